This is an optimization exercise on Yosys and OpenROAD, whose aim is small area, not a production implementation. RTL that was checked went through simulation tests only; none was proved equivalent to the original. Order is by start time. A run may have started before the one above it ended, and the first run may already hold edits. Some runs may be left out. An edit can pass the tests and still lose a function that they never use. Only the layout flow was run in runs 2, 3, 6 and 9; the RTL was not checked for function there. No driver is modelled on the clock port, so clocking that relies on it looks cheaper here than on a real chip. Power and IR drop assume default switching activity.

==> flow/design.v <==
	module rtlfa32_4(s, cout, a, b, cin, clk);
		input [31:0] a,b;
		input cin, clk;
		output reg cout;
		output [31:0] s;
		reg [5:0] a1, a2, b1, b2, a22, b22, s1, s11, s111, s1111, s11111, s111111, s2, s22, s222, s2222, s22222, s1111111, s222222;
		reg [3:0] a3, a4, b3, b4, a33, a44, a333, a444, a4444, b333, b33, b44, b444, b4444;
		reg [3:0] s3, s33, s333, s3333, s4, s44, s4444, s33333, s444;
		reg c1, c2, c3, c4, c5, c6, ci;
		reg[3:0] a5,a55,a555,a5555,a55555,b5,b55,b555,b5555,b55555,s5,s55,s555;
		reg[3:0] a6,a66,a666,a6666,a66666,a666666,b6,b66,b666,b6666,b66666,b666666,s6,s66;
		reg[3:0] a7,a77,a777,a7777,a77777,a777777,a7777777,b7,b77,b777,b7777,b77777,b777777,b7777777,s7;
		always @ (posedge clk)
		        begin
		                a1<={a[5:0]};
		                a2<={a[11:6]};
		                a3<={a[15:12]};
		                a4<={a[19:16]};
		                a5<={a[23:20]};
				a6<={a[27:24]};
				a7<={a[31:28]};
		                b1<={b[5:0]};
		                b2<={b[11:6]};
		                b3<={b[15:12]};
		                b4<={b[19:16]};
		                b5<={b[23:20]};
				b6<={b[27:24]};
				b7<={b[31:28]};
		                ci<=cin;
		        end
		always @ (posedge clk)
		        begin
		          {c1,s1}<=a1+b1+ci;
		          a22<=a2;
			  b22<=b2;
		          a33<=a3;
		          a44<=a4;
		          b33<=b3;
		          b44<=b4;
		          a55<=a5;
		          b55<=b5;
			  a66<=a6;
		          b66<=b6;
			  a77<=a7;
			  b77<=b7;
		        end
		always @ (posedge clk)
		        begin
		          s11<=s1;
		          {c2,s2}<=a22+b22+c1;
		          a333<=a33;
		          a444<=a44;
		          b333<=b33;
		          b444<=b44;
		          a555<=a55;
		          b555<=b55;
			  a666<=a66;
		          b666<=b66;
			  a777<=a77;
			  b777<=b77;
		        end
		always @ (posedge clk)
		        begin
		          s111<=s11;
		          s22<=s2;
			{c3,s3}<=a333+b333+c2;
		          a4444<=a444;
		          b4444<=b444;
		          a5555<=a555;
		          b5555<=b555;
			  a6666<=a666;
		          b6666<=b666;
			  a7777<=a777;
			  b7777<=b777;
		        end
		always @ (posedge clk)
		        begin
		          s1111<=s111;
		          s222<=s22;
		          s33<=s3;
		          {c4,s4}<=a4444+b4444+c3;
		          a55555<=a5555;
		          b55555<=b5555;
			  a66666<=a6666;
		          b66666<=b6666;
			  a77777<=a7777;
			  b77777<=b7777;
		        end
		     always @ (posedge clk)
		        begin
		          s11111<=s1111;
		          s2222<=s222;
		          s333<=s33;
		          s44<=s4;
		          {c5,s5}<=a55555+b55555+c4;
			  a666666<=a66666;
		          b666666<=b66666;
			  a777777<=a77777;
			  b777777<=b77777;
		        end
			 always @ (posedge clk)
					begin
					  s111111<=s11111;
					  s22222<=s2222;
		          		s3333<=s333;
		         		 s444<=s44;
					s55<=s5;
				{c6,s6}<=a666666+b666666+c5;
				a7777777<=a777777;
				b7777777<=b777777;
					end
			always @ (posedge clk)
					begin
					  s1111111<=s111111;
					  s222222<=s22222;
		          		s33333<=s3333;
		         		 s4444<=s444;
					s555<=s55;
					s66<=s6;
				{cout,s7}<=a7777777+b7777777+c6;
					end
			assign s={{s7[3:0]},{s66[3:0]},{s555[3:0]},{s4444[3:0]},{s33333[3:0]},{s222222[5:0]},{s1111111[5:0]}};
	endmodule
==> flow/run.sh <==
#!/bin/bash
# synth_recipe.tcl (not shown) runs the flow's synth.tcl, then flattens the netlist and writes it again
# the make line also repeats each setting of config.mk as NAME=value (left out here)
make -C /OpenROAD-flow-scripts/flow DESIGN_CONFIG=/design/flow/config.mk WORK_HOME=/design/flow/orfs CLKGATE_MAP_FILE= SYNTH_SCRIPT=/design/flow/synth_recipe.tcl finish
==> flow/config.mk <==
export PLATFORM = sky130hd
export DESIGN_NAME = rtlfa32_4
export DESIGN_NICKNAME = rtlfa32_4
export VERILOG_FILES = /design/flow/design.v
export SDC_FILE = /design/flow/constraint.sdc
export NUM_CORES = 4
export LEC_CHECK = 0
export CAP_MARGIN = 20
export CORE_MARGIN = 2
export CORE_UTILIZATION = 40
export SLEW_MARGIN = 20
==> flow/constraint.sdc <==
create_clock -name core_clock -period 2.0 [get_ports {clk}]
set_input_delay 0.4000 -clock core_clock [delete_from_list [all_inputs] [get_ports {clk}]]
set_output_delay 0.4000 -clock core_clock [all_outputs]
set_load 0.01 [all_outputs]
==> run_results.csv, run 1 <==
group,metric,value,unit
yosys,yosysMostFrequentCell,"dfxtp_1",
clock_network,cts_tree,"built",
die,coreArea,21800,um2
yosys,syn_nets,637,
power_and_ir_drop,vdd.ir_drop.worst,0.713,mV
final_layout,stdcell_count,975,
clock_network,ctsRootBufferMaster,"clkbuf_16",
clock_network,path_clk_slew,0.06,ns
die,die_h,153,um
yosys,ys_warn_count,1,
final_layout,nFillCells,1766,
global_route,grt_overflow,0,
timing,rsz0062_at_grt,"false",
worst_setup_path,endpoint_kind,"register",
final_layout,multi_input_area,1080,um2
job,maxCapViolCount,0,
worst_setup_path,crit_required,2.39,ns
worst_setup_path,worst-path-max-fanout,3,
timing,period_share,90.7,%
worst_setup_path,slowest_stage,"fa_1",
worst_setup_path,worst-path-buf-inv,2,
clock_network,cts.sinks,382,
die,ios,99,
place,portBuffers,98,
clock_network,htree_levels,2,
yosys,synthTopCellsByCount,"dfxtp_1, inv_1, ha_1",
yosys,synth_simple_gate_area_share,1.44,%
worst_setup_path,slowest_delay,0.42,ns
yosys,synth_top_area_share,86.2,%
worst_setup_path,cp_top_family,"adder cells",
worst_setup_path,cp.arrival,2.20,ns
timing,setup_tns,0,ns
clock_network,cts_resized,0,
clock_network,cts_buffers,37,
worst_setup_path,path_cells,"inv_1, fa_1, inv_1, fa_1, a211oi_1, nor2_1, o21ai_0, nand2b_1",
route,vias,3764,
timing,tightest_slew,0.289,ns
clock_network,insertion_delay,0.50,ns
route,totalWireLength,9.95,mm
place,dp_hpwl,6.11,mm
timing,min_period,1.81,ns
yosys,synth-xor-area-share,1.38,%
die,placementRows,54,
timing,slew_violations,0,
die,start_util,40.6,%
global_route,antenna_found_initial,0,
route,dr.pass1.iters,4,
worst_setup_path,criticalPathCategory,"reg -> reg",
route,drc_errors,0,
die,die_area,23400,um2
yosys,muxShareOfSynthArea,0,%
final_layout,seq_area,7650,um2
yosys,synth_compound_area_share,2.67,%
final_layout,area_growth,28.8,%
yosys,avgSynthCellArea,16.7,um2
timing,finalSetupViolCount,0,
yosys,ys_types,19,
timing,max_freq,551,MHz
yosys,async_flop_share,0,%
timing,fin_skew,0.0151,ns
yosys,synth_area_leaders,"dfxtp_1, ha_1, fa_1",
power_and_ir_drop,power_density,1420,nW/um2
place,dp_cells,910,
yosys,yosysTopAreaCell,"dfxtp_1",
status,status,"finished clean",
final_layout,drive_gt1_share,8.35,%
global_route,track_usage,8.98,%
place,place.gp.congestion,0.733,
timing,slew_headroom,80.6,%
route,viasPerCell,3.86,
global_route,grt_max_degree,15,
yosys,syn-cell-area,8870,um2
worst_hold_path,hold_class,"reg -> reg",
route,drt_iter0_drc,72,
final_layout,diodes,0,
route,post_drt_wl_per_cell,10.2,um
yosys,synth-edff-count,0,
clock_network,cts_hold_buffers,0,
global_route,first_global_vias,3915,
yosys,synth_ff_type,"dfxtp_1",
yosys,synth_top_family_by_area,"adder cells",
power_and_ir_drop,p_leak,4.89,nW
worst_setup_path,start_kind,"register",
yosys,syn_inst,532,
global_route,grt_pass1_wl,17.0,mm
final_layout,nets,774,
timing,finalHoldViolCount,0,
clock_network,cts_buffer_depth,3,
clock_network,post_cts_buffers,0,
yosys,ys_seq_area_share,86.2,%
worst_setup_path,ff2ff_setup_slack,0.19,ns
yosys,synthAdderAreaFrac,6.69,%
route,drtAntennaViolNets,0,
die,fp.dieW,153,um
yosys,ys_seq_elements,382,
[per-stage QoR]
stage / hold slack (ns) / total power [mW] / utilization [%] / cell area, um2 / setup WS (ns)
2_1_floorplan: 0.310 / 9.12 / - / 8870 / 0.398
6_report: 0.309 / 16.2 / 52.4 / 11400 / 0.186
5_1_grt: 0.317 / 17.0 / 52.4 / 11400 / 0.0430
3_3_place_gp: 0.310 / 9.62 / 46.7 / 10200 / 0.314
3_5_place_dp: 0.312 / 9.66 / 46.7 / 10200 / 0.227
4_1_cts: 0.314 / 16.5 / 52.4 / 11400 / 0.166
[final timing paths]
| kind | end | startpoint | depth (start not counted) |
|---|---|---|---|
| hold / removal | a7777[2]$_DFF_P_ | a777[2]$_DFF_P_ | 0 |
| setup reg to reg | c2$_DFF_P_ | a22[0]$_DFF_P_ | 8 |
| hold reg to reg | a7777[2]$_DFF_P_ | a777[2]$_DFF_P_ | 0 |
| setup / recovery | c2$_DFF_P_ | a22[0]$_DFF_P_ | 8 |
[flip-flops by register name (all words and copies together) (netlist names), 6 cells and up]
register  flops
b22           6
s2            6
b1            6
a2            6
a1            6
s22           6
s22222        6
s11           6
a22           6
s111          6
s222222       6
b2            6
s11111        6
s1111         6
s1111111      6
s2222         6
s222          6
s111111       6
s1            6
[layout make-up]
class / instances / area share (%)
multi-input cells: 112 / 9.45
flip-flops and latches: 382 / 66.9
well taps: 280 / 3.07
inverters: 38 / 1.25
clock buffers: 55 / 9.77
repair buffers: 98 / 8.58
clock inverters: 10 / 0.974
[routing by layer]
metal	GRT usage, %	wire [um]
met2	14.7	4650
met1	9.99	4240
met4	5.29	377
met5	0	0
met3	3.40	692
[where the power goes]
part           total [mW]  switching (mW)  internal (mW)
Sequential           8.67           0.201           8.47
Combinational       0.807           0.305          0.502
Clock                6.73            2.61           4.12
[logic make-up (layout without fill, tap and decap cells)]
logic type                 Yosys count  count (layout)
AOI/OAI and AO/OA                   38              38
adders and majority gates           39              39
xor gates and xnor gates            14              14
DFF                                382             382
and+or+nand+nor                     21              21
buffers and inverters               38             201
[cell usage in the layout, fill, tap and decap left out, types with 3 or more instances in the layout]
cell type	instances
inv_1	38
o21ai_0	12
nand2b_1	7
clkdlybuf4s50_1	98
a211oi_1	3
clkbuf_1	8
a21oi_1	9
clkbuf_8	8
clkinvlp_4	3
nor2_1	5
dfxtp_1	382
fa_1	14
a21o_1	7
clkbuf_16	39
xnor2_1	13
nor2b_1	8
ha_1	25
clkinv_2	4
==> run 2, diff against run 1 <==
==> flow/design.v (replaced) <==
module rtlfa32_4(s, cout, a, b, cin, clk);
	input [31:0] a, b;
	input cin, clk;
	output cout;
	output [31:0] s;
	wire [31:0] bs;           
	wire [32:0] k;            
	wire [7:0] bc;            
	assign bs[0] = a[0] ^ b[0] ^ cin;
	assign k[1] = (a[0] & b[0]) | (a[0] & cin) | (b[0] & cin);
	assign bs[1] = a[1] ^ b[1] ^ k[1];
	assign k[2] = (a[1] & b[1]) | (a[1] & k[1]) | (b[1] & k[1]);
	assign bs[2] = a[2] ^ b[2] ^ k[2];
	assign k[3] = (a[2] & b[2]) | (a[2] & k[2]) | (b[2] & k[2]);
	assign bs[3] = a[3] ^ b[3] ^ k[3];
	assign k[4] = (a[3] & b[3]) | (a[3] & k[3]) | (b[3] & k[3]);
	assign bc[0] = k[4];
	assign bs[4] = a[4] ^ b[4];
	assign k[5] = a[4] & b[4];
	assign bs[5] = a[5] ^ b[5] ^ k[5];
	assign k[6] = (a[5] & b[5]) | (a[5] & k[5]) | (b[5] & k[5]);
	assign bs[6] = a[6] ^ b[6] ^ k[6];
	assign k[7] = (a[6] & b[6]) | (a[6] & k[6]) | (b[6] & k[6]);
	assign bs[7] = a[7] ^ b[7] ^ k[7];
	assign k[8] = (a[7] & b[7]) | (a[7] & k[7]) | (b[7] & k[7]);
	assign bc[1] = k[8];
	assign bs[8] = a[8] ^ b[8];
	assign k[9] = a[8] & b[8];
	assign bs[9] = a[9] ^ b[9] ^ k[9];
	assign k[10] = (a[9] & b[9]) | (a[9] & k[9]) | (b[9] & k[9]);
	assign bs[10] = a[10] ^ b[10] ^ k[10];
	assign k[11] = (a[10] & b[10]) | (a[10] & k[10]) | (b[10] & k[10]);
	assign bs[11] = a[11] ^ b[11] ^ k[11];
	assign k[12] = (a[11] & b[11]) | (a[11] & k[11]) | (b[11] & k[11]);
	assign bc[2] = k[12];
	assign bs[12] = a[12] ^ b[12];
	assign k[13] = a[12] & b[12];
	assign bs[13] = a[13] ^ b[13] ^ k[13];
	assign k[14] = (a[13] & b[13]) | (a[13] & k[13]) | (b[13] & k[13]);
	assign bs[14] = a[14] ^ b[14] ^ k[14];
	assign k[15] = (a[14] & b[14]) | (a[14] & k[14]) | (b[14] & k[14]);
	assign bs[15] = a[15] ^ b[15] ^ k[15];
	assign k[16] = (a[15] & b[15]) | (a[15] & k[15]) | (b[15] & k[15]);
	assign bc[3] = k[16];
	assign bs[16] = a[16] ^ b[16];
	assign k[17] = a[16] & b[16];
	assign bs[17] = a[17] ^ b[17] ^ k[17];
	assign k[18] = (a[17] & b[17]) | (a[17] & k[17]) | (b[17] & k[17]);
	assign bs[18] = a[18] ^ b[18] ^ k[18];
	assign k[19] = (a[18] & b[18]) | (a[18] & k[18]) | (b[18] & k[18]);
	assign bs[19] = a[19] ^ b[19] ^ k[19];
	assign k[20] = (a[19] & b[19]) | (a[19] & k[19]) | (b[19] & k[19]);
	assign bc[4] = k[20];
	assign bs[20] = a[20] ^ b[20];
	assign k[21] = a[20] & b[20];
	assign bs[21] = a[21] ^ b[21] ^ k[21];
	assign k[22] = (a[21] & b[21]) | (a[21] & k[21]) | (b[21] & k[21]);
	assign bs[22] = a[22] ^ b[22] ^ k[22];
	assign k[23] = (a[22] & b[22]) | (a[22] & k[22]) | (b[22] & k[22]);
	assign bs[23] = a[23] ^ b[23] ^ k[23];
	assign k[24] = (a[23] & b[23]) | (a[23] & k[23]) | (b[23] & k[23]);
	assign bc[5] = k[24];
	assign bs[24] = a[24] ^ b[24];
	assign k[25] = a[24] & b[24];
	assign bs[25] = a[25] ^ b[25] ^ k[25];
	assign k[26] = (a[25] & b[25]) | (a[25] & k[25]) | (b[25] & k[25]);
	assign bs[26] = a[26] ^ b[26] ^ k[26];
	assign k[27] = (a[26] & b[26]) | (a[26] & k[26]) | (b[26] & k[26]);
	assign bs[27] = a[27] ^ b[27] ^ k[27];
	assign k[28] = (a[27] & b[27]) | (a[27] & k[27]) | (b[27] & k[27]);
	assign bc[6] = k[28];
	assign bs[28] = a[28] ^ b[28];
	assign k[29] = a[28] & b[28];
	assign bs[29] = a[29] ^ b[29] ^ k[29];
	assign k[30] = (a[29] & b[29]) | (a[29] & k[29]) | (b[29] & k[29]);
	assign bs[30] = a[30] ^ b[30] ^ k[30];
	assign k[31] = (a[30] & b[30]) | (a[30] & k[30]) | (b[30] & k[30]);
	assign bs[31] = a[31] ^ b[31] ^ k[31];
	assign k[32] = (a[31] & b[31]) | (a[31] & k[31]) | (b[31] & k[31]);
	assign bc[7] = k[32];
	reg [31:0] ps;
	reg [7:0] pc;
	always @(posedge clk) begin
		ps <= bs;
		pc <= bc;
	end
	wire [8:1] ci;
	wire [31:4] t;            
	wire [31:0] rs;
	assign ci[1] = pc[0];
	assign ci[2] = pc[1] | (&ps[7:4] & ci[1]);
	assign ci[3] = pc[2] | (&ps[11:8] & ci[2]);
	assign ci[4] = pc[3] | (&ps[15:12] & ci[3]);
	assign ci[5] = pc[4] | (&ps[19:16] & ci[4]);
	assign ci[6] = pc[5] | (&ps[23:20] & ci[5]);
	assign ci[7] = pc[6] | (&ps[27:24] & ci[6]);
	assign ci[8] = pc[7] | (&ps[31:28] & ci[7]);
	assign rs[3:0] = ps[3:0];
	assign t[4] = ci[1];
	assign rs[4] = ps[4] ^ t[4];
	assign t[5] = ps[4] & t[4];
	assign rs[5] = ps[5] ^ t[5];
	assign t[6] = ps[5] & t[5];
	assign rs[6] = ps[6] ^ t[6];
	assign t[7] = ps[6] & t[6];
	assign rs[7] = ps[7] ^ t[7];
	assign t[8] = ci[2];
	assign rs[8] = ps[8] ^ t[8];
	assign t[9] = ps[8] & t[8];
	assign rs[9] = ps[9] ^ t[9];
	assign t[10] = ps[9] & t[9];
	assign rs[10] = ps[10] ^ t[10];
	assign t[11] = ps[10] & t[10];
	assign rs[11] = ps[11] ^ t[11];
	assign t[12] = ci[3];
	assign rs[12] = ps[12] ^ t[12];
	assign t[13] = ps[12] & t[12];
	assign rs[13] = ps[13] ^ t[13];
	assign t[14] = ps[13] & t[13];
	assign rs[14] = ps[14] ^ t[14];
	assign t[15] = ps[14] & t[14];
	assign rs[15] = ps[15] ^ t[15];
	assign t[16] = ci[4];
	assign rs[16] = ps[16] ^ t[16];
	assign t[17] = ps[16] & t[16];
	assign rs[17] = ps[17] ^ t[17];
	assign t[18] = ps[17] & t[17];
	assign rs[18] = ps[18] ^ t[18];
	assign t[19] = ps[18] & t[18];
	assign rs[19] = ps[19] ^ t[19];
	assign t[20] = ci[5];
	assign rs[20] = ps[20] ^ t[20];
	assign t[21] = ps[20] & t[20];
	assign rs[21] = ps[21] ^ t[21];
	assign t[22] = ps[21] & t[21];
	assign rs[22] = ps[22] ^ t[22];
	assign t[23] = ps[22] & t[22];
	assign rs[23] = ps[23] ^ t[23];
	assign t[24] = ci[6];
	assign rs[24] = ps[24] ^ t[24];
	assign t[25] = ps[24] & t[24];
	assign rs[25] = ps[25] ^ t[25];
	assign t[26] = ps[25] & t[25];
	assign rs[26] = ps[26] ^ t[26];
	assign t[27] = ps[26] & t[26];
	assign rs[27] = ps[27] ^ t[27];
	assign t[28] = ci[7];
	assign rs[28] = ps[28] ^ t[28];
	assign t[29] = ps[28] & t[28];
	assign rs[29] = ps[29] ^ t[29];
	assign t[30] = ps[29] & t[29];
	assign rs[30] = ps[30] ^ t[30];
	assign t[31] = ps[30] & t[30];
	assign rs[31] = ps[31] ^ t[31];
	reg [32:0] r1, r2, r3, r4, r5, r6, r7;
	always @(posedge clk) begin
		r1 <= {ci[8], rs};
		r2 <= r1;
		r3 <= r2;
		r4 <= r3;
		r5 <= r4;
		r6 <= r5;
		r7 <= r6;
	end
	assign {cout, s} = r7;
endmodule
==> flow/flow/run.sh (new file) <==
#!/bin/bash
# Standard ORFS layout, with the port buffers made of the smallest buffer
# (sky130_fd_sc_hd__buf_1) instead of the default choice.
set -euo pipefail
bash standard.sh finish \
  "BUFFER_PORTS_ARGS=-buffer_cell sky130_fd_sc_hd__buf_1" \
  > standard.log 2>&1
==> flow/standard.sh (new file) <==
#!/bin/bash
# synth_recipe.tcl (not shown) runs the flow's synth.tcl, then flattens the netlist and writes it again
# the make line also repeats each setting of config.mk as NAME=value (left out here)
make -C /OpenROAD-flow-scripts/flow DESIGN_CONFIG=/design/flow/config.mk WORK_HOME=/design/flow/orfs CLKGATE_MAP_FILE= SYNTH_SCRIPT=/design/flow/synth_recipe.tcl "${@:-finish}"
--- a/flow/config.mk
+++ b/flow/config.mk
@@ -5,7 +5,9 @@
 export SDC_FILE = /design/flow/constraint.sdc
 export NUM_CORES = 4
 export LEC_CHECK = 0
+export ABC_AREA = 1
 export CAP_MARGIN = 20
 export CORE_MARGIN = 2
 export CORE_UTILIZATION = 40
+export CTS_BUF_LIST = sky130_fd_sc_hd__clkbuf_4 sky130_fd_sc_hd__clkbuf_8
 export SLEW_MARGIN = 20
removed: flow/run.sh
==> run_results.csv, run 2 <==
group,metric,value,unit
timing,max_freq,534,MHz
die,ios,99,
die,die_area,17800,um2
power_and_ir_drop,power_switching,2.50,mW
place,placed_cell_area,7340,um2
final_layout,final_common_cell,"dfxtp_1",
worst_setup_path,cp.arrival,2.28,ns
global_route,first_global_vias,3117,
worst_hold_path,hold_class,"in -> reg",
worst_setup_path,crit_required,2.40,ns
place,place.gp.congestion,0.729,
yosys,synthTopCellsByCount,"dfxtp_1, inv_1, ha_1",
job,maxCapViolCount,0,
yosys,yosysTopAreaCell,"dfxtp_1",
power_and_ir_drop,p_leak,3.68,nW
global_route,antenna_found_initial,0,
yosys,syn-cell-area,6700,um2
yosys,async_flop_share,0,%
final_layout,drive_gt1_share,17.5,%
clock_network,htree_levels,2,
clock_network,cts_buffer_depth,3,
yosys,avgSynthCellArea,16.1,um2
route,wl_met2,3.48,mm
die,fp.dieW,133,um
yosys,synth_area_leaders,"dfxtp_1, fa_1, ha_1",
route,dr_wl_met3,555,um
clock_network,cts.sinks,271,
timing,fin_skew,0.0160,ns
yosys,synth-edff-count,0,
global_route,grt_overflow,0,
clock_network,cts_tree,"built",
route,drtAntennaViolNets,0,
yosys,synth_top_area_share,81.0,%
worst_setup_path,endpoint_kind,"register",
worst_setup_path,cpMostUsedCell,"nand2_2",
status,status,"finished clean",
route,drc_errors,0,
route,viasPerCell,3.58,
power_and_ir_drop,netSwitchingFraction,20.7,%
power_and_ir_drop,p_int,9.58,mW
yosys,ys_seq_area_share,81.0,%
global_route,grt_pass1_wl,12.9,mm
final_layout,multi_input_area,1130,um2
timing,min_period,1.87,ns
global_route,grt_max_degree,12,
clock_network,path_clk_slew,0.06,ns
timing,slew_violations,0,
timing,setup_tns,0,ns
route,totalWireLength,7.63,mm
yosys,syn_nets,534,
die,coreArea,16500,um2
global_route,track_usage,9.00,%
die,placementRows,47,
power_and_ir_drop,seq_power_share,57.9,%
timing,period_share,93.7,%
final_layout,area_growth,24.1,%
route,vias,2898,
route,dr.max_layer_used,"met4",
route,post_drt_wl_per_cell,9.42,um
worst_setup_path,slowest_stage,"dfxtp_2",
route,drt_iter0_drc,52,
timing,tightest_slew,0.176,ns
worst_setup_path,start_kind,"register",
worst_setup_path,worst-path-max-fanout,2,
power_and_ir_drop,power.share.combinational,4.9,%
yosys,yosysMostFrequentCell,"dfxtp_1",
final_layout,nets,682,
yosys,synth_ff_type,"dfxtp_1",
route,drt-met1-wl,3.36,mm
yosys,ys_warn_count,1,
clock_network,cts_hold_buffers,0,
power_and_ir_drop,power_frac_clock,37.1,%
power_and_ir_drop,power_density,1450,nW/um2
die,die_h,133,um
timing,finalSetupViolCount,0,
clock_network,ctsRootBufferMaster,"clkbuf_8",
die,start_util,40.7,%
clock_network,insertion_delay,0.51,ns
final_layout,diodes,0,
place,portBuffers,98,
yosys,ys_seq_elements,271,
yosys,ys_types,12,
final_layout,seq_area,5430,um2
place,place_ws,-0.133,ns
yosys,syn_inst,415,
final_layout,fin_area,8310,um2
clock_network,cts_buffers,41,
place,dp_hpwl,4.97,mm
worst_setup_path,path_cells,"nand3_2, o21bai_4, nand2_2, nand2_2, nand2_2, nand2_2, nand2_2, nand2_2, nand2_2, nand2_2, buf_4, ha_1, ha_2, ha_2",
worst_setup_path,slowest_delay,0.33,ns
timing,finalHoldViolCount,0,
timing,slew_headroom,88.3,%
route,dr.pass1.iters,2,
final_layout,layout_common_cells,"dfxtp_1, buf_1, inv_1, clkbuf_8, fa_1",
final_layout,nFillCells,1422,
power_and_ir_drop,vdd.ir_drop.worst,0.456,mV
timing,worst_slack,0.126,ns
worst_setup_path,criticalPathCategory,"reg -> reg",
## run 2: changes by cell type after synthesis, sizes merged, moves of 9 or more
cell | previous run | this run
a21oi | 9 | 0
dfxtp | 382 | 271
fa | 14 | 25
inv | 38 | 51
nand2 | 0 | 25
o21ai | 12 | 0
xnor2 | 13 | 0
## run 2: cell type report
type	count	share of cell area (%)
clock buffers	63	9.46
repair buffers	105	5.06
flip-flops and latches	271	65.4
clock inverters	7	0.858
well taps	220	3.31
inverters	51	2.30
multi-input cells	93	13.7
## run 2: final timing paths
| check | slack, ns | endpoint | startpoint | depth (start not counted) |
|---|---|---|---|---|
| setup / recovery | 0.13 | r1[26]$_DFF_P_ | pc[0]$_DFF_P_ | 14 |
| hold reg to reg | 0.32 | r6[9]$_DFF_P_ | r5[9]$_DFF_P_ | 0 |
| setup reg to reg | 0.13 | r1[26]$_DFF_P_ | pc[0]$_DFF_P_ | 14 |
| hold / removal | 0.10 | ps[8]$_DFF_P_ | b[8] | 2 |
## run 2: repair_timing
item / 4_1_cts / 5_1_grt
setup endpoints to repair: 0 / 2
hold endpoints to repair: 0 / 0
resized for setup: 0 / 14
setup buffers: 0 / 7
## run 2: routing by layer
| metal | vias to the layer above | global-route usage (%) |
|---|---|---|
| met1 | 1238 | 9.59 |
| met4 | 0 | 6.80 |
| li1 | 1546 | - |
| met5 | - | 0 |
| met2 | 92 | 14.2 |
| met3 | 22 | 3.77 |
## run 2: through the flow
stage	utilization, %	instances	hold slack [ns]	total power, mW
after floorplan	-	415	0.310	7.32
after global placement	44.6	733	0.310	7.63
after detailed placement	44.6	733	0.312	7.70
after CTS	49.8	803	0.0625	12.3
after global routing	50.5	810	0.0863	12.7
final	50.5	810	0.101	12.1
## run 2: power by group through the flow
| stage | Combinational, mW | Clock, mW | Sequential (mW) |
|---|---|---|---|
| after floorplan | 0.223 | 0 | 7.10 |
| after global placement | 0.541 | 0 | 7.09 |
| after detailed placement | 0.567 | 0 | 7.13 |
| after CTS | 0.575 | 4.69 | 7.01 |
| after global routing | 0.701 | 4.92 | 7.13 |
| final | 0.598 | 4.48 | 7.00 |
## run 2: worst max-delay path, delay by kind of cell, from the launching register on
family | cells | cell delay, ns
flip-flops | 1 | 0.33
adder cells (fa/ha/maj) | 3 | 0.55
buffers and inverters | 1 | 0.10
AO/OA/AOI/OAI | 1 | 0.17
AND/OR/NAND/NOR | 9 | 0.62
## run 2: cell families after synthesis
group                    count (synthesis)  share of synthesized area [%]
adder cells (fa/ha/maj)                 53                           12.7
AND/OR/NAND/NOR                         32                           2.34
AO/OA/AOI/OAI                            1                          0.168
flip-flops                             271                           81.0
XOR/XNOR                                 7                          0.916
buffers and inverters                   51                           2.86
==> run 3, diff against run 2 <==
--- a/flow/design.v
+++ b/flow/design.v
@@ -7,76 +7,76 @@
 	wire [32:0] k;            
 	wire [7:0] bc;            
 	assign bs[0] = a[0] ^ b[0] ^ cin;
-	assign k[1] = (a[0] & b[0]) | (a[0] & cin) | (b[0] & cin);
+	assign k[1] = ~((~a[0] & ~b[0]) | (~cin & ~a[0]) | (~b[0] & ~cin));
 	assign bs[1] = a[1] ^ b[1] ^ k[1];
-	assign k[2] = (a[1] & b[1]) | (a[1] & k[1]) | (b[1] & k[1]);
+	assign k[2] = ~((~a[1] & ~b[1]) | (~k[1] & ~a[1]) | (~b[1] & ~k[1]));
 	assign bs[2] = a[2] ^ b[2] ^ k[2];
-	assign k[3] = (a[2] & b[2]) | (a[2] & k[2]) | (b[2] & k[2]);
+	assign k[3] = ~((~a[2] & ~b[2]) | (~k[2] & ~a[2]) | (~b[2] & ~k[2]));
 	assign bs[3] = a[3] ^ b[3] ^ k[3];
-	assign k[4] = (a[3] & b[3]) | (a[3] & k[3]) | (b[3] & k[3]);
+	assign k[4] = ~((~a[3] & ~b[3]) | (~k[3] & ~a[3]) | (~b[3] & ~k[3]));
 	assign bc[0] = k[4];
 	assign bs[4] = a[4] ^ b[4];
 	assign k[5] = a[4] & b[4];
 	assign bs[5] = a[5] ^ b[5] ^ k[5];
-	assign k[6] = (a[5] & b[5]) | (a[5] & k[5]) | (b[5] & k[5]);
+	assign k[6] = ~((~a[5] & ~b[5]) | (~k[5] & ~a[5]) | (~b[5] & ~k[5]));
 	assign bs[6] = a[6] ^ b[6] ^ k[6];
-	assign k[7] = (a[6] & b[6]) | (a[6] & k[6]) | (b[6] & k[6]);
+	assign k[7] = ~((~a[6] & ~b[6]) | (~k[6] & ~a[6]) | (~b[6] & ~k[6]));
 	assign bs[7] = a[7] ^ b[7] ^ k[7];
-	assign k[8] = (a[7] & b[7]) | (a[7] & k[7]) | (b[7] & k[7]);
+	assign k[8] = ~((~a[7] & ~b[7]) | (~k[7] & ~a[7]) | (~b[7] & ~k[7]));
 	assign bc[1] = k[8];
 	assign bs[8] = a[8] ^ b[8];
 	assign k[9] = a[8] & b[8];
 	assign bs[9] = a[9] ^ b[9] ^ k[9];
-	assign k[10] = (a[9] & b[9]) | (a[9] & k[9]) | (b[9] & k[9]);
+	assign k[10] = ~((~a[9] & ~b[9]) | (~k[9] & ~a[9]) | (~b[9] & ~k[9]));
 	assign bs[10] = a[10] ^ b[10] ^ k[10];
-	assign k[11] = (a[10] & b[10]) | (a[10] & k[10]) | (b[10] & k[10]);
+	assign k[11] = ~((~a[10] & ~b[10]) | (~k[10] & ~a[10]) | (~b[10] & ~k[10]));
 	assign bs[11] = a[11] ^ b[11] ^ k[11];
-	assign k[12] = (a[11] & b[11]) | (a[11] & k[11]) | (b[11] & k[11]);
+	assign k[12] = ~((~a[11] & ~b[11]) | (~k[11] & ~a[11]) | (~b[11] & ~k[11]));
 	assign bc[2] = k[12];
 	assign bs[12] = a[12] ^ b[12];
 	assign k[13] = a[12] & b[12];
 	assign bs[13] = a[13] ^ b[13] ^ k[13];
-	assign k[14] = (a[13] & b[13]) | (a[13] & k[13]) | (b[13] & k[13]);
+	assign k[14] = ~((~a[13] & ~b[13]) | (~k[13] & ~a[13]) | (~b[13] & ~k[13]));
 	assign bs[14] = a[14] ^ b[14] ^ k[14];
-	assign k[15] = (a[14] & b[14]) | (a[14] & k[14]) | (b[14] & k[14]);
+	assign k[15] = ~((~a[14] & ~b[14]) | (~k[14] & ~a[14]) | (~b[14] & ~k[14]));
 	assign bs[15] = a[15] ^ b[15] ^ k[15];
-	assign k[16] = (a[15] & b[15]) | (a[15] & k[15]) | (b[15] & k[15]);
+	assign k[16] = ~((~a[15] & ~b[15]) | (~k[15] & ~a[15]) | (~b[15] & ~k[15]));
 	assign bc[3] = k[16];
 	assign bs[16] = a[16] ^ b[16];
 	assign k[17] = a[16] & b[16];
 	assign bs[17] = a[17] ^ b[17] ^ k[17];
-	assign k[18] = (a[17] & b[17]) | (a[17] & k[17]) | (b[17] & k[17]);
+	assign k[18] = ~((~a[17] & ~b[17]) | (~k[17] & ~a[17]) | (~b[17] & ~k[17]));
 	assign bs[18] = a[18] ^ b[18] ^ k[18];
-	assign k[19] = (a[18] & b[18]) | (a[18] & k[18]) | (b[18] & k[18]);
+	assign k[19] = ~((~a[18] & ~b[18]) | (~k[18] & ~a[18]) | (~b[18] & ~k[18]));
 	assign bs[19] = a[19] ^ b[19] ^ k[19];
-	assign k[20] = (a[19] & b[19]) | (a[19] & k[19]) | (b[19] & k[19]);
+	assign k[20] = ~((~a[19] & ~b[19]) | (~k[19] & ~a[19]) | (~b[19] & ~k[19]));
 	assign bc[4] = k[20];
 	assign bs[20] = a[20] ^ b[20];
 	assign k[21] = a[20] & b[20];
 	assign bs[21] = a[21] ^ b[21] ^ k[21];
-	assign k[22] = (a[21] & b[21]) | (a[21] & k[21]) | (b[21] & k[21]);
+	assign k[22] = ~((~a[21] & ~b[21]) | (~k[21] & ~a[21]) | (~b[21] & ~k[21]));
 	assign bs[22] = a[22] ^ b[22] ^ k[22];
-	assign k[23] = (a[22] & b[22]) | (a[22] & k[22]) | (b[22] & k[22]);
+	assign k[23] = ~((~a[22] & ~b[22]) | (~k[22] & ~a[22]) | (~b[22] & ~k[22]));
 	assign bs[23] = a[23] ^ b[23] ^ k[23];
-	assign k[24] = (a[23] & b[23]) | (a[23] & k[23]) | (b[23] & k[23]);
+	assign k[24] = ~((~a[23] & ~b[23]) | (~k[23] & ~a[23]) | (~b[23] & ~k[23]));
 	assign bc[5] = k[24];
 	assign bs[24] = a[24] ^ b[24];
 	assign k[25] = a[24] & b[24];
 	assign bs[25] = a[25] ^ b[25] ^ k[25];
-	assign k[26] = (a[25] & b[25]) | (a[25] & k[25]) | (b[25] & k[25]);
+	assign k[26] = ~((~a[25] & ~b[25]) | (~k[25] & ~a[25]) | (~b[25] & ~k[25]));
 	assign bs[26] = a[26] ^ b[26] ^ k[26];
-	assign k[27] = (a[26] & b[26]) | (a[26] & k[26]) | (b[26] & k[26]);
+	assign k[27] = ~((~a[26] & ~b[26]) | (~k[26] & ~a[26]) | (~b[26] & ~k[26]));
 	assign bs[27] = a[27] ^ b[27] ^ k[27];
-	assign k[28] = (a[27] & b[27]) | (a[27] & k[27]) | (b[27] & k[27]);
+	assign k[28] = ~((~a[27] & ~b[27]) | (~k[27] & ~a[27]) | (~b[27] & ~k[27]));
 	assign bc[6] = k[28];
 	assign bs[28] = a[28] ^ b[28];
 	assign k[29] = a[28] & b[28];
 	assign bs[29] = a[29] ^ b[29] ^ k[29];
-	assign k[30] = (a[29] & b[29]) | (a[29] & k[29]) | (b[29] & k[29]);
+	assign k[30] = ~((~a[29] & ~b[29]) | (~k[29] & ~a[29]) | (~b[29] & ~k[29]));
 	assign bs[30] = a[30] ^ b[30] ^ k[30];
-	assign k[31] = (a[30] & b[30]) | (a[30] & k[30]) | (b[30] & k[30]);
+	assign k[31] = ~((~a[30] & ~b[30]) | (~k[30] & ~a[30]) | (~b[30] & ~k[30]));
 	assign bs[31] = a[31] ^ b[31] ^ k[31];
-	assign k[32] = (a[31] & b[31]) | (a[31] & k[31]) | (b[31] & k[31]);
+	assign k[32] = ~((~a[31] & ~b[31]) | (~k[31] & ~a[31]) | (~b[31] & ~k[31]));
 	assign bc[7] = k[32];
 	reg [31:0] ps;
 	reg [7:0] pc;
==> flow/flow/run.sh (replaced) <==
#!/bin/bash
# Standard ORFS layout, except:
# - the port buffers are the smallest buffer (sky130_fd_sc_hd__buf_1);
# - clock tree synthesis clusters more flip-flops per leaf buffer and adds
#   no dummy loads.
set -euo pipefail
bash standard.sh finish \
  "BUFFER_PORTS_ARGS=-buffer_cell sky130_fd_sc_hd__buf_1" \
  "CTS_ARGS=-sink_clustering_enable -repair_clock_nets -buf_list sky130_fd_sc_hd__clkbuf_8 -sink_clustering_size 20 -sink_clustering_max_diameter 60 -dont_use_dummy_load" \
  > standard.log 2>&1
--- a/flow/config.mk
+++ b/flow/config.mk
@@ -9,5 +9,4 @@
 export CAP_MARGIN = 20
 export CORE_MARGIN = 2
 export CORE_UTILIZATION = 40
-export CTS_BUF_LIST = sky130_fd_sc_hd__clkbuf_4 sky130_fd_sc_hd__clkbuf_8
 export SLEW_MARGIN = 20
==> run_results.csv, run 3 <==
group,metric,value,unit
status,status,"finished clean",
worst_setup_path,slowest_delay,0.35,ns
worst_setup_path,worst-path-max-fanout,2,
final_layout,final_common_cell,"dfxtp_1",
worst_setup_path,criticalPathCategory,"reg -> reg",
final_layout,layout_common_cells,"dfxtp_1, buf_1, ha_1",
job,maxCapViolCount,0,
clock_network,ctsRootBufferMaster,"clkbuf_8",
timing,period_share,94.2,%
die,start_util,40.9,%
die,die_area,17400,um2
die,fp.dieW,132,um
route,totalWireLength,6.87,mm
clock_network,cts_hold_buffers,0,
global_route,track_usage,8.32,%
final_layout,drive_gt1_share,10.8,%
yosys,synthTopCellsByCount,"dfxtp_1, ha_1, fa_1",
timing,slew_headroom,87.7,%
yosys,syn_nets,489,
timing,min_period,1.88,ns
route,drt-met1-wl,3.07,mm
power_and_ir_drop,vdd.ir_drop.worst,0.443,mV
power_and_ir_drop,power_density,1300,nW/um2
worst_setup_path,start_kind,"register",
route,dr.pass1.iters,4,
route,drt_iter0_drc,112,
route,drc_errors,0,
place,dp_hpwl,4.70,mm
yosys,syn_inst,370,
route,vias,2598,
route,drtAntennaViolNets,0,
power_and_ir_drop,p_leak,3.13,nW
route,wl_met2,3.06,mm
clock_network,cts_buffers,18,
timing,tightest_slew,0.185,ns
power_and_ir_drop,seq_power_share,71.3,%
timing,max_freq,531,MHz
worst_setup_path,crit_required,2.41,ns
place,placed_cell_area,7170,um2
clock_network,htree_levels,1,
route,dr_wl_met3,478,um
final_layout,nets,614,
yosys,syn-cell-area,6530,um2
yosys,ys_types,12,
power_and_ir_drop,power_frac_clock,22.8,%
power_and_ir_drop,power_switching,2.03,mW
place,dp_cells,684,
yosys,synth-edff-count,0,
worst_setup_path,path_cells,"nand3_2, o21bai_4, nand2_2, nand2_2, nand2_2, nand2_2, nand2_2, nand2_2, nand2_2, nand2_4, nand2_2, nand2_2, ha_2, ha_4, ha_4, xor2_1",
global_route,grt_overflow,0,
final_layout,diodes,0,
worst_setup_path,endpoint_kind,"register",
yosys,yosysMostFrequentCell,"dfxtp_1",
final_layout,fin_area,7520,um2
yosys,synth_top_area_share,83.1,%
clock_network,cts_buffer_depth,3,
yosys,ys_seq_elements,271,
clock_network,path_clk_slew,0.10,ns
clock_network,insertion_delay,0.49,ns
global_route,first_global_vias,2774,
route,post_drt_wl_per_cell,9.70,um
yosys,synth_ff_type,"dfxtp_1",
yosys,async_flop_share,0,%
power_and_ir_drop,power.share.combinational,5.9,%
yosys,yosysTopAreaCell,"dfxtp_1",
clock_network,cts_tree,"built",
global_route,grt_pass1_wl,12.0,mm
place,place.gp.congestion,0.748,
die,coreArea,15900,um2
yosys,ys_warn_count,1,
worst_setup_path,cpMostUsedCell,"nand2_2",
place,portBuffers,98,
final_layout,nFillCells,1421,
final_layout,fin_util,47.2,%
route,dr.max_layer_used,"met4",
die,ios,99,
yosys,avgSynthCellArea,17.6,um2
worst_setup_path,slowest_stage,"dfxtp_2",
final_layout,stdcell_count,709,
power_and_ir_drop,p_int,7.74,mW
worst_hold_path,hold_class,"in -> reg",
route,viasPerCell,3.66,
timing,slew_violations,0,
timing,fin_skew,0.0454,ns
yosys,ys_seq_area_share,83.1,%
timing,finalHoldViolCount,0,
worst_setup_path,ff2ff_setup_slack,0.12,ns
die,placementRows,46,
final_layout,area_growth,15.3,%
power_and_ir_drop,p_total,9.77,mW
worst_setup_path,cp.arrival,2.29,ns
global_route,grt_max_degree,21,
timing,holdWs,0.112,ns
global_route,antenna_found_initial,0,
timing,finalSetupViolCount,0,
yosys,synth_area_leaders,"dfxtp_1, fa_1, ha_1",
die,die_h,132,um
power_and_ir_drop,netSwitchingFraction,20.8,%
clock_network,cts.sinks,271,
run 3: cell count changes after synthesis, sizes merged:
cell  delta
inv     -45
run 3: final cells by class:
class	count	area [um2]	share of cell area, %
tap	216	270	3.59
sequential	271	5430	72.2
timing repair buffer	105	420	5.59
inverter	6	22.5	0.299
multi-input combinational	93	1130	15.0
clock buffer	18	248	3.29
run 3: critical path, delay by kind of cell, from the launching register on:
kind / cells / cell delay [ns]
flip-flops: 1 / 0.35
adder cells (fa/ha/maj): 3 / 0.44
AND/OR/NAND/NOR: 11 / 0.73
XOR/XNOR: 1 / 0.13
AO/OA/AOI/OAI: 1 / 0.16
run 3: metal layers:
layer | vias to the layer above | global-route usage (%)
met5 | - | 0
met4 | 0 | 4.77
met3 | 21 | 2.42
met2 | 75 | 13.9
met1 | 1118 | 9.56
li1 | 1384 | -
run 3: path summary, 6_finish.rpt:
kind	startpoint	to	cells after the start
max	pc[0]$_DFF_P_	r1[31]$_DFF_P_	16
min	b[4]	ps[4]$_DFF_P_	2
max reg2reg	pc[0]$_DFF_P_	r1[31]$_DFF_P_	16
min reg2reg	r1[12]$_DFF_P_	r2[12]$_DFF_P_	0
run 3: repair_timing:
item / CTS / global route
buffers inserted: 3 / 4
pin swaps: 4 / 6
gates resized for setup: 7 / 6
hold endpoints to repair: 0 / 0
setup endpoints to repair: 1 / 2
run 3: power by group through the flow:
| stage | Combinational, mW | Clock, mW | Sequential [mW] |
|---|---|---|---|
| after CTS | 0.569 | 2.37 | 6.98 |
| after global placement | 0.523 | 0 | 7.08 |
| after detailed placement | 0.549 | 0 | 7.11 |
| after floorplan | 0.190 | 0 | 7.10 |
| final | 0.574 | 2.23 | 6.97 |
| after global routing | 0.669 | 2.57 | 7.11 |
run 3: cells by family (layout without fill, tap and decap cells):
kind of cell | count (synthesis) | after routing | share of synthesized area, %
compound gates | 1 | 1 | 0.173
simple gates | 32 | 32 | 2.40
fa+ha+maj | 53 | 53 | 13.0
flops | 271 | 271 | 83.1
xor+xnor | 7 | 7 | 0.939
buf+inv | 6 | 129 | 0.345
run 3: through the flow:
stage          setup slack (ns)  setup TNS, ns
6_report                  0.116              0
5_1_grt                -0.00668       -0.00668
4_1_cts                 0.00168              0
3_5_place_dp             -0.190         -0.485
3_3_place_gp             -0.133         -0.197
2_1_floorplan           -0.0167        -0.0167
==> run 4, diff against run 3 <==
--- a/flow/design.v
+++ b/flow/design.v
@@ -4,7 +4,7 @@
 	output cout;
 	output [31:0] s;
 	wire [31:0] bs;           
-	wire [32:0] k;            
+	wire [32:1] k;            
 	wire [7:0] bc;            
 	assign bs[0] = a[0] ^ b[0] ^ cin;
 	assign k[1] = ~((~a[0] & ~b[0]) | (~cin & ~a[0]) | (~b[0] & ~cin));
==> run_results.csv, run 4 <==
group,metric,value,unit
global_route,track_usage,8.32,%
global_route,grt_pass1_wl,12.0,mm
clock_network,insertion_delay,0.49,ns
timing,worst_slack,0.116,ns
worst_setup_path,crit_required,2.41,ns
power_and_ir_drop,power_switching,2.03,mW
timing,tightest_slew,0.185,ns
global_route,use_met3,2.42,%
route,totalWireLength,6.87,mm
power_and_ir_drop,seq_power_share,71.3,%
die,placementRows,46,
clock_network,cts_buffers,18,
global_route,grt_max_degree,21,
route,vias,2598,
final_layout,layout_common_cells,"dfxtp_1, buf_1, ha_1",
yosys,async_flop_share,0,%
place,portBuffers,98,
place,dp_hpwl,4.70,mm
yosys,synth_top_area_share,83.1,%
timing,finalHoldViolCount,0,
place,place_ws,-0.190,ns
final_layout,diodes,0,
route,drt_iter0_drc,112,
final_layout,nFillCells,1421,
timing,period_share,94.2,%
global_route,antenna_found_initial,0,
route,dr.pass1.iters,4,
power_and_ir_drop,power_density,1300,nW/um2
yosys,ys_seq_area_share,83.1,%
power_and_ir_drop,power.share.combinational,5.9,%
timing,max_freq,531,MHz
clock_network,cts_tree,"built",
worst_setup_path,endpoint_kind,"register",
die,coreArea,15900,um2
power_and_ir_drop,p_leak,3.13,nW
clock_network,cts_hold_buffers,0,
yosys,synth_area_leaders,"dfxtp_1, fa_1, ha_1",
final_layout,area_growth,15.3,%
power_and_ir_drop,power_frac_clock,22.8,%
worst_setup_path,reg2reg_depth,16,
global_route,first_global_vias,2774,
power_and_ir_drop,netSwitchingFraction,20.8,%
timing,slew_violations,0,
timing,slew_headroom,87.7,%
power_and_ir_drop,vdd.ir_drop.worst,0.443,mV
power_and_ir_drop,p_int,7.74,mW
clock_network,path_clk_slew,0.10,ns
route,drc_errors,0,
clock_network,htree_levels,1,
yosys,yosysMostFrequentCell,"dfxtp_1",
final_layout,final_common_cell,"dfxtp_1",
route,drtAntennaViolNets,0,
global_route,met1_usage,9.56,%
timing,min_period,1.88,ns
worst_hold_path,holdPathStages,2,
clock_network,cts_buffer_depth,3,
route,viasPerCell,3.66,
yosys,synth_ff_type,"dfxtp_1",
yosys,syn_nets,489,
die,ios,99,
yosys,ys_types,12,
worst_setup_path,start_kind,"register",
yosys,syn_inst,370,
worst_setup_path,cp.arrival,2.29,ns
yosys,syn-cell-area,6530,um2
global_route,grt_use_met2,13.9,%
die,fp.dieW,132,um
place,place.gp.congestion,0.748,
yosys,synthTopCellsByCount,"dfxtp_1, ha_1, fa_1",
final_layout,drive_gt1_share,10.8,%
yosys,avgSynthCellArea,17.6,um2
timing,fin_skew,0.0454,ns
die,die_area,17400,um2
global_route,grt_overflow,0,
power_and_ir_drop,p_total,9.77,mW
worst_hold_path,hold_class,"in -> reg",
yosys,synth-edff-count,0,
worst_setup_path,worst-path-max-fanout,2,
status,status,"finished clean",
yosys,ys_seq_elements,271,
die,die_h,132,um
final_layout,fin_util,47.2,%
clock_network,cts.sinks,271,
final_layout,nets,614,
route,post_drt_wl_per_cell,9.70,um
timing,finalSetupViolCount,0,
die,start_util,40.9,%
yosys,yosysTopAreaCell,"dfxtp_1",
clock_network,ctsRootBufferMaster,"clkbuf_8",
job,maxCapViolCount,0,
global_route,gr-max-usage-layer,"met2",
worst_setup_path,criticalPathCategory,"reg -> reg",
yosys,ys_warn_count,1,
-- run 4: power groups by stage --
stage	clock, mW	combinational, mW	sequential (mW)
finish	2.23	0.574	6.97
global route	2.57	0.669	7.11
CTS	2.37	0.569	6.98
detailed placement	0	0.549	7.11
global placement	0	0.523	7.08
floorplan	0	0.190	7.10
-- run 4: final timing paths --
check	slack [ns]	to	startpoint
worst max-delay path	0.12	r1[31]$_DFF_P_	pc[0]$_DFF_P_
worst min-delay path	0.11	ps[4]$_DFF_P_	b[4]
worst max register to register	0.12	r1[31]$_DFF_P_	pc[0]$_DFF_P_
worst min register to register	0.30	r2[12]$_DFF_P_	r1[12]$_DFF_P_
-- run 4: per-layer routing --
| metal | wire length [um] | vias to the layer above |
|---|---|---|
| li1 | - | 1384 |
| met1 | 3070 | 1118 |
| met2 | 3060 | 75 |
| met3 | 478 | 21 |
| met4 | 262 | 0 |
| met5 | 0 | - |
-- run 4: metrics by stage --
stage,instance area (um2),std cells,setup TNS [ns],hold slack (ns)
final,7520,709,0,0.112
after global routing,7520,709,-0.00668,0.0856
after CTS,7460,705,0,0.0792
after detailed placement,7170,684,-0.485,0.312
after global placement,7170,684,-0.197,0.310
after floorplan,6540,370,-0.0167,0.310
-- run 4: kinds of logic after synthesis --
| logic type | share of synthesized area (%) |
|---|---|
| flops | 83.1 |
| buf+inv | 0.345 |
| xor+xnor | 0.939 |
| fa+ha+maj | 13.0 |
| compound gates | 0.173 |
| simple gates | 2.40 |
-- run 4: layout make-up --
| type | count | area (um2) | share of cell area [%] |
|---|---|---|---|
| Sequential cell | 271 | 5430 | 72.2 |
| Multi-Input combinational cell | 93 | 1130 | 15.0 |
| Timing Repair Buffer | 105 | 420 | 5.59 |
| Tap cell | 216 | 270 | 3.59 |
| Inverter | 6 | 22.5 | 0.299 |
| Clock buffer | 18 | 248 | 3.29 |
-- run 4: worst max-delay path, stage by stage (launching register included) --
cell and delay (ns):
dfxtp_2 0.35, nand3_2 0.10, o21bai_4 0.16, nand2_2 0.07, nand2_2 0.07, nand2_2 0.05
nand2_2 0.08, nand2_2 0.05, nand2_2 0.07, nand2_2 0.06, nand2_4 0.07, nand2_2 0.05
nand2_2 0.06, ha_2 0.19, ha_4 0.13, ha_4 0.12, xor2_1 0.13
-- run 4: what timing repair did --
item | 4_1_cts | 5_1_grt
pin swaps | 4 | 6
setup buffers | 3 | 4
endpoints found under the setup margin | 1 | 2
gates resized for setup | 7 | 6
==> run 5, diff against run 4 <==
--- a/flow/design.v
+++ b/flow/design.v
@@ -5,7 +5,7 @@
 	output [31:0] s;
 	wire [31:0] bs;           
 	wire [32:1] k;            
-	wire [7:0] bc;            
+	wire [6:0] bc;            
 	assign bs[0] = a[0] ^ b[0] ^ cin;
 	assign k[1] = ~((~a[0] & ~b[0]) | (~cin & ~a[0]) | (~b[0] & ~cin));
 	assign bs[1] = a[1] ^ b[1] ^ k[1];
@@ -32,43 +32,42 @@
 	assign k[11] = ~((~a[10] & ~b[10]) | (~k[10] & ~a[10]) | (~b[10] & ~k[10]));
 	assign bs[11] = a[11] ^ b[11] ^ k[11];
 	assign k[12] = ~((~a[11] & ~b[11]) | (~k[11] & ~a[11]) | (~b[11] & ~k[11]));
-	assign bc[2] = k[12];
-	assign bs[12] = a[12] ^ b[12];
-	assign k[13] = a[12] & b[12];
-	assign bs[13] = a[13] ^ b[13] ^ k[13];
-	assign k[14] = ~((~a[13] & ~b[13]) | (~k[13] & ~a[13]) | (~b[13] & ~k[13]));
+	assign bs[12] = a[12] ^ b[12] ^ k[12];
+	assign k[13] = ~((~a[12] & ~b[12]) | (~k[12] & ~a[12]) | (~b[12] & ~k[12]));
+	assign bc[2] = k[13];
+	assign bs[13] = a[13] ^ b[13];
+	assign k[14] = a[13] & b[13];
 	assign bs[14] = a[14] ^ b[14] ^ k[14];
 	assign k[15] = ~((~a[14] & ~b[14]) | (~k[14] & ~a[14]) | (~b[14] & ~k[14]));
 	assign bs[15] = a[15] ^ b[15] ^ k[15];
 	assign k[16] = ~((~a[15] & ~b[15]) | (~k[15] & ~a[15]) | (~b[15] & ~k[15]));
-	assign bc[3] = k[16];
-	assign bs[16] = a[16] ^ b[16];
-	assign k[17] = a[16] & b[16];
+	assign bs[16] = a[16] ^ b[16] ^ k[16];
+	assign k[17] = ~((~a[16] & ~b[16]) | (~k[16] & ~a[16]) | (~b[16] & ~k[16]));
 	assign bs[17] = a[17] ^ b[17] ^ k[17];
 	assign k[18] = ~((~a[17] & ~b[17]) | (~k[17] & ~a[17]) | (~b[17] & ~k[17]));
-	assign bs[18] = a[18] ^ b[18] ^ k[18];
-	assign k[19] = ~((~a[18] & ~b[18]) | (~k[18] & ~a[18]) | (~b[18] & ~k[18]));
+	assign bc[3] = k[18];
+	assign bs[18] = a[18] ^ b[18];
+	assign k[19] = a[18] & b[18];
 	assign bs[19] = a[19] ^ b[19] ^ k[19];
 	assign k[20] = ~((~a[19] & ~b[19]) | (~k[19] & ~a[19]) | (~b[19] & ~k[19]));
-	assign bc[4] = k[20];
-	assign bs[20] = a[20] ^ b[20];
-	assign k[21] = a[20] & b[20];
+	assign bs[20] = a[20] ^ b[20] ^ k[20];
+	assign k[21] = ~((~a[20] & ~b[20]) | (~k[20] & ~a[20]) | (~b[20] & ~k[20]));
 	assign bs[21] = a[21] ^ b[21] ^ k[21];
 	assign k[22] = ~((~a[21] & ~b[21]) | (~k[21] & ~a[21]) | (~b[21] & ~k[21]));
 	assign bs[22] = a[22] ^ b[22] ^ k[22];
 	assign k[23] = ~((~a[22] & ~b[22]) | (~k[22] & ~a[22]) | (~b[22] & ~k[22]));
-	assign bs[23] = a[23] ^ b[23] ^ k[23];
-	assign k[24] = ~((~a[23] & ~b[23]) | (~k[23] & ~a[23]) | (~b[23] & ~k[23]));
-	assign bc[5] = k[24];
-	assign bs[24] = a[24] ^ b[24];
-	assign k[25] = a[24] & b[24];
+	assign bc[4] = k[23];
+	assign bs[23] = a[23] ^ b[23];
+	assign k[24] = a[23] & b[23];
+	assign bs[24] = a[24] ^ b[24] ^ k[24];
+	assign k[25] = ~((~a[24] & ~b[24]) | (~k[24] & ~a[24]) | (~b[24] & ~k[24]));
 	assign bs[25] = a[25] ^ b[25] ^ k[25];
 	assign k[26] = ~((~a[25] & ~b[25]) | (~k[25] & ~a[25]) | (~b[25] & ~k[25]));
 	assign bs[26] = a[26] ^ b[26] ^ k[26];
 	assign k[27] = ~((~a[26] & ~b[26]) | (~k[26] & ~a[26]) | (~b[26] & ~k[26]));
 	assign bs[27] = a[27] ^ b[27] ^ k[27];
 	assign k[28] = ~((~a[27] & ~b[27]) | (~k[27] & ~a[27]) | (~b[27] & ~k[27]));
-	assign bc[6] = k[28];
+	assign bc[5] = k[28];
 	assign bs[28] = a[28] ^ b[28];
 	assign k[29] = a[28] & b[28];
 	assign bs[29] = a[29] ^ b[29] ^ k[29];
@@ -77,24 +76,23 @@
 	assign k[31] = ~((~a[30] & ~b[30]) | (~k[30] & ~a[30]) | (~b[30] & ~k[30]));
 	assign bs[31] = a[31] ^ b[31] ^ k[31];
 	assign k[32] = ~((~a[31] & ~b[31]) | (~k[31] & ~a[31]) | (~b[31] & ~k[31]));
-	assign bc[7] = k[32];
+	assign bc[6] = k[32];
 	reg [31:0] ps;
-	reg [7:0] pc;
+	reg [6:0] pc;
 	always @(posedge clk) begin
 		ps <= bs;
 		pc <= bc;
 	end
-	wire [8:1] ci;
+	wire [7:1] ci;
 	wire [31:4] t;            
 	wire [31:0] rs;
 	assign ci[1] = pc[0];
 	assign ci[2] = pc[1] | (&ps[7:4] & ci[1]);
-	assign ci[3] = pc[2] | (&ps[11:8] & ci[2]);
-	assign ci[4] = pc[3] | (&ps[15:12] & ci[3]);
-	assign ci[5] = pc[4] | (&ps[19:16] & ci[4]);
-	assign ci[6] = pc[5] | (&ps[23:20] & ci[5]);
-	assign ci[7] = pc[6] | (&ps[27:24] & ci[6]);
-	assign ci[8] = pc[7] | (&ps[31:28] & ci[7]);
+	assign ci[3] = pc[2] | (&ps[12:8] & ci[2]);
+	assign ci[4] = pc[3] | (&ps[17:13] & ci[3]);
+	assign ci[5] = pc[4] | (&ps[22:18] & ci[4]);
+	assign ci[6] = pc[5] | (&ps[27:23] & ci[5]);
+	assign ci[7] = pc[6] | (&ps[31:28] & ci[6]);
 	assign rs[3:0] = ps[3:0];
 	assign t[4] = ci[1];
 	assign rs[4] = ps[4] ^ t[4];
@@ -112,31 +110,31 @@
 	assign rs[10] = ps[10] ^ t[10];
 	assign t[11] = ps[10] & t[10];
 	assign rs[11] = ps[11] ^ t[11];
-	assign t[12] = ci[3];
+	assign t[12] = ps[11] & t[11];
 	assign rs[12] = ps[12] ^ t[12];
-	assign t[13] = ps[12] & t[12];
+	assign t[13] = ci[3];
 	assign rs[13] = ps[13] ^ t[13];
 	assign t[14] = ps[13] & t[13];
 	assign rs[14] = ps[14] ^ t[14];
 	assign t[15] = ps[14] & t[14];
 	assign rs[15] = ps[15] ^ t[15];
-	assign t[16] = ci[4];
+	assign t[16] = ps[15] & t[15];
 	assign rs[16] = ps[16] ^ t[16];
 	assign t[17] = ps[16] & t[16];
 	assign rs[17] = ps[17] ^ t[17];
-	assign t[18] = ps[17] & t[17];
+	assign t[18] = ci[4];
 	assign rs[18] = ps[18] ^ t[18];
 	assign t[19] = ps[18] & t[18];
 	assign rs[19] = ps[19] ^ t[19];
-	assign t[20] = ci[5];
+	assign t[20] = ps[19] & t[19];
 	assign rs[20] = ps[20] ^ t[20];
 	assign t[21] = ps[20] & t[20];
 	assign rs[21] = ps[21] ^ t[21];
 	assign t[22] = ps[21] & t[21];
 	assign rs[22] = ps[22] ^ t[22];
-	assign t[23] = ps[22] & t[22];
+	assign t[23] = ci[5];
 	assign rs[23] = ps[23] ^ t[23];
-	assign t[24] = ci[6];
+	assign t[24] = ps[23] & t[23];
 	assign rs[24] = ps[24] ^ t[24];
 	assign t[25] = ps[24] & t[24];
 	assign rs[25] = ps[25] ^ t[25];
@@ -144,7 +142,7 @@
 	assign rs[26] = ps[26] ^ t[26];
 	assign t[27] = ps[26] & t[26];
 	assign rs[27] = ps[27] ^ t[27];
-	assign t[28] = ci[7];
+	assign t[28] = ci[6];
 	assign rs[28] = ps[28] ^ t[28];
 	assign t[29] = ps[28] & t[28];
 	assign rs[29] = ps[29] ^ t[29];
@@ -154,7 +152,7 @@
 	assign rs[31] = ps[31] ^ t[31];
 	reg [32:0] r1, r2, r3, r4, r5, r6, r7;
 	always @(posedge clk) begin
-		r1 <= {ci[8], rs};
+		r1 <= {ci[7], rs};
 		r2 <= r1;
 		r3 <= r2;
 		r4 <= r3;
==> run_results.csv, run 5 <==
group,metric,value,unit
job,maxCapViolCount,0,
yosys,synth-edff-count,0,
clock_network,htree_levels,1,
worst_setup_path,cp.arrival,2.26,ns
route,dr_wl_met3,457,um
worst_setup_path,reg2reg_depth,13,
worst_setup_path,slowest_stage,"dfxtp_1",
clock_network,path_clk_slew,0.11,ns
route,dr.pass1.iters,2,
clock_network,insertion_delay,0.49,ns
power_and_ir_drop,power_density,1300,nW/um2
worst_hold_path,holdPathStages,2,
timing,slew_headroom,87.1,%
route,drtAntennaViolNets,0,
power_and_ir_drop,vdd.ir_drop.worst,0.434,mV
timing,period_share,93.0,%
route,drt_iter0_drc,77,
worst_setup_path,cpMostUsedCell,"nand2_2",
clock_network,cts_buffers,18,
yosys,syn_inst,363,
global_route,grt_overflow,0,
global_route,grt_pass1_wl,11.7,mm
yosys,ys_types,11,
place,placed_cell_area,7230,um2
route,dr.max_layer_used,"met4",
yosys,synth_top_family_by_area,"adder cells",
yosys,ys_seq_area_share,83.2,%
worst_hold_path,hold_class,"in -> reg",
final_layout,nets,601,
place,place.gp.congestion,0.763,
clock_network,cts_buffer_depth,3,
die,placementRows,46,
final_layout,seq_area,5410,um2
die,die_area,17300,um2
global_route,first_global_vias,2567,
clock_network,ctsRootBufferMaster,"clkbuf_8",
die,start_util,40.9,%
final_layout,multi_input_area,1180,um2
final_layout,diodes,0,
worst_hold_path,hold_end,"ps[28]$_DFF_P_",
status,status,"finished clean",
final_layout,drive_gt1_share,11.3,%
worst_setup_path,cp_top_family,"adder cells",
power_and_ir_drop,power.share.combinational,5.5,%
yosys,synth_ff_type,"dfxtp_1",
place,dp_hpwl,4.84,mm
worst_setup_path,r2r-end,"r1[27]$_DFF_P_",
global_route,track_usage,8.25,%
worst_setup_path,crit_required,2.40,ns
clock_network,post_cts_buffers,0,
yosys,synthAdderAreaFrac,13.4,%
route,viasPerCell,3.65,
final_layout,stdcell_count,695,
yosys,syn_nets,483,
timing,rsz0062_at_grt,"false",
route,vias,2539,
global_route,grt_max_degree,21,
timing,holdWs,0.113,ns
final_layout,fin_util,47.1,%
yosys,avgSynthCellArea,17.9,um2
worst_setup_path,endpoint_kind,"register",
global_route,antenna_found_initial,0,
worst_hold_path,worstHoldStart,"b[28]",
yosys,synth_area_leaders,"dfxtp_1, fa_1, ha_1",
power_and_ir_drop,netSwitchingFraction,20.9,%
final_layout,fin_area,7490,um2
timing,fin_skew,0.0522,ns
timing,finalSetupViolCount,0,
yosys,synth_top_area_share,83.2,%
timing,max_freq,538,MHz
clock_network,cts_tree,"built",
worst_setup_path,worst-path-buf-inv,0,
power_and_ir_drop,power_frac_clock,23.2,%
timing,min_period,1.86,ns
worst_setup_path,path_cells,"nand3_1, o21bai_4, nand2_2, nand2_2, nand2_2, nand2_2, nand2_2, nand2_2, ha_1, ha_1, ha_1, ha_1, xor2_1",
die,die_h,131,um
route,drt-met1-wl,3.18,mm
route,totalWireLength,7.07,mm
worst_setup_path,start_kind,"register",
yosys,yosysMostFrequentCell,"dfxtp_1",
worst_setup_path,criticalPathCategory,"reg -> reg",
final_layout,nFillCells,1419,
timing,tightest_slew,0.194,ns
final_layout,layout_common_cells,"dfxtp_1, buf_1, ha_1",
worst_setup_path,r2r-start,"pc[0]$_DFF_P_",
yosys,synth-xor-area-share,0.809,%
power_and_ir_drop,power_switching,2.03,mW
timing,slew_violations,0,
yosys,synthTopCellsByCount,"dfxtp_1, ha_1, fa_1",
yosys,muxShareOfSynthArea,0,%
timing,setup_tns,0,ns
final_layout,final_common_cell,"dfxtp_1",
timing,finalHoldViolCount,0,
yosys,synth_compound_area_share,0.173,%
route,post_drt_wl_per_cell,10.2,um
place,dp_cells,677,
worst_setup_path,ff2ff_setup_slack,0.14,ns
yosys,ys_warn_count,1,
power_and_ir_drop,p_int,7.69,mW
worst_setup_path,slowest_delay,0.33,ns
die,ios,99,
power_and_ir_drop,seq_power_share,71.3,%
final_layout,area_growth,15.3,%
yosys,synth_simple_gate_area_share,2.12,%
yosys,async_flop_share,0,%
die,coreArea,15900,um2
route,drc_errors,0,
yosys,ys_seq_elements,270,
power_and_ir_drop,p_leak,3.05,nW
clock_network,cts.sinks,270,
place,portBuffers,98,
die,fp.dieW,131,um
worst_setup_path,worst-path-max-fanout,2,
yosys,syn-cell-area,6500,um2
route,wl_met2,3.17,mm
yosys,yosysTopAreaCell,"dfxtp_1",
## run 5: repair_timing
| action | CTS | global route |
|---|---|---|
| hold buffers | 0 | 0 |
| endpoints found under the setup margin | 0 | 1 |
| gates resized for setup | 0 | 1 |
## run 5: routing by layer
| layer | up-vias | track usage (%) |
|---|---|---|
| met3 | 23 | 2.20 |
| li1 | 1357 | - |
| met4 | 0 | 4.83 |
| met2 | 73 | 13.1 |
| met5 | - | 0 |
| met1 | 1086 | 10.1 |
## run 5: how the worst max path moves through the flow
stage                              from              to  slack [ns]  cells past startpoint
final                     pc[0]$_DFF_P_  r1[27]$_DFF_P_        0.14                     13
after global routing      pc[0]$_DFF_P_  r1[27]$_DFF_P_        0.02                     13
after CTS                 pc[0]$_DFF_P_  r1[27]$_DFF_P_        0.10                     13
after detailed placement          a[23]  ps[27]$_DFF_P_       -0.29                      6
after global placement            a[23]  ps[27]$_DFF_P_       -0.26                      6
after floorplan                    a[8]  ps[12]$_DFF_P_       -0.11                      5
## run 5: cells by family (layout without fill, tap and decap cells)
kind of cell | after synthesis | count (layout)
xor+xnor | 6 | 6
simple gates | 27 | 27
fa+ha+maj | 54 | 54
flops | 270 | 270
compound gates | 1 | 1
buf+inv | 5 | 121
## run 5: cell type report
| cell class | instances | area share (%) |
|---|---|---|
| repair buffers | 98 | 4.91 |
| clock buffers | 18 | 3.31 |
| inverters | 5 | 0.251 |
| well taps | 216 | 3.61 |
| flip-flops and latches | 270 | 72.2 |
| multi-input cells | 88 | 15.7 |
## run 5: through the flow
| stage | power [mW] | setup WS [ns] |
|---|---|---|
| after floorplan | 7.26 | -0.111 |
| after global placement | 7.58 | -0.258 |
| after detailed placement | 7.64 | -0.286 |
| after CTS | 9.89 | 0.101 |
| after global routing | 10.3 | 0.0153 |
| final | 9.72 | 0.140 |
## run 5: power by group through the flow
| stage | Clock (mW) | Combinational [mW] | Sequential, mW |
|---|---|---|---|
| floorplan | 0 | 0.187 | 7.07 |
| global placement | 0 | 0.528 | 7.05 |
| detailed placement | 0 | 0.550 | 7.09 |
| CTS | 2.38 | 0.558 | 6.96 |
| global route | 2.58 | 0.626 | 7.06 |
| finish | 2.25 | 0.536 | 6.93 |
==> run 6, diff against run 5 <==
==> flow/design.v (replaced) <==
module rtlfa32_4(s, cout, a, b, cin, clk);
	input [31:0] a, b;
	input cin, clk;
	output cout;
	output [31:0] s;
	wire [31:0] bs;           
	wire [32:1] k;            
	wire [6:0] bc;            
	assign bs[0] = a[0] ^ b[0] ^ cin;
	assign k[1] = ~((~a[0] & ~b[0]) | (~cin & ~a[0]) | (~b[0] & ~cin));
	assign bs[1] = a[1] ^ b[1] ^ k[1];
	assign k[2] = ~((~a[1] & ~b[1]) | (~k[1] & ~a[1]) | (~b[1] & ~k[1]));
	assign bs[2] = a[2] ^ b[2] ^ k[2];
	assign k[3] = ~((~a[2] & ~b[2]) | (~k[2] & ~a[2]) | (~b[2] & ~k[2]));
	assign bs[3] = a[3] ^ b[3] ^ k[3];
	assign k[4] = ~((~a[3] & ~b[3]) | (~k[3] & ~a[3]) | (~b[3] & ~k[3]));
	assign bc[0] = k[4];
	assign bs[4] = a[4] ^ b[4];
	assign k[5] = a[4] & b[4];
	assign bs[5] = a[5] ^ b[5] ^ k[5];
	assign k[6] = ~((~a[5] & ~b[5]) | (~k[5] & ~a[5]) | (~b[5] & ~k[5]));
	assign bs[6] = a[6] ^ b[6] ^ k[6];
	assign k[7] = ~((~a[6] & ~b[6]) | (~k[6] & ~a[6]) | (~b[6] & ~k[6]));
	assign bs[7] = a[7] ^ b[7] ^ k[7];
	assign k[8] = ~((~a[7] & ~b[7]) | (~k[7] & ~a[7]) | (~b[7] & ~k[7]));
	assign bs[8] = a[8] ^ b[8] ^ k[8];
	assign k[9] = ~((~a[8] & ~b[8]) | (~k[8] & ~a[8]) | (~b[8] & ~k[8]));
	assign bc[1] = k[9];
	assign bs[9] = a[9] ^ b[9];
	assign k[10] = a[9] & b[9];
	assign bs[10] = a[10] ^ b[10] ^ k[10];
	assign k[11] = ~((~a[10] & ~b[10]) | (~k[10] & ~a[10]) | (~b[10] & ~k[10]));
	assign bs[11] = a[11] ^ b[11] ^ k[11];
	assign k[12] = ~((~a[11] & ~b[11]) | (~k[11] & ~a[11]) | (~b[11] & ~k[11]));
	assign bs[12] = a[12] ^ b[12] ^ k[12];
	assign k[13] = ~((~a[12] & ~b[12]) | (~k[12] & ~a[12]) | (~b[12] & ~k[12]));
	assign bs[13] = a[13] ^ b[13] ^ k[13];
	assign k[14] = ~((~a[13] & ~b[13]) | (~k[13] & ~a[13]) | (~b[13] & ~k[13]));
	assign bc[2] = k[14];
	assign bs[14] = a[14] ^ b[14];
	assign k[15] = a[14] & b[14];
	assign bs[15] = a[15] ^ b[15] ^ k[15];
	assign k[16] = ~((~a[15] & ~b[15]) | (~k[15] & ~a[15]) | (~b[15] & ~k[15]));
	assign bs[16] = a[16] ^ b[16] ^ k[16];
	assign k[17] = ~((~a[16] & ~b[16]) | (~k[16] & ~a[16]) | (~b[16] & ~k[16]));
	assign bs[17] = a[17] ^ b[17] ^ k[17];
	assign k[18] = ~((~a[17] & ~b[17]) | (~k[17] & ~a[17]) | (~b[17] & ~k[17]));
	assign bs[18] = a[18] ^ b[18] ^ k[18];
	assign k[19] = ~((~a[18] & ~b[18]) | (~k[18] & ~a[18]) | (~b[18] & ~k[18]));
	assign bc[3] = k[19];
	assign bs[19] = a[19] ^ b[19];
	assign k[20] = a[19] & b[19];
	assign bs[20] = a[20] ^ b[20] ^ k[20];
	assign k[21] = ~((~a[20] & ~b[20]) | (~k[20] & ~a[20]) | (~b[20] & ~k[20]));
	assign bs[21] = a[21] ^ b[21] ^ k[21];
	assign k[22] = ~((~a[21] & ~b[21]) | (~k[21] & ~a[21]) | (~b[21] & ~k[21]));
	assign bs[22] = a[22] ^ b[22] ^ k[22];
	assign k[23] = ~((~a[22] & ~b[22]) | (~k[22] & ~a[22]) | (~b[22] & ~k[22]));
	assign bs[23] = a[23] ^ b[23] ^ k[23];
	assign k[24] = ~((~a[23] & ~b[23]) | (~k[23] & ~a[23]) | (~b[23] & ~k[23]));
	assign bc[4] = k[24];
	assign bs[24] = a[24] ^ b[24];
	assign k[25] = a[24] & b[24];
	assign bs[25] = a[25] ^ b[25] ^ k[25];
	assign k[26] = ~((~a[25] & ~b[25]) | (~k[25] & ~a[25]) | (~b[25] & ~k[25]));
	assign bs[26] = a[26] ^ b[26] ^ k[26];
	assign k[27] = ~((~a[26] & ~b[26]) | (~k[26] & ~a[26]) | (~b[26] & ~k[26]));
	assign bs[27] = a[27] ^ b[27] ^ k[27];
	assign k[28] = ~((~a[27] & ~b[27]) | (~k[27] & ~a[27]) | (~b[27] & ~k[27]));
	assign bs[28] = a[28] ^ b[28] ^ k[28];
	assign k[29] = ~((~a[28] & ~b[28]) | (~k[28] & ~a[28]) | (~b[28] & ~k[28]));
	assign bc[5] = k[29];
	assign bs[29] = a[29] ^ b[29];
	assign k[30] = a[29] & b[29];
	assign bs[30] = a[30] ^ b[30] ^ k[30];
	assign k[31] = ~((~a[30] & ~b[30]) | (~k[30] & ~a[30]) | (~b[30] & ~k[30]));
	assign bs[31] = a[31] ^ b[31] ^ k[31];
	assign k[32] = ~((~a[31] & ~b[31]) | (~k[31] & ~a[31]) | (~b[31] & ~k[31]));
	assign bc[6] = k[32];
	reg [31:0] ps;
	reg [6:0] pc;
	always @(posedge clk) begin
		ps <= bs;
		pc <= bc;
	end
	wire [7:1] ci;
	wire [31:4] t;            
	wire [31:0] rs;
	assign ci[1] = pc[0];
	assign ci[2] = pc[1] | (&ps[8:4] & ci[1]);
	assign ci[3] = pc[2] | (&ps[13:9] & ci[2]);
	assign ci[4] = pc[3] | (&ps[18:14] & ci[3]);
	assign ci[5] = pc[4] | (&ps[23:19] & ci[4]);
	assign ci[6] = pc[5] | (&ps[28:24] & ci[5]);
	assign ci[7] = pc[6] | (&ps[31:29] & ci[6]);
	assign rs[3:0] = ps[3:0];
	assign t[4] = ci[1];
	assign rs[4] = ps[4] ^ t[4];
	assign t[5] = ps[4] & t[4];
	assign rs[5] = ps[5] ^ t[5];
	assign t[6] = ps[5] & t[5];
	assign rs[6] = ps[6] ^ t[6];
	assign t[7] = ps[6] & t[6];
	assign rs[7] = ps[7] ^ t[7];
	assign t[8] = ps[7] & t[7];
	assign rs[8] = ps[8] ^ t[8];
	assign t[9] = ci[2];
	assign rs[9] = ps[9] ^ t[9];
	assign t[10] = ps[9] & t[9];
	assign rs[10] = ps[10] ^ t[10];
	assign t[11] = ps[10] & t[10];
	assign rs[11] = ps[11] ^ t[11];
	assign t[12] = ps[11] & t[11];
	assign rs[12] = ps[12] ^ t[12];
	assign t[13] = ps[12] & t[12];
	assign rs[13] = ps[13] ^ t[13];
	assign t[14] = ci[3];
	assign rs[14] = ps[14] ^ t[14];
	assign t[15] = ps[14] & t[14];
	assign rs[15] = ps[15] ^ t[15];
	assign t[16] = ps[15] & t[15];
	assign rs[16] = ps[16] ^ t[16];
	assign t[17] = ps[16] & t[16];
	assign rs[17] = ps[17] ^ t[17];
	assign t[18] = ps[17] & t[17];
	assign rs[18] = ps[18] ^ t[18];
	assign t[19] = ci[4];
	assign rs[19] = ps[19] ^ t[19];
	assign t[20] = ps[19] & t[19];
	assign rs[20] = ps[20] ^ t[20];
	assign t[21] = ps[20] & t[20];
	assign rs[21] = ps[21] ^ t[21];
	assign t[22] = ps[21] & t[21];
	assign rs[22] = ps[22] ^ t[22];
	assign t[23] = ps[22] & t[22];
	assign rs[23] = ps[23] ^ t[23];
	assign t[24] = ci[5];
	assign rs[24] = ps[24] ^ t[24];
	assign t[25] = ps[24] & t[24];
	assign rs[25] = ps[25] ^ t[25];
	assign t[26] = ps[25] & t[25];
	assign rs[26] = ps[26] ^ t[26];
	assign t[27] = ps[26] & t[26];
	assign rs[27] = ps[27] ^ t[27];
	assign t[28] = ps[27] & t[27];
	assign rs[28] = ps[28] ^ t[28];
	assign t[29] = ci[6];
	assign rs[29] = ps[29] ^ t[29];
	assign t[30] = ps[29] & t[29];
	assign rs[30] = ps[30] ^ t[30];
	assign t[31] = ps[30] & t[30];
	assign rs[31] = ps[31] ^ t[31];
	reg [32:0] r1, r2, r3, r4, r5, r6, r7;
	always @(posedge clk) begin
		r1 <= {ci[7], rs};
		r2 <= r1;
		r3 <= r2;
		r4 <= r3;
		r5 <= r4;
		r6 <= r5;
		r7 <= r6;
	end
	assign {cout, s} = r7;
endmodule
==> run_results.csv, run 6 <==
group,metric,value,unit
yosys,synth_top_area_share,83.1,%
final_layout,final_common_cell,"dfxtp_1",
yosys,async_flop_share,0,%
clock_network,htree_levels,1,
global_route,grt_pass1_wl,12.7,mm
final_layout,drive_gt1_share,14.2,%
place,place.gp.congestion,0.686,
global_route,first_global_vias,2707,
worst_hold_path,hold_class,"in -> reg",
global_route,grt_max_degree,21,
timing,fin_skew,0.0560,ns
timing,finalHoldViolCount,0,
yosys,ys_warn_count,1,
yosys,syn-cell-area,6510,um2
yosys,synthTopCellsByCount,"dfxtp_1, ha_1, fa_1",
power_and_ir_drop,vdd.ir_drop.worst,0.555,mV
power_and_ir_drop,p_total,9.74,mW
clock_network,path_clk_slew,0.11,ns
yosys,yosysTopAreaCell,"dfxtp_1",
route,drtAntennaViolNets,0,
route,viasPerCell,3.65,
final_layout,layout_common_cells,"dfxtp_1, buf_1, fa_2",
clock_network,cts_tree,"built",
die,die_area,17300,um2
job,maxCapViolCount,0,
place,dp_hpwl,5.08,mm
yosys,avgSynthCellArea,17.8,um2
power_and_ir_drop,seq_power_share,71.3,%
global_route,track_usage,8.92,%
worst_setup_path,crit_required,2.39,ns
timing,max_freq,536,MHz
yosys,yosysMostFrequentCell,"dfxtp_1",
route,drt_iter0_drc,134,
clock_network,cts.sinks,270,
route,dr.pass1.iters,3,
global_route,antenna_found_initial,0,
clock_network,ctsRootBufferMaster,"clkbuf_8",
place,portBuffers,98,
clock_network,insertion_delay,0.50,ns
worst_setup_path,worst-path-max-fanout,2,
die,ios,99,
yosys,ys_types,12,
timing,min_period,1.87,ns
route,post_drt_wl_per_cell,10.5,um
clock_network,cts_buffer_depth,3,
route,drc_errors,0,
die,placementRows,46,
worst_setup_path,criticalPathCategory,"reg -> reg",
clock_network,cts_buffers,18,
global_route,grt_overflow,0,
worst_setup_path,start_kind,"register",
power_and_ir_drop,power_switching,2.04,mW
yosys,synth_ff_type,"dfxtp_1",
timing,tightest_slew,0.173,ns
yosys,synth_area_leaders,"dfxtp_1, fa_1, ha_1",
timing,finalSetupViolCount,0,
final_layout,area_growth,16.1,%
worst_setup_path,endpoint_kind,"register",
timing,slew_violations,0,
final_layout,nets,607,
yosys,ys_seq_elements,270,
power_and_ir_drop,power_density,1290,nW/um2
route,vias,2557,
die,start_util,41.0,%
final_layout,diodes,0,
place,dp_cells,680,
timing,slew_headroom,88.5,%
timing,setup_tns,0,ns
route,totalWireLength,7.36,mm
die,die_h,132,um
power_and_ir_drop,power.share.combinational,5.7,%
final_layout,stdcell_count,701,
yosys,syn_inst,366,
yosys,synth-edff-count,0,
yosys,syn_nets,486,
power_and_ir_drop,p_int,7.70,mW
die,coreArea,15900,um2
power_and_ir_drop,netSwitchingFraction,21.0,%
power_and_ir_drop,power_frac_clock,23.1,%
die,fp.dieW,132,um
status,status,"finished clean",
yosys,ys_seq_area_share,83.1,%
worst_setup_path,cp.arrival,2.26,ns
power_and_ir_drop,p_leak,3.07,nW
timing,period_share,93.3,%
[run 6: cell count changes in the layout (fill, tap and decap cells not counted), moves of 2 or more]
cell / before / now
buf_4: 0 / 3
dfxtp_1: 270 / 268
dfxtp_2: 0 / 2
fa_1: 7 / 3
fa_2: 19 / 23
ha_1: 24 / 20
ha_2: 0 / 2
ha_4: 4 / 6
nand2_2: 8 / 10
[run 6: cell type report]
class / instances / area, um2
clock buffer: 18 / 248
fill: 1443 / 8330
inverter: 7 / 26.3
multi-input combinational: 89 / 1210
sequential: 270 / 5410
tap: 216 / 270
timing repair buffer: 101 / 390
[run 6: repair_timing]
action	in CTS	in global routing
setup buffers	0	3
hold buffers	0	0
resized for setup	0	6
setup endpoints to repair	0	2
hold endpoints to repair	0	0
[run 6: worst paths after layout]
path	start	endpoint	slack (ns)	cells after the start
hold / removal	b[29]	ps[29]$_DFF_P_	0.17	2
setup / recovery	pc[0]$_DFF_P_	r1[28]$_DFF_P_	0.13	15
hold reg to reg	r1[30]$_DFF_P_	r2[30]$_DFF_P_	0.29	0
setup reg to reg	pc[0]$_DFF_P_	r1[28]$_DFF_P_	0.13	15
[run 6: cell families after synthesis]
kind of cell	count (synthesis)	share of synthesized area, %
XOR/XNOR	6	0.808
flip-flops	270	83.1
AND/OR/NAND/NOR	29	2.33
adder cells (fa/ha/maj)	54	13.4
buffers and inverters	7	0.404
[run 6: critical path, cell delays in order, from the launching register on]
cell	delay (ns)
dfxtp_2	0.34
nand2_1	0.06
nor2_1	0.04
nand2_1	0.08
nand2_2	0.07
nand2_2	0.06
nand2_2	0.07
nand2_2	0.06
nand2_2	0.06
nand2_2	0.06
nand2_2	0.08
ha_4	0.16
ha_1	0.17
ha_2	0.17
ha_2	0.16
xor2_1	0.13
[run 6: power groups by stage]
stage	Clock [mW]	Combinational (mW)	Sequential (mW)
floorplan	0	0.191	7.07
global placement	0	0.529	7.06
detailed placement	0	0.555	7.09
CTS	2.39	0.562	6.96
global route	2.60	0.651	7.07
finish	2.25	0.552	6.94
[run 6: metrics by stage]
stage               hold WS [ns]  worst slack (ns)  util, %  instance area [um2]
floorplan                  0.310            -0.111        -                 6630
global placement           0.310            -0.253     45.7                 7260
detailed placement         0.312            -0.308     45.7                 7260
CTS                        0.138            0.0425     47.3                 7510
global route               0.134          -0.00356     47.6                 7550
finish                     0.175             0.134     47.6                 7550
[run 6: layer usage]
metal / up-vias / global-route usage, % / share of wire [%]
met5: - / 0 / 0
met2: 71 / 13.9 / 44
met1: 1100 / 11.0 / 45
met3: 19 / 2.93 / 6.6
met4: 0 / 4.89 / 3.6
li1: 1367 / - / -
==> run 7, diff against run 6 <==
==> flow/design.v: back to that of run 5 <==
--- a/flow/config.mk
+++ b/flow/config.mk
@@ -8,5 +8,5 @@
 export ABC_AREA = 1
 export CAP_MARGIN = 20
 export CORE_MARGIN = 2
-export CORE_UTILIZATION = 40
+export CORE_UTILIZATION = 65
 export SLEW_MARGIN = 20
==> run_results.csv, run 7 <==
group,metric,value,unit
status,status,"finished clean",
clock_network,insertion_delay,0.50,ns
yosys,ys_seq_area_share,83.2,%
timing,finalHoldViolCount,0,
route,viasPerCell,4.30,
worst_setup_path,crit_required,2.40,ns
timing,period_share,93.0,%
yosys,syn-cell-area,6500,um2
yosys,avgSynthCellArea,17.9,um2
place,place_ws,-0.285,ns
power_and_ir_drop,vdd.ir_drop.worst,0.650,mV
final_layout,area_growth,14.1,%
die,fp.dieW,104,um
yosys,synth_top_area_share,83.2,%
yosys,synth_ff_type,"dfxtp_1",
worst_hold_path,hold_class,"in -> reg",
clock_network,path_clk_slew,0.11,ns
yosys,ys_seq_elements,270,
yosys,ys_warn_count,1,
clock_network,cts_hold_buffers,0,
yosys,yosysMostFrequentCell,"dfxtp_1",
timing,tightest_slew,0.176,ns
global_route,antenna_found_initial,0,
clock_network,ctsRootBufferMaster,"clkbuf_8",
route,dr.pass1.iters,4,
route,drc_errors,0,
place,place.gp.congestion,0.723,
place,dp_hpwl,4.53,mm
timing,rsz0062_at_grt,"false",
power_and_ir_drop,seq_power_share,71.9,%
route,totalWireLength,6.72,mm
final_layout,stdcell_count,613,
worst_setup_path,worst-path-max-fanout,2,
final_layout,fin_area,7410,um2
global_route,grt_max_degree,21,
final_layout,nFillCells,605,
final_layout,multi_input_area,1200,um2
route,post_drt_wl_per_cell,11.0,um
final_layout,final_common_cell,"dfxtp_1",
timing,holdWs,0.139,ns
timing,max_freq,537,MHz
final_layout,drive_gt1_share,12.5,%
place,placed_cell_area,7130,um2
clock_network,htree_levels,1,
yosys,syn_nets,483,
final_layout,nets,602,
yosys,ys_types,11,
final_layout,diodes,0,
place,dp_cells,594,
timing,setup_tns,0,ns
timing,slew_headroom,88.3,%
power_and_ir_drop,power_density,1300,nW/um2
die,start_util,66.8,%
place,portBuffers,98,
yosys,synthTopCellsByCount,"dfxtp_1, ha_1, fa_1",
power_and_ir_drop,power.share.combinational,5.8,%
timing,fin_skew,0.0365,ns
clock_network,cts_buffer_depth,3,
global_route,first_global_vias,2715,
worst_setup_path,criticalPathCategory,"reg -> reg",
global_route,grt_pass1_wl,11.4,mm
die,ios,99,
die,die_h,104,um
clock_network,cts.sinks,270,
power_and_ir_drop,netSwitchingFraction,20.7,%
yosys,async_flop_share,0,%
global_route,grt_overflow,0,
die,placementRows,36,
clock_network,cts_buffers,17,
timing,min_period,1.86,ns
final_layout,seq_area,5410,um2
route,drtAntennaViolNets,0,
clock_network,cts_tree,"built",
final_layout,layout_common_cells,"dfxtp_1, buf_1, ha_1",
yosys,synth-edff-count,0,
yosys,syn_inst,363,
worst_setup_path,endpoint_kind,"register",
worst_setup_path,start_kind,"register",
worst_setup_path,cp.arrival,2.26,ns
route,vias,2636,
die,die_area,10800,um2
route,drt_iter0_drc,42,
yosys,yosysTopAreaCell,"dfxtp_1",
final_layout,fin_util,76.2,%
power_and_ir_drop,power_switching,2.00,mW
power_and_ir_drop,power_frac_clock,22.3,%
die,coreArea,9730,um2
timing,worst_slack,0.139,ns
job,maxCapViolCount,0,
timing,finalSetupViolCount,0,
power_and_ir_drop,p_int,7.66,mW
global_route,track_usage,12.9,%
power_and_ir_drop,p_total,9.66,mW
power_and_ir_drop,p_leak,3.05,nW
yosys,synth_area_leaders,"dfxtp_1, fa_1, ha_1",
timing,slew_violations,0,
## run 7: cell type report
type                    count  area share (%)
clock buffers              17            3.16
inverters                   5           0.253
multi-input cells          88            16.3
flip-flops and latches    270            72.9
well taps                 133            2.24
repair buffers            100            5.16
## run 7: logic make-up after synthesis
group	synth area share, %
flip-flops	83.2
adder cells (fa/ha/maj)	13.4
AND/OR/NAND/NOR	2.12
XOR/XNOR	0.809
buffers and inverters	0.289
AO/OA/AOI/OAI	0.173
## run 7: per-layer routing
metal  up-vias  wire length, um  track usage, %
met1      1176             2940            15.6
met3        21              438            3.38
met4         0              217            4.92
met5         -                0               0
li1       1357                -               -
met2        82             3130            22.4
## run 7: power by group through the flow
stage / combinational [mW] / sequential (mW) / clock (mW)
floorplan: 0.187 / 7.07 / 0
global placement: 0.524 / 7.03 / 0
detailed placement: 0.551 / 7.09 / 0
CTS: 0.560 / 6.96 / 2.23
global route: 0.651 / 7.08 / 2.43
finish: 0.564 / 6.94 / 2.15
## run 7: timing repair
action	CTS	global route
endpoints found under the setup margin	0	3
hold endpoints to repair	0	0
setup buffers	0	2
gates resized for setup	0	8
## run 7: final timing paths
path                                     from  cells after the start  slack [ns]        endpoint
worst max-delay path            ps[6]$_DFF_P_                     14        0.14  r1[31]$_DFF_P_
worst min-delay path                     b[4]                      2        0.14   ps[4]$_DFF_P_
worst min register to register  r1[8]$_DFF_P_                      0        0.30   r2[8]$_DFF_P_
worst max register to register  ps[6]$_DFF_P_                     14        0.14  r1[31]$_DFF_P_
## run 7: worst max-delay path, stage by stage (launching register included)
cell and delay (ns):
dfxtp_1 0.38, nand3_2 0.11, o21bai_4 0.19, nand2_2 0.07, nand2_2 0.09, nand2_2 0.05
nand2_2 0.06, nand2_2 0.05, nand2_2 0.07, nand2_2 0.06, nand2_4 0.08, ha_4 0.13
ha_2 0.16, ha_2 0.17, xor2_1 0.12
==> run 8, diff against run 7 <==
==> flow/flow/run.sh (replaced) <==
#!/bin/bash
# Standard ORFS layout, except:
# - the port buffers are the smallest buffer (sky130_fd_sc_hd__buf_1);
# - clock tree synthesis clusters more flip-flops per leaf buffer and adds
#   no dummy loads.
set -euo pipefail
bash standard.sh finish \
  "BUFFER_PORTS_ARGS=-buffer_cell sky130_fd_sc_hd__buf_1" \
  "CTS_ARGS=-sink_clustering_enable -repair_clock_nets -buf_list sky130_fd_sc_hd__clkbuf_16 -sink_clustering_size 36 -sink_clustering_max_diameter 80 -dont_use_dummy_load" \
  > standard.log 2>&1
--- a/flow/config.mk
+++ b/flow/config.mk
@@ -8,5 +8,5 @@
 export ABC_AREA = 1
 export CAP_MARGIN = 20
 export CORE_MARGIN = 2
-export CORE_UTILIZATION = 65
+export CORE_UTILIZATION = 40
 export SLEW_MARGIN = 20
==> run_results.csv, run 8 <==
group,metric,value,unit
status,status,"finished clean",
yosys,async_flop_share,0,%
worst_setup_path,crit_required,2.36,ns
yosys,synth_area_leaders,"dfxtp_1, fa_1, ha_1",
clock_network,ctsRootBufferMaster,"clkbuf_16",
yosys,synth_ff_type,"dfxtp_1",
final_layout,diodes,0,
job,maxCapViolCount,0,
timing,finalSetupViolCount,0,
route,drt_iter0_drc,89,
clock_network,cts_buffer_depth,3,
global_route,gr-max-usage-layer,"met2",
clock_network,cts.sinks,270,
place,dp_hpwl,4.84,mm
route,viasPerCell,3.68,
timing,slew_headroom,87.1,%
route,vias,2534,
power_and_ir_drop,vdd.ir_drop.worst,0.598,mV
die,fp.dieW,131,um
final_layout,nets,595,
worst_setup_path,worst-path-max-fanout,2,
worst_setup_path,start_kind,"register",
final_layout,layout_common_cells,"dfxtp_1, buf_1, ha_1",
die,die_area,17300,um2
yosys,ys_seq_elements,270,
clock_network,cts_tree,"built",
die,coreArea,15900,um2
yosys,ys_types,11,
yosys,synth-edff-count,0,
timing,worst_slack,0.138,ns
yosys,avgSynthCellArea,17.9,um2
yosys,ys_seq_area_share,83.2,%
global_route,grt_overflow,0,
place,portBuffers,98,
route,dr.pass1.iters,3,
worst_setup_path,cp_top_family,"adder cells",
worst_setup_path,path_cells,"nand3_1, o21bai_4, nand2_2, nand2_2, nand2_2, nand2_2, nand2_2, nand2_2, ha_1, ha_1, ha_1, ha_1, xor2_1",
timing,setup_tns,0,ns
final_layout,fin_util,47.5,%
global_route,grt_max_degree,37,
route,post_drt_wl_per_cell,10.1,um
timing,period_share,93.1,%
yosys,syn-cell-area,6500,um2
final_layout,final_common_cell,"dfxtp_1",
clock_network,htree_levels,1,
global_route,met1_usage,9.95,%
worst_setup_path,slowest_stage,"dfxtp_1",
die,die_h,131,um
final_layout,drive_gt1_share,10.1,%
clock_network,insertion_delay,0.47,ns
yosys,yosysTopAreaCell,"dfxtp_1",
timing,min_period,1.86,ns
final_layout,area_growth,16.1,%
yosys,synth_top_area_share,83.2,%
die,ios,99,
die,start_util,40.9,%
yosys,yosysMostFrequentCell,"dfxtp_1",
timing,holdWs,0.145,ns
worst_setup_path,cpMostUsedCell,"nand2_2",
global_route,grt_use_met2,13.2,%
worst_setup_path,criticalPathCategory,"reg -> reg",
timing,fin_skew,0.0463,ns
worst_setup_path,worst-path-buf-inv,0,
route,drtAntennaViolNets,0,
final_layout,stdcell_count,689,
yosys,synthTopCellsByCount,"dfxtp_1, ha_1, fa_1",
timing,rsz0062_at_grt,"false",
power_and_ir_drop,power_density,1320,nW/um2
timing,max_freq,537,MHz
global_route,first_global_vias,2509,
global_route,track_usage,7.97,%
global_route,antenna_found_initial,0,
timing,tightest_slew,0.195,ns
worst_hold_path,hold_class,"in -> reg",
place,place_ws,-0.286,ns
timing,slew_violations,0,
clock_network,path_clk_slew,0.12,ns
yosys,syn_nets,483,
global_route,use_met3,1.81,%
place,place.gp.congestion,0.763,
worst_setup_path,cp.arrival,2.22,ns
route,drc_errors,0,
clock_network,cts_buffers,12,
worst_setup_path,slowest_delay,0.33,ns
place,dp_cells,677,
die,placementRows,46,
timing,finalHoldViolCount,0,
yosys,ys_warn_count,1,
yosys,syn_inst,363,
route,totalWireLength,6.93,mm
power_and_ir_drop,p_leak,3.07,nW
worst_setup_path,endpoint_kind,"register",
global_route,grt_pass1_wl,11.5,mm
[run 8: cell counts after synthesis]
No cell type changed its count.
[run 8: report_power, final]
part / internal, mW / switching (mW) / leakage, nW
sequential: 6.64 / 0.294 / 2.28
combinational: 0.227 / 0.309 / 0.645
clock: 1.09 / 1.43 / 0.148
total: 7.96 / 2.03 / 3.07
[run 8: timing repair]
action                     4_1_cts  5_1_grt
hold buffers                     0        0
setup buffers                    0        0
setup endpoints to repair        0        1
gates resized for setup          0        1
[run 8: worst register-to-register path, delay by kind of cell (launching register included)]
kind | cells | cell delay, ns
AO/OA/AOI/OAI | 1 | 0.08
XOR/XNOR | 1 | 0.13
AND/OR/NAND/NOR | 7 | 0.49
adder cells (fa/ha/maj) | 4 | 0.72
flip-flops | 1 | 0.33
[run 8: cells by family after synthesis]
logic type,synth area share (%)
buffers and inverters,0.289
adder cells (fa/ha/maj),13.4
AO/OA/AOI/OAI,0.173
AND/OR/NAND/NOR,2.12
flip-flops,83.2
XOR/XNOR,0.809
[run 8: worst paths after layout]
kind                                     from             end  slack, ns  cells after the start
worst max-delay path            pc[0]$_DFF_P_  r1[27]$_DFF_P_       0.14                     13
worst min-delay path                    b[28]  ps[28]$_DFF_P_       0.15                      2
worst max register to register  pc[0]$_DFF_P_  r1[27]$_DFF_P_       0.14                     13
worst min register to register  r2[8]$_DFF_P_   r3[8]$_DFF_P_       0.30                      0
[run 8: routing by layer]
metal / wire length [um] / share of wire, %
met5: 0 / 0
met4: 223 / 3.2
met3: 375 / 5.4
met2: 3260 / 47
met1: 3070 / 44
[run 8: metrics by stage]
step	power, mW	cell area, um2
floorplan	7.26	6590
global placement	7.58	7230
detailed placement	7.64	7230
CTS	10.2	7530
global route	10.5	7540
finish	9.99	7540
[run 8: final cells by class]
class	instances	area, um2
inverter	5	18.8
fill	1411	8350
clock buffer	12	300
tap	216	270
sequential	270	5410
multi-input combinational	88	1180
timing repair buffer	98	368
==> run 9, diff against run 8 <==
==> flow/design.v: back to that of run 6 <==
==> flow/flow/run.sh (replaced) <==
#!/bin/bash
# Standard ORFS layout, except:
# - the port buffers are the smallest buffer (sky130_fd_sc_hd__buf_1);
# - clock tree synthesis clusters more flip-flops per leaf buffer and adds
#   no dummy loads;
# - the floorplan step does not size gates for timing (with ideal clocks);
#   timing is repaired after clock tree synthesis.
set -euo pipefail
bash standard.sh finish \
  REMOVE_ABC_BUFFERS=1 \
  "BUFFER_PORTS_ARGS=-buffer_cell sky130_fd_sc_hd__buf_1" \
  "CTS_ARGS=-sink_clustering_enable -repair_clock_nets -buf_list sky130_fd_sc_hd__clkbuf_8 -sink_clustering_size 20 -sink_clustering_max_diameter 60 -dont_use_dummy_load" \
  > standard.log 2>&1
==> run_results.csv, run 9 <==
group,metric,value,unit
status,status,"finished clean",
clock_network,cts_buffer_depth,3,
worst_setup_path,start_kind,"primary input",
place,dp_hpwl,4.73,mm
worst_setup_path,crit_required,2.34,ns
clock_network,insertion_delay,0.50,ns
place,placed_cell_area,7140,um2
yosys,ys_seq_elements,270,
timing,slew_violations,0,
global_route,grt_overflow,0,
timing,rsz0062_at_grt,"true",
power_and_ir_drop,vdd.ir_drop.worst,0.570,mV
global_route,first_global_vias,2768,
timing,slew_headroom,86.7,%
final_layout,area_growth,14.3,%
route,totalWireLength,6.81,mm
global_route,antenna_found_initial,0,
final_layout,final_common_cell,"dfxtp_1",
worst_setup_path,slowest_delay,0.45,ns
worst_setup_path,cpMostUsedCell,"fa_1",
route,drc_errors,0,
global_route,grt_pass1_wl,12.0,mm
yosys,synth_area_leaders,"dfxtp_1, fa_1, ha_1",
final_layout,layout_common_cells,"dfxtp_1, buf_1, fa_1",
die,coreArea,15900,um2
timing,finalHoldViolCount,0,
route,post_drt_wl_per_cell,9.73,um
timing,min_period,1.95,ns
worst_setup_path,slowest_stage,"fa_1",
power_and_ir_drop,power_density,1300,nW/um2
worst_setup_path,path_cells,"buf_1, ha_1, fa_1, fa_1, fa_1, fa_1",
clock_network,cts_tree,"built",
timing,holdWs,0.102,ns
yosys,yosysTopAreaCell,"dfxtp_1",
final_layout,fin_area,7430,um2
yosys,syn_inst,366,
place,portBuffers,98,
job,maxCapViolCount,0,
yosys,yosysMostFrequentCell,"dfxtp_1",
die,die_h,132,um
timing,max_freq,514,MHz
clock_network,cts_hold_buffers,0,
worst_setup_path,worst-path-buf-inv,1,
die,fp.dieW,132,um
clock_network,cts.sinks,270,
die,die_area,17300,um2
worst_setup_path,endpoint_kind,"register",
route,drtAntennaViolNets,0,
yosys,synth-edff-count,0,
clock_network,ctsRootBufferMaster,"clkbuf_8",
final_layout,drive_gt1_share,9.09,%
die,placementRows,46,
worst_setup_path,cp.arrival,2.28,ns
timing,period_share,97.3,%
timing,finalSetupViolCount,0,
worst_setup_path,worst-path-max-fanout,1,
route,vias,2553,
place,place.gp.congestion,0.714,
route,dr.pass1.iters,4,
yosys,ys_types,12,
yosys,syn-cell-area,6510,um2
timing,fin_skew,0.0476,ns
route,viasPerCell,3.65,
yosys,ys_warn_count,1,
timing,tightest_slew,0.200,ns
worst_hold_path,hold_class,"in -> reg",
route,drt_iter0_drc,96,
worst_setup_path,cp_top_family,"adder cells",
clock_network,htree_levels,1,
final_layout,diodes,0,
clock_network,cts_buffers,17,
worst_setup_path,criticalPathCategory,"in -> reg",
yosys,synth_top_area_share,83.1,%
power_and_ir_drop,p_total,9.63,mW
global_route,grt_max_degree,21,
yosys,synth_ff_type,"dfxtp_1",
die,ios,99,
final_layout,nets,606,
yosys,synthTopCellsByCount,"dfxtp_1, ha_1, fa_1",
clock_network,path_clk_slew,0.11,ns
yosys,avgSynthCellArea,17.8,um2
yosys,async_flop_share,0,%
die,start_util,41.0,%
yosys,ys_seq_area_share,83.1,%
power_and_ir_drop,p_leak,3.09,nW
global_route,track_usage,8.35,%
run 9: cells by family after synthesis:
| group | share of synthesized area [%] |
|---|---|
| buffers and inverters | 0.404 |
| adder cells (fa/ha/maj) | 13.4 |
| flip-flops | 83.1 |
| AND/OR/NAND/NOR | 2.33 |
| XOR/XNOR | 0.808 |
run 9: cell type report:
cell class,instances,area (um2)
multi-input cells,89,1100
repair buffers,101,390
clock buffers,17,234
inverters,7,26.3
fillers,1421,8450
well taps,216,270
flip-flops and latches,270,5410
run 9: worst paths after layout:
kind              slack (ns)           start              to  cells past startpoint
setup / recovery        0.05           a[14]  ps[18]$_DFF_P_                      6
hold / removal          0.10            b[9]   ps[9]$_DFF_P_                      2
setup reg to reg        0.13   pc[0]$_DFF_P_  r1[22]$_DFF_P_                     13
hold reg to reg         0.30  r1[21]$_DFF_P_  r2[21]$_DFF_P_                      0
run 9: worst register-to-register path: stages, from the launching register on:
cell     delay (ns)
dfxtp_2        0.35
nand2_1        0.06
nor2_1         0.03
nand2_1        0.07
nand2_2        0.07
nand2_2        0.06
nand2_2        0.06
nand2_2        0.06
nand2_2        0.06
buf_4          0.13
ha_1           0.17
ha_1           0.18
ha_1           0.18
ha_2           0.31
run 9: where the power goes:
part	total (mW)	switching, mW	internal [mW]	leakage, nW
combinational	0.537	0.309	0.228	0.685
sequential	6.93	0.290	6.64	2.28
clock	2.16	1.39	0.773	0.122
run 9: routing by layer:
metal / wire (um) / GRT usage [%]
met5: 0 / 0
met4: 257 / 4.77
met3: 459 / 2.51
met2: 3000 / 13.8
met1: 3100 / 9.63
run 9: per-stage QoR:
stage          setup TNS (ns)  instances  setup slack, ns  utilization, %
2_1_floorplan           -2.43        366           -0.260               -
3_3_place_gp            -3.74        680           -0.374            45.0
3_5_place_dp            -4.63        680           -0.467            45.0
4_1_cts                     0        697           0.0458            46.4
5_1_grt             -0.000645        700        -0.000645            46.8
6_report                    0        700           0.0544            46.8
run 9: repair_timing:
item,4_1_cts,5_1_grt
resized for setup,0,11
setup buffers,0,3
setup endpoints to repair,0,2
==> run 10, diff against run 9 <==
==> flow/design.v: back to that of run 4 <==
==> run_results.csv, run 10 <==
group,metric,value,unit
status,status,"finished clean",
worst_setup_path,criticalPathCategory,"reg -> reg",
route,drt_iter0_drc,64,
timing,worst_slack,0.0823,ns
final_layout,area_growth,14.9,%
global_route,gr-max-usage-layer,"met2",
global_route,grt_overflow,0,
route,drtAntennaViolNets,0,
global_route,track_usage,8.12,%
timing,slew_headroom,87.8,%
power_and_ir_drop,p_leak,3.11,nW
timing,tightest_slew,0.183,ns
timing,setup_tns,0,ns
worst_setup_path,crit_required,2.43,ns
place,dp_cells,684,
worst_setup_path,ff2ff_setup_slack,0.08,ns
timing,finalSetupViolCount,0,
timing,period_share,95.9,%
yosys,synth_ff_type,"dfxtp_1",
clock_network,cts_buffer_depth,3,
yosys,synth_top_area_share,83.1,%
power_and_ir_drop,vdd.ir_drop.worst,0.499,mV
die,fp.dieW,132,um
yosys,ys_seq_area_share,83.1,%
worst_setup_path,start_kind,"register",
route,vias,2596,
worst_setup_path,cp.arrival,2.34,ns
place,dp_hpwl,4.77,mm
clock_network,path_clk_slew,0.11,ns
worst_setup_path,worst-path-buf-inv,0,
power_and_ir_drop,power_density,1300,nW/um2
yosys,synth_area_leaders,"dfxtp_1, fa_1, ha_1",
final_layout,fin_util,47.0,%
global_route,antenna_found_initial,0,
final_layout,stdcell_count,705,
yosys,async_flop_share,0,%
yosys,yosysMostFrequentCell,"dfxtp_1",
worst_hold_path,hold_class,"in -> reg",
global_route,met1_usage,9.05,%
clock_network,ctsRootBufferMaster,"clkbuf_8",
final_layout,diodes,0,
timing,max_freq,521,MHz
place,place.gp.congestion,0.790,
die,placementRows,46,
worst_setup_path,path_cells,"nand3_2, o21bai_4, nand2_2, nand2_2, nand2_2, nand2_2, nand2_2, nand2_2, nand2_2, nand2_4, nand2_2, nand2_2, ha_4, ha_4, ha_4, xor2_1",
global_route,use_met3,2.92,%
yosys,syn_inst,370,
die,start_util,40.9,%
die,die_area,17400,um2
timing,finalHoldViolCount,0,
worst_setup_path,worst-path-max-fanout,2,
route,dr.pass1.iters,6,
job,maxCapViolCount,0,
die,coreArea,15900,um2
global_route,grt_use_met2,13.8,%
worst_hold_path,worstHoldStart,"b[24]",
clock_network,cts_tree,"built",
yosys,avgSynthCellArea,17.6,um2
die,ios,99,
place,portBuffers,98,
timing,slew_violations,0,
worst_setup_path,endpoint_kind,"register",
clock_network,cts_hold_buffers,0,
timing,min_period,1.92,ns
yosys,ys_seq_elements,271,
worst_hold_path,holdPathStages,2,
global_route,grt_max_degree,21,
clock_network,htree_levels,1,
route,post_drt_wl_per_cell,9.82,um
worst_hold_path,hold_end,"ps[24]$_DFF_P_",
worst_setup_path,r2r-start,"ps[4]$_DFF_P_",
yosys,syn-cell-area,6530,um2
worst_setup_path,cpMostUsedCell,"nand2_2",
clock_network,insertion_delay,0.49,ns
worst_setup_path,slowest_delay,0.35,ns
yosys,synthTopCellsByCount,"dfxtp_1, ha_1, fa_1",
place,place_ws,-0.306,ns
final_layout,layout_common_cells,"dfxtp_1, buf_1, fa_1, ha_1, clkbuf_8",
clock_network,cts_buffers,18,
yosys,yosysTopAreaCell,"dfxtp_1",
route,totalWireLength,6.93,mm
route,viasPerCell,3.68,
die,die_h,132,um
yosys,ys_types,12,
final_layout,nets,610,
final_layout,drive_gt1_share,9.41,%
yosys,ys_warn_count,1,
global_route,grt_pass1_wl,11.7,mm
yosys,synth-edff-count,0,
timing,fin_skew,0.0556,ns
worst_setup_path,cp_top_family,"simple AND/OR/NAND/NOR gates",
global_route,first_global_vias,2748,
clock_network,cts.sinks,271,
worst_setup_path,r2r-end,"r1[31]$_DFF_P_",
worst_setup_path,slowest_stage,"dfxtp_2",
timing,rsz0062_at_grt,"true",
final_layout,final_common_cell,"dfxtp_1",
worst_setup_path,reg2reg_depth,16,
route,drc_errors,0,
==> run 10: cell types whose count changed in the layout (fill, tap and decap cells not counted), moves of 2 or more <==
cell	before	now
ha_1	23	25
ha_2	4	0
ha_4	1	3
nand2_1	9	15
nand3_1	4	0
==> run 10: cells by family after synthesis <==
logic type / Yosys count / synth area share [%]
xor gates and xnor gates: 7 / 0.939
DFF: 271 / 83.1
and+or+nand+nor: 32 / 2.40
adders and majority gates: 53 / 13.0
buffers and inverters: 6 / 0.345
AOI/OAI and AO/OA: 1 / 0.173
==> run 10: routing by layer <==
layer  up-vias  part of all wire (%)
li1       1374                     -
met1      1123                    44
met2        78                    46
met3        21                   6.5
met4         0                   3.7
met5         -                     0
==> run 10: worst max path at each step <==
| stage | from | cells past startpoint | end |
|---|---|---|---|
| CTS | ps[5]$_DFF_P_ | 16 | r1[31]$_DFF_P_ |
| finish | ps[4]$_DFF_P_ | 16 | r1[31]$_DFF_P_ |
| global placement | a[0] | 5 | ps[3]$_DFF_P_ |
| floorplan | a[0] | 4 | ps[3]$_DFF_P_ |
| global route | ps[4]$_DFF_P_ | 16 | r1[31]$_DFF_P_ |
| detailed placement | a[0] | 5 | ps[3]$_DFF_P_ |
==> run 10: layout make-up <==
cell class	instances	area, um2
Fill cell	1419	8450
Sequential cell	271	5430
Multi-Input combinational cell	93	1130
Timing Repair Buffer	101	390
Tap cell	216	270
Clock buffer	18	248
Inverter	6	22.5
==> run 10: timing repair <==
action / CTS / global route
endpoints found under the hold margin: 0 / 0
buffers inserted: 0 / 3
setup endpoints to repair: 0 / 3
gates resized for setup: 0 / 14
==> run 10: per-stage QoR <==
stage	area, um2	power (mW)	hold WS [ns]
floorplan	6530	7.28	0.310
global placement	7170	7.60	0.310
detailed placement	7170	7.66	0.312
CTS	7410	9.89	0.0848
global route	7500	10.3	0.0794
finish	7500	9.74	0.123
==> run 10: where the power goes <==
| part | switching (mW) | total (mW) | leakage [nW] | internal, mW |
|---|---|---|---|---|
| clock network | 1.40 | 2.22 | 0.129 | 0.815 |
| registers | 0.294 | 6.97 | 2.29 | 6.68 |
| logic | 0.319 | 0.557 | 0.695 | 0.238 |
| total | 2.02 | 9.74 | 3.11 | 7.73 |
==> run 11, diff against run 10 <==
==> flow/design.v: back to that of run 5 <==
==> run_results.csv, run 11 <==
group,metric,value,unit
die,coreArea,15900,um2
final_layout,final_common_cell,"dfxtp_1",
yosys,synth_top_area_share,83.2,%
yosys,syn_inst,363,
yosys,ys_warn_count,1,
place,dp_hpwl,4.85,mm
route,post_drt_wl_per_cell,10.0,um
clock_network,ctsRootBufferMaster,"clkbuf_8",
final_layout,multi_input_area,1070,um2
timing,slew_headroom,89.0,%
yosys,ys_types,11,
worst_setup_path,criticalPathCategory,"in -> reg",
route,viasPerCell,3.70,
power_and_ir_drop,vdd.ir_drop.worst,0.420,mV
timing,slew_violations,0,
die,ios,99,
final_layout,nFillCells,1444,
worst_setup_path,start_kind,"primary input",
timing,max_freq,517,MHz
yosys,avgSynthCellArea,17.9,um2
yosys,async_flop_share,0,%
die,placementRows,46,
timing,tightest_slew,0.164,ns
yosys,yosysMostFrequentCell,"dfxtp_1",
route,drt_iter0_drc,83,
final_layout,layout_common_cells,"dfxtp_1, buf_1, ha_1",
yosys,yosysTopAreaCell,"dfxtp_1",
timing,holdWs,0.122,ns
timing,finalHoldViolCount,0,
final_layout,drive_gt1_share,7.50,%
final_layout,diodes,0,
place,dp_cells,677,
yosys,synth-edff-count,0,
final_layout,seq_area,5410,um2
worst_hold_path,hold_class,"in -> reg",
route,dr.pass1.iters,2,
die,die_area,17300,um2
final_layout,fin_util,46.5,%
die,fp.dieW,131,um
clock_network,cts.sinks,270,
die,start_util,40.9,%
timing,min_period,1.94,ns
route,totalWireLength,6.97,mm
worst_hold_path,worstHoldStart,"b[13]",
worst_setup_path,ff2ff_setup_slack,0.16,ns
die,die_h,131,um
global_route,grt_pass1_wl,12.0,mm
power_and_ir_drop,power_density,1300,nW/um2
yosys,ys_seq_area_share,83.2,%
yosys,ys_seq_elements,270,
worst_setup_path,crit_required,2.35,ns
global_route,grt_overflow,0,
final_layout,stdcell_count,696,
yosys,synthTopCellsByCount,"dfxtp_1, ha_1, fa_1",
timing,period_share,96.8,%
clock_network,cts_buffer_depth,3,
final_layout,nets,602,
worst_setup_path,worst-path-max-fanout,1,
yosys,syn-cell-area,6500,um2
worst_setup_path,startpoint,"a[18]",
status,status,"finished clean",
clock_network,htree_levels,1,
worst_setup_path,endpoint_kind,"register",
clock_network,insertion_delay,0.49,ns
global_route,antenna_found_initial,0,
place,place.gp.congestion,0.729,
worst_setup_path,r2r-start,"ps[6]$_DFF_P_",
route,drc_errors,0,
yosys,synth_ff_type,"dfxtp_1",
final_layout,area_growth,13.8,%
clock_network,cts_hold_buffers,0,
place,portBuffers,98,
global_route,grt_max_degree,21,
timing,finalSetupViolCount,0,
route,vias,2578,
timing,fin_skew,0.0348,ns
route,drtAntennaViolNets,0,
clock_network,cts_buffers,17,
worst_setup_path,cp.arrival,2.28,ns
global_route,first_global_vias,2720,
global_route,track_usage,8.41,%
yosys,synth_area_leaders,"dfxtp_1, fa_1, ha_1",
clock_network,path_clk_slew,0.11,ns
job,maxCapViolCount,0,
clock_network,cts_tree,"built",
power_and_ir_drop,p_leak,3.07,nW
run 11: cell type report:
cell class / instances / area share [%]
Multi-Input combinational cell: 88 / 14.5
Inverter: 5 / 0.254
Timing Repair Buffer: 100 / 5.18
Clock buffer: 17 / 3.17
Tap cell: 216 / 3.66
Sequential cell: 270 / 73.2
run 11: final timing paths:
| path | end | cells past startpoint |
|---|---|---|
| setup / recovery | ps[22]$_DFF_P_ | 6 |
| hold reg to reg | r2[10]$_DFF_P_ | 0 |
| hold / removal | ps[13]$_DFF_P_ | 2 |
| setup reg to reg | r1[27]$_DFF_P_ | 13 |
run 11: report_power, final:
| group | total, mW | leakage (nW) | switching (mW) | internal [mW] |
|---|---|---|---|---|
| clock network | 2.17 | 0.122 | 1.40 | 0.773 |
| logic | 0.523 | 0.669 | 0.300 | 0.223 |
| registers | 6.94 | 2.28 | 0.295 | 6.65 |
| total | 9.64 | 3.07 | 1.99 | 7.64 |
run 11: through the flow:
stage	setup TNS (ns)	area (um2)	worst slack [ns]	total power [mW]
after global routing	-0.00815	7390	-0.00815	10.2
after detailed placement	-3.84	7130	-0.424	7.63
after global placement	-3.10	7130	-0.373	7.57
final	0	7390	0.0642	9.64
after CTS	0	7370	0.0867	9.84
after floorplan	-1.98	6500	-0.260	7.25
run 11: cell families after synthesis:
| group | synth area share [%] |
|---|---|
| AOI/OAI and AO/OA | 0.173 |
| and+or+nand+nor | 2.12 |
| buffers and inverters | 0.289 |
| DFF | 83.2 |
| xor gates and xnor gates | 0.809 |
| adders and majority gates | 13.4 |
run 11: layer usage:
layer  wire, um  GRT usage (%)  up-vias
met5          0              0        -
met4        234           4.35        0
met3        459           2.35       22
met2       3110           13.4       83
met1       3170           10.4     1118
li1           -              -     1355
run 11: timing repair:
action | in CTS | in global routing
setup buffers | 0 | 2
gates resized for setup | 0 | 4
endpoints found under the setup margin | 0 | 3
run 11: critical path: stages:
cell,delay (ns)
buf_1,0.07
ha_1,0.20
fa_1,0.38
fa_1,0.40
fa_1,0.39
fa_1,0.43
==> run 12, diff against run 11 <==
--- a/flow/flow/run.sh
+++ b/flow/flow/run.sh
@@ -9,5 +9,5 @@
 bash standard.sh finish \
   REMOVE_ABC_BUFFERS=1 \
   "BUFFER_PORTS_ARGS=-buffer_cell sky130_fd_sc_hd__buf_1" \
-  "CTS_ARGS=-sink_clustering_enable -repair_clock_nets -buf_list sky130_fd_sc_hd__clkbuf_8 -sink_clustering_size 20 -sink_clustering_max_diameter 60 -dont_use_dummy_load" \
+  "CTS_ARGS=-sink_clustering_enable -repair_clock_nets -buf_list sky130_fd_sc_hd__clkbuf_8 -sink_clustering_size 25 -sink_clustering_max_diameter 35 -dont_use_dummy_load" \
   > standard.log 2>&1
--- a/flow/config.mk
+++ b/flow/config.mk
@@ -8,5 +8,5 @@
 export ABC_AREA = 1
 export CAP_MARGIN = 20
 export CORE_MARGIN = 2
-export CORE_UTILIZATION = 40
+export CORE_UTILIZATION = 60
 export SLEW_MARGIN = 20
==> run_results.csv, run 12 <==
group,metric,value,unit
global_route,first_global_vias,2703,
timing,max_freq,528,MHz
yosys,async_flop_share,0,%
place,dp_cells,597,
yosys,avgSynthCellArea,17.9,um2
global_route,grt_max_degree,20,
final_layout,layout_common_cells,"dfxtp_1, buf_1, clkbuf_8",
timing,slew_violations,0,
global_route,track_usage,11.8,%
die,start_util,62.4,%
worst_hold_path,hold_end,"ps[13]$_DFF_P_",
die,die_h,108,um
worst_hold_path,hold_class,"in -> reg",
worst_setup_path,reg2reg_depth,13,
yosys,synth_area_leaders,"dfxtp_1, fa_1, ha_1",
final_layout,area_growth,15.7,%
yosys,ys_seq_elements,270,
power_and_ir_drop,power_density,1360,nW/um2
worst_setup_path,worst-path-max-fanout,1,
place,dp_hpwl,4.50,mm
power_and_ir_drop,p_leak,3.15,nW
global_route,antenna_found_initial,0,
timing,fin_skew,0.0508,ns
yosys,yosysTopAreaCell,"dfxtp_1",
worst_setup_path,cpMostUsedCell,"fa_1",
timing,finalHoldViolCount,0,
final_layout,fin_util,72.2,%
final_layout,drive_gt1_share,10.6,%
worst_setup_path,slowest_stage,"fa_1",
global_route,grt_pass1_wl,11.1,mm
route,dr.max_layer_used,"met4",
final_layout,diodes,0,
yosys,synth_ff_type,"dfxtp_1",
worst_setup_path,crit_required,2.39,ns
clock_network,cts.sinks,270,
route,wl_met2,3.10,mm
yosys,ys_seq_area_share,83.2,%
route,drc_errors,0,
clock_network,cts_hold_buffers,0,
final_layout,final_common_cell,"dfxtp_1",
route,drtAntennaViolNets,0,
final_layout,nets,614,
worst_hold_path,worstHoldStart,"b[13]",
yosys,ys_types,11,
yosys,yosysMostFrequentCell,"dfxtp_1",
clock_network,path_clk_slew,0.06,ns
timing,finalSetupViolCount,0,
route,post_drt_wl_per_cell,10.7,um
route,totalWireLength,6.70,mm
die,placementRows,37,
worst_setup_path,endpoint_kind,"register",
power_and_ir_drop,p_total,10.3,mW
timing,setup_tns,0,ns
die,ios,99,
worst_setup_path,ff2ff_setup_slack,0.10,ns
status,status,"finished clean",
yosys,synth-edff-count,0,
place,place.gp.congestion,0.690,
clock_network,htree_levels,1,
clock_network,cts_buffer_depth,3,
yosys,synth_top_area_share,83.2,%
worst_setup_path,start_kind,"primary input",
worst_setup_path,cp.arrival,2.28,ns
timing,period_share,94.8,%
die,fp.dieW,108,um
yosys,syn_inst,363,
yosys,synthTopCellsByCount,"dfxtp_1, ha_1, fa_1",
route,dr_wl_met3,498,um
clock_network,cts_buffers,29,
worst_setup_path,r2r-end,"r1[30]$_DFF_P_",
place,portBuffers,98,
die,coreArea,10400,um2
worst_setup_path,r2r-start,"pc[0]$_DFF_P_",
clock_network,cts_tree,"built",
clock_network,ctsRootBufferMaster,"clkbuf_8",
timing,slew_headroom,85.5,%
route,vias,2693,
worst_setup_path,criticalPathCategory,"in -> reg",
power_and_ir_drop,vdd.ir_drop.worst,0.690,mV
worst_setup_path,slowest_delay,0.43,ns
route,viasPerCell,4.29,
route,dr.pass1.iters,4,
route,drt-met1-wl,2.96,mm
die,die_area,11700,um2
worst_setup_path,path_cells,"buf_1, ha_1, fa_1, fa_1, fa_1, fa_1",
timing,tightest_slew,0.217,ns
yosys,syn-cell-area,6500,um2
final_layout,stdcell_count,628,
route,drt_iter0_drc,87,
timing,min_period,1.90,ns
clock_network,insertion_delay,0.52,ns
global_route,grt_overflow,0,
job,maxCapViolCount,0,
yosys,ys_warn_count,1,
worst_hold_path,holdPathStages,2,
run 12: logic make-up (layout without fill, tap and decap cells):
family	after synthesis	in the layout	share of synthesized area, %
buffers and inverters	5	134	0.289
AND/OR/NAND/NOR	27	27	2.12
AO/OA/AOI/OAI	1	1	0.173
adder cells (fa/ha/maj)	54	54	13.4
XOR/XNOR	6	6	0.809
flip-flops	270	270	83.2
run 12: how the worst max path moves through the flow:
stage / from / end / slack (ns) / cells after the start
2_1_floorplan: a[8] / ps[12]$_DFF_P_ / -0.26 / 5
3_3_place_gp: a[13] / ps[17]$_DFF_P_ / -0.38 / 6
3_5_place_dp: a[8] / ps[12]$_DFF_P_ / -0.41 / 6
4_1_cts: pc[0]$_DFF_P_ / r1[31]$_DFF_P_ / 0.06 / 14
5_1_grt: pc[0]$_DFF_P_ / r1[31]$_DFF_P_ / -0.02 / 14
6_report: a[8] / ps[12]$_DFF_P_ / 0.10 / 6
run 12: routing by layer:
layer | GRT usage (%) | up-vias
met5 | 0 | -
met4 | 5.40 | 0
met3 | 3.74 | 15
met2 | 18.9 | 93
met1 | 14.8 | 1204
li1 | - | 1381
run 12: stage by stage:
step	hold slack, ns	instance area [um2]	setup slack [ns]
after floorplan	0.310	6500	-0.260
after global placement	0.310	7030	-0.377
after detailed placement	0.312	7030	-0.415
after CTS	0.0665	7430	0.0575
after global routing	0.0656	7520	-0.0248
final	0.0989	7520	0.105
run 12: critical path, delay by kind of cell:
kind                     cells  cell delay (ns)
adder cells (fa/ha/maj)      5             1.80
buffers and inverters        1             0.08
run 12: what timing repair did:
action / 4_1_cts / 5_1_grt
hold endpoints to repair: 0 / 0
gates resized for setup: 0 / 14
endpoints found under the setup margin: 0 / 3
buffers inserted: 0 / 2
run 12: final cells by class:
type / instances / area (um2)
inverters: 5 / 18.8
clock buffers: 29 / 399
fillers: 722 / 2900
multi-input cells: 88 / 1140
flip-flops and latches: 270 / 5410
repair buffers: 100 / 383
well taps: 136 / 170
run 12: power by group:
group / internal [mW] / leakage [nW] / switching (mW)
logic: 0.230 / 0.666 / 0.306
clock network: 1.28 / 0.209 / 1.48
registers: 6.66 / 2.28 / 0.305
==> run 13, diff against run 12 <==
--- a/flow/flow/run.sh
+++ b/flow/flow/run.sh
@@ -9,5 +9,5 @@
 bash standard.sh finish \
   REMOVE_ABC_BUFFERS=1 \
   "BUFFER_PORTS_ARGS=-buffer_cell sky130_fd_sc_hd__buf_1" \
-  "CTS_ARGS=-sink_clustering_enable -repair_clock_nets -buf_list sky130_fd_sc_hd__clkbuf_8 -sink_clustering_size 25 -sink_clustering_max_diameter 35 -dont_use_dummy_load" \
+  "CTS_ARGS=-sink_clustering_enable -repair_clock_nets -buf_list sky130_fd_sc_hd__clkbuf_8 -sink_clustering_size 22 -sink_clustering_max_diameter 50 -dont_use_dummy_load" \
   > standard.log 2>&1
==> run_results.csv, run 13 <==
group,metric,value,unit
status,status,"finished clean",
worst_setup_path,worst-path-max-fanout,1,
yosys,synth_area_leaders,"dfxtp_1, fa_1, ha_1",
power_and_ir_drop,power.share.combinational,5.5,%
global_route,use_met3,2.95,%
die,die_h,108,um
worst_setup_path,endpoint_kind,"register",
final_layout,nFillCells,737,
die,fp.dieW,108,um
power_and_ir_drop,power_frac_clock,21.8,%
die,coreArea,10400,um2
clock_network,insertion_delay,0.47,ns
timing,period_share,97.6,%
yosys,avgSynthCellArea,17.9,um2
route,drtAntennaViolNets,0,
power_and_ir_drop,vdd.ir_drop.worst,0.714,mV
timing,slew_violations,0,
yosys,synth-edff-count,0,
global_route,grt_max_degree,23,
clock_network,cts_tree,"built",
global_route,gr-max-usage-layer,"met2",
worst_setup_path,cpMostUsedCell,"fa_1",
route,totalWireLength,6.52,mm
worst_setup_path,startpoint,"a[8]",
power_and_ir_drop,netSwitchingFraction,20.5,%
clock_network,cts.sinks,270,
global_route,track_usage,11.6,%
yosys,yosysMostFrequentCell,"dfxtp_1",
worst_setup_path,path_cells,"buf_1, ha_1, fa_1, fa_1, fa_1, fa_1",
worst_setup_path,slowest_stage,"fa_1",
yosys,async_flop_share,0,%
route,drt_iter0_drc,85,
final_layout,area_growth,12.3,%
place,place.gp.congestion,0.690,
worst_setup_path,cp_top_family,"adder cells",
route,drc_errors,0,
global_route,met1_usage,15.2,%
die,ios,99,
timing,fin_skew,0.0340,ns
timing,slew_headroom,85.3,%
power_and_ir_drop,power_switching,1.96,mW
power_and_ir_drop,p_leak,3.06,nW
global_route,grt_use_met2,19.1,%
worst_hold_path,hold_class,"in -> reg",
clock_network,cts_buffer_depth,3,
yosys,synthTopCellsByCount,"dfxtp_1, ha_1, fa_1",
yosys,ys_types,11,
worst_setup_path,cp.arrival,2.28,ns
route,viasPerCell,4.26,
route,dr.pass1.iters,3,
worst_setup_path,start_kind,"primary input",
final_layout,diodes,0,
power_and_ir_drop,p_int,7.60,mW
worst_setup_path,criticalPathCategory,"in -> reg",
clock_network,htree_levels,1,
job,maxCapViolCount,0,
final_layout,layout_common_cells,"dfxtp_1, buf_1, fa_1",
timing,tightest_slew,0.220,ns
die,start_util,62.4,%
place,dp_hpwl,4.50,mm
worst_setup_path,slowest_delay,0.43,ns
die,placementRows,37,
timing,finalSetupViolCount,0,
die,die_area,11700,um2
global_route,antenna_found_initial,0,
final_layout,drive_gt1_share,7.52,%
final_layout,final_common_cell,"dfxtp_1",
worst_hold_path,worstHoldStart,"b[28]",
yosys,yosysTopAreaCell,"dfxtp_1",
route,post_drt_wl_per_cell,10.6,um
yosys,ys_warn_count,1,
worst_setup_path,crit_required,2.33,ns
yosys,syn_inst,363,
yosys,syn-cell-area,6500,um2
global_route,grt_overflow,0,
timing,finalHoldViolCount,0,
worst_setup_path,r2r-start,"pc[0]$_DFF_P_",
yosys,ys_seq_area_share,83.2,%
timing,max_freq,512,MHz
clock_network,cts_buffers,16,
power_and_ir_drop,seq_power_share,72.7,%
clock_network,ctsRootBufferMaster,"clkbuf_8",
yosys,synth_ff_type,"dfxtp_1",
yosys,synth_top_area_share,83.2,%
worst_setup_path,worst-path-buf-inv,1,
power_and_ir_drop,power_density,1310,nW/um2
route,vias,2617,
timing,min_period,1.95,ns
global_route,first_global_vias,2571,
timing,setup_tns,0,ns
global_route,grt_pass1_wl,10.8,mm
timing,holdWs,0.125,ns
clock_network,path_clk_slew,0.11,ns
yosys,ys_seq_elements,270,
place,portBuffers,98,
final_layout,nets,601,
final_layout,fin_util,70.0,%
==> run 13: cell type report <==
type	count	area [um2]	area share, %
Tap cell	136	170	2.33
Multi-Input combinational cell	88	1090	15.0
Inverter	5	18.8	0.257
Timing Repair Buffer	100	383	5.25
Sequential cell	270	5410	74.1
Clock buffer	16	220	3.02
==> run 13: logic make-up (layout without fill, tap and decap cells) <==
family                   count (synthesis)  in the layout  share of synthesized area [%]
flip-flops                             270            270                           83.2
adder cells (fa/ha/maj)                 54             54                           13.4
AND/OR/NAND/NOR                         27             27                           2.12
XOR/XNOR                                 6              6                          0.809
buffers and inverters                    5            121                          0.289
AO/OA/AOI/OAI                            1              1                          0.173
==> run 13: timing repair <==
| item | CTS | global route |
|---|---|---|
| setup endpoints to repair | 0 | 1 |
| hold buffers | 0 | 0 |
| setup buffers | 0 | 2 |
| gates resized for setup | 0 | 7 |
==> run 13: worst paths after layout <==
| check | depth (start not counted) | endpoint | slack, ns |
|---|---|---|---|
| worst max-delay path | 6 | ps[12]$_DFF_P_ | 0.05 |
| worst min-delay path | 2 | ps[28]$_DFF_P_ | 0.12 |
| worst max register to register | 14 | r1[31]$_DFF_P_ | 0.09 |
| worst min register to register | 0 | r3[8]$_DFF_P_ | 0.31 |
==> run 13: layer usage <==
metal | wire length, um | vias up
li1 | - | 1351
met2 | 2970 | 81
met4 | 127 | 0
met3 | 485 | 15
met1 | 2930 | 1170
met5 | 0 | -
==> run 13: power groups by stage <==
| stage | combinational, mW | clock, mW | sequential [mW] |
|---|---|---|---|
| 6_report | 0.525 | 2.08 | 6.95 |
| 5_1_grt | 0.618 | 2.40 | 7.08 |
| 4_1_cts | 0.530 | 2.20 | 6.97 |
| 3_5_place_dp | 0.525 | 0 | 7.10 |
| 3_3_place_gp | 0.509 | 0 | 7.03 |
| 2_1_floorplan | 0.178 | 0 | 7.07 |
==> run 13: through the flow <==
| stage | cells | cell area (um2) | total power [mW] | setup slack (ns) |
|---|---|---|---|---|
| after floorplan | 363 | 6500 | 7.25 | -0.260 |
| after global placement | 597 | 7030 | 7.54 | -0.377 |
| after detailed placement | 597 | 7030 | 7.62 | -0.415 |
| after CTS | 613 | 7250 | 9.70 | 0.0719 |
| after global routing | 615 | 7290 | 10.1 | -0.0354 |
| final | 615 | 7290 | 9.55 | 0.0475 |
==> run 14, diff against run 13 <==
--- a/flow/config.mk
+++ b/flow/config.mk
@@ -5,7 +5,7 @@
 export SDC_FILE = /design/flow/constraint.sdc
 export NUM_CORES = 4
 export LEC_CHECK = 0
-export ABC_AREA = 1
+export ABC_AREA = 0
 export CAP_MARGIN = 20
 export CORE_MARGIN = 2
 export CORE_UTILIZATION = 60
==> run_results.csv, run 14 <==
group,metric,value,unit
status,status,"finished with violations",
status,so_faults,"setup timing",
yosys,yosysTopAreaCell,"dfxtp_1",
power_and_ir_drop,seq_power_share,72.0,%
worst_setup_path,crit_required,2.38,ns
yosys,ys_types,20,
power_and_ir_drop,p_int,7.67,mW
route,drtAntennaViolNets,0,
power_and_ir_drop,netSwitchingFraction,20.9,%
worst_setup_path,path_cells,"and3_4, a311oi_4, nor3_2, o31a_1, ha_2, ha_4, ha_4, ha_4, xor2_1",
worst_setup_path,cp.arrival,2.42,ns
clock_network,cts_tree,"built",
worst_setup_path,worst-path-max-fanout,2,
yosys,async_flop_share,0,%
worst_setup_path,criticalPathCategory,"reg -> reg",
worst_setup_path,slowest_stage,"dfxtp_2",
clock_network,htree_levels,1,
timing,max_freq,489,MHz
timing,worst_slack,-0.0440,ns
worst_setup_path,r2r-start,"ps[4]$_DFF_P_",
power_and_ir_drop,power.share.combinational,6.3,%
clock_network,cts.sinks,270,
final_layout,nets,601,
final_layout,stdcell_count,615,
worst_setup_path,endpoint_kind,"register",
final_layout,layout_common_cells,"dfxtp_1, buf_1, fa_1",
clock_network,cts_buffers,16,
die,start_util,62.3,%
yosys,syn-cell-area,6490,um2
global_route,antenna_found_initial,0,
yosys,yosysMostFrequentCell,"dfxtp_1",
route,post_drt_wl_per_cell,12.1,um
yosys,synth-edff-count,0,
worst_setup_path,slowest_delay,0.34,ns
final_layout,multi_input_area,1260,um2
worst_setup_path,worst-path-buf-inv,0,
timing,slew_violations,0,
yosys,synth_top_area_share,83.3,%
global_route,first_global_vias,2607,
worst_setup_path,cpMostUsedCell,"ha_4",
global_route,track_usage,12.8,%
final_layout,drive_gt1_share,12.1,%
global_route,grt_overflow,0,
timing,fin_skew,0.0211,ns
timing,min_period,2.04,ns
die,die_area,11700,um2
worst_hold_path,holdPathStages,2,
yosys,ys_seq_elements,270,
yosys,synth_area_leaders,"dfxtp_1, fa_1, ha_1",
worst_setup_path,cp_top_family,"adder cells",
route,dr.pass1.iters,4,
worst_setup_path,reg2reg_depth,9,
timing,finalSetupViolCount,1,
power_and_ir_drop,p_leak,3.11,nW
route,totalWireLength,7.46,mm
global_route,grt_max_degree,23,
route,viasPerCell,4.38,
yosys,avgSynthCellArea,18.3,um2
clock_network,path_clk_slew,0.12,ns
power_and_ir_drop,power_frac_clock,21.6,%
place,dp_hpwl,5.15,mm
clock_network,ctsRootBufferMaster,"clkbuf_8",
place,place.gp.congestion,0.763,
yosys,synthTopCellsByCount,"dfxtp_1, ha_1, fa_1",
timing,slew_headroom,79.9,%
timing,period_share,102,%
final_layout,final_common_cell,"dfxtp_1",
final_layout,diodes,0,
worst_hold_path,hold_end,"ps[18]$_DFF_P_",
global_route,grt_pass1_wl,11.7,mm
clock_network,insertion_delay,0.48,ns
yosys,ys_warn_count,1,
power_and_ir_drop,power_switching,2.03,mW
die,placementRows,37,
final_layout,area_growth,16.0,%
timing,rsz0062_at_grt,"true",
job,maxCapViolCount,0,
yosys,ys_seq_area_share,83.3,%
worst_setup_path,r2r-end,"r1[27]$_DFF_P_",
timing,setup_tns,-0.0440,ns
place,place_ws,-0.468,ns
place,dp_cells,598,
timing,finalHoldViolCount,0,
power_and_ir_drop,power_density,1290,nW/um2
worst_hold_path,hold_class,"in -> reg",
power_and_ir_drop,vdd.ir_drop.worst,0.713,mV
worst_setup_path,ff2ff_setup_slack,-0.04,ns
worst_hold_path,worstHoldStart,"b[18]",
route,drt_iter0_drc,87,
worst_setup_path,start_kind,"register",
die,coreArea,10400,um2
die,fp.dieW,108,um
final_layout,nFillCells,673,
final_layout,seq_area,5420,um2
route,drc_errors,0,
die,die_h,108,um
final_layout,fin_util,72.3,%
yosys,syn_inst,354,
place,portBuffers,98,
timing,tightest_slew,0.301,ns
timing,holdWs,0.131,ns
clock_network,cts_buffer_depth,3,
die,ios,99,
yosys,synth_ff_type,"dfxtp_1",
route,vias,2691,
[run 14: kinds of logic (layout without fill, tap and decap cells)]
kind of cell    after synthesis  in the layout  share of synthesized area [%]
xor+xnor                      6              6                          0.810
fa+ha+maj                    54             54                           13.4
flops                       270            270                           83.3
simple gates                 14             14                           1.29
compound gates                8              8                           1.06
buf+inv                       2            127                          0.116
[run 14: layout make-up]
cell class	instances	share of cell area, %
Sequential cell	270	71.9
Multi-Input combinational cell	82	16.8
Timing Repair Buffer	109	5.98
Clock buffer	16	2.93
Tap cell	136	2.26
Inverter	2	0.0997
[run 14: metal layers]
layer,up-vias,GRT usage [%],routed length (um)
met4,0,3.66,112
met3,11,3.13,518
met2,87,20.8,3360
li1,1380,-,-
met5,-,0,0
met1,1213,17.4,3460
[run 14: worst max path at each step]
stage                        startpoint              to  slack [ns]  depth (start not counted)
after detailed placement          a[13]  ps[17]$_DFF_P_       -0.47                          6
after floorplan                    a[8]  ps[12]$_DFF_P_       -0.26                          5
after global placement            a[18]  ps[22]$_DFF_P_       -0.37                          6
after global routing      ps[4]$_DFF_P_  r1[27]$_DFF_P_       -0.11                          9
final                     ps[4]$_DFF_P_  r1[27]$_DFF_P_       -0.04                          9
after CTS                 ps[7]$_DFF_P_  r1[27]$_DFF_P_       -0.13                         10
[run 14: through the flow]
stage	instance area (um2)	total power, mW
after floorplan	6490	7.24
after global placement	7100	7.59
after detailed placement	7100	7.67
after CTS	7440	9.79
after global routing	7530	10.2
final	7530	9.71
[run 14: what timing repair did]
| item | 4_1_cts | 5_1_grt |
|---|---|---|
| endpoints found under the setup margin | 11 | 8 |
| buffers inserted | 0 | 2 |
| pin swaps | 6 | 4 |
| hold buffers | 0 | 0 |
| gates resized for setup | 23 | 17 |
[run 14: power groups by stage]
stage | sequential, mW | combinational [mW] | clock, mW
3_5_place_dp | 7.12 | 0.555 | 0
5_1_grt | 7.12 | 0.720 | 2.37
3_3_place_gp | 7.05 | 0.536 | 0
4_1_cts | 7.01 | 0.595 | 2.19
2_1_floorplan | 7.07 | 0.171 | 0
6_report | 6.99 | 0.615 | 2.10
[run 14: worst register-to-register path: cells and delay by family (launching register included)]
| family | cells | cell delay, ns |
|---|---|---|
| AO/OA/AOI/OAI | 2 | 0.56 |
| adder cells (fa/ha/maj) | 4 | 0.65 |
| flip-flops | 1 | 0.34 |
| AND/OR/NAND/NOR | 2 | 0.28 |
| XOR/XNOR | 1 | 0.13 |
==> run 15, diff against run 14 <==
--- a/flow/flow/run.sh
+++ b/flow/flow/run.sh
@@ -9,5 +9,5 @@
 bash standard.sh finish \
   REMOVE_ABC_BUFFERS=1 \
   "BUFFER_PORTS_ARGS=-buffer_cell sky130_fd_sc_hd__buf_1" \
-  "CTS_ARGS=-sink_clustering_enable -repair_clock_nets -buf_list sky130_fd_sc_hd__clkbuf_8 -sink_clustering_size 22 -sink_clustering_max_diameter 50 -dont_use_dummy_load" \
+  "CTS_ARGS=-sink_clustering_enable -repair_clock_nets -buf_list sky130_fd_sc_hd__clkbuf_8 -sink_clustering_size 20 -sink_clustering_max_diameter 60 -dont_use_dummy_load" \
   > standard.log 2>&1
--- a/flow/config.mk
+++ b/flow/config.mk
@@ -8,5 +8,5 @@
 export ABC_AREA = 0
 export CAP_MARGIN = 20
 export CORE_MARGIN = 2
-export CORE_UTILIZATION = 60
+export CORE_UTILIZATION = 40
 export SLEW_MARGIN = 20
==> run_results.csv, run 15 <==
group,metric,value,unit
yosys,synth_ff_type,"dfxtp_1",
worst_setup_path,criticalPathCategory,"reg -> reg",
clock_network,insertion_delay,0.50,ns
status,status,"finished with violations",
power_and_ir_drop,netSwitchingFraction,21.0,%
yosys,synth_compound_area_share,1.06,%
die,die_h,131,um
die,die_area,17300,um2
timing,slew_violations,0,
route,drt_iter0_drc,96,
final_layout,nets,606,
final_layout,area_growth,18.4,%
worst_setup_path,path_cells,"and3_4, a311oi_4, nor3_2, o31a_1, ha_2, ha_4, ha_4, ha_4, xor2_1",
final_layout,fin_util,48.4,%
yosys,synthAdderAreaFrac,13.4,%
yosys,synth_top_family_by_area,"adder cells",
yosys,avgSynthCellArea,18.3,um2
global_route,grt_max_degree,21,
yosys,synth_area_leaders,"dfxtp_1, fa_1, ha_1",
place,dp_cells,680,
die,ios,99,
worst_setup_path,endpoint_kind,"register",
timing,fin_skew,0.0477,ns
global_route,grt_use_met2,13.8,%
yosys,muxShareOfSynthArea,0,%
yosys,ys_warn_count,1,
worst_setup_path,start_kind,"register",
final_layout,stdcell_count,700,
yosys,ys_seq_elements,270,
yosys,ys_seq_area_share,83.3,%
global_route,gr-max-usage-layer,"met2",
power_and_ir_drop,vdd.ir_drop.worst,0.508,mV
clock_network,path_clk_slew,0.11,ns
timing,tightest_slew,0.280,ns
final_layout,layout_common_cells,"dfxtp_1, buf_1, fa_1",
power_and_ir_drop,p_total,9.80,mW
yosys,async_flop_share,0,%
power_and_ir_drop,p_leak,3.13,nW
worst_setup_path,slowest_delay,0.34,ns
yosys,yosysMostFrequentCell,"dfxtp_1",
power_and_ir_drop,power.share.combinational,6.5,%
worst_setup_path,cp.arrival,2.45,ns
worst_setup_path,cpMostUsedCell,"ha_4",
clock_network,cts_buffer_depth,3,
global_route,first_global_vias,2769,
route,dr.pass1.iters,2,
job,maxCapViolCount,0,
power_and_ir_drop,seq_power_share,71.2,%
route,drtAntennaViolNets,0,
die,start_util,40.8,%
clock_network,cts_hold_buffers,0,
final_layout,diodes,0,
route,vias,2604,
route,totalWireLength,7.43,mm
power_and_ir_drop,power_switching,2.06,mW
yosys,synth-edff-count,0,
die,placementRows,46,
yosys,synth-xor-area-share,0.810,%
yosys,synthTopCellsByCount,"dfxtp_1, ha_1, fa_1",
global_route,grt_overflow,0,
timing,rsz0062_at_grt,"true",
yosys,synth_top_area_share,83.3,%
power_and_ir_drop,p_int,7.73,mW
timing,max_freq,482,MHz
yosys,synth_simple_gate_area_share,1.29,%
global_route,use_met3,2.58,%
power_and_ir_drop,power_density,1280,nW/um2
worst_hold_path,hold_class,"in -> reg",
timing,holdWs,0.111,ns
power_and_ir_drop,power_frac_clock,22.2,%
timing,slew_headroom,81.3,%
timing,finalHoldViolCount,0,
final_layout,final_common_cell,"dfxtp_1",
timing,min_period,2.07,ns
clock_network,htree_levels,1,
yosys,yosysTopAreaCell,"dfxtp_1",
clock_network,cts_buffers,17,
yosys,syn-cell-area,6490,um2
timing,finalSetupViolCount,2,
final_layout,nFillCells,1437,
worst_setup_path,slowest_stage,"dfxtp_2",
route,drc_errors,0,
final_layout,drive_gt1_share,12.6,%
worst_setup_path,worst-path-max-fanout,2,
global_route,track_usage,8.79,%
timing,worst_slack,-0.0746,ns
timing,period_share,104,%
place,dp_hpwl,5.06,mm
global_route,grt_pass1_wl,12.6,mm
route,post_drt_wl_per_cell,10.6,um
clock_network,cts_tree,"built",
clock_network,cts.sinks,270,
yosys,ys_types,20,
die,fp.dieW,131,um
clock_network,ctsRootBufferMaster,"clkbuf_8",
die,coreArea,15900,um2
timing,setup_tns,-0.105,ns
route,viasPerCell,3.72,
place,place.gp.congestion,0.793,
global_route,met1_usage,11.3,%
place,portBuffers,98,
yosys,syn_inst,354,
global_route,antenna_found_initial,0,
status,so_faults,"setup timing",
worst_setup_path,crit_required,2.37,ns
[run 15: cell count changes in the layout (fill, tap and decap cells not counted), sizes merged]
cell / delta
buf: +4
clkbuf: +1
[run 15: final cells by class]
class,count,area (um2),area share [%]
Sequential cell,270,5410,70.4
Multi-Input combinational cell,82,1280,16.6
Timing Repair Buffer,113,484,6.30
Tap cell,216,270,3.52
Clock buffer,17,234,3.05
Inverter,2,7.51,0.0977
[run 15: kinds of logic after synthesis]
logic type / count (synthesis)
AOI/OAI and AO/OA: 8
xor gates and xnor gates: 6
adders and majority gates: 54
buffers and inverters: 2
DFF: 270
and+or+nand+nor: 14
[run 15: routing by layer]
layer,part of all wire [%],up-vias
met3,7.0,11
met1,47,1128
met4,2.0,0
li1,-,1385
met5,0,-
met2,44,80
[run 15: power groups by stage]
| stage | sequential (mW) | clock, mW | combinational (mW) |
|---|---|---|---|
| 2_1_floorplan | 7.07 | 0 | 0.171 |
| 3_3_place_gp | 7.07 | 0 | 0.541 |
| 3_5_place_dp | 7.10 | 0 | 0.576 |
| 4_1_cts | 6.99 | 2.32 | 0.617 |
| 5_1_grt | 7.11 | 2.52 | 0.735 |
| 6_report | 6.98 | 2.18 | 0.640 |
[run 15: what timing repair did]
item | 4_1_cts | 5_1_grt
pin swaps | 5 | 2
endpoints found under the setup margin | 12 | 7
setup buffers | 1 | 3
gates cloned | 0 | 0
resized for setup | 25 | 14
[run 15: per-stage QoR]
stage,setup slack [ns],cell area (um2)
5_1_grt,-0.139,7680
3_5_place_dp,-0.442,7220
6_report,-0.0746,7680
4_1_cts,-0.0914,7570
2_1_floorplan,-0.260,6490
3_3_place_gp,-0.375,7220
[run 15: worst max-delay path, delay by kind of cell, from the launching register on]
kind            cells  cell delay [ns]
fa+ha+maj           4             0.66
xor+xnor            1             0.13
simple gates        2             0.27
flops               1             0.34
compound gates      2             0.55
[run 15: worst paths after layout]
| path | from | slack, ns | endpoint | cells past startpoint |
|---|---|---|---|---|
| worst min register to register | r1[19]$_DFF_P_ | 0.31 | r2[19]$_DFF_P_ | 0 |
| worst max-delay path | ps[7]$_DFF_P_ | -0.07 | r1[27]$_DFF_P_ | 9 |
| worst min-delay path | b[4] | 0.11 | ps[4]$_DFF_P_ | 2 |
| worst max register to register | ps[7]$_DFF_P_ | -0.07 | r1[27]$_DFF_P_ | 9 |
==> run 16, diff against run 15 <==
--- a/flow/flow/run.sh
+++ b/flow/flow/run.sh
@@ -9,5 +9,5 @@
 bash standard.sh finish \
   REMOVE_ABC_BUFFERS=1 \
   "BUFFER_PORTS_ARGS=-buffer_cell sky130_fd_sc_hd__buf_1" \
-  "CTS_ARGS=-sink_clustering_enable -repair_clock_nets -buf_list sky130_fd_sc_hd__clkbuf_8 -sink_clustering_size 20 -sink_clustering_max_diameter 60 -dont_use_dummy_load" \
+  "CTS_ARGS=-sink_clustering_enable -repair_clock_nets -buf_list sky130_fd_sc_hd__clkbuf_8 -sink_clustering_size 24 -sink_clustering_max_diameter 40 -dont_use_dummy_load" \
   > standard.log 2>&1
--- a/flow/config.mk
+++ b/flow/config.mk
@@ -5,8 +5,8 @@
 export SDC_FILE = /design/flow/constraint.sdc
 export NUM_CORES = 4
 export LEC_CHECK = 0
-export ABC_AREA = 0
+export ABC_AREA = 1
 export CAP_MARGIN = 20
 export CORE_MARGIN = 2
-export CORE_UTILIZATION = 40
+export CORE_UTILIZATION = 60
 export SLEW_MARGIN = 20
==> run_results.csv, run 16 <==
group,metric,value,unit
global_route,grt_max_degree,23,
route,dr.pass1.iters,3,
worst_setup_path,start_kind,"primary input",
clock_network,cts.sinks,270,
global_route,grt_overflow,0,
final_layout,drive_gt1_share,9.09,%
final_layout,nFillCells,726,
worst_setup_path,worst-path-max-fanout,1,
yosys,ys_types,11,
place,portBuffers,98,
global_route,track_usage,11.7,%
worst_setup_path,reg2reg_depth,14,
timing,slew_violations,0,
worst_setup_path,startpoint,"a[8]",
route,drtAntennaViolNets,0,
clock_network,htree_levels,1,
die,die_h,108,um
yosys,syn_inst,363,
global_route,first_global_vias,2616,
final_layout,diodes,0,
timing,tightest_slew,0.217,ns
yosys,yosysMostFrequentCell,"dfxtp_1",
final_layout,fin_util,71.2,%
yosys,synth_area_leaders,"dfxtp_1, fa_1, ha_1",
power_and_ir_drop,vdd.ir_drop.worst,0.654,mV
die,placementRows,37,
clock_network,cts_tree,"built",
timing,finalSetupViolCount,0,
timing,rsz0062_at_grt,"true",
worst_setup_path,cp.arrival,2.28,ns
timing,period_share,95.9,%
final_layout,multi_input_area,1150,um2
route,drt_iter0_drc,86,
yosys,ys_seq_area_share,83.2,%
timing,finalHoldViolCount,0,
timing,fin_skew,0.0556,ns
route,vias,2663,
clock_network,cts_buffer_depth,3,
job,maxCapViolCount,0,
yosys,ys_warn_count,1,
yosys,synth_top_area_share,83.2,%
yosys,syn-cell-area,6500,um2
clock_network,cts_buffers,21,
worst_setup_path,ff2ff_setup_slack,0.09,ns
power_and_ir_drop,power_density,1330,nW/um2
place,place.gp.congestion,0.690,
worst_setup_path,r2r-start,"pc[0]$_DFF_P_",
die,ios,99,
die,coreArea,10400,um2
timing,slew_headroom,85.5,%
worst_setup_path,endpoint,"ps[12]$_DFF_P_",
place,dp_hpwl,4.50,mm
yosys,ys_seq_elements,270,
yosys,yosysTopAreaCell,"dfxtp_1",
yosys,async_flop_share,0,%
worst_setup_path,criticalPathCategory,"in -> reg",
global_route,grt_pass1_wl,11.0,mm
route,viasPerCell,4.30,
clock_network,ctsRootBufferMaster,"clkbuf_8",
route,post_drt_wl_per_cell,10.7,um
die,start_util,62.4,%
die,die_area,11700,um2
worst_hold_path,hold_class,"in -> reg",
worst_setup_path,r2r-end,"r1[31]$_DFF_P_",
route,totalWireLength,6.62,mm
timing,setup_tns,0,ns
worst_setup_path,endpoint_kind,"register",
clock_network,insertion_delay,0.51,ns
clock_network,path_clk_slew,0.07,ns
status,status,"finished clean",
final_layout,seq_area,5410,um2
final_layout,nets,606,
worst_setup_path,crit_required,2.36,ns
final_layout,layout_common_cells,"dfxtp_1, buf_1, fa_1",
global_route,antenna_found_initial,0,
timing,holdWs,0.125,ns
power_and_ir_drop,p_total,9.85,mW
final_layout,stdcell_count,620,
yosys,synthTopCellsByCount,"dfxtp_1, ha_1, fa_1",
yosys,avgSynthCellArea,17.9,um2
final_layout,area_growth,14.2,%
yosys,synth-edff-count,0,
yosys,synth_ff_type,"dfxtp_1",
timing,max_freq,521,MHz
die,fp.dieW,108,um
final_layout,final_common_cell,"dfxtp_1",
power_and_ir_drop,p_leak,3.10,nW
timing,min_period,1.92,ns
place,dp_cells,597,
route,drc_errors,0,
==> run 16: worst min-delay path by stage <==
stage,startpoint,to,slack [ns],depth (start not counted)
floorplan,ps[0]$_DFF_P_,r1[0]$_DFF_P_,0.31,0
global placement,r3[13]$_DFF_P_,r4[13]$_DFF_P_,0.31,0
detailed placement,r1[17]$_DFF_P_,r2[17]$_DFF_P_,0.31,0
CTS,b[4],ps[4]$_DFF_P_,0.1,2
global route,b[4],ps[4]$_DFF_P_,0.08,2
finish,b[13],ps[13]$_DFF_P_,0.13,2
==> run 16: report_power, final <==
| group | internal, mW | total, mW | switching (mW) |
|---|---|---|---|
| clock | 0.942 | 2.36 | 1.41 |
| sequential | 6.65 | 6.96 | 0.308 |
| combinational | 0.231 | 0.536 | 0.305 |
==> run 16: routing by layer <==
| metal | GRT usage (%) | up-vias | wire length [um] |
|---|---|---|---|
| met5 | 0 | - | 0 |
| met3 | 3.56 | 15 | 558 |
| li1 | - | 1366 | - |
| met1 | 14.9 | 1195 | 2910 |
| met2 | 19.1 | 87 | 2970 |
| met4 | 4.58 | 0 | 181 |
==> run 16: layout make-up <==
class | count | area share, %
sequential | 270 | 72.9
multi-input combinational | 88 | 15.5
timing repair buffer | 100 | 5.16
clock buffer | 21 | 3.90
tap | 136 | 2.29
inverter | 5 | 0.253
==> run 16: logic make-up after synthesis <==
kind of cell    Yosys count  share of synthesized area [%]
buf+inv                   5                          0.289
simple gates             27                           2.12
compound gates            1                          0.173
xor+xnor                  6                          0.809
fa+ha+maj                54                           13.4
flops                   270                           83.2
==> run 16: per-stage QoR <==
stage | worst slack (ns) | area [um2]
final | 0.0819 | 7420
after global routing | -0.0501 | 7420
after CTS | 0.0393 | 7320
after detailed placement | -0.415 | 7030
after global placement | -0.377 | 7030
after floorplan | -0.260 | 6500
==> run 16: what timing repair did <==
action / in CTS / in global routing
hold buffers: 0 / 0
setup buffers: 0 / 2
endpoints found under the setup margin: 0 / 4
gates resized for setup: 0 / 15
==> run 16: worst max-delay path, stage by stage <==
cell	delay, ns
buf_1	0.08
ha_1	0.20
fa_1	0.38
fa_1	0.40
fa_1	0.39
fa_1	0.43
==> run 17, diff against run 16 <==
--- a/flow/flow/run.sh
+++ b/flow/flow/run.sh
@@ -9,5 +9,5 @@
 bash standard.sh finish \
   REMOVE_ABC_BUFFERS=1 \
   "BUFFER_PORTS_ARGS=-buffer_cell sky130_fd_sc_hd__buf_1" \
-  "CTS_ARGS=-sink_clustering_enable -repair_clock_nets -buf_list sky130_fd_sc_hd__clkbuf_8 -sink_clustering_size 24 -sink_clustering_max_diameter 40 -dont_use_dummy_load" \
+  "CTS_ARGS=-sink_clustering_enable -repair_clock_nets -buf_list sky130_fd_sc_hd__clkbuf_8 -sink_clustering_size 25 -sink_clustering_max_diameter 50 -dont_use_dummy_load" \
   > standard.log 2>&1
--- a/flow/config.mk
+++ b/flow/config.mk
@@ -8,5 +8,5 @@
 export ABC_AREA = 1
 export CAP_MARGIN = 20
 export CORE_MARGIN = 2
-export CORE_UTILIZATION = 60
+export CORE_UTILIZATION = 70
 export SLEW_MARGIN = 20
==> run_results.csv, run 17 <==
group,metric,value,unit
worst_setup_path,cp.arrival,2.28,ns
global_route,track_usage,13.4,%
status,status,"finished clean",
final_layout,final_common_cell,"dfxtp_1",
final_layout,diodes,0,
route,viasPerCell,4.47,
yosys,ys_warn_count,1,
route,drtAntennaViolNets,0,
final_layout,area_growth,12.0,%
yosys,yosysMostFrequentCell,"dfxtp_1",
job,maxCapViolCount,0,
worst_hold_path,hold_class,"in -> reg",
power_and_ir_drop,vdd.ir_drop.worst,0.656,mV
die,ios,99,
worst_setup_path,r2r-start,"pc[0]$_DFF_P_",
timing,finalHoldViolCount,0,
route,drt_iter0_drc,30,
worst_setup_path,criticalPathCategory,"in -> reg",
die,coreArea,9110,um2
route,post_drt_wl_per_cell,11.2,um
clock_network,cts_buffer_depth,3,
power_and_ir_drop,power_density,1310,nW/um2
place,dp_hpwl,4.59,mm
final_layout,nets,602,
timing,tightest_slew,0.161,ns
final_layout,drive_gt1_share,8.75,%
yosys,synthTopCellsByCount,"dfxtp_1, ha_1, fa_1",
route,dr.pass1.iters,3,
yosys,ys_seq_area_share,83.2,%
yosys,synth_area_leaders,"dfxtp_1, fa_1, ha_1",
timing,slew_headroom,89.2,%
global_route,antenna_found_initial,0,
worst_setup_path,crit_required,2.36,ns
global_route,first_global_vias,2579,
yosys,syn-cell-area,6500,um2
worst_hold_path,worstHoldStart,"b[13]",
clock_network,path_clk_slew,0.11,ns
route,vias,2644,
yosys,avgSynthCellArea,17.9,um2
die,die_h,100,um
yosys,syn_inst,363,
place,place.gp.congestion,0.763,
final_layout,nFillCells,520,
clock_network,ctsRootBufferMaster,"clkbuf_8",
worst_setup_path,start_kind,"primary input",
timing,fin_skew,0.0317,ns
timing,max_freq,522,MHz
route,totalWireLength,6.64,mm
power_and_ir_drop,p_leak,3.06,nW
place,portBuffers,98,
clock_network,cts_tree,"built",
die,placementRows,35,
clock_network,cts_buffers,15,
yosys,ys_types,11,
die,fp.dieW,100,um
clock_network,htree_levels,1,
timing,period_share,95.8,%
clock_network,insertion_delay,0.47,ns
timing,setup_tns,0,ns
timing,slew_violations,0,
final_layout,layout_common_cells,"dfxtp_1, buf_1, fa_1",
timing,min_period,1.92,ns
yosys,synth_ff_type,"dfxtp_1",
timing,finalSetupViolCount,0,
global_route,grt_max_degree,26,
clock_network,cts.sinks,270,
yosys,synth-edff-count,0,
yosys,yosysTopAreaCell,"dfxtp_1",
worst_setup_path,worst-path-max-fanout,1,
die,die_area,10100,um2
die,start_util,71.3,%
worst_setup_path,endpoint_kind,"register",
yosys,synth_top_area_share,83.2,%
yosys,ys_seq_elements,270,
global_route,grt_overflow,0,
global_route,grt_pass1_wl,10.8,mm
yosys,async_flop_share,0,%
route,drc_errors,0,
timing,holdWs,0.132,ns
worst_setup_path,startpoint,"a[8]",
## run 17: area by class of cell
class                   count  area, um2  area share [%]
flip-flops and latches    270       5410            74.4
multi-input cells          88       1100            15.2
repair buffers            102        398            5.47
clock buffers              15        206            2.84
well taps                 111        139            1.91
inverters                   5       18.8           0.258
## run 17: final timing paths
| check | endpoint | slack, ns | cells past startpoint |
|---|---|---|---|
| worst max-delay path | ps[12]$_DFF_P_ | 0.08 | 6 |
| worst min register to register | r2[21]$_DFF_P_ | 0.30 | 0 |
| worst min-delay path | ps[13]$_DFF_P_ | 0.13 | 2 |
| worst max register to register | r1[27]$_DFF_P_ | 0.09 | 13 |
## run 17: routing by layer
metal	up-vias	GRT usage (%)	share of wire, %
met2	87	22.8	47
met4	0	4.53	1.7
met1	1192	16.6	45
met3	10	3.76	6.6
met5	-	0	0
li1	1355	-	-
## run 17: kinds of logic after synthesis
group | count (synthesis) | share of synthesized area, %
buffers and inverters | 5 | 0.289
DFF | 270 | 83.2
xor gates and xnor gates | 6 | 0.809
adders and majority gates | 54 | 13.4
AOI/OAI and AO/OA | 1 | 0.173
and+or+nand+nor | 27 | 2.12
## run 17: report_power, final
part	switching, mW	internal, mW	leakage, nW	total (mW)
Combinational	0.306	0.232	0.676	0.538
Clock	1.33	0.686	0.108	2.02
Sequential	0.316	6.65	2.28	6.96
## run 17: per-stage QoR
stage	instance area (um2)	worst slack, ns	power, mW	cells	utilization, %
after floorplan	6500	-0.260	7.25	363	-
after global placement	7000	-0.376	7.53	572	76.9
after detailed placement	7000	-0.428	7.63	572	76.9
after CTS	7220	0.0237	9.61	587	79.2
after global routing	7280	-0.0366	10.0	591	79.9
final	7280	0.0844	9.52	591	79.9
## run 17: critical path, stage by stage
cell and delay, ns:
buf_1 0.08, ha_1 0.21, fa_1 0.38, fa_1 0.38
fa_1 0.39, fa_1 0.43
## run 17: repair_timing
action,in CTS,in global routing
hold buffers,0,0
setup buffers,0,4
pin swaps,0,2
endpoints found under the setup margin,1,2
resized for setup,1,11
==> run 18, diff against run 17 <==
==> flow/flow/run.sh (replaced) <==
#!/bin/bash
# Standard ORFS layout, except:
# - the port buffers are the smallest buffer (sky130_fd_sc_hd__buf_1);
# - clock tree synthesis clusters more flip-flops per leaf buffer and adds
#   no dummy loads;
# - the floorplan step does not size gates for timing (with ideal clocks);
#   timing is repaired after clock tree synthesis;
# - after global routing, gates on paths with slack are downsized
#   (RECOVER_POWER).
set -euo pipefail
bash standard.sh finish \
  REMOVE_ABC_BUFFERS=1 \
  RECOVER_POWER=100 \
  "BUFFER_PORTS_ARGS=-buffer_cell sky130_fd_sc_hd__buf_1" \
  "CTS_ARGS=-sink_clustering_enable -repair_clock_nets -buf_list sky130_fd_sc_hd__clkbuf_8 -sink_clustering_size 20 -sink_clustering_max_diameter 60 -dont_use_dummy_load" \
  > standard.log 2>&1
--- a/flow/config.mk
+++ b/flow/config.mk
@@ -8,5 +8,5 @@
 export ABC_AREA = 1
 export CAP_MARGIN = 20
 export CORE_MARGIN = 2
-export CORE_UTILIZATION = 70
+export CORE_UTILIZATION = 40
 export SLEW_MARGIN = 20
==> run_results.csv, run 18 <==
group,metric,value,unit
status,status,"finished clean",
yosys,async_flop_share,0,%
worst_setup_path,cpMostUsedCell,"fa_1",
clock_network,ctsRootBufferMaster,"clkbuf_8",
yosys,syn-cell-area,6500,um2
die,ios,99,
worst_hold_path,hold_class,"in -> reg",
clock_network,path_clk_slew,0.11,ns
worst_setup_path,path_cells,"buf_1, ha_1, fa_1, fa_1, fa_1, fa_1",
worst_hold_path,holdPathStages,2,
power_and_ir_drop,vdd.ir_drop.worst,0.420,mV
die,die_area,17300,um2
final_layout,drive_gt1_share,7.50,%
worst_setup_path,start_kind,"primary input",
worst_setup_path,endpoint_kind,"register",
final_layout,fin_util,46.5,%
clock_network,cts_tree,"built",
yosys,ys_types,11,
global_route,grt_max_degree,21,
clock_network,htree_levels,1,
yosys,ys_seq_elements,270,
worst_setup_path,crit_required,2.35,ns
route,drtAntennaViolNets,0,
route,wl_met2,3.11,mm
timing,tightest_slew,0.164,ns
clock_network,cts.sinks,270,
worst_setup_path,cp.arrival,2.28,ns
timing,finalHoldViolCount,0,
route,dr_wl_met3,459,um
timing,setup_tns,0,ns
yosys,avgSynthCellArea,17.9,um2
yosys,ys_seq_area_share,83.2,%
yosys,synth_ff_type,"dfxtp_1",
die,start_util,40.9,%
power_and_ir_drop,power_density,1300,nW/um2
yosys,synth_top_area_share,83.2,%
timing,max_freq,517,MHz
place,place.gp.congestion,0.729,
timing,fin_skew,0.0348,ns
global_route,first_global_vias,2720,
yosys,synth_area_leaders,"dfxtp_1, fa_1, ha_1",
final_layout,area_growth,13.8,%
worst_setup_path,reg2reg_depth,13,
worst_setup_path,worst-path-max-fanout,1,
clock_network,cts_buffers,17,
place,dp_hpwl,4.85,mm
power_and_ir_drop,p_leak,3.07,nW
clock_network,insertion_delay,0.49,ns
yosys,synth-edff-count,0,
timing,slew_violations,0,
worst_hold_path,hold_end,"ps[13]$_DFF_P_",
worst_setup_path,slowest_delay,0.43,ns
worst_setup_path,r2r-end,"r1[27]$_DFF_P_",
yosys,synthTopCellsByCount,"dfxtp_1, ha_1, fa_1",
die,placementRows,46,
clock_network,cts_hold_buffers,0,
timing,slew_headroom,89.0,%
final_layout,nets,602,
timing,min_period,1.94,ns
worst_setup_path,ff2ff_setup_slack,0.16,ns
timing,finalSetupViolCount,0,
route,totalWireLength,6.97,mm
worst_setup_path,r2r-start,"ps[6]$_DFF_P_",
route,post_drt_wl_per_cell,10.0,um
global_route,grt_overflow,0,
final_layout,diodes,0,
final_layout,layout_common_cells,"dfxtp_1, buf_1, ha_1",
global_route,grt_pass1_wl,12.0,mm
global_route,track_usage,8.41,%
place,portBuffers,98,
worst_setup_path,slowest_stage,"fa_1",
timing,period_share,96.8,%
yosys,ys_warn_count,1,
yosys,yosysMostFrequentCell,"dfxtp_1",
route,dr.pass1.iters,2,
yosys,syn_inst,363,
route,drt_iter0_drc,83,
route,vias,2578,
worst_setup_path,criticalPathCategory,"in -> reg",
job,maxCapViolCount,0,
die,fp.dieW,131,um
route,dr.max_layer_used,"met4",
clock_network,cts_buffer_depth,3,
yosys,yosysTopAreaCell,"dfxtp_1",
die,coreArea,15900,um2
route,drc_errors,0,
final_layout,final_common_cell,"dfxtp_1",
route,drt-met1-wl,3.17,mm
die,die_h,131,um
global_route,antenna_found_initial,0,
worst_hold_path,worstHoldStart,"b[13]",
route,viasPerCell,3.70,
run 18: how the worst max path moves through the flow:
stage | start | end | slack [ns] | depth (start not counted)
global placement | a[8] | ps[12]$_DFF_P_ | -0.37 | 6
floorplan | a[8] | ps[12]$_DFF_P_ | -0.26 | 5
detailed placement | a[13] | ps[17]$_DFF_P_ | -0.42 | 6
finish | a[18] | ps[22]$_DFF_P_ | 0.06 | 6
CTS | ps[6]$_DFF_P_ | r1[27]$_DFF_P_ | 0.09 | 13
global route | pc[0]$_DFF_P_ | r1[27]$_DFF_P_ | -0.008 | 13
run 18: where the power goes:
part	internal [mW]	switching, mW
clock network	0.773	1.40
logic	0.223	0.300
registers	6.65	0.295
run 18: routing by layer:
metal	vias up	track usage, %
li1	1355	-
met1	1118	10.4
met2	83	13.4
met3	22	2.35
met4	0	4.35
met5	-	0
run 18: cells by family after synthesis:
group	after synthesis	synth area share (%)
AND/OR/NAND/NOR	27	2.12
adder cells (fa/ha/maj)	54	13.4
XOR/XNOR	6	0.809
flip-flops	270	83.2
buffers and inverters	5	0.289
AO/OA/AOI/OAI	1	0.173
run 18: cell type report:
class	count	area [um2]
Clock buffer	17	234
Fill cell	1444	8500
Inverter	5	18.8
Multi-Input combinational cell	88	1070
Sequential cell	270	5410
Tap cell	216	270
Timing Repair Buffer	100	383
run 18: through the flow:
step | hold slack, ns | worst slack (ns) | total power [mW] | std cells | instance area [um2]
6_report | 0.122 | 0.0642 | 9.64 | 696 | 7390
3_3_place_gp | 0.310 | -0.373 | 7.57 | 677 | 7130
2_1_floorplan | 0.310 | -0.260 | 7.25 | 363 | 6500
4_1_cts | 0.0797 | 0.0867 | 9.84 | 694 | 7370
5_1_grt | 0.0956 | -0.00815 | 10.2 | 696 | 7390
3_5_place_dp | 0.312 | -0.424 | 7.63 | 677 | 7130
run 18: timing repair:
action                     CTS  global route
gates resized for setup      0             4
setup endpoints to repair    0             3
buffers inserted             0             2
run 18: critical path: cells and delay by family:
kind       cells  cell delay, ns
fa+ha+maj      5            1.80
buf+inv        1            0.07
==> run 19, diff against run 18 <==
==> flow/flow/run.sh (replaced) <==
#!/bin/bash
# Standard ORFS layout, except:
# - the port buffers are the smallest buffer (sky130_fd_sc_hd__buf_1);
# - clock tree synthesis clusters more flip-flops per leaf buffer and adds
#   no dummy loads;
# - the floorplan step does not size gates for timing (with ideal clocks);
#   timing is repaired after clock tree synthesis.
set -euo pipefail
bash standard.sh finish \
  REMOVE_ABC_BUFFERS=1 \
  "BUFFER_PORTS_ARGS=-buffer_cell sky130_fd_sc_hd__buf_1" \
  "CTS_ARGS=-sink_clustering_enable -repair_clock_nets -buf_list sky130_fd_sc_hd__clkbuf_8 -sink_clustering_size 20 -sink_clustering_max_diameter 60 -dont_use_dummy_load" \
  > standard.log 2>&1
--- a/flow/config.mk
+++ b/flow/config.mk
@@ -9,4 +9,5 @@
 export CAP_MARGIN = 20
 export CORE_MARGIN = 2
 export CORE_UTILIZATION = 40
+export PLACE_DENSITY = 0.8
 export SLEW_MARGIN = 20
==> run_results.csv, run 19 <==
group,metric,value,unit
status,status,"finished clean",
worst_setup_path,criticalPathCategory,"in -> reg",
global_route,grt_pass1_wl,12.6,mm
final_layout,nFillCells,1416,
die,ios,99,
yosys,async_flop_share,0,%
place,portBuffers,98,
timing,finalHoldViolCount,0,
clock_network,cts_resized,0,
die,die_h,131,um
yosys,synthAdderAreaFrac,13.4,%
yosys,ys_types,11,
yosys,synth_simple_gate_area_share,2.12,%
clock_network,cts_tree,"built",
worst_setup_path,endpoint_kind,"register",
route,drc_errors,0,
timing,min_period,1.96,ns
worst_setup_path,slowest_delay,0.44,ns
final_layout,area_growth,13.7,%
global_route,first_global_vias,2834,
yosys,muxShareOfSynthArea,0,%
worst_setup_path,worst-path-max-fanout,1,
yosys,synth-edff-count,0,
clock_network,cts.sinks,270,
place,place_ws,-0.462,ns
yosys,synth_area_leaders,"dfxtp_1, fa_1, ha_1",
timing,slew_violations,0,
power_and_ir_drop,p_leak,3.07,nW
power_and_ir_drop,power_density,1310,nW/um2
die,start_util,40.9,%
die,coreArea,15900,um2
clock_network,cts_buffers,18,
global_route,antenna_found_initial,0,
yosys,synth_top_family_by_area,"adder cells",
clock_network,cts_buffer_depth,3,
worst_setup_path,cpMostUsedCell,"fa_1",
yosys,ys_seq_elements,270,
yosys,synth-xor-area-share,0.809,%
worst_hold_path,hold_class,"in -> reg",
clock_network,ctsRootBufferMaster,"clkbuf_8",
yosys,synthTopCellsByCount,"dfxtp_1, ha_1, fa_1",
yosys,ys_warn_count,1,
timing,tightest_slew,0.166,ns
route,dr_wl_met3,388,um
route,post_drt_wl_per_cell,10.9,um
yosys,avgSynthCellArea,17.9,um2
timing,period_share,97.8,%
route,viasPerCell,3.74,
timing,fin_skew,0.0428,ns
worst_setup_path,path_cells,"buf_1, ha_1, fa_1, fa_1, fa_1, fa_1",
place,place.gp.congestion,0.760,
job,maxCapViolCount,0,
worst_setup_path,cp_top_family,"adder cells",
yosys,ys_seq_area_share,83.2,%
final_layout,nets,601,
route,drt_iter0_drc,106,
route,dr.max_layer_used,"met4",
clock_network,htree_levels,1,
yosys,synth_ff_type,"dfxtp_1",
worst_setup_path,cp.arrival,2.31,ns
die,placementRows,46,
worst_setup_path,start_kind,"primary input",
power_and_ir_drop,p_total,9.71,mW
yosys,synth_top_area_share,83.2,%
clock_network,path_clk_slew,0.10,ns
final_layout,diodes,0,
die,die_area,17300,um2
route,vias,2602,
yosys,synth_compound_area_share,0.173,%
worst_setup_path,worst-path-buf-inv,1,
timing,max_freq,511,MHz
final_layout,drive_gt1_share,6.68,%
worst_setup_path,slowest_stage,"fa_1",
clock_network,insertion_delay,0.50,ns
place,dp_hpwl,5.50,mm
timing,rsz0062_at_grt,"false",
route,drt-met1-wl,3.27,mm
clock_network,cts_hold_buffers,0,
yosys,syn_inst,363,
global_route,track_usage,8.86,%
route,drtAntennaViolNets,0,
power_and_ir_drop,vdd.ir_drop.worst,0.421,mV
clock_network,post_cts_buffers,0,
final_layout,final_common_cell,"dfxtp_1",
timing,finalSetupViolCount,0,
route,wl_met2,3.57,mm
die,fp.dieW,131,um
timing,worst_slack,0.0438,ns
worst_setup_path,ff2ff_setup_slack,0.18,ns
global_route,grt_overflow,0,
timing,slew_headroom,88.9,%
worst_setup_path,crit_required,2.35,ns
yosys,syn-cell-area,6500,um2
global_route,grt_max_degree,21,
final_layout,layout_common_cells,"dfxtp_1, buf_1, ha_1",
route,totalWireLength,7.54,mm
yosys,yosysTopAreaCell,"dfxtp_1",
route,dr.pass1.iters,4,
yosys,yosysMostFrequentCell,"dfxtp_1",
## run 19: cell counts after synthesis
No cell type changed its count.
## run 19: per-layer routing
layer	up-vias	track usage (%)
met1	1146	9.94
met3	27	1.97
met4	0	5.50
met2	77	15.3
met5	-	0
li1	1352	-
## run 19: final timing paths
path	endpoint	start	depth (start not counted)
max	ps[22]$_DFF_P_	a[18]	6
min	ps[8]$_DFF_P_	a[8]	2
max reg2reg	r1[27]$_DFF_P_	ps[5]$_DFF_P_	13
min reg2reg	r4[6]$_DFF_P_	r3[6]$_DFF_P_	0
## run 19: through the flow
step                utilization, %  cells  setup TNS, ns  hold slack (ns)  instance area, um2
detailed placement            44.9    677          -4.04            0.312                7130
global route                  46.5    695              0            0.110                7380
global placement              44.9    677          -3.07            0.310                7130
CTS                           46.5    695              0            0.112                7380
floorplan                        -    363          -1.98            0.310                6500
finish                        46.5    695              0            0.139                7380
## run 19: final cells by class
class / instances / area (um2) / share of cell area (%)
Clock buffer: 18 / 248 / 3.35
Inverter: 5 / 18.8 / 0.254
Multi-Input combinational cell: 88 / 1070 / 14.6
Sequential cell: 270 / 5410 / 73.2
Tap cell: 216 / 270 / 3.66
Timing Repair Buffer: 98 / 368 / 4.98
## run 19: cell families after synthesis
| family | Yosys count |
|---|---|
| simple gates | 27 |
| buf+inv | 5 |
| compound gates | 1 |
| xor+xnor | 6 |
| fa+ha+maj | 54 |
| flops | 270 |
## run 19: report_power, final
part	switching [mW]	total, mW	leakage (nW)	internal (mW)
Combinational	0.307	0.526	0.661	0.219
Clock	1.40	2.21	0.129	0.816
Sequential	0.318	6.97	2.28	6.65
==> run 20, diff against run 19 <==
--- a/flow/flow/run.sh
+++ b/flow/flow/run.sh
@@ -9,5 +9,5 @@
 bash standard.sh finish \
   REMOVE_ABC_BUFFERS=1 \
   "BUFFER_PORTS_ARGS=-buffer_cell sky130_fd_sc_hd__buf_1" \
-  "CTS_ARGS=-sink_clustering_enable -repair_clock_nets -buf_list sky130_fd_sc_hd__clkbuf_8 -sink_clustering_size 20 -sink_clustering_max_diameter 60 -dont_use_dummy_load" \
+  "CTS_ARGS=-sink_clustering_enable -repair_clock_nets -buf_list sky130_fd_sc_hd__clkbuf_8 -sink_clustering_size 24 -sink_clustering_max_diameter 50 -dont_use_dummy_load" \
   > standard.log 2>&1
==> run_results.csv, run 20 <==
group,metric,value,unit
status,status,"finished clean",
yosys,synth_top_area_share,83.2,%
route,drc_errors,0,
timing,min_period,1.96,ns
global_route,antenna_found_initial,0,
yosys,async_flop_share,0,%
worst_setup_path,reg2reg_depth,13,
global_route,grt_max_degree,25,
yosys,synth_ff_type,"dfxtp_1",
timing,tightest_slew,0.173,ns
worst_setup_path,crit_required,2.34,ns
die,start_util,40.9,%
yosys,ys_types,11,
route,drtAntennaViolNets,0,
die,fp.dieW,131,um
yosys,yosysMostFrequentCell,"dfxtp_1",
final_layout,layout_common_cells,"dfxtp_1, buf_1, ha_1",
place,dp_cells,677,
global_route,grt_use_met2,15.3,%
yosys,syn_inst,363,
global_route,met1_usage,9.83,%
clock_network,ctsRootBufferMaster,"clkbuf_8",
global_route,gr-max-usage-layer,"met2",
timing,finalHoldViolCount,0,
yosys,avgSynthCellArea,17.9,um2
worst_hold_path,holdPathStages,2,
worst_hold_path,hold_class,"in -> reg",
route,viasPerCell,3.76,
clock_network,cts_tree,"built",
yosys,yosysTopAreaCell,"dfxtp_1",
final_layout,nFillCells,1424,
power_and_ir_drop,vdd.ir_drop.worst,0.432,mV
clock_network,cts_resized,0,
yosys,synth_area_leaders,"dfxtp_1, fa_1, ha_1",
job,maxCapViolCount,0,
worst_setup_path,endpoint_kind,"register",
route,dr.pass1.iters,4,
clock_network,cts_buffer_depth,3,
die,placementRows,46,
die,coreArea,15900,um2
worst_setup_path,cp.arrival,2.30,ns
timing,slew_headroom,88.5,%
final_layout,nets,603,
worst_setup_path,ff2ff_setup_slack,0.17,ns
worst_setup_path,start_kind,"primary input",
die,die_h,131,um
place,place.gp.congestion,0.760,
timing,slew_violations,0,
clock_network,cts_hold_buffers,0,
yosys,synth-edff-count,0,
worst_setup_path,worst-path-max-fanout,1,
global_route,use_met3,2.16,%
final_layout,diodes,0,
global_route,grt_overflow,0,
clock_network,path_clk_slew,0.08,ns
place,portBuffers,98,
clock_network,post_cts_buffers,0,
route,drt_iter0_drc,106,
final_layout,stdcell_count,697,
yosys,ys_seq_elements,270,
yosys,syn-cell-area,6500,um2
timing,max_freq,511,MHz
global_route,grt_pass1_wl,12.6,mm
clock_network,htree_levels,1,
route,post_drt_wl_per_cell,10.8,um
worst_setup_path,criticalPathCategory,"in -> reg",
final_layout,final_common_cell,"dfxtp_1",
place,dp_hpwl,5.50,mm
timing,period_share,97.8,%
yosys,ys_warn_count,1,
die,die_area,17300,um2
die,ios,99,
yosys,ys_seq_area_share,83.2,%
global_route,first_global_vias,2834,
route,vias,2620,
timing,finalSetupViolCount,0,
place,placed_cell_area,7130,um2
route,totalWireLength,7.56,mm
yosys,synthTopCellsByCount,"dfxtp_1, ha_1, fa_1",
clock_network,cts_buffers,20,
clock_network,cts.sinks,270,
global_route,track_usage,8.84,%
timing,fin_skew,0.0549,ns
timing,rsz0062_at_grt,"false",
final_layout,fin_area,7410,um2
final_layout,drive_gt1_share,7.07,%
clock_network,insertion_delay,0.51,ns
final_layout,area_growth,14.1,%
power_and_ir_drop,power_density,1320,nW/um2
power_and_ir_drop,p_leak,3.08,nW
-- run 20: cell counts after synthesis --
Identical to the previous run, type by type.
-- run 20: logic make-up after synthesis --
logic type | synth area share, %
compound gates | 0.173
xor+xnor | 0.809
fa+ha+maj | 13.4
buf+inv | 0.289
flops | 83.2
simple gates | 2.12
-- run 20: power breakdown --
group	internal, mW	total [mW]	switching, mW
sequential	6.65	6.97	0.316
combinational	0.219	0.526	0.307
clock	0.901	2.32	1.42
-- run 20: stage by stage --
step / total power, mW / worst slack, ns / setup TNS [ns] / util [%] / hold WS (ns)
finish: 9.81 / 0.0440 / 0 / 46.7 / 0.143
global route: 10.3 / 0.0154 / 0 / 46.7 / 0.0903
CTS: 9.96 / 0.0454 / 0 / 46.6 / 0.0948
detailed placement: 7.66 / -0.462 / -4.04 / 44.9 / 0.312
global placement: 7.56 / -0.379 / -3.07 / 44.9 / 0.310
floorplan: 7.25 / -0.260 / -1.98 / - / 0.310
-- run 20: cell type report --
| cell class | instances | area (um2) | area share (%) |
|---|---|---|---|
| clock buffer | 20 | 275 | 3.71 |
| multi-input combinational | 88 | 1070 | 14.5 |
| inverter | 5 | 18.8 | 0.253 |
| timing repair buffer | 98 | 368 | 4.96 |
| tap | 216 | 270 | 3.65 |
| sequential | 270 | 5410 | 72.9 |
-- run 20: critical path: stages --
cell	delay (ns)
buf_1	0.08
ha_1	0.20
fa_1	0.39
fa_1	0.40
fa_1	0.40
fa_1	0.43
-- run 20: path summary, 6_finish.rpt --
check / startpoint / endpoint
max: a[13] / ps[17]$_DFF_P_
min: a[8] / ps[8]$_DFF_P_
max reg2reg: ps[5]$_DFF_P_ / r1[27]$_DFF_P_
min reg2reg: r4[12]$_DFF_P_ / r5[12]$_DFF_P_
-- run 20: per-layer routing --
layer  up-vias  share of wire, %
met5         -                 0
met4         0               4.1
met3        26               5.9
met2        78                47
met1      1160                43
li1       1356                 -

[static timing again, ports no longer ideal]
In the flow no input, the clock included, has a driving cell. The finished layouts below were timed again as built, in two steps.
Step 1 sets driving cells, clkbuf_16 on the clock port and buf_2 on the other inputs (assumed; they add their load-dependent delay and slew).
Step 2 times the ports against the registers' clock, not the clock port: input delays grow and output delays shrink by t, the midpoint of the rising clock arrivals with the driver on.
Slacks: ideal / step 1 / step 2; pairs: ideal / step 1.
run | t, ns | setup WS [ns] | worst data-port slew with drivers (ns) | cell pins on the clock port's net
run 1 | 0.535 | 0.186 / 0.160 / 0.186 | 0.05 | 1
run 2 | 0.539 | 0.126 / 0.126 / -0.134 | 0.03 | 1
run 3 | 0.505 | 0.116 / 0.116 / -0.174 | 0.04 | 1
run 4 | 0.505 | 0.116 / 0.116 / -0.174 | 0.04 | 1
run 5 | 0.507 | 0.140 / 0.140 / -0.271 | 0.04 | 1
run 6 | 0.504 | 0.134 / 0.134 / -0.348 | 0.08 | 1
run 7 | 0.509 | 0.139 / 0.139 / -0.276 | 0.03 | 1
run 8 | 0.489 | 0.138 / 0.138 / -0.297 | 0.04 | 1
run 9 | 0.510 | 0.054 / 0.066 / -0.444 | 0.03 | 1
run 10 | 0.497 | 0.082 / 0.082 / -0.285 | 0.04 | 1
run 11 | 0.506 | 0.064 / 0.074 / -0.432 | 0.03 | 1
run 12 | 0.528 | 0.105 / 0.113 / -0.413 | 0.03 | 1
run 13 | 0.487 | 0.048 / 0.058 / -0.429 | 0.03 | 1
run 14 | 0.500 | -0.044 / -0.044 / -0.464 | 0.03 | 1
run 15 | 0.514 | -0.075 / -0.075 / -0.416 | 0.04 | 1
run 16 | 0.514 | 0.082 / 0.089 / -0.422 | 0.03 | 1
run 17 | 0.491 | 0.084 / 0.092 / -0.395 | 0.04 | 1
run 18 | 0.506 | 0.064 / 0.074 / -0.432 | 0.03 | 1
run 19 | 0.508 | 0.044 / 0.055 / -0.452 | 0.05 | 1
run 20 | 0.512 | 0.044 / 0.052 / -0.460 | 0.05 | 1
With both steps, setup timing fails in 17 of these runs, where it was met with ideal ports. For run 12, which loses most, drivers alone change the setup slack by +0.008 ns; drivers and shift together by -0.518 ns.
